From an optimization exercise on the open Yosys and OpenROAD flow, aimed at small area; shortcuts taken in it are not production practice.
In this exercise RTL edits were held to simulation tests only and were not proved equivalent to the original.
Order is by start time. A run may have started before the one above it ended, and the first run may already hold edits.
Some runs may be left out. An edit can pass the tests and still lose a function that they never use.
Power figures rest on the tool's default switching activity, not on a simulated workload.

File: design/flow/run.sh
#!/bin/bash
# synth_recipe.tcl (not shown) runs the flow's synth.tcl, then flattens the netlist and writes it again
# the make line also repeats each setting of config.mk as NAME=value (left out here)
make -C /OpenROAD-flow-scripts/flow DESIGN_CONFIG=/design/flow/config.mk WORK_HOME=/design/flow/orfs CLKGATE_MAP_FILE= SYNTH_SCRIPT=/design/flow/synth_recipe.tcl finish
File: design/flow/config.mk
export PLATFORM = sky130hd
export DESIGN_NAME = Guess
export DESIGN_NICKNAME = Guess
export VERILOG_FILES = /design/flow/design.v
export SDC_FILE = /design/flow/constraint.sdc
export NUM_CORES = 4
export LEC_CHECK = 0
export CAP_MARGIN = 20
export CORE_MARGIN = 2
export CORE_UTILIZATION = 40
export SLEW_MARGIN = 20
File: design/flow/design.v
module BCD_to_seg(num, seg_out, dot); 
	input[3:0] num; 
	input dot;
	output reg[0:7] seg_out; 
	always@(*) begin
		case(num)
			0: seg_out = 8'b00000010 + dot;
			1: seg_out = 8'b10011110 + dot;
			2: seg_out = 8'b00100100 + dot;
			3: seg_out = 8'b00001100 + dot;
			4: seg_out = 8'b10011000 + dot;
			5: seg_out = 8'b01001000 + dot;
			6: seg_out = 8'b01000000 + dot;
			7: seg_out = 8'b00011110 + dot;
			8: seg_out = 8'b00000000 + dot;
			9: seg_out = 8'b00001000 + dot;
			10:seg_out = 8'b00010000 + dot;
			11:seg_out = 8'b11000000 + dot;
			14:seg_out = 8'b01100000 + dot;
			15:seg_out = 8'b11100010 + dot;
			default: seg_out = 8'b00110000;
		endcase
	end
endmodule
module checker_(ans, in, out);
	input[15:0] ans, in;
	output[15:0] out;
	reg[3:0] A, B;
	assign out = {A,4'ha,B,4'hb};
	always@(ans or in) begin
		A = (ans[15:12] == in[15:12]) + (ans[11:8] == in[11:8]) + (ans[7:4] == in[7:4]) + (ans[3:0] == in[3:0]);
		B = (ans[11:8] == in[15:12]) + (ans[7:4] == in[15:12]) + (ans[3:0] == in[15:12])
			+ (ans[15:12] == in[11:8]) + (ans[7:4] == in[11:8]) + (ans[3:0] == in[11:8])
			+ (ans[15:12] == in[7:4]) + (ans[11:8] == in[7:4]) + (ans[3:0] == in[7:4])
			+ (ans[15:12] == in[3:0]) + (ans[11:8] == in[3:0]) + (ans[7:4] == in[3:0]);
	end
endmodule
module clock_(clk, rst, tick, period);
	input clk, rst;
	input[15:0] period;
	output tick;
	reg clk_;
	reg[31:0] counter, p;
	assign tick = (p != 0) && (counter >= p) && !clk_;
	always@(posedge clk) begin
		if(rst) begin
			counter <= 0;
			clk_ <= 0;
			p <= 0;
		end
		else if(!p) p <= period;
		else if(counter >= p) begin
			counter <= 0;
			clk_ <= ~clk_;
		end
		else
			counter <= counter + 1;
	end
endmodule
module randGen(clk, rst, en, nums);
	input clk, rst, en;
	output reg[15:0] nums;
	reg[79:0] arr1, arr2;
	reg[3:0] i, v;
	always@(posedge clk) begin
		if(rst) begin
			arr2 <= 80'h00000000001736048295;
			nums <= 16'h8763;
			i <= 0;
			v <= 0;
		end
		else if(en) begin
			if(i == 0) begin
				nums <= arr2[15:0];
				if(v == 7) begin
					i <= nums[3:0];
					v <= 2;
				end
				else begin
					v <= v + 1;
				end
				i <= v;
				arr1 <= arr2 << (v * 4);
			end
			else begin
				arr2 <= (arr2 << 4) + arr1[43:40];
				arr1 <= arr1 >> 4;
				i <= i - 1;
			end
		end
	end
endmodule
module Guess(clk, rst, in, seg_out, led_out);
	input clk;
	input rst;
	input[0:12] in;
	output reg[0:31] seg_out;
	output reg[0:9] led_out;
	reg[3:0] hp_v, sel_num_sig;
	reg[5:0] title_delay;
	reg[9:0] hp;
	reg[15:0] val_out, ans, guess_num;
	wire[7:0] seg0, seg1, seg2, seg3;
	wire tick_1, tick_rnd, tick_display;
	wire[15:0] randnum, check_res;
	BCD_to_seg u_seg0(val_out[15:12], seg0, sel_num_sig[3]);
	BCD_to_seg u_seg1(val_out[11:8], seg1, sel_num_sig[2]);
	BCD_to_seg u_seg2(val_out[7:4], seg2, sel_num_sig[1]);
	BCD_to_seg u_seg3(val_out[3:0], seg3, sel_num_sig[0]);
	clock_ u_clk_1(clk, rst, tick_1, 16'd250);
	clock_ u_clk_rnd(clk, rst, tick_rnd, 16'd10);
	clock_ u_clk_display(clk, rst, tick_display, 16'd16);
	randGen u_rand(clk, rst, tick_rnd, randnum);
	checker_ u_check(ans, guess_num, check_res);
	parameter s_init = 4'd0, s_input = 4'd1, s_show = 4'd2, s_end = 4'd3, s_win = 4'd4, s_lose = 4'd5;
	reg[3:0] state;
	wire mode;
	reg[2:0] sel_num;
	assign mode = in[9];
	reg[3:0] n_hp_v, n_sel_num_sig, n_state;
	reg[5:0] n_title_delay;
	reg[9:0] n_hp;
	reg[15:0] n_val_out, n_ans, n_guess_num;
	reg[2:0] n_sel_num;
	always@(*) begin
		n_hp_v = hp_v;
		n_sel_num_sig = sel_num_sig;
		n_state = state;
		n_title_delay = title_delay;
		n_hp = hp;
		n_val_out = val_out;
		n_ans = ans;
		n_guess_num = guess_num;
		n_sel_num = sel_num;
		if(~mode) begin
			case(n_state)
				s_init: begin
					n_hp_v = 10;
					n_hp = 10'h3ff;
					n_guess_num = 0;
					n_ans = randnum;
					n_sel_num = 0;
					n_sel_num_sig = 4'b0111;
					n_val_out = 16'h1a2b;
					if(n_title_delay == 15 || ~in[11]) begin
						n_state = s_input;
						n_title_delay = 0;
					end
					else
						n_title_delay = n_title_delay + 1;
				end
				s_input: begin
					if(~in[10])
						case(n_sel_num)
							0: begin
								if(n_guess_num[15:12] == 9)
									n_guess_num[15:12] = 0;
								else
									n_guess_num[15:12] = n_guess_num[15:12] + 1;
							end
							1: begin
								if(n_guess_num[11:8] == 9)
									n_guess_num[11:8] = 0;
								else
									n_guess_num[11:8] = n_guess_num[11:8] + 1;
							end
							2: begin
								if(n_guess_num[7:4] == 9)
									n_guess_num[7:4] = 0;
								else
									n_guess_num[7:4] = n_guess_num[7:4] + 1;
							end
							3: begin
								if(n_guess_num[3:0] == 9)
									n_guess_num[3:0] = 0;
								else
									n_guess_num[3:0] = n_guess_num[3:0] + 1;
							end
						endcase
					if(~in[11]) begin
						if(n_sel_num == 3)
							n_sel_num = 0;
						else
							n_sel_num = n_sel_num + 1;
						n_sel_num_sig = {n_sel_num_sig[0],n_sel_num_sig[3:1]};
					end
					if(~in[12]) begin
						n_state = s_show;
						if(check_res[15:12] != 4) begin
							if(n_hp_v > 0) begin
								if(n_hp_v == 1)
									n_state = s_lose;
								n_hp_v = n_hp_v - 1;
								n_hp = n_hp >> 1;
							end
						end
						else
							n_state = s_win;
					end
					n_val_out = n_guess_num;
				end
				s_show: begin
					n_val_out = check_res;
					if(~in[11])
						n_state = s_input;
				end
				s_end: begin
				end
				s_win: begin
					if(!in[11])
						n_state = s_init;
				end
				s_lose: begin
					n_val_out = 16'hf05e;
					if(~in[11])
						n_state = s_init;
					if(~in[10])
						n_val_out = ans;
				end
				default: begin
				end
			endcase
		end
		else begin
			if(~in[10])
				n_state = s_init;
			if(~in[11])
				if(n_hp_v < 10)begin
					n_hp_v = n_hp_v + 1;
					n_hp = (n_hp << 1) + 1;
				end
			if(~in[12])
				n_val_out = ans;
		end
	end
	always@(posedge clk) begin
		if(rst) begin
			hp_v <= 10;
			hp <= 10'h3ff;
			guess_num <= 0;
			ans <= 16'h8763;
			sel_num <= 0;
			sel_num_sig <= 4'b0111;
			title_delay <= 0;
			val_out <= 16'h1a2b;
			state <= s_init;
		end
		else if(tick_1) begin
			hp_v <= n_hp_v;
			hp <= n_hp;
			guess_num <= n_guess_num;
			ans <= n_ans;
			sel_num <= n_sel_num;
			sel_num_sig <= n_sel_num_sig;
			title_delay <= n_title_delay;
			val_out <= n_val_out;
			state <= n_state;
		end
	end
	always@(posedge clk) begin
		if(tick_display) begin
			seg_out <= {seg0,seg1,seg2,seg3};
			if(state == s_win)
				led_out <= {led_out[1:9],led_out[0]};
			else
				led_out <= hp;
		end
	end
endmodule
File: design/flow/constraint.sdc
create_clock -name core_clock -period 20.0 [get_ports {clk}]
set_input_delay 4.0000 -clock core_clock [delete_from_list [all_inputs] [get_ports {clk}]]
set_output_delay 4.0000 -clock core_clock [all_outputs]
set_load 0.01 [all_outputs]
==> impl_metrics.ini, run 1 <==
[final_layout]
fin_area_sq_um = 21470
n_antenna_cell = 0
fin_cells = 2735
area_growth_syn_to_layout_pct = 10.70
fin_nets = 2140
fillers = 4587
drive_gt1_frac = 0.09104

[worst_setup_path]
critPathSlowestCell = o211ai_2
endpoint_kind = flop
crit_buf_inv = 2
max_stage_delay_ns = 1.02
start_kind = primary input
cp.arrival_ns = 7.92
crit_chain = clkdlybuf4s50_1 > inv_1 > nand3_1 > o211ai_2 > a211oi_1 > a211o_1
cp.required_ns = 20.47
path_delay_family = buffers and inverters
crit_type = in -> reg
crit_fanout = 25

[clock_network]
htreeDepth = 2
cts_tree = yes
root_buffer = clkbuf_16
post_cts_resized = 0
insertion_delay_ns = 0.58
post_cts_buffers = 0
cts_buffers = 43
path_clk_slew_ns = 0.06
clock_path_buffers = 3
numClockSinks = 366
hold_buffers = 0

[power_and_ir_drop]
powerDensity_nw_per_um2 = 75.70
ir_drop_mv = 0.04764
p_leak_nw = 7.408
p_total_mw = 1.625

[synthesis]
post-synth-top-count-cell = nand2_1
synth_xor_area_frac = 0.05328
synth_top_family_by_area = simple AND/OR/NAND/NOR gates
synth_top_area_frac = 0.2931
synth_area_sq_um = 19400
post_synth_fa_ha_maj_area_fraction = 0.02761
synth_cells = 2150
synth_compound_area_frac = 0.1344
synth_flop_cell = dfxtp_1
synth_area_leader_cell = dfxtp_1
synth.yosys.seq_area_share = 0.4201
avgSynthCellArea_sq_um = 9.021
synth.top_cells.by_count = nand2_1, dfxtp_1, nor2_1
synth.area.mux_share = 0.1147
synth-async-reset-ratio = 0
synth-edff-count = 82
synth_fp_nets = 2203
synthTopCellsByArea = dfxtp_1, edfxtp_1, mux4_2, nand2_1, a21oi_1
yosys_warnings = 5
synth.ff_latch_count = 366
ys_types = 72
synth_simple_gate_area_frac = 0.2031

[detailed_routing]
via_per_inst = 5.624
wirelength_mm = 43.31
antenna_left = 0
drt-pass1-iter-count = 5
wire_per_inst_um = 15.84
drc_errors = 0
vias = 15380
drt_iter0_drc = 999

[floorplan]
start_util = 0.4054
die_area_sq_um = 50270
die-height_um = 224.2
num_rows = 80
core_area_sq_um = 47850
die-width_um = 224.2
design.portCount = 57

[global_route]
grt_max_degree = 83
grtUsageTotal = 0.1713
grt-ovfl-total = 0
antenna_found_initial = 0
grt_pass1_wl_mm = 71.99
grt_pass1_vias = 14380

[timing]
worst_slew_pin_slew_ns = 1.040
rsz0062_at_grt = no
fin_skew_ns = 0.01808
finalSetupViolations = 0
hold_viol = 0
fin_crit_ns = 7.447
finalSetupTns_ns = 0
period_share = 0.3723
relSlewSlack = 0.3070
fmax_ghz = 0.1343
final_max_slew_viol_count = 0

[placement]
hpwlAfterDp_mm = 28.53
placed_cells = 2655
placed_area_sq_um = 20040
io_buffers = 47
place_congestion = 0.8980

[job]
cap_violations = 0

[min_path]
hold_class = reg -> reg

[run_status]
status = finished clean
[worst reg2reg max path, cell delays in order (launching register included)]
cell	delay, ns
dfxtp_1	0.58
xor2_1	0.13
nor4_1	0.32
ha_1	0.29
inv_1	0.08
fa_1	0.43
fa_1	0.56
inv_1	0.06
fa_1	0.51
fa_1	0.46
inv_1	0.09
fa_1	0.41
a21o_1	0.17
a21oi_1	0.28
a211oi_1	0.11
o21ai_1	0.14
[stage by stage]
step / hold slack, ns / setup WS, ns / utilization
finish: 0.4556 / 12.55 / 0.4487
global route: 0.4756 / 12.21 / 0.4487
CTS: 0.4574 / 12.58 / 0.4474
detailed placement: 0.4490 / 11.93 / 0.4189
global placement: 0.4368 / 11.98 / 0.4189
floorplan: 0.4321 / 13.28 / -
[layout make-up]
cell class,count,area [sq um],area share
inverter,49,183.9,0.008566
clock inverter,18,138.9,0.006469
tap,615,769.5,0.03584
sequential,366,8158,0.3800
multi-input combinational,1566,10390,0.4841
clock buffer,60,1221,0.05688
timing repair buffer,61,605.6,0.02821
[report_power, final]
part           leakage (nW)  switching (mW)  internal, mW  total, mW
Sequential             3.01          0.0106         0.768      0.778
Clock                 0.664           0.320         0.431      0.751
Combinational          3.74          0.0600        0.0360     0.0960
Total                  7.41           0.391          1.23       1.63
[state kept, by name, summed over array words and instances, names as in the netlist, 4 cells and up]
signal,count
title_delay,6
u_clk_rnd.counter,32
u_clk_1.counter,32
u_rand.v,4
u_rand.nums,16
hp_v,4
ans,16
u_rand.arr1,40
seg_out,32
sel_num_sig,4
u_rand.arr2,80
led_out,10
guess_num,16
u_clk_display.counter,32
u_rand.i,4
val_out,16
hp,10
[per-layer routing]
metal / vias up / part of all wire / GRT usage
li1: 7534 / - / -
met3: 81 / 0.044 / 0.03214
met4: 0 / 0.024 / 0.05490
met5: - / 0 / 0
met1: 7489 / 0.46 / 0.2256
met2: 279 / 0.47 / 0.2846
[cell usage in the layout (no fill, tap or decap), types with 19 or more instances in the layout]
cell type          n
nand2_1          365
dfxtp_1          280
nor2_1           203
a21oi_1          168
edfxtp_1          82
o21ai_0           81
mux4_2            72
xor2_1            60
xnor2_1           58
nand3_1           56
mux2i_1           49
inv_1             48
clkdlybuf4s50_1   46
clkbuf_16         44
nand4_1           35
ha_1              30
a211oi_1          29
nor2b_1           27
a31oi_1           26
nor4_1            25
nor3_1            23
and3_1            23
nand2b_1          19
[cells by family after synthesis]
| group | Yosys count |
|---|---|
| multiplexers | 131 |
| buffers and inverters | 218 |
| XOR/XNOR | 118 |
| AND/OR/NAND/NOR | 855 |
| flip-flops | 366 |
| AO/OA/AOI/OAI | 424 |
| adder cells (fa/ha/maj) | 38 |
[worst paths after layout]
kind                                startpoint    endpoint  slack, ns  cells past startpoint
worst max register to register   guess_num[12]  val_out[5]      15.33                     15
worst max-delay path                     in[9]     hp_v[1]      12.55                      6
worst min-delay path            u_rand.nums[2]      ans[2]       0.46                      2
worst min register to register  u_rand.nums[2]      ans[2]       0.46                      2
==> run 2, diff against run 1 <==
==> design/flow/design.v (replaced) <==
module BCD_to_seg(num, seg_out, dot); 
	input[3:0] num; 
	input dot;
	output reg[0:7] seg_out; 
	always@(*) begin
		case(num)
			0: seg_out = {7'b0000001, dot};
			1: seg_out = {7'b1001111, dot};
			2: seg_out = {7'b0010010, dot};
			3: seg_out = {7'b0000110, dot};
			4: seg_out = {7'b1001100, dot};
			5: seg_out = {7'b0100100, dot};
			6: seg_out = {7'b0100000, dot};
			7: seg_out = {7'b0001111, dot};
			8: seg_out = {7'b0000000, dot};
			9: seg_out = {7'b0000100, dot};
			10:seg_out = {7'b0001000, dot};
			11:seg_out = {7'b1100000, dot};
			14:seg_out = {7'b0110000, dot};
			15:seg_out = {7'b1110001, dot};
			default: seg_out = 8'b00110000;
		endcase
	end
endmodule
module checker_(ans, in, A, B);
	input[15:0] ans, in;
	output[2:0] A, B;
	wire[3:0] a0 = ans[3:0], a1 = ans[7:4], a2 = ans[11:8], a3 = ans[15:12];
	wire[3:0] g0 = in[3:0], g1 = in[7:4], g2 = in[11:8], g3 = in[15:12];
	assign A = (a3 == g3) + (a2 == g2) + (a1 == g1) + (a0 == g0);
	assign B = (a2 == g3) + (a1 == g3) + (a0 == g3)
		+ (a3 == g2) + (a1 == g2) + (a0 == g2)
		+ (a3 == g1) + (a2 == g1) + (a0 == g1)
		+ (a3 == g0) + (a2 == g0) + (a1 == g0);
endmodule
module ansval(o, v);
	input[7:0] o;
	output reg[15:0] v;
	always@(*) begin
		case(o)
			8'h00: v = 16'h2951;
			8'h05: v = 16'h1374;
			8'h0a: v = 16'h4598;
			8'h0f: v = 16'h8730;
			8'h10: v = 16'h0952;
			8'h01: v = 16'h2371;
			8'h06: v = 16'h1594;
			8'h0b: v = 16'h4738;
			8'h0c: v = 16'h8950;
			8'h11: v = 16'h0372;
			8'h02: v = 16'h2591;
			8'h07: v = 16'h1734;
			8'h08: v = 16'h4958;
			8'h0d: v = 16'h8370;
			8'h12: v = 16'h0592;
			8'h03: v = 16'h2731;
			8'h04: v = 16'h1954;
			8'h09: v = 16'h4378;
			8'h0e: v = 16'h8590;
			8'h13: v = 16'h0732;
			8'h20: v = 16'h5137;
			8'h25: v = 16'h7459;
			8'h2a: v = 16'h9873;
			8'h2f: v = 16'h3095;
			8'h30: v = 16'h5237;
			8'h21: v = 16'h7159;
			8'h26: v = 16'h9473;
			8'h2b: v = 16'h3895;
			8'h2c: v = 16'h5037;
			8'h31: v = 16'h7259;
			8'h22: v = 16'h9173;
			8'h27: v = 16'h3495;
			8'h28: v = 16'h5837;
			8'h2d: v = 16'h7059;
			8'h32: v = 16'h9273;
			8'h23: v = 16'h3195;
			8'h24: v = 16'h5437;
			8'h29: v = 16'h7859;
			8'h2e: v = 16'h9073;
			8'h33: v = 16'h3295;
			8'h40: v = 16'h7406;
			8'h45: v = 16'h9826;
			8'h4a: v = 16'h3016;
			8'h4f: v = 16'h5246;
			8'h50: v = 16'h7186;
			8'h41: v = 16'h9406;
			8'h46: v = 16'h3826;
			8'h4b: v = 16'h5016;
			8'h4c: v = 16'h7246;
			8'h51: v = 16'h9186;
			8'h42: v = 16'h3406;
			8'h47: v = 16'h5826;
			8'h48: v = 16'h7016;
			8'h4d: v = 16'h9246;
			8'h52: v = 16'h3186;
			8'h43: v = 16'h5406;
			8'h44: v = 16'h7826;
			8'h49: v = 16'h9016;
			8'h4e: v = 16'h3246;
			8'h53: v = 16'h5186;
			8'h60: v = 16'h5928;
			8'h65: v = 16'h7310;
			8'h6a: v = 16'h9542;
			8'h6f: v = 16'h3781;
			8'h70: v = 16'h5904;
			8'h61: v = 16'h7328;
			8'h66: v = 16'h9510;
			8'h6b: v = 16'h3742;
			8'h6c: v = 16'h5981;
			8'h71: v = 16'h7304;
			8'h62: v = 16'h9528;
			8'h67: v = 16'h3710;
			8'h68: v = 16'h5942;
			8'h6d: v = 16'h7381;
			8'h72: v = 16'h9504;
			8'h63: v = 16'h3728;
			8'h64: v = 16'h5910;
			8'h69: v = 16'h7342;
			8'h6e: v = 16'h9581;
			8'h73: v = 16'h3704;
			8'h80: v = 16'h4731;
			8'h85: v = 16'h8954;
			8'h8a: v = 16'h0378;
			8'h8f: v = 16'h2590;
			8'h90: v = 16'h1732;
			8'h81: v = 16'h4951;
			8'h86: v = 16'h8374;
			8'h8b: v = 16'h0598;
			8'h8c: v = 16'h2730;
			8'h91: v = 16'h1952;
			8'h82: v = 16'h4371;
			8'h87: v = 16'h8594;
			8'h88: v = 16'h0738;
			8'h8d: v = 16'h2950;
			8'h92: v = 16'h1372;
			8'h83: v = 16'h4591;
			8'h84: v = 16'h8734;
			8'h89: v = 16'h0958;
			8'h8e: v = 16'h2370;
			8'h93: v = 16'h1592;
			8'ha0: v = 16'h2956;
			8'ha5: v = 16'h1376;
			8'haa: v = 16'h4596;
			8'haf: v = 16'h8736;
			8'hb0: v = 16'h0956;
			8'ha1: v = 16'h2376;
			8'ha6: v = 16'h1596;
			8'hab: v = 16'h4736;
			8'hac: v = 16'h8956;
			8'hb1: v = 16'h0376;
			8'ha2: v = 16'h2596;
			8'ha7: v = 16'h1736;
			8'ha8: v = 16'h4956;
			8'had: v = 16'h8376;
			8'hb2: v = 16'h0596;
			8'ha3: v = 16'h2736;
			8'ha4: v = 16'h1956;
			8'ha9: v = 16'h4376;
			8'hae: v = 16'h8596;
			8'hb3: v = 16'h0736;
			8'hd3: v = 16'h8295;
			8'hf3: v = 16'h8295;
			default: v = 16'h8763;
		endcase
	end
endmodule
module clock_(clk, rst, tick);
	parameter W = 8;
	parameter [W-1:0] TAPS = 8'hb8;   
	parameter [W-1:0] LAST = 8'h00;   
	input clk, rst;
	output tick;
	reg[W-1:0] s;
	reg tg;
	wire wrap = (s == LAST);
	wire fb = ^(s & TAPS);
	assign tick = wrap & ~tg;
	always@(posedge clk) begin
		if(rst) begin
			s <= {W{1'b1}};
			tg <= 0;
		end
		else begin
			s <= wrap ? {{(W-1){1'b1}}, 1'b0} : {s[W-2:0], fb};
			tg <= tg ^ wrap;
		end
	end
endmodule
module randGen(clk, rst, en, n);
	input clk, rst, en;
	output[7:0] n;
	reg[2:0] ph, c5, i;
	reg[1:0] c4;
	wire[2:0] nph = (ph == 5) ? 3'd0 : ph + 3'd1;
	assign n = {ph, c5, c4};
	always@(posedge clk) begin
		if(rst) begin
			ph <= 6;
			c5 <= 4;
			c4 <= 3;
			i <= 1;
		end
		else if(en) begin
			if(i == 0) begin
				ph <= nph;
				i <= nph + 3'd2;
				if(nph == 0) begin
					c5 <= (c5 == 4) ? 3'd0 : c5 + 3'd1;
					c4 <= c4 + 2'd1;
				end
			end
			else
				i <= i - 3'd1;
		end
	end
endmodule
module Guess(clk, rst, in, seg_out, led_out);
	input clk;
	input rst;
	input[0:12] in;
	output[0:31] seg_out;
	output reg[0:9] led_out;
	localparam S_INIT = 3'd0, S_INPUT = 3'd1, S_SHOW = 3'd2, S_WIN = 3'd3, S_LOSE = 3'd4;
	localparam K_TITLE = 3'd0, K_GUESS = 3'd1, K_RES = 3'd2, K_F05E = 3'd3, K_ANS = 3'd4;
	wire tick_1, tick_rnd, tick_display;
	wire[7:0] rnd;
	clock_ #(8, 8'hb8, 8'h4f) u_clk_1(clk, rst, tick_1);
	clock_ #(4, 4'hc, 4'ha) u_clk_rnd(clk, rst, tick_rnd);
	clock_ #(5, 5'h14, 5'h10) u_clk_display(clk, rst, tick_display);
	randGen u_rand(clk, rst, tick_rnd, rnd);
	reg[2:0] state, kind;
	reg[3:0] hp_v, title_delay;
	reg[7:0] ans;
	reg[15:0] guess_num;
	reg[1:0] sel_num;
	reg l_rst, l_mode, l_b10, l_b11, l_b12;
	reg[7:0] l_rnd;
	wire[15:0] ans_v;
	ansval u_ans(ans, ans_v);
	wire[2:0] A, B;
	checker_ u_check(ans_v, guess_num, A, B);
	reg[2:0] n_state, n_kind;
	reg[3:0] n_hp_v, n_title_delay;
	reg[7:0] n_ans;
	reg[15:0] n_guess_num;
	reg[1:0] n_sel_num;
	always@(*) begin
		n_state = state;
		n_kind = kind;
		n_hp_v = hp_v;
		n_title_delay = title_delay;
		n_ans = ans;
		n_guess_num = guess_num;
		n_sel_num = sel_num;
		if(l_rst) begin
			n_state = S_INIT;
			n_kind = K_TITLE;
			n_hp_v = 10;
			n_title_delay = 0;
			n_ans = 8'hc0;
			n_guess_num = 0;
			n_sel_num = 0;
		end
		else if(~l_mode) begin
			case(state)
				S_INIT: begin
					n_hp_v = 10;
					n_guess_num = 0;
					n_ans = l_rnd;
					n_sel_num = 0;
					n_kind = K_TITLE;
					if(title_delay == 15 || l_b11) begin
						n_state = S_INPUT;
						n_title_delay = 0;
					end
					else
						n_title_delay = title_delay + 1;
				end
				S_INPUT: begin
					if(l_b10)
						case(sel_num)
							0: n_guess_num[15:12] = (guess_num[15:12] == 9) ? 4'd0 : guess_num[15:12] + 4'd1;
							1: n_guess_num[11:8] = (guess_num[11:8] == 9) ? 4'd0 : guess_num[11:8] + 4'd1;
							2: n_guess_num[7:4] = (guess_num[7:4] == 9) ? 4'd0 : guess_num[7:4] + 4'd1;
							3: n_guess_num[3:0] = (guess_num[3:0] == 9) ? 4'd0 : guess_num[3:0] + 4'd1;
						endcase
					if(l_b11)
						n_sel_num = sel_num + 2'd1;
					if(l_b12) begin
						n_state = S_SHOW;
						if(A != 4) begin
							if(hp_v != 0) begin
								if(hp_v == 1)
									n_state = S_LOSE;
								n_hp_v = hp_v - 1;
							end
						end
						else
							n_state = S_WIN;
					end
					n_kind = K_GUESS;
				end
				S_SHOW: begin
					n_kind = K_RES;
					if(l_b11)
						n_state = S_INPUT;
				end
				S_WIN: begin
					if(l_b11)
						n_state = S_INIT;
				end
				S_LOSE: begin
					n_kind = l_b10 ? K_ANS : K_F05E;
					if(l_b11)
						n_state = S_INIT;
				end
				default: begin
				end
			endcase
		end
		else begin
			if(l_b10)
				n_state = S_INIT;
			if(l_b11 && hp_v < 10)
				n_hp_v = hp_v + 1;
			if(l_b12)
				n_kind = K_ANS;
		end
	end
	always@(posedge clk) begin
		if(tick_display) begin
			state <= n_state;
			kind <= n_kind;
			hp_v <= n_hp_v;
			title_delay <= n_title_delay;
			ans <= n_ans;
			guess_num <= n_guess_num;
			sel_num <= n_sel_num;
		end
	end
	always@(posedge clk) begin
		if(rst) begin
			l_rst <= 1;
			l_mode <= 1;
			l_b10 <= 0;
			l_b11 <= 0;
			l_b12 <= 0;
		end
		else if(tick_1) begin
			l_rst <= 0;
			l_mode <= in[9];
			l_b10 <= ~in[10];
			l_b11 <= ~in[11];
			l_b12 <= ~in[12];
			l_rnd <= rnd;
		end
		else if(tick_display) begin
			l_rst <= 0;
			l_mode <= 1;
			l_b10 <= 0;
			l_b11 <= 0;
			l_b12 <= 0;
		end
	end
	wire[9:0] hp = (10'd1 << n_hp_v) - 10'd1;
	always@(posedge clk) begin
		if(tick_display) begin
			if(n_state == S_WIN)
				led_out <= {led_out[1:9], led_out[0]};
			else
				led_out <= hp;
		end
	end
	reg[15:0] val;
	always@(*) begin
		case(kind)
			K_TITLE: val = 16'h1a2b;
			K_GUESS: val = guess_num;
			K_RES: val = {1'b0, A, 4'ha, 1'b0, B, 4'hb};
			K_F05E: val = 16'hf05e;
			default: val = ans_v;
		endcase
	end
	BCD_to_seg u_seg0(val[15:12], seg_out[0:7], sel_num != 0);
	BCD_to_seg u_seg1(val[11:8], seg_out[8:15], sel_num != 1);
	BCD_to_seg u_seg2(val[7:4], seg_out[16:23], sel_num != 2);
	BCD_to_seg u_seg3(val[3:0], seg_out[24:31], sel_num != 3);
endmodule
--- a/design/flow/config.mk
+++ b/design/flow/config.mk
@@ -5,6 +5,7 @@
 export SDC_FILE = /design/flow/constraint.sdc
 export NUM_CORES = 4
 export LEC_CHECK = 0
+export ABC_AREA = 1
 export CAP_MARGIN = 20
 export CORE_MARGIN = 2
 export CORE_UTILIZATION = 40
==> run 2 against run 1 <==
  * Register-to-register slack gained 0.39 ns
  * Hold slack lost 0.019 ns
  * Setup slack lost 2.4 ns
  * Die area shrank 59%
==> impl_metrics.ini, run 2 <==
[synthesis]
synth.top_cells.by_count = nand2_1, inv_1, nor2_1
synthTopCellsByArea = edfxtp_1, dfxtp_1, nand2_1, inv_1, ha_1
avgSynthCellArea_sq_um = 7.360
synth_flop_cell = edfxtp_1
synth_top_area_frac = 0.2224
synth_fp_nets = 1123
synth_area_sq_um = 7831
synth_area_leader_cell = edfxtp_1
yosys_warnings = 7
synth.ff_latch_count = 110
synth-edff-count = 58
synth_cells = 1064
synth-async-reset-ratio = 0
synth.yosys.seq_area_share = 0.3553
post-synth-top-count-cell = nand2_1
ys_types = 53

[clock_network]
post_cts_resized = 0
cts_buffers = 9
path_clk_slew_ns = 0.08
numClockSinks = 110
insertion_delay_ns = 0.36
root_buffer = clkbuf_16
clock_path_buffers = 2
htreeDepth = 3
cts_tree = yes
hold_buffers = 0
post_cts_buffers = 0

[final_layout]
fin_nets = 1140
area_growth_syn_to_layout_pct = 11.82
final_cell_mix = nand2_1, inv_1, nor2_1
fillers = 1997
fin_cells = 1351
drive_gt1_frac = 0.05617
n_antenna_cell = 0
final_common_cell = nand2_1

[worst_setup_path]
cp.required_ns = 16.00
crit_type = reg -> out
cp.arrival_ns = 5.81
crit_top_cell = fa_1
critPathSlowestCell = clkdlybuf4s50_1
regToRegStartpoint = guess_num[10]
r2r_end = led_out[5]
worstRegToRegCells = 24
crit_buf_inv = 4
endpoint_kind = primary output
crit_fanout = 7
reg2reg_slack_ns = 15.72
crit_chain = inv_1 > nand2_1 > a221oi_1 > ha_1 > fa_1 > fa_1 > fa_1 > fa_1 > inv_1 > fa_1 > o221ai_1 > nor2_1 > inv_1 > nand2_1 > a211oi_1 > clkdlybuf4s50_1
path_delay_family = adder cells
crit_cells = 16
worstSetupStartpoint = guess_num[13]
cp-endpoint = seg_out[21]
max_stage_delay_ns = 0.57
start_kind = flop

[run_status]
status = finished clean

[timing]
worst_slack_ns = 10.19
hold_viol = 0
rsz0062_at_grt = no
final_max_slew_viol_count = 0
fmax_ghz = 0.1020
fin_skew_ns = 0.01002
period_share = 0.4903
relSlewSlack = 0.3763
worst_slew_pin_slew_ns = 0.9355
finalSetupViolations = 0
fin_crit_ns = 9.807
finalSetupTns_ns = 0

[floorplan]
die-height_um = 143.9
num_rows = 51
start_util = 0.4050
design.portCount = 57
die_area_sq_um = 20710
die-width_um = 143.9
core_area_sq_um = 19330

[global_route]
antenna_found_initial = 0
grt_max_degree = 29
grt-ovfl-total = 0
grtUsageTotal = 0.1844
grt_pass1_wl_mm = 30.77
grt_pass1_vias = 6363

[placement]
io_buffers = 47
place_congestion = 0.9481
pre_cts_slack_ns = 10.61
placed_cells = 1335
hpwlAfterDp_mm = 13.79

[min_path]
hold_class = reg -> reg
worstHoldStart = u_clk_display.s[3]

[job]
cap_violations = 0

[detailed_routing]
wirelength_mm = 18.35
antenna_left = 0
drt-pass1-iter-count = 7
vias = 6919
drt_iter0_drc = 526
wire_per_inst_um = 13.58
drc_errors = 0
via_per_inst = 5.121
run 2: area by class of cell:
class                      instances  area, sq um  area share
clock buffer                       9        225.2     0.02572
clock inverter                     7        87.58     0.01000
inverter                         164        620.6     0.07087
multi-input combinational        749         4239      0.4841
sequential                       110         2783      0.3178
tap                              265        331.6     0.03786
timing repair buffer              47        470.5     0.05372
run 2: through the flow:
step                utilization  cell area, sq um  hold WS (ns)
finish                   0.4529              8757        0.4362
global route             0.4529              8757        0.4594
CTS                      0.4529              8757        0.4423
detailed placement       0.4367              8444        0.4217
global placement         0.4367              8444        0.4203
floorplan                     -              7831        0.3993
run 2: kinds of logic (layout without fill, tap and decap cells):
kind of cell | Yosys count | count (layout) | share of synthesized area
buffers and inverters | 205 | 227 | 0.1034
AO/OA/AOI/OAI | 166 | 166 | 0.1342
XOR/XNOR | 57 | 57 | 0.06375
AND/OR/NAND/NOR | 482 | 482 | 0.2654
adder cells (fa/ha/maj) | 44 | 44 | 0.07797
flip-flops | 110 | 110 | 0.3553
run 2: worst min path at each step:
stage,to,cells past startpoint
after floorplan,u_clk_display.s[4],2
after global placement,u_clk_1.s[1],2
after detailed placement,u_clk_display.s[4],2
after CTS,u_clk_rnd.s[2],2
after global routing,u_clk_display.s[4],2
final,u_clk_display.s[4],2
run 2: worst register-to-register path, delay by kind of cell, from the launching register on:
kind | cells | cell delay [ns]
xor gates and xnor gates | 1 | 0.21
buffers and inverters | 5 | 0.38
and+or+nand+nor | 14 | 1.92
adders and majority gates | 4 | 0.99
DFF | 1 | 0.56
run 2: routing by layer:
metal | global-route usage | vias to the layer above | wire, um | part of all wire
met4 | 0.06244 | 0 | 435 | 0.024
li1 | - | 3517 | - | -
met2 | 0.2972 | 186 | 8424 | 0.46
met1 | 0.2526 | 3178 | 8605 | 0.47
met5 | 0 | - | 0 | 0
met3 | 0.02866 | 38 | 883 | 0.048
Power of run 2 is not shown: the default activity estimate is doubtful for this run.
==> run 3, diff against run 2 <==
--- a/design/flow/config.mk
+++ b/design/flow/config.mk
@@ -8,5 +8,5 @@
 export ABC_AREA = 1
 export CAP_MARGIN = 20
 export CORE_MARGIN = 2
-export CORE_UTILIZATION = 40
+export CORE_UTILIZATION = 70
 export SLEW_MARGIN = 20
==> run 3 against run 2 <==
  * Clock skew shrank 0.0017 ns
  * First-iteration DRC count is 33% higher
  * Synthesized area did not move
  * Non-clock buffer count stayed put
  * Flip-flop and latch count is the same
==> impl_metrics.ini, run 3 <==
[floorplan]
die-height_um = 109.8
die-width_um = 109.8
start_util = 0.7193
num_rows = 38
design.portCount = 57
core_area_sq_um = 10890
die_area_sq_um = 12050

[placement]
place_congestion = 1.040
hpwlAfterDp_mm = 13.48
placed_cells = 1210
io_buffers = 47
pre_cts_slack_ns = 10.61

[timing]
finalSetupViolations = 0
worst_slew_pin_slew_ns = 0.8616
period_share = 0.4932
finalSetupTns_ns = 0
fin_skew_ns = 0.008308
rsz0062_at_grt = no
worst_slack_ns = 10.14
final_max_slew_viol_count = 0
hold_viol = 0
fin_crit_ns = 9.864
relSlewSlack = 0.4243
fmax_ghz = 0.1014

[detailed_routing]
drc_errors = 0
vias = 7160
drt-pass1-iter-count = 7
via_per_inst = 5.840
antenna_left = 0
wire_per_inst_um = 14.74
drt_iter0_drc = 698
wirelength_mm = 18.07

[global_route]
antenna_found_initial = 0
grt_pass1_vias = 6483
grtUsageTotal = 0.3155
grt-ovfl-total = 0
grt_max_degree = 29
grt_pass1_wl_mm = 29.60

[synthesis]
synth-edff-count = 58
synth-async-reset-ratio = 0
synth_flop_cell = edfxtp_1
synth_fp_nets = 1123
synth.top_cells.by_count = nand2_1, inv_1, nor2_1
synth_area_leader_cell = edfxtp_1
synth_cells = 1064
synthTopCellsByArea = edfxtp_1, dfxtp_1, nand2_1, inv_1, ha_1
post-synth-top-count-cell = nand2_1
ys_types = 53
synth.ff_latch_count = 110
synth_area_sq_um = 7831
yosys_warnings = 7
synth_top_area_frac = 0.2224
avgSynthCellArea_sq_um = 7.360
synth.yosys.seq_area_share = 0.3553

[final_layout]
fillers = 846
fin_nets = 1140
fin_cells = 1226
regArea_sq_um = 2783
final_cell_mix = nand2_1, inv_1, nor2_1
area_growth_syn_to_layout_pct = 8.388
final_common_cell = nand2_1
n_antenna_cell = 0
final_util = 0.7796
multi_input_area_sq_um = 4239
drive_gt1_frac = 0.05617

[worst_setup_path]
endpoint_kind = primary output
cp.arrival_ns = 5.86
cp-endpoint = seg_out[21]
cp.required_ns = 16.00
reg2reg_slack_ns = 15.86
crit_type = reg -> out
crit_fanout = 9
start_kind = flop
worstSetupStartpoint = guess_num[13]
regToRegStartpoint = guess_num[10]
worstRegToRegCells = 25
r2r_end = led_out[3]

[clock_network]
path_clk_slew_ns = 0.11
post_cts_resized = 0
numClockSinks = 110
post_cts_buffers = 0
htreeDepth = 3
hold_buffers = 0
insertion_delay_ns = 0.39
root_buffer = clkbuf_8
clock_path_buffers = 2
cts_buffers = 9
cts_tree = yes

[min_path]
hold_class = reg -> reg

[run_status]
status = finished clean

[job]
cap_violations = 0
run 3: metrics by stage:
stage / instance area, sq um / hold slack, ns
4_1_cts: 8488 / 0.4464
3_3_place_gp: 8288 / 0.4125
5_1_grt: 8488 / 0.4689
2_1_floorplan: 7831 / 0.3993
3_5_place_dp: 8288 / 0.4237
6_report: 8488 / 0.4492
run 3: how the worst min path moves through the flow:
stage | start | end | slack (ns) | cells after the start
finish | u_clk_1.s[5] | u_clk_1.s[6] | 0.45 | 2
floorplan | u_clk_display.s[3] | u_clk_display.s[4] | 0.40 | 2
CTS | u_clk_1.s[6] | u_clk_1.s[7] | 0.45 | 2
global route | u_clk_1.s[5] | u_clk_1.s[6] | 0.47 | 2
detailed placement | u_clk_1.s[5] | u_clk_1.s[6] | 0.42 | 2
global placement | u_clk_1.s[1] | u_clk_1.s[2] | 0.41 | 2
run 3: kinds of logic after synthesis:
family                   Yosys count  share of synthesized area
XOR/XNOR                          57                    0.06375
adder cells (fa/ha/maj)           44                    0.07797
AO/OA/AOI/OAI                    166                     0.1342
flip-flops                       110                     0.3553
AND/OR/NAND/NOR                  482                     0.2654
buffers and inverters            205                     0.1034
run 3: worst max-delay path: stages (launching register included):
cell and delay [ns]:
edfxtp_1 0.54, inv_1 0.19, nand2_1 0.07, a221oi_1 0.32, ha_1 0.32, fa_1 0.60, fa_1 0.45, fa_1 0.52
fa_1 0.43, inv_1 0.07, fa_1 0.16, inv_1 0.05, or2_2 0.28, nand3_1 0.07, nand3_1 0.07, o21ai_1 0.35
inv_1 0.17, a211oi_1 0.23, clkdlybuf4s50_1 0.56
run 3: per-layer routing:
| metal | up-vias | part of all wire | global-route usage |
|---|---|---|---|
| met3 | 51 | 0.081 | 0.05928 |
| met1 | 3283 | 0.42 | 0.4000 |
| met2 | 307 | 0.47 | 0.5273 |
| met4 | 0 | 0.030 | 0.1347 |
| met5 | - | 0 | 0 |
| li1 | 3519 | - | - |
run 3: area by class of cell:
type                    instances  area share
inverters                     164     0.07311
flip-flops and latches        110      0.3278
clock buffers                   9     0.01459
clock inverters                 7    0.008992
multi-input cells             749      0.4994
well taps                     140     0.02064
repair buffers                 47     0.05542
Power of run 3 is not shown: the default activity estimate is doubtful for this run.
==> run 4, diff against run 3 <==
==> design/flow/design.v (replaced) <==
module BCD_to_seg(num, seg_out, dot); 
	input[3:0] num; 
	input dot;
	output reg[0:7] seg_out; 
	always@(*) begin
		case(num)
			0: seg_out = {7'b0000001, dot};
			1: seg_out = {7'b1001111, dot};
			2: seg_out = {7'b0010010, dot};
			3: seg_out = {7'b0000110, dot};
			4: seg_out = {7'b1001100, dot};
			5: seg_out = {7'b0100100, dot};
			6: seg_out = {7'b0100000, dot};
			7: seg_out = {7'b0001111, dot};
			8: seg_out = {7'b0000000, dot};
			9: seg_out = {7'b0000100, dot};
			10:seg_out = {7'b0001000, dot};
			11:seg_out = {7'b1100000, dot};
			14:seg_out = {7'b0110000, dot};
			15:seg_out = {7'b1110001, dot};
			default: seg_out = 8'b00110000;
		endcase
	end
endmodule
module checker_(clk, clr, ans, in, A, B, all4);
	input clk, clr;
	input[15:0] ans, in;
	output[2:0] A, B;
	output all4;
	reg[1:0] p;
	reg[3:0] x, y;
	wire[3:0] g = (p == 0) ? in[3:0] : (p == 1) ? in[7:4] : (p == 2) ? in[11:8] : in[15:12];
	wire[3:0] e = {ans[15:12] == g, ans[11:8] == g, ans[7:4] == g, ans[3:0] == g};
	wire ex = e[p];
	always@(posedge clk) begin
		if(clr)
			p <= 0;
		else
			p <= p + 2'd1;
		x <= {ex, x[3:1]};
		y <= {(e != 0) & ~ex, y[3:1]};
	end
	assign A = x[3] + x[2] + x[1] + x[0];
	assign B = y[3] + y[2] + y[1] + y[0];
	assign all4 = &x;
endmodule
module ansval(n, v);
	input[7:0] n;
	output reg[15:0] v;
	wire[2:0] ph = n[7:5], c5 = n[4:2];
	wire[1:0] c4 = n[1:0];
	wire[4:0] o5 = 5'b1 << c5;
	wire[1:0] c4_0 = c4 + 2'd0;
	wire[3:0] w4_0 = {c4_0 == 2, ~c4_0[1], c4_0[0], 1'b1};
	wire[1:0] c4_1 = c4 + 2'd1;
	wire[3:0] w4_1 = {c4_1 == 2, ~c4_1[1], c4_1[0], 1'b1};
	wire[1:0] c4_2 = c4 + 2'd2;
	wire[3:0] w4_2 = {c4_2 == 2, ~c4_2[1], c4_2[0], 1'b1};
	wire[1:0] c4_3 = c4 + 2'd3;
	wire[3:0] w4_3 = {c4_3 == 2, ~c4_3[1], c4_3[0], 1'b1};
	always@(*) begin
		case(ph)
			0: v = {{o5[3], o5[2], o5[0], o5[1]}, w4_2, w4_0, {o5[2], o5[1], o5[4], o5[0]}};
			1: v = {w4_0, {o5[2], o5[1], o5[4], o5[0]}, w4_3, w4_1};
			2: v = {w4_1, {o5[1], o5[0], o5[3], o5[4]}, {o5[4], o5[3], o5[1], o5[2]}, 4'd6};
			3: v = {w4_0, w4_2, {o5[3], o5[2], o5[0], o5[1]}, {o5[0], o5[4], o5[2], o5[3]}};
			4: v = {{o5[1], o5[0], o5[3], o5[4]}, w4_1, w4_3, {o5[2], o5[1], o5[4], o5[0]}};
			5: v = {{o5[3], o5[2], o5[0], o5[1]}, w4_2, w4_0, 4'd6};
			default: v = 16'h8763;
		endcase
	end
endmodule
module clock_(clk, rst, tick);
	parameter W = 8;
	parameter [W-1:0] TAPS = 8'hb8;   
	parameter [W-1:0] LAST = 8'h00;   
	input clk, rst;
	output tick;
	reg[W-1:0] s;
	reg tg;
	wire wrap = (s == LAST);
	wire fb = ^(s & TAPS);
	assign tick = wrap & ~tg;
	always@(posedge clk) begin
		if(rst) begin
			s <= {W{1'b1}};
			tg <= 0;
		end
		else begin
			s <= wrap ? {{(W-1){1'b1}}, 1'b0} : {s[W-2:0], fb};
			tg <= tg ^ wrap;
		end
	end
endmodule
module randGen(clk, rst, en, n);
	input clk, rst, en;
	output[7:0] n;
	reg[2:0] ph, c5, i;
	reg[1:0] c4;
	wire[2:0] nph = (ph == 5) ? 3'd0 : ph + 3'd1;
	assign n = {ph, c5, c4};
	always@(posedge clk) begin
		if(rst) begin
			ph <= 6;
			c5 <= 4;
			c4 <= 3;
			i <= 1;
		end
		else if(en) begin
			if(i == 0) begin
				ph <= nph;
				i <= nph + 3'd2;
				if(nph == 0) begin
					c5 <= (c5 == 4) ? 3'd0 : c5 + 3'd1;
					c4 <= c4 + 2'd1;
				end
			end
			else
				i <= i - 3'd1;
		end
	end
endmodule
module Guess(clk, rst, in, seg_out, led_out);
	input clk;
	input rst;
	input[0:12] in;
	output[0:31] seg_out;
	output reg[0:9] led_out;
	localparam S_INIT0 = 3'd0, S_INITC = 3'd1, S_INPUT = 3'd2, S_SHOW = 3'd3, S_WIN = 3'd4, S_LOSE = 3'd5;
	localparam K_TITLE = 3'd0, K_GUESS = 3'd1, K_RES = 3'd2, K_F05E = 3'd3, K_ANS = 3'd4;
	wire tick_1, tick_rnd, tick_display;
	wire[7:0] rnd;
	clock_ #(8, 8'hb8, 8'h4f) u_clk_1(clk, rst, tick_1);
	clock_ #(4, 4'hc, 4'ha) u_clk_rnd(clk, rst, tick_rnd);
	clock_ #(5, 5'h14, 5'h10) u_clk_display(clk, rst, tick_display);
	randGen u_rand(clk, rst, tick_rnd, rnd);
	reg[2:0] state, kind;
	reg[3:0] hp_v;
	reg[7:0] ans;
	reg[15:0] guess_num;
	reg[1:0] sel_num;
	wire init = (state == S_INIT0) || (state == S_INITC);
	reg l_mode, l_b11;
	reg[7:0] l_x;
	wire l_rst = l_mode & l_x[7];
	wire l_b10 = l_x[0], l_b12 = l_x[1];
	wire[15:0] ans_v;
	ansval u_ans(ans, ans_v);
	wire[2:0] A, B;
	wire all4;
	checker_ u_check(clk, tick_display & l_rst, ans_v, guess_num, A, B, all4);
	reg[2:0] n_state, n_kind;
	reg[3:0] n_hp_v;
	reg[7:0] n_ans;
	reg[15:0] n_guess_num;
	reg[1:0] n_sel_num;
	always@(*) begin
		n_state = state;
		n_kind = kind;
		n_hp_v = hp_v;
		n_ans = ans;
		n_guess_num = guess_num;
		n_sel_num = sel_num;
		if(l_rst) begin
			n_state = S_INIT0;
			n_kind = K_TITLE;
			n_hp_v = 10;
			n_ans = 8'hc0;
			n_guess_num = 0;
			n_sel_num = 0;
		end
		else if(~l_mode) begin
			case(state)
				S_INIT0, S_INITC: begin
					n_hp_v = 10;
					n_ans = l_x;
					n_sel_num = 0;
					n_kind = K_TITLE;
					n_guess_num = 0;
					if((state == S_INITC && guess_num[3:0] == 15) || l_b11)
						n_state = S_INPUT;
					else begin
						n_state = S_INITC;
						n_guess_num[3:0] = (state == S_INITC) ? guess_num[3:0] + 4'd1 : 4'd1;
					end
				end
				S_INPUT: begin
					if(l_b10)
						case(sel_num)
							0: n_guess_num[15:12] = (guess_num[15:12] == 9) ? 4'd0 : guess_num[15:12] + 4'd1;
							1: n_guess_num[11:8] = (guess_num[11:8] == 9) ? 4'd0 : guess_num[11:8] + 4'd1;
							2: n_guess_num[7:4] = (guess_num[7:4] == 9) ? 4'd0 : guess_num[7:4] + 4'd1;
							3: n_guess_num[3:0] = (guess_num[3:0] == 9) ? 4'd0 : guess_num[3:0] + 4'd1;
						endcase
					if(l_b11)
						n_sel_num = sel_num + 2'd1;
					if(l_b12) begin
						n_state = S_SHOW;
						if(!all4) begin
							if(hp_v != 0) begin
								if(hp_v == 1)
									n_state = S_LOSE;
								n_hp_v = hp_v - 1;
							end
						end
						else
							n_state = S_WIN;
					end
					n_kind = K_GUESS;
				end
				S_SHOW: begin
					n_kind = K_RES;
					if(l_b11)
						n_state = S_INPUT;
				end
				S_WIN: begin
					if(l_b11)
						n_state = S_INIT0;
				end
				S_LOSE: begin
					n_kind = l_b10 ? K_ANS : K_F05E;
					if(l_b11)
						n_state = S_INIT0;
				end
				default: begin
				end
			endcase
		end
		else begin
			if(l_b10 && !init)
				n_state = S_INIT0;
			if(l_b11 && hp_v < 10)
				n_hp_v = hp_v + 1;
			if(l_b12)
				n_kind = K_ANS;
		end
	end
	always@(posedge clk) begin
		if(tick_display) begin
			state <= n_state;
			kind <= n_kind;
			hp_v <= n_hp_v;
			ans <= n_ans;
			guess_num <= n_guess_num;
			sel_num <= n_sel_num;
		end
	end
	always@(posedge clk) begin
		if(rst) begin
			l_mode <= 1;
			l_b11 <= 0;
			l_x <= 8'h80;
		end
		else if(tick_1) begin
			l_mode <= in[9];
			l_b11 <= ~in[11];
			if(init && !in[9])
				l_x <= rnd;
			else
				l_x <= {6'd0, ~in[12], ~in[10]};
		end
		else if(tick_display) begin
			l_mode <= 1;
			l_b11 <= 0;
			l_x <= 0;
		end
	end
	wire[9:0] hp = (10'd1 << n_hp_v) - 10'd1;
	always@(posedge clk) begin
		if(tick_display) begin
			if(n_state == S_WIN)
				led_out <= {led_out[1:9], led_out[0]};
			else
				led_out <= hp;
		end
	end
	reg[15:0] val;
	always@(*) begin
		case(kind)
			K_TITLE: val = 16'h1a2b;
			K_GUESS: val = guess_num;
			K_RES: val = {1'b0, A, 4'ha, 1'b0, B, 4'hb};
			K_F05E: val = 16'hf05e;
			default: val = ans_v;
		endcase
	end
	BCD_to_seg u_seg0(val[15:12], seg_out[0:7], sel_num != 0);
	BCD_to_seg u_seg1(val[11:8], seg_out[8:15], sel_num != 1);
	BCD_to_seg u_seg2(val[7:4], seg_out[16:23], sel_num != 2);
	BCD_to_seg u_seg3(val[3:0], seg_out[24:31], sel_num != 3);
endmodule
==> run 4 against run 3 <==
  * Synthesized cell count down 7.0%
  * Still clean on timing, DRC and antenna
  * Sequential share of layout area decreased by 0.91 points
  * Critical endpoint is now seg_out[28]
  * Clock skew is 0.0047 ns higher
  * Die area fell by 13%
  * Non-clock buffer count rose by 1
  * Critical path type unchanged
==> impl_metrics.ini, run 4 <==
[run_status]
status = finished clean

[synthesis]
synth_xor_area_frac = 0.01680
synth_simple_gate_area_frac = 0.3258
synth_top_family_by_area = simple AND/OR/NAND/NOR gates
synth.top_cells.by_count = nand2_1, inv_1, nor2_1
synthTopCellsByArea = edfxtp_1, nand2_1, dfxtp_1, inv_1, nor2_1
synth-edff-count = 46
synth_cells = 989
avgSynthCellArea_sq_um = 6.854
post_synth_fa_ha_maj_area_fraction = 0.07235
synth_area_sq_um = 6779
ys_types = 52
synth_area_leader_cell = edfxtp_1
synth_flop_cell = dfxtp_1
synth.ff_latch_count = 97
synth_top_area_frac = 0.2038
yosys_warnings = 8
synth.yosys.seq_area_share = 0.3544
post-synth-top-count-cell = nand2_1
synth_fp_nets = 1042
synth-async-reset-ratio = 0
synth.area.mux_share = 0.001477
synth_compound_area_frac = 0.1329

[timing]
hold_viol = 0
worst_slack_ns = 12.83
final_max_slew_viol_count = 0
finalSetupTns_ns = 0
finalSetupViolations = 0
rsz0062_at_grt = no
fin_crit_ns = 7.169
worst_slew_pin_slew_ns = 0.7064
relSlewSlack = 0.5276
period_share = 0.3584
fmax_ghz = 0.1395
fin_skew_ns = 0.01305

[clock_network]
root_buffer = clkbuf_8
post_cts_buffers = 0
path_clk_slew_ns = 0.09
insertion_delay_ns = 0.37
hold_buffers = 0
cts_tree = yes
clock_path_buffers = 2
post_cts_resized = 0
numClockSinks = 97
cts_buffers = 9
htreeDepth = 3

[power_and_ir_drop]
ir_drop_mv = 0.05955
p_leak_nw = 3.578
powerDensity_nw_per_um2 = 50.80

[final_layout]
final_cell_mix = nand2_1, inv_1, nor2_1
fin_cells = 1172
final_common_cell = nand2_1
n_antenna_cell = 0
largest_reg_flops = 16
largest-register = guess_num
drive_gt1_frac = 0.06424
fin_nets = 1091
area_growth_syn_to_layout_pct = 11.17

[detailed_routing]
drc_errors = 0
wirelength_mm = 15.94
wire_per_inst_um = 13.60
drt_iter0_drc = 473
drt-pass1-iter-count = 8
antenna_left = 0
via_per_inst = 5.632
vias = 6601

[floorplan]
die_area_sq_um = 10490
die-height_um = 102.4
start_util = 0.7268
num_rows = 35
design.portCount = 57
core_area_sq_um = 9328
die-width_um = 102.4

[worst_setup_path]
crit_chain = inv_1 > ha_1 > inv_1 > nand2_1 > o21ai_0 > inv_1 > nand2_1 > o21ai_2 > nor2_1 > nor3b_1 > clkdlybuf4s50_1
crit_top_cell = inv_1
crit_buf_inv = 4
cp.required_ns = 16.00
crit_type = reg -> out
endpoint_kind = primary output
critPathSlowestCell = clkdlybuf4s50_1
cp.arrival_ns = 3.17
max_stage_delay_ns = 0.59
start_kind = flop
path_delay_family = buffers and inverters
crit_fanout = 9

[min_path]
hold_class = reg -> reg

[global_route]
grt_pass1_vias = 5788
antenna_found_initial = 0
grt_max_degree = 22
grt-ovfl-total = 0
grt_pass1_wl_mm = 25.87
grtUsageTotal = 0.3104

[placement]
io_buffers = 47
place_congestion = 0.9818
placed_cells = 1156
hpwlAfterDp_mm = 12.25
pre_cts_slack_ns = 13.33

[job]
cap_violations = 0
-- run 4: cell count changes in the layout (fill, tap and decap cells not counted), moves of 12 or more --
cell | previous run | this run
edfxtp_1 | 58 | 46
xor2_1 | 30 | 6
nand2_1 | 252 | 285
xnor2_1 | 27 | 7
nor2_1 | 93 | 124
a21oi_1 | 36 | 48
-- run 4: layout make-up --
| type | instances | area [sq um] |
|---|---|---|
| fillers | 692 | 1792 |
| clock buffers | 9 | 123.9 |
| well taps | 129 | 161.4 |
| inverters | 156 | 585.6 |
| repair buffers | 48 | 478.0 |
| multi-input cells | 726 | 3724 |
| clock inverters | 7 | 61.31 |
| flip-flops and latches | 97 | 2402 |
-- run 4: report_power, final --
part / switching, mW / leakage [nW] / internal, mW
clock network: 0.0710 / 0.0966 / 0.0476
registers: 0.00263 / 0.863 / 0.211
logic: 0.0315 / 2.62 / 0.0194
total: 0.105 / 3.58 / 0.278
-- run 4: logic make-up (layout without fill, tap and decap cells) --
family	after synthesis	count (layout)
AO/OA/AOI/OAI	148	148
XOR/XNOR	13	13
adder cells (fa/ha/maj)	38	38
buffers and inverters	166	220
flip-flops	97	97
multiplexers	1	1
AND/OR/NAND/NOR	526	526
-- run 4: worst paths after layout --
| kind | start | to | slack (ns) | cells past startpoint |
|---|---|---|---|---|
| worst max-delay path | ans[0] | seg_out[28] | 12.83 | 11 |
| worst min-delay path | u_check.y[1] | u_check.y[0] | 0.36 | 0 |
| worst max register to register | hp_v[0] | led_out[5] | 17.37 | 16 |
| worst min register to register | u_check.y[1] | u_check.y[0] | 0.36 | 0 |
-- run 4: per-layer routing --
layer / global-route usage / up-vias / part of all wire
li1: - / 3308 / -
met1: 0.4006 / 2918 / 0.42
met2: 0.5294 / 324 / 0.47
met3: 0.04856 / 51 / 0.080
met4: 0.1149 / 0 / 0.032
met5: 0 / - / 0
-- run 4: through the flow --
step,hold slack [ns],cell area (sq um),util,power (mW)
6_report,0.3587,7536,0.8079,0.3828
3_5_place_dp,0.3426,7351,0.7881,0.2672
5_1_grt,0.3626,7536,0.8079,0.3966
2_1_floorplan,0.3308,6779,-,0.2520
3_3_place_gp,0.3361,7351,0.7881,0.2652
4_1_cts,0.3596,7536,0.8079,0.3825
==> run 5, diff against run 4 <==
==> design/flow/flow/run.sh (new file) <==
#!/bin/bash
# Own flow: the standard synthesis, then the combinational logic re-mapped
# with a stronger ABC script (flip-flops untouched), then the standard
# layout, with port buffers of the smallest buffer cell.
set -euo pipefail
W=$(pwd)
F=$W/flow
R=$W/orfs/results/$FLOW_PLATFORM/Guess/base
LIB=$FLOW_HOME/platforms/$FLOW_PLATFORM/lib/sky130_fd_sc_hd__tt_025C_1v80.lib
bash standard.sh synth > $W/synth_standard.log 2>&1
cp $R/1_2_yosys.v $W/1_2_yosys_standard.v
python3 $F/cellmap.py $LIB $W/1_2_yosys_standard.v $W/cellmap.v > $W/cellmap.log 2>&1
LIB=$LIB NET=$W/1_2_yosys_standard.v TOP=$FLOW_TOP MAPV=$W/cellmap.v \
  ABCSCRIPT=$F/abc.script DONTUSE="$(cat $F/dontuse.txt)" STAT=$W/remap_stat.txt \
  OUTV=$W/1_2_yosys_remapped.v yosys -c $F/remap.tcl > $W/remap.log 2>&1
cp $W/1_2_yosys_remapped.v $R/1_2_yosys.v
bash standard.sh "BUFFER_PORTS_ARGS=-buffer_cell sky130_fd_sc_hd__buf_1" finish > $W/layout.log 2>&1
==> design/flow/flow/abc.script (new file) <==
strash
&get -n
&deepsyn -T 60
&dch -f
&nf -R 1000
&put
==> design/flow/flow/cellmap.py (new file) <==
# cellmap.py LIB NETLIST OUT: write a Yosys techmap file that replaces each
# combinational cell used in NETLIST by its function from the liberty file
# (flip-flops and tie cells are left alone).
import re, sys
lib, net, out = sys.argv[1:4]
used = set(re.findall(r'\b(sky130_fd_sc_hd__\w+)\s', open(net).read()))
cells = {}; cur = None; pin = None; seq = set()
for line in open(lib):
    m = re.match(r'\s*cell\s*\(\s*"?(\w+)"?\s*\)', line)
    if m: cur = m.group(1); cells[cur] = []; pin = None; continue
    if cur is None: continue
    if re.match(r'\s*(ff|latch|statetable)\s*\(', line): seq.add(cur)
    m = re.match(r'\s*pin\s*\(\s*"?(\w+)"?\s*\)', line)
    if m: pin = [m.group(1), None, None]; cells[cur].append(pin); continue
    m = re.match(r'\s*direction\s*:\s*"?(\w+)"?', line)
    if m and pin: pin[1] = m.group(1); continue
    m = re.match(r'\s*function\s*:\s*"([^"]*)"', line)
    if m and pin: pin[2] = m.group(1)
o = []
for c in sorted(used):
    if c not in cells or c in seq: continue
    pins = cells[c]
    outs = [p for p in pins if p[1] == 'output']
    if not outs or any(p[2] is None for p in outs): continue
    ins = [p[0] for p in pins if p[1] == 'input']
    o.append('module %s(%s);' % (c, ', '.join(ins + [p[0] for p in outs])))
    if ins: o.append('  input %s;' % ', '.join(ins))
    o.append('  output %s;' % ', '.join(p[0] for p in outs))
    for p in outs:
        o.append('  assign %s = %s;' % (p[0], p[2].replace('!', '~')))
    o.append('endmodule')
open(out, 'w').write('\n'.join(o) + '\n')
==> design/flow/flow/dontuse.txt (new file) <==
-dont_use sky130_fd_sc_hd__lpflow_bleeder_1 -dont_use sky130_fd_sc_hd__lpflow_clkbufkapwr_1 -dont_use sky130_fd_sc_hd__lpflow_clkbufkapwr_16 -dont_use sky130_fd_sc_hd__lpflow_clkbufkapwr_2 -dont_use sky130_fd_sc_hd__lpflow_clkbufkapwr_4 -dont_use sky130_fd_sc_hd__lpflow_clkbufkapwr_8 -dont_use sky130_fd_sc_hd__lpflow_clkinvkapwr_1 -dont_use sky130_fd_sc_hd__lpflow_clkinvkapwr_16 -dont_use sky130_fd_sc_hd__lpflow_clkinvkapwr_2 -dont_use sky130_fd_sc_hd__lpflow_clkinvkapwr_4 -dont_use sky130_fd_sc_hd__lpflow_clkinvkapwr_8 -dont_use sky130_fd_sc_hd__lpflow_decapkapwr_12 -dont_use sky130_fd_sc_hd__lpflow_decapkapwr_3 -dont_use sky130_fd_sc_hd__lpflow_decapkapwr_4 -dont_use sky130_fd_sc_hd__lpflow_decapkapwr_6 -dont_use sky130_fd_sc_hd__lpflow_decapkapwr_8 -dont_use sky130_fd_sc_hd__lpflow_inputiso0n_1 -dont_use sky130_fd_sc_hd__lpflow_inputiso0p_1 -dont_use sky130_fd_sc_hd__lpflow_inputiso1n_1 -dont_use sky130_fd_sc_hd__lpflow_inputiso1p_1 -dont_use sky130_fd_sc_hd__lpflow_inputisolatch_1 -dont_use sky130_fd_sc_hd__lpflow_isobufsrc_1 -dont_use sky130_fd_sc_hd__lpflow_isobufsrc_16 -dont_use sky130_fd_sc_hd__lpflow_isobufsrc_2 -dont_use sky130_fd_sc_hd__lpflow_isobufsrc_4 -dont_use sky130_fd_sc_hd__lpflow_isobufsrc_8 -dont_use sky130_fd_sc_hd__lpflow_isobufsrckapwr_16 -dont_use sky130_fd_sc_hd__lpflow_lsbuf_lh_hl_isowell_tap_1 -dont_use sky130_fd_sc_hd__lpflow_lsbuf_lh_hl_isowell_tap_2 -dont_use sky130_fd_sc_hd__lpflow_lsbuf_lh_hl_isowell_tap_4 -dont_use sky130_fd_sc_hd__lpflow_lsbuf_lh_isowell_4 -dont_use sky130_fd_sc_hd__lpflow_lsbuf_lh_isowell_tap_1 -dont_use sky130_fd_sc_hd__lpflow_lsbuf_lh_isowell_tap_2 -dont_use sky130_fd_sc_hd__lpflow_lsbuf_lh_isowell_tap_4 -dont_use sky130_fd_sc_hd__probe_p_8 -dont_use sky130_fd_sc_hd__probec_p_8 
==> design/flow/flow/remap.tcl (new file) <==
# Re-map the combinational logic of the standard synthesis with a stronger
# ABC script; flip-flops, their names and cell types stay as they are.

set lib $::env(LIB)
set net $::env(NET)
yosys read_liberty -lib $lib
yosys read_verilog $net
yosys hierarchy -top $::env(TOP)
yosys read_verilog -lib $::env(MAPV)
yosys techmap -map $::env(MAPV)
yosys proc
yosys opt_clean
yosys techmap
yosys opt -fast
yosys stat
yosys abc -script $::env(ABCSCRIPT) -liberty $lib {*}$::env(DONTUSE)
yosys opt_clean -purge
yosys splitnets
yosys opt_clean -purge
yosys hilomap -singleton -hicell sky130_fd_sc_hd__conb_1 HI -locell sky130_fd_sc_hd__conb_1 LO
yosys insbuf -buf sky130_fd_sc_hd__buf_4 A X
yosys tee -o $::env(STAT) stat -liberty $lib
yosys write_verilog -noattr -nohex -nodec $::env(OUTV)
==> design/flow/standard.sh (new file) <==
#!/bin/bash
# synth_recipe.tcl (not shown) runs the flow's synth.tcl, then flattens the netlist and writes it again
# the make line also repeats each setting of config.mk as NAME=value (left out here)
make -C /OpenROAD-flow-scripts/flow DESIGN_CONFIG=/design/flow/config.mk WORK_HOME=/design/flow/orfs CLKGATE_MAP_FILE= SYNTH_SCRIPT=/design/flow/synth_recipe.tcl "${@:-finish}"
removed: design/flow/run.sh
==> run 5 against run 4 <==
  * Die area shrank 21%
  * Sequential share of layout area grew 9.6 points
  * Core utilization shrank 1.3 points
  * Register-to-register slack lost 1.1 ns
  * Critical path type unchanged
  * Largest cell class unchanged
  * Largest power group unchanged
==> impl_metrics.ini, run 5 <==
[clock_network]
post_cts_buffers = 0
post_cts_resized = 0
htreeDepth = 3
clock_path_buffers = 2
path_clk_slew_ns = 0.11
numClockSinks = 97
root_buffer = clkbuf_8
cts_buffers = 9
insertion_delay_ns = 0.38
hold_buffers = 0
cts_tree = yes

[worst_setup_path]
cp.required_ns = 16.00
start_kind = flop
critPathSlowestCell = a211oi_1
endpoint_kind = primary output
reg2reg_slack_ns = 16.29
worstRegToRegCells = 12
crit_chain = clkinv_1 > nand2_1 > and2_0 > nor2_1 > nor2_1 > a221oi_1 > nand2_1 > a211oi_1 > clkinv_1 > nor2_1 > o21a_1 > nand2_1 > nand2_1 > buf_1
max_stage_delay_ns = 0.83
regToRegStartpoint = state[2]
cp.arrival_ns = 4.15
r2r_end = led_out[9]
crit_type = reg -> out
crit_fanout = 10
crit_top_cell = nand2_1

[min_path]
hold_class = reg -> reg
worstHoldStart = u_check.y[3]
whs_path_depth = 0
hold_end = u_check.y[2]

[power_and_ir_drop]
powerDensity_nw_per_um2 = 63.43
p_total_mw = 0.3678
ir_drop_mv = 0.05645
p_leak_nw = 2.010

[final_layout]
final_common_cell = nor2_1
fin_cells = 776
fillers = 469
largest_reg_flops = 16
drive_gt1_frac = 0.02659
n_antenna_cell = 0
fin_nets = 687
largest-register = guess_num
area_growth_syn_to_layout_pct = 9.447
final_util = 0.7951
final_cell_mix = nor2_1, nand2_1, dfxtp_1

[global_route]
grt_pass1_wl_mm = 22.29
grt_max_degree = 33
antenna_found_initial = 0
grt-ovfl-total = 0
grt_pass1_vias = 4785
grtUsageTotal = 0.3335

[synthesis]
synth_cells = 613
avgSynthCellArea_sq_um = 8.642
yosys_warnings = 8
synth_area_sq_um = 5298
synth_fp_nets = 628

[detailed_routing]
drt_iter0_drc = 506
wirelength_mm = 13.72
wire_per_inst_um = 17.68
via_per_inst = 6.602
drt-pass1-iter-count = 5
vias = 5123
antenna_left = 0
drc_errors = 0

[timing]
finalSetupViolations = 0
hold_viol = 0
final_max_slew_viol_count = 0
fmax_ghz = 0.1228
rsz0062_at_grt = no
fin_crit_ns = 8.145
finalSetupTns_ns = 0
worst_slack_ns = 11.85
relSlewSlack = 0.3440
fin_skew_ns = 0.02049
period_share = 0.4073
worst_slew_pin_slew_ns = 0.9765

[placement]
place_congestion = 0.9490
io_buffers = 47
placed_cells = 760
hpwlAfterDp_mm = 9.765
pre_cts_slack_ns = 12.31

[floorplan]
die-height_um = 91.00
start_util = 0.7265
die_area_sq_um = 8280
design.portCount = 57
core_area_sq_um = 7292
num_rows = 31
die-width_um = 91.00

[run_status]
status = finished clean

[job]
cap_violations = 0
## run 5: worst max path at each step
| stage | startpoint | endpoint | depth (start not counted) | slack [ns] |
|---|---|---|---|---|
| final | ans[5] | seg_out[16] | 14 | 11.85 |
| after global routing | ans[5] | seg_out[25] | 18 | 11.50 |
| after CTS | ans[5] | seg_out[25] | 18 | 11.90 |
| after detailed placement | ans[5] | seg_out[25] | 18 | 12.31 |
| after global placement | ans[5] | seg_out[25] | 18 | 12.32 |
| after floorplan | ans[5] | seg_out[25] | 17 | 12.84 |
## run 5: worst max-delay path, delay by kind of cell (launching register included)
kind	cells	cell delay [ns]
compound gates	3	1.61
flops	1	0.55
buf+inv	3	0.48
simple gates	8	1.14
## run 5: per-layer routing
layer / GRT usage / part of all wire / vias to the layer above
met4: 0.1843 / 0.043 / 0
met5: 0 / 0 / -
met2: 0.5889 / 0.50 / 302
met3: 0.04564 / 0.073 / 70
met1: 0.3903 / 0.38 / 2358
li1: - / - / 2393
## run 5: layout make-up
class / instances / area, sq um / share of cell area
Clock inverter: 6 / 48.80 / 0.008416
Inverter: 22 / 82.58 / 0.01424
Sequential cell: 97 / 2402 / 0.4143
Timing Repair Buffer: 48 / 183.9 / 0.03172
Multi-Input combinational cell: 494 / 2819 / 0.4862
Tap cell: 99 / 123.9 / 0.02136
Clock buffer: 10 / 137.6 / 0.02374
## run 5: report_power, final
part / internal (mW) / switching [mW]
sequential: 0.213 / 0.00630
combinational: 0.0108 / 0.0162
clock: 0.0505 / 0.0712
total: 0.274 / 0.0937
## run 5: through the flow
stage	hold slack [ns]	cell area [sq um]
after floorplan	0.3461	5298
after global placement	0.3553	5605
after detailed placement	0.3580	5605
after CTS	0.3718	5792
after global routing	0.3920	5798
final	0.3729	5798
==> run 6, diff against run 5 <==
--- a/design/flow/config.mk
+++ b/design/flow/config.mk
@@ -8,5 +8,5 @@
 export ABC_AREA = 1
 export CAP_MARGIN = 20
 export CORE_MARGIN = 2
-export CORE_UTILIZATION = 70
+export CORE_UTILIZATION = 85
 export SLEW_MARGIN = 20
==> run 6 against run 5 <==
  * The run now fails in global placement without I/O
  * Synthesized area is the same
  * Synthesized cell count is the same
==> impl_metrics.ini, run 6 <==
[synthesis]
synth_cells = 613
synth_fp_nets = 628
yosys_warnings = 8
avgSynthCellArea_sq_um = 8.642
synth_area_sq_um = 5298

[run_status]
lastStage = global placement without I/O
status = aborted with a tool error
error = [ERROR GPL-0301] Utilization 102.269 % exceeds 100%.

[floorplan]
num_rows = 28
start_util = 0.8895
die-height_um = 82.95
die-width_um = 82.95
==> run 7, diff against run 6 <==
--- a/design/flow/flow/run.sh
+++ b/design/flow/flow/run.sh
@@ -14,4 +14,4 @@
   ABCSCRIPT=$F/abc.script DONTUSE="$(cat $F/dontuse.txt)" STAT=$W/remap_stat.txt \
   OUTV=$W/1_2_yosys_remapped.v yosys -c $F/remap.tcl > $W/remap.log 2>&1
 cp $W/1_2_yosys_remapped.v $R/1_2_yosys.v
-bash standard.sh "BUFFER_PORTS_ARGS=-buffer_cell sky130_fd_sc_hd__buf_1" finish > $W/layout.log 2>&1
+bash standard.sh "BUFFER_PORTS_ARGS=-buffer_cell sky130_fd_sc_hd__buf_1" "CTS_ARGS=-sink_clustering_enable -repair_clock_nets -buf_list sky130_fd_sc_hd__clkbuf_8 -root_buf sky130_fd_sc_hd__clkbuf_8 -dont_use_dummy_load" finish > $W/layout.log 2>&1
--- a/design/flow/config.mk
+++ b/design/flow/config.mk
@@ -8,5 +8,5 @@
 export ABC_AREA = 1
 export CAP_MARGIN = 20
 export CORE_MARGIN = 2
-export CORE_UTILIZATION = 85
+export CORE_UTILIZATION = 70
 export SLEW_MARGIN = 20
==> run 7 against run 6 <==
  * Synthesized area stayed put
  * Synthesized cell count stayed put
  * The run now finishes clean
==> impl_metrics.ini, run 7 <==
[timing]
finalSetupViolations = 0
finalSetupTns_ns = 0
period_share = 0.4043
hold_slack_ns = 0.3720
fin_crit_ns = 8.086
hold_viol = 0
final_max_slew_viol_count = 0
worst_slew_pin_slew_ns = 0.9591
relSlewSlack = 0.3549
fmax_ghz = 0.1237
rsz0062_at_grt = no
fin_skew_ns = 0.03138

[final_layout]
drive_gt1_frac = 0.01642
fin_area_sq_um = 5736
largest_reg_flops = 16
largest-register = guess_num
area_growth_syn_to_layout_pct = 8.266
final_common_cell = nor2_1
final_util = 0.7865
fin_nets = 687
n_antenna_cell = 0
final_cell_mix = nor2_1, nand2_1, dfxtp_1

[placement]
hpwlAfterDp_mm = 9.765
placed_area_sq_um = 5605
place_congestion = 0.9490
io_buffers = 47

[run_status]
status = finished clean

[worst_setup_path]
cp.required_ns = 16.00
max_stage_delay_ns = 0.59
crit_buf_inv = 3
start_kind = flop
crit_chain = clkinv_1 > nand2_1 > and2_0 > nor2_1 > nor2_1 > a221oi_1 > a32o_1 > and3_1 > clkinv_1 > a21oi_1 > nor2_1 > a21oi_1 > nor2_1 > nand2_1 > nand2_1 > a41o_1 > nor2_1 > buf_1
cp.arrival_ns = 4.09
path_delay_family = compound AO/OA/AOI/OAI gates
critPathSlowestCell = a221oi_1
crit_top_cell = nor2_1
crit_type = reg -> out
crit_fanout = 10
endpoint_kind = primary output

[global_route]
grt_max_degree = 33
use_met1 = 0.3796
grt_use_met3 = 0.04315
gr-max-usage-layer = met2
use_met2 = 0.5660
antenna_found_initial = 0
grt_pass1_vias = 4751
grtUsageTotal = 0.3194
grt_pass1_wl_mm = 21.64
grt-ovfl-total = 0

[floorplan]
design.portCount = 57
core_area_sq_um = 7292
die-width_um = 91.00
die-height_um = 91.00
die_area_sq_um = 8280
start_util = 0.7265
num_rows = 31

[power_and_ir_drop]
powerDensity_nw_per_um2 = 59.84
ir_drop_mv = 0.05491
p_total_mw = 0.3432
p_leak_nw = 1.975

[clock_network]
root_buffer = clkbuf_8
cts_tree = yes
insertion_delay_ns = 0.36
cts_buffers = 9
path_clk_slew_ns = 0.09
htreeDepth = 3
post_cts_buffers = 0
hold_buffers = 0
clock_path_buffers = 2
numClockSinks = 97
post_cts_resized = 0

[synthesis]
synth_fp_nets = 628
avgSynthCellArea_sq_um = 8.642
synth_cells = 613
synth_area_sq_um = 5298
yosys_warnings = 8

[detailed_routing]
drt_iter0_drc = 450
drt-pass1-iter-count = 9
drc_errors = 0
wirelength_mm = 13.03
vias = 5010
wire_per_inst_um = 16.95
antenna_left = 0
via_per_inst = 6.515

[job]
cap_violations = 0

[min_path]
hold_class = reg -> reg
run 7: path summary, 6_finish.rpt:
check	slack [ns]	end	depth (start not counted)	startpoint
max reg2reg	16.45	led_out[9]	12	state[2]
min	0.37	u_check.y[2]	0	u_check.y[3]
min reg2reg	0.37	u_check.y[2]	0	u_check.y[3]
max	11.91	seg_out[25]	18	ans[5]
run 7: power by group:
part	internal, mW	switching (mW)
clock network	0.0404	0.0560
logic	0.0108	0.0164
registers	0.213	0.00671
run 7: stage by stage:
stage / instances / setup WS (ns)
finish: 769 / 11.91
global route: 769 / 11.52
CTS: 769 / 11.92
detailed placement: 760 / 12.31
global placement: 760 / 12.32
floorplan: 613 / 12.84
run 7: layout make-up:
type | instances | area [sq um]
repair buffers | 48 | 183.9
well taps | 99 | 123.9
inverters | 22 | 82.58
flip-flops and latches | 97 | 2402
multi-input cells | 494 | 2819
fillers | 486 | 1556
clock buffers | 9 | 123.9
run 7: per-layer routing:
metal / wire, um / vias to the layer above
met5: 0 / -
met2: 6545 / 277
met4: 452 / 0
li1: - / 2381
met1: 5135 / 2298
met3: 899 / 54
run 7: worst register-to-register path, cell delays in order (launching register included):
cell,delay [ns]
edfxtp_1,0.55
nor2_1,0.27
nand2_1,0.13
nor2_1,0.15
nand3_1,0.16
nor3_1,0.42
clkinv_1,0.12
mux2i_1,0.25
a21oi_1,0.11
nor3_1,0.22
and2_0,0.39
nand2_1,0.18
o32a_1,0.36
==> run 8, diff against run 7 <==
--- a/design/flow/flow/run.sh
+++ b/design/flow/flow/run.sh
@@ -14,4 +14,4 @@
   ABCSCRIPT=$F/abc.script DONTUSE="$(cat $F/dontuse.txt)" STAT=$W/remap_stat.txt \
   OUTV=$W/1_2_yosys_remapped.v yosys -c $F/remap.tcl > $W/remap.log 2>&1
 cp $W/1_2_yosys_remapped.v $R/1_2_yosys.v
-bash standard.sh "BUFFER_PORTS_ARGS=-buffer_cell sky130_fd_sc_hd__buf_1" "CTS_ARGS=-sink_clustering_enable -repair_clock_nets -buf_list sky130_fd_sc_hd__clkbuf_8 -root_buf sky130_fd_sc_hd__clkbuf_8 -dont_use_dummy_load" finish > $W/layout.log 2>&1
+bash standard.sh "BUFFER_PORTS_ARGS=-buffer_cell sky130_fd_sc_hd__buf_1" "CTS_ARGS=-sink_clustering_enable -repair_clock_nets -buf_list sky130_fd_sc_hd__clkbuf_4 -root_buf sky130_fd_sc_hd__clkbuf_8 -sink_clustering_size 12 -sink_clustering_max_diameter 50 -dont_use_dummy_load" finish > $W/layout.log 2>&1
==> run 8 against run 7 <==
  * Hold slack stayed put
  * First-iteration DRC count unchanged
  * Core utilization unchanged
  * Combinational power barely moved
  * Fmax unchanged
  * Via count unchanged
  * Die area did not move
  * Synthesized cell count unchanged
  * Critical path type unchanged
  * Largest power group unchanged
  * Highest routed layer unchanged
==> impl_metrics.ini, run 8 <==
[floorplan]
num_rows = 31
core_area_sq_um = 7292
start_util = 0.7265
die_area_sq_um = 8280
design.portCount = 57
die-width_um = 91.00
die-height_um = 91.00

[timing]
period_share = 0.4043
fmax_ghz = 0.1237
fin_crit_ns = 8.086
hold_viol = 0
finalSetupTns_ns = 0
worst_slack_ns = 11.91
worst_slew_pin_slew_ns = 0.9591
fin_skew_ns = 0.03138
relSlewSlack = 0.3549
rsz0062_at_grt = no
final_max_slew_viol_count = 0
finalSetupViolations = 0

[job]
cap_violations = 0

[clock_network]
path_clk_slew_ns = 0.09
hold_buffers = 0
cts_tree = yes
clock_path_buffers = 2
numClockSinks = 97
post_cts_resized = 0
insertion_delay_ns = 0.36
htreeDepth = 3
cts_buffers = 9
post_cts_buffers = 0
root_buffer = clkbuf_8

[detailed_routing]
drt_iter0_drc = 450
antenna_left = 0
drt-pass1-iter-count = 9
vias = 5010
drc_errors = 0
wire_per_inst_um = 16.95
wirelength_mm = 13.03
via_per_inst = 6.515

[placement]
io_buffers = 47
hpwlAfterDp_mm = 9.765
place_congestion = 0.9490
pre_cts_slack_ns = 12.31

[final_layout]
largest_reg_flops = 16
drive_gt1_frac = 0.01642
final_common_cell = nor2_1
regArea_sq_um = 2402
multi_input_area_sq_um = 2819
largest-register = guess_num
fin_nets = 687
n_antenna_cell = 0
area_growth_syn_to_layout_pct = 8.266
fillers = 486
final_cell_mix = nor2_1, nand2_1, dfxtp_1
final_util = 0.7865

[worst_setup_path]
crit_type = reg -> out
cp.required_ns = 16.00
crit_fanout = 10
endpoint_kind = primary output
start_kind = flop
cp.arrival_ns = 4.09

[global_route]
antenna_found_initial = 0
grt_pass1_wl_mm = 21.64
grtUsageTotal = 0.3194
grt_pass1_vias = 4751
grt-ovfl-total = 0
grt_max_degree = 33

[power_and_ir_drop]
powerDensity_nw_per_um2 = 59.84
p_total_mw = 0.3432
p_leak_nw = 1.975
ir_drop_mv = 0.05491

[min_path]
hold_class = reg -> reg

[synthesis]
synth_cells = 613
synth_fp_nets = 628
yosys_warnings = 8
synth_area_sq_um = 5298
avgSynthCellArea_sq_um = 8.642

[run_status]
status = finished clean
[run 8: cell counts in the layout (fill, tap and decap cells not counted)]
No cell type changed its count.
[run 8: per-stage QoR]
stage	std cells	hold slack [ns]	instance area, sq um
floorplan	613	0.3461	5298
global placement	760	0.3553	5605
detailed placement	760	0.3580	5605
CTS	769	0.3712	5729
global route	769	0.3907	5736
finish	769	0.3720	5736
[run 8: layer usage]
metal / routed length, um / vias up / global-route usage
met5: 0 / - / 0
li1: - / 2381 / -
met4: 452 / 0 / 0.1604
met3: 899 / 54 / 0.04315
met2: 6545 / 277 / 0.5660
met1: 5135 / 2298 / 0.3796
[run 8: report_power, final]
group,switching (mW),internal (mW),leakage [nW]
sequential,0.00671,0.213,0.879
clock,0.0560,0.0404,0.0647
combinational,0.0164,0.0108,1.03
[run 8: cell type report]
| cell class | instances | share of cell area |
|---|---|---|
| Clock buffer | 9 | 0.02160 |
| Inverter | 22 | 0.01440 |
| Multi-Input combinational cell | 494 | 0.4915 |
| Sequential cell | 97 | 0.4188 |
| Tap cell | 99 | 0.02160 |
| Timing Repair Buffer | 48 | 0.03207 |
[run 8: worst paths after layout]
check                                    end  cells after the start    startpoint  slack [ns]
worst max register to register    led_out[9]                     12      state[2]       16.45
worst max-delay path             seg_out[25]                     18        ans[5]       11.91
worst min-delay path            u_check.y[2]                      0  u_check.y[3]        0.37
worst min register to register  u_check.y[2]                      0  u_check.y[3]        0.37
[run 8: critical path, cell delays in order (launching register included)]
cell and delay (ns):
edfxtp_1 0.54, clkinv_1 0.14, nand2_1 0.11, and2_0 0.24, nor2_1 0.14, nor2_1 0.06, a221oi_1 0.59, a32o_1 0.34
and3_1 0.22, clkinv_1 0.07, a21oi_1 0.34, nor2_1 0.11, a21oi_1 0.12, nor2_1 0.08, nand2_1 0.09, nand2_1 0.07
a41o_1 0.23, nor2_1 0.09, buf_1 0.15
==> run 9, diff against run 8 <==
--- a/design/flow/design.v
+++ b/design/flow/design.v
@@ -70,26 +70,21 @@
 		endcase
 	end
 endmodule
-module clock_(clk, rst, tick);
+module clock_(clk, rst, odd, tick);
 	parameter W = 8;
 	parameter [W-1:0] TAPS = 8'hb8;   
 	parameter [W-1:0] LAST = 8'h00;   
-	input clk, rst;
+	input clk, rst, odd;
 	output tick;
 	reg[W-1:0] s;
-	reg tg;
 	wire wrap = (s == LAST);
 	wire fb = ^(s & TAPS);
-	assign tick = wrap & ~tg;
-	always@(posedge clk) begin
-		if(rst) begin
+	assign tick = wrap & odd;
+	always@(posedge clk) begin
+		if(rst)
 			s <= {W{1'b1}};
-			tg <= 0;
-		end
-		else begin
+		else
 			s <= wrap ? {{(W-1){1'b1}}, 1'b0} : {s[W-2:0], fb};
-			tg <= tg ^ wrap;
-		end
 	end
 endmodule
 module randGen(clk, rst, en, n);
@@ -130,9 +125,12 @@
 	localparam K_TITLE = 3'd0, K_GUESS = 3'd1, K_RES = 3'd2, K_F05E = 3'd3, K_ANS = 3'd4;
 	wire tick_1, tick_rnd, tick_display;
 	wire[7:0] rnd;
-	clock_ #(8, 8'hb8, 8'h4f) u_clk_1(clk, rst, tick_1);
-	clock_ #(4, 4'hc, 4'ha) u_clk_rnd(clk, rst, tick_rnd);
-	clock_ #(5, 5'h14, 5'h10) u_clk_display(clk, rst, tick_display);
+	reg odd;
+	always@(posedge clk)
+		odd <= ~rst & ~odd;
+	clock_ #(8, 8'hb8, 8'h4f) u_clk_1(clk, rst, odd, tick_1);
+	clock_ #(4, 4'hc, 4'ha) u_clk_rnd(clk, rst, odd, tick_rnd);
+	clock_ #(5, 5'h14, 5'h10) u_clk_display(clk, rst, odd, tick_display);
 	randGen u_rand(clk, rst, tick_rnd, rnd);
 	reg[2:0] state, kind;
 	reg[3:0] hp_v;
@@ -197,11 +195,9 @@
 					if(l_b12) begin
 						n_state = S_SHOW;
 						if(!all4) begin
-							if(hp_v != 0) begin
-								if(hp_v == 1)
-									n_state = S_LOSE;
-								n_hp_v = hp_v - 1;
-							end
+							if(hp_v == 1)
+								n_state = S_LOSE;
+							n_hp_v = hp_v - 1;
 						end
 						else
 							n_state = S_WIN;
--- a/design/flow/flow/run.sh
+++ b/design/flow/flow/run.sh
@@ -14,4 +14,4 @@
   ABCSCRIPT=$F/abc.script DONTUSE="$(cat $F/dontuse.txt)" STAT=$W/remap_stat.txt \
   OUTV=$W/1_2_yosys_remapped.v yosys -c $F/remap.tcl > $W/remap.log 2>&1
 cp $W/1_2_yosys_remapped.v $R/1_2_yosys.v
-bash standard.sh "BUFFER_PORTS_ARGS=-buffer_cell sky130_fd_sc_hd__buf_1" "CTS_ARGS=-sink_clustering_enable -repair_clock_nets -buf_list sky130_fd_sc_hd__clkbuf_4 -root_buf sky130_fd_sc_hd__clkbuf_8 -sink_clustering_size 12 -sink_clustering_max_diameter 50 -dont_use_dummy_load" finish > $W/layout.log 2>&1
+bash standard.sh "BUFFER_PORTS_ARGS=-buffer_cell sky130_fd_sc_hd__buf_1" "CTS_ARGS=-sink_clustering_enable -repair_clock_nets -buf_list sky130_fd_sc_hd__clkbuf_8 -root_buf sky130_fd_sc_hd__clkbuf_8 -dont_use_dummy_load" finish > $W/layout.log 2>&1
==> design/flow/flow/abc.script (replaced) <==
strash
&get -n
&deepsyn -T 60
&dch -f -C 10000
&nf -R 2000 -F 20 -A 20 -E 1000
&put
==> run 9 against run 8 <==
  * Still clean
  * Non-clock buffer count did not move
  * Critical path depth decreased by 2
  * Clock skew is 0.0013 ns lower
  * Power fell by 4.7%
  * Sequential power fell by 5%
  * Sequential share of layout area barely moved
  * Combinational power decreased by 29%
  * Final area is 1.7% lower
  * Clock-buffer cell count is the same
  * Setup slack lost 0.59 ns
  * Critical endpoint is now seg_out[9]
  * Largest power group unchanged
  * Highest routed layer unchanged
==> impl_metrics.ini, run 9 <==
[run_status]
status = finished clean

[timing]
fin_crit_ns = 8.678
finalSetupViolations = 0
hold_viol = 0
finalSetupTns_ns = 0
rsz0062_at_grt = no
fmax_ghz = 0.1152
fin_skew_ns = 0.03006
worst_slew_pin_slew_ns = 0.8860
final_max_slew_viol_count = 0
period_share = 0.4339
relSlewSlack = 0.4093
hold_slack_ns = 0.3648

[min_path]
hold_class = reg -> reg
hold_end = u_check.x[2]
whs_path_depth = 0
worstHoldStart = u_check.x[3]

[floorplan]
die_area_sq_um = 8143
num_rows = 31
die-width_um = 90.24
start_util = 0.7216
core_area_sq_um = 7214
design.portCount = 57
die-height_um = 90.24

[power_and_ir_drop]
p_int_mw = 0.2539
powerDensity_nw_per_um2 = 57.99
p_seq_frac = 0.640
pwr-share-comb = 0.059
netSwitchingFraction = 0.2235
p_total_mw = 0.3270
p_switching_mw = 0.07307
clkPwrFrac = 0.301
p_leak_nw = 1.951
ir_drop_mv = 0.05571

[global_route]
grt_pass1_wl_mm = 21.22
grt-ovfl-total = 0
grt_max_degree = 32
grtUsageTotal = 0.3188
grt_pass1_vias = 4617
antenna_found_initial = 0

[job]
cap_violations = 0

[detailed_routing]
antenna_left = 0
wire_per_inst_um = 17.39
wirelength_mm = 13.04
drt_iter0_drc = 410
drt-pass1-iter-count = 6
drc_errors = 0
via_per_inst = 6.581
vias = 4936

[placement]
place_congestion = 0.9396
io_buffers = 47
hpwlAfterDp_mm = 9.305
placed_cells = 741

[synthesis]
synth_fp_nets = 609
synth_cells = 594
yosys_warnings = 8
synth_area_sq_um = 5206
avgSynthCellArea_sq_um = 8.765

[worst_setup_path]
worstRegToRegCells = 12
crit_chain = nor2b_1 > nor2_1 > nor2_1 > o21bai_1 > a21oi_1 > or3_1 > nand2_1 > o211ai_1 > o22ai_1 > a221oi_1 > clkinv_1 > nor2_1 > xnor2_1 > o22ai_1 > o21ba_1 > buf_1
crit_top_cell = nor2_1
path_delay_family = compound AO/OA/AOI/OAI gates
max_stage_delay_ns = 0.78
regToRegStartpoint = ans[5]
cp.required_ns = 16.00
start_kind = flop
crit_fanout = 10
endpoint_kind = primary output
cp.arrival_ns = 4.68
r2r_end = u_check.y[3]
crit_buf_inv = 2
crit_type = reg -> out
critPathSlowestCell = a221oi_1
reg2reg_slack_ns = 16.51
crit_cells = 16

[final_layout]
drive_gt1_frac = 0.01997
final_util = 0.7817
largest_reg_flops = 16
area_growth_syn_to_layout_pct = 8.315
final_cell_mix = nor2_1, nand2_1, dfxtp_1
fin_cells = 750
largest-register = guess_num
n_antenna_cell = 0
final_common_cell = nor2_1
fin_nets = 668

[clock_network]
hold_buffers = 0
numClockSinks = 95
cts_tree = yes
clock_path_buffers = 2
post_cts_buffers = 0
insertion_delay_ns = 0.36
htreeDepth = 3
path_clk_slew_ns = 0.07
root_buffer = clkbuf_8
cts_buffers = 9
post_cts_resized = 0
==> run 9: through the flow <==
step           cell area, sq um  setup WS, ns
2_1_floorplan              5206         12.67
3_3_place_gp               5514         11.88
3_5_place_dp               5514         11.83
4_1_cts                    5638         11.45
5_1_grt                    5639         10.92
6_report                   5639         11.32
==> run 9: final cells by class <==
| type | count | area [sq um] |
|---|---|---|
| Inverter | 25 | 93.84 |
| Tap cell | 99 | 123.9 |
| Clock buffer | 9 | 123.9 |
| Multi-Input combinational cell | 474 | 2750 |
| Timing Repair Buffer | 48 | 185.2 |
| Sequential cell | 95 | 2362 |
| Fill cell | 518 | 1575 |
==> run 9: worst max path at each step <==
stage / from / to / slack [ns]
global route: ans[7] / seg_out[9] / 10.92
detailed placement: ans[7] / seg_out[9] / 11.83
global placement: ans[7] / seg_out[9] / 11.88
CTS: ans[5] / seg_out[9] / 11.45
finish: ans[5] / seg_out[9] / 11.32
floorplan: ans[7] / seg_out[30] / 12.67
==> run 9: power groups by stage <==
stage / sequential (mW) / clock [mW] / combinational [mW]
6_report: 0.209 / 0.0983 / 0.0193
5_1_grt: 0.210 / 0.104 / 0.0212
4_1_cts: 0.209 / 0.0976 / 0.0190
3_5_place_dp: 0.214 / 0 / 0.0186
3_3_place_gp: 0.213 / 0 / 0.0177
2_1_floorplan: 0.213 / 0 / 0.0139
==> run 9: worst reg2reg max path, cell delays in order, from the launching register on <==
cell,delay [ns]
edfxtp_1,0.53
nor2b_1,0.51
nor2_1,0.15
nor2_1,0.25
a21oi_1,0.13
or3_1,0.47
nand2_1,0.10
o211ai_1,0.17
o22ai_1,0.27
xnor2_1,0.16
nand4_1,0.15
o21ai_0,0.37
a41oi_1,0.10
==> run 9: routing by layer <==
layer  vias to the layer above  share of wire  routed length [um]  global-route usage
met2                       294           0.49                6436              0.5476
met4                         0          0.036                 471              0.1615
li1                       2318              -                   -                   -
met3                        48          0.075                 972             0.03940
met5                         -              0                   0                   0
met1                      2276           0.40                5162              0.3975
==> run 10, diff against run 9 <==
--- a/design/flow/design.v
+++ b/design/flow/design.v
@@ -70,21 +70,26 @@
 		endcase
 	end
 endmodule
-module clock_(clk, rst, odd, tick);
+module clock_(clk, rst, tick);
 	parameter W = 8;
 	parameter [W-1:0] TAPS = 8'hb8;   
 	parameter [W-1:0] LAST = 8'h00;   
-	input clk, rst, odd;
+	input clk, rst;
 	output tick;
 	reg[W-1:0] s;
+	reg tg;
 	wire wrap = (s == LAST);
 	wire fb = ^(s & TAPS);
-	assign tick = wrap & odd;
-	always@(posedge clk) begin
-		if(rst)
+	assign tick = wrap & ~tg;
+	always@(posedge clk) begin
+		if(rst) begin
 			s <= {W{1'b1}};
-		else
+			tg <= 0;
+		end
+		else begin
 			s <= wrap ? {{(W-1){1'b1}}, 1'b0} : {s[W-2:0], fb};
+			tg <= tg ^ wrap;
+		end
 	end
 endmodule
 module randGen(clk, rst, en, n);
@@ -125,12 +130,9 @@
 	localparam K_TITLE = 3'd0, K_GUESS = 3'd1, K_RES = 3'd2, K_F05E = 3'd3, K_ANS = 3'd4;
 	wire tick_1, tick_rnd, tick_display;
 	wire[7:0] rnd;
-	reg odd;
-	always@(posedge clk)
-		odd <= ~rst & ~odd;
-	clock_ #(8, 8'hb8, 8'h4f) u_clk_1(clk, rst, odd, tick_1);
-	clock_ #(4, 4'hc, 4'ha) u_clk_rnd(clk, rst, odd, tick_rnd);
-	clock_ #(5, 5'h14, 5'h10) u_clk_display(clk, rst, odd, tick_display);
+	clock_ #(8, 8'hb8, 8'h4f) u_clk_1(clk, rst, tick_1);
+	clock_ #(4, 4'hc, 4'ha) u_clk_rnd(clk, rst, tick_rnd);
+	clock_ #(5, 5'h14, 5'h10) u_clk_display(clk, rst, tick_display);
 	randGen u_rand(clk, rst, tick_rnd, rnd);
 	reg[2:0] state, kind;
 	reg[3:0] hp_v;
@@ -195,9 +197,11 @@
 					if(l_b12) begin
 						n_state = S_SHOW;
 						if(!all4) begin
-							if(hp_v == 1)
-								n_state = S_LOSE;
-							n_hp_v = hp_v - 1;
+							if(hp_v != 0) begin
+								if(hp_v == 1)
+									n_state = S_LOSE;
+								n_hp_v = hp_v - 1;
+							end
 						end
 						else
 							n_state = S_WIN;
--- a/design/flow/flow/run.sh
+++ b/design/flow/flow/run.sh
@@ -14,4 +14,4 @@
   ABCSCRIPT=$F/abc.script DONTUSE="$(cat $F/dontuse.txt)" STAT=$W/remap_stat.txt \
   OUTV=$W/1_2_yosys_remapped.v yosys -c $F/remap.tcl > $W/remap.log 2>&1
 cp $W/1_2_yosys_remapped.v $R/1_2_yosys.v
-bash standard.sh "BUFFER_PORTS_ARGS=-buffer_cell sky130_fd_sc_hd__buf_1" "CTS_ARGS=-sink_clustering_enable -repair_clock_nets -buf_list sky130_fd_sc_hd__clkbuf_8 -root_buf sky130_fd_sc_hd__clkbuf_8 -dont_use_dummy_load" finish > $W/layout.log 2>&1
+bash standard.sh "BUFFER_PORTS_ARGS=-buffer_cell sky130_fd_sc_hd__buf_1" "CTS_ARGS=-sink_clustering_enable -repair_clock_nets -buf_list sky130_fd_sc_hd__clkbuf_16 -root_buf sky130_fd_sc_hd__clkbuf_16 -sink_clustering_size 50 -sink_clustering_max_diameter 300 -dont_use_dummy_load" finish > $W/layout.log 2>&1
==> design/flow/flow/abc.script (replaced) <==
strash
&get -n
&deepsyn -T 60
&dch -f
&nf -R 1000
&put
==> run 10 against run 9 <==
  * Clock power increased by 43%
  * Largest power group unchanged
  * Still clean on timing, DRC and antenna
  * Critical path type unchanged
  * Synthesized area increased by 1.8%
  * Final cell count increased by 2.5%
==> impl_metrics.ini, run 10 <==
[min_path]
whs_path_depth = 0
hold_class = reg -> reg

[detailed_routing]
antenna_left = 0
drc_errors = 0
wire_per_inst_um = 17.75
wirelength_mm = 13.65
vias = 5096
drt-pass1-iter-count = 7
via_per_inst = 6.627
drt_iter0_drc = 498

[clock_network]
clock_path_buffers = 2
post_cts_buffers = 0
post_cts_resized = 0
numClockSinks = 97
htreeDepth = 3
cts_tree = yes
cts_buffers = 9
hold_buffers = 0
path_clk_slew_ns = 0.07
insertion_delay_ns = 0.34
root_buffer = clkbuf_16

[timing]
period_share = 0.4045
final_max_slew_viol_count = 0
finalSetupTns_ns = 0
relSlewSlack = 0.3345
fin_crit_ns = 8.090
hold_viol = 0
worst_slew_pin_slew_ns = 0.9893
fin_skew_ns = 0.02072
rsz0062_at_grt = no
finalSetupViolations = 0
fmax_ghz = 0.1236
worst_slack_ns = 11.91

[worst_setup_path]
cp.arrival_ns = 4.09
critPathSlowestCell = a211oi_1
max_stage_delay_ns = 0.81
worstRegToRegCells = 12
crit_cells = 14
crit_buf_inv = 3
crit_fanout = 10
crit_top_cell = nand2_1
crit_type = reg -> out
start_kind = flop
path_delay_family = compound AO/OA/AOI/OAI gates
endpoint_kind = primary output
crit_chain = clkinv_1 > nand2_1 > and2_0 > nor2_1 > nor2_1 > a221oi_1 > nand2_1 > a211oi_1 > clkinv_1 > nor2_1 > o21a_1 > nand2_1 > nand2_1 > buf_1
cp.required_ns = 16.00

[power_and_ir_drop]
powerDensity_nw_per_um2 = 66.43
p_leak_nw = 2.021
ir_drop_mv = 0.06697

[floorplan]
die-height_um = 91.00
design.portCount = 57
num_rows = 31
die_area_sq_um = 8280
die-width_um = 91.00
core_area_sq_um = 7292
start_util = 0.7265

[final_layout]
drive_gt1_frac = 0.01642
final_cell_mix = nor2_1, nand2_1, dfxtp_1
n_antenna_cell = 0
largest-register = guess_num
fin_nets = 687
largest_reg_flops = 16
final_common_cell = nor2_1
final_util = 0.8004
area_growth_syn_to_layout_pct = 10.18

[synthesis]
synth_cells = 613
avgSynthCellArea_sq_um = 8.642
yosys_warnings = 8
synth_area_sq_um = 5298
synth_fp_nets = 628

[placement]
hpwlAfterDp_mm = 9.765
io_buffers = 47
place_congestion = 0.9490
pre_cts_slack_ns = 12.31

[global_route]
grt_pass1_wl_mm = 22.15
grt_max_degree = 33
grt_pass1_vias = 4813
grtUsageTotal = 0.3298
grt-ovfl-total = 0
antenna_found_initial = 0

[job]
cap_violations = 0

[run_status]
status = finished clean
==> run 10: layout make-up <==
class                           instances  area [sq um]
Tap cell                               99         123.9
Multi-Input combinational cell        494          2819
Sequential cell                        97          2402
Inverter                               22         82.58
Clock buffer                            9         225.2
Timing Repair Buffer                   48         183.9
Fill cell                             473          1455
==> run 10: worst paths after layout <==
check	start	endpoint	slack (ns)
min	u_check.y[3]	u_check.y[2]	0.37
min reg2reg	u_check.y[3]	u_check.y[2]	0.37
max reg2reg	state[2]	led_out[9]	16.34
max	ans[5]	seg_out[16]	11.91
==> run 10: power by group <==
part,total (mW),internal (mW),switching [mW]
logic,0.0271,0.0108,0.0163
clock network,0.141,0.0792,0.0615
registers,0.220,0.213,0.00676
total,0.388,0.303,0.0846
==> run 10: per-layer routing <==
layer | part of all wire | up-vias | track usage | wire length (um)
li1 | - | 2391 | - | -
met1 | 0.38 | 2307 | 0.3883 | 5119
met2 | 0.50 | 323 | 0.5796 | 6824
met3 | 0.085 | 75 | 0.04813 | 1163
met4 | 0.040 | 0 | 0.1780 | 544
met5 | 0 | - | 0 | 0
==> run 10: per-stage QoR <==
stage | total power, mW | hold slack, ns | std cells | area (sq um)
after CTS | 0.3874 | 0.3669 | 769 | 5831
final | 0.3878 | 0.3685 | 769 | 5837
after detailed placement | 0.2498 | 0.3580 | 760 | 5605
after global routing | 0.4000 | 0.3860 | 769 | 5837
after floorplan | 0.2417 | 0.3461 | 613 | 5298
after global placement | 0.2471 | 0.3553 | 760 | 5605
==> run 10: worst reg2reg max path, delay by kind of cell, from the launching register on <==
kind                   cells  cell delay, ns
AO/OA/AOI/OAI              2            0.47
buffers and inverters      1            0.12
flip-flops                 1            0.58
multiplexers               1            0.25
AND/OR/NAND/NOR            8            1.99
==> run 11, diff against run 10 <==
--- a/design/flow/design.v
+++ b/design/flow/design.v
@@ -70,35 +70,32 @@
 		endcase
 	end
 endmodule
-module clock_(clk, rst, tick);
+module clock_(clk, rst, odd, tick);
 	parameter W = 8;
 	parameter [W-1:0] TAPS = 8'hb8;   
 	parameter [W-1:0] LAST = 8'h00;   
-	input clk, rst;
+	input clk, rst, odd;
 	output tick;
 	reg[W-1:0] s;
-	reg tg;
 	wire wrap = (s == LAST);
 	wire fb = ^(s & TAPS);
-	assign tick = wrap & ~tg;
-	always@(posedge clk) begin
-		if(rst) begin
+	assign tick = wrap & odd;
+	always@(posedge clk) begin
+		if(rst)
 			s <= {W{1'b1}};
-			tg <= 0;
-		end
-		else begin
+		else
 			s <= wrap ? {{(W-1){1'b1}}, 1'b0} : {s[W-2:0], fb};
-			tg <= tg ^ wrap;
-		end
-	end
-endmodule
-module randGen(clk, rst, en, n);
+	end
+endmodule
+module randGen(clk, rst, en, n, rstart);
 	input clk, rst, en;
 	output[7:0] n;
+	output rstart;   
 	reg[2:0] ph, c5, i;
 	reg[1:0] c4;
 	wire[2:0] nph = (ph == 5) ? 3'd0 : ph + 3'd1;
 	assign n = {ph, c5, c4};
+	assign rstart = en & ~rst & (i == 0);
 	always@(posedge clk) begin
 		if(rst) begin
 			ph <= 6;
@@ -130,20 +127,32 @@
 	localparam K_TITLE = 3'd0, K_GUESS = 3'd1, K_RES = 3'd2, K_F05E = 3'd3, K_ANS = 3'd4;
 	wire tick_1, tick_rnd, tick_display;
 	wire[7:0] rnd;
-	clock_ #(8, 8'hb8, 8'h4f) u_clk_1(clk, rst, tick_1);
-	clock_ #(4, 4'hc, 4'ha) u_clk_rnd(clk, rst, tick_rnd);
-	clock_ #(5, 5'h14, 5'h10) u_clk_display(clk, rst, tick_display);
-	randGen u_rand(clk, rst, tick_rnd, rnd);
+	reg odd;
+	always@(posedge clk)
+		odd <= ~rst & ~odd;
+	clock_ #(8, 8'hb8, 8'h4f) u_clk_1(clk, rst, odd, tick_1);
+	clock_ #(4, 4'hc, 4'ha) u_clk_rnd(clk, rst, odd, tick_rnd);
+	clock_ #(5, 5'h14, 5'h10) u_clk_display(clk, rst, odd, tick_display);
+	randGen u_rand(clk, rst, tick_rnd, rnd, rstart);
 	reg[2:0] state, kind;
 	reg[3:0] hp_v;
 	reg[7:0] ans;
 	reg[15:0] guess_num;
 	reg[1:0] sel_num;
 	wire init = (state == S_INIT0) || (state == S_INITC);
-	reg l_mode, l_b11;
-	reg[7:0] l_x;
-	wire l_rst = l_mode & l_x[7];
-	wire l_b10 = l_x[0], l_b12 = l_x[1];
+	reg l_rst, l_mode, l_b10, l_b11, l_b12;
+	wire rstart;
+	reg rs;
+	always@(posedge clk)
+		if(rstart)
+			rs <= 1;
+		else if(tick_1)
+			rs <= 0;
+	wire[2:0] r_ph = rnd[7:5], r_c5 = rnd[4:2];
+	wire[1:0] r_c4 = rnd[1:0];
+	wire[7:0] l_rnd = !rs ? rnd :
+		(r_ph == 0) ? {3'd5, (r_c5 == 0) ? 3'd4 : r_c5 - 3'd1, r_c4 - 2'd1} :
+		{r_ph - 3'd1, r_c5, r_c4};
 	wire[15:0] ans_v;
 	ansval u_ans(ans, ans_v);
 	wire[2:0] A, B;
@@ -173,7 +182,7 @@
 			case(state)
 				S_INIT0, S_INITC: begin
 					n_hp_v = 10;
-					n_ans = l_x;
+					n_ans = l_rnd;
 					n_sel_num = 0;
 					n_kind = K_TITLE;
 					n_guess_num = 0;
@@ -197,11 +206,9 @@
 					if(l_b12) begin
 						n_state = S_SHOW;
 						if(!all4) begin
-							if(hp_v != 0) begin
-								if(hp_v == 1)
-									n_state = S_LOSE;
-								n_hp_v = hp_v - 1;
-							end
+							if(hp_v == 1)
+								n_state = S_LOSE;
+							n_hp_v = hp_v - 1;
 						end
 						else
 							n_state = S_WIN;
@@ -247,22 +254,25 @@
 	end
 	always@(posedge clk) begin
 		if(rst) begin
+			l_rst <= 1;
 			l_mode <= 1;
+			l_b10 <= 0;
 			l_b11 <= 0;
-			l_x <= 8'h80;
+			l_b12 <= 0;
 		end
 		else if(tick_1) begin
+			l_rst <= 0;
 			l_mode <= in[9];
+			l_b10 <= ~in[10];
 			l_b11 <= ~in[11];
-			if(init && !in[9])
-				l_x <= rnd;
-			else
-				l_x <= {6'd0, ~in[12], ~in[10]};
+			l_b12 <= ~in[12];
 		end
 		else if(tick_display) begin
+			l_rst <= 0;
 			l_mode <= 1;
+			l_b10 <= 0;
 			l_b11 <= 0;
-			l_x <= 0;
+			l_b12 <= 0;
 		end
 	end
 	wire[9:0] hp = (10'd1 << n_hp_v) - 10'd1;
--- a/design/flow/flow/run.sh
+++ b/design/flow/flow/run.sh
@@ -14,4 +14,4 @@
   ABCSCRIPT=$F/abc.script DONTUSE="$(cat $F/dontuse.txt)" STAT=$W/remap_stat.txt \
   OUTV=$W/1_2_yosys_remapped.v yosys -c $F/remap.tcl > $W/remap.log 2>&1
 cp $W/1_2_yosys_remapped.v $R/1_2_yosys.v
-bash standard.sh "BUFFER_PORTS_ARGS=-buffer_cell sky130_fd_sc_hd__buf_1" "CTS_ARGS=-sink_clustering_enable -repair_clock_nets -buf_list sky130_fd_sc_hd__clkbuf_16 -root_buf sky130_fd_sc_hd__clkbuf_16 -sink_clustering_size 50 -sink_clustering_max_diameter 300 -dont_use_dummy_load" finish > $W/layout.log 2>&1
+bash standard.sh "BUFFER_PORTS_ARGS=-buffer_cell sky130_fd_sc_hd__buf_1" "CTS_ARGS=-sink_clustering_enable -repair_clock_nets -buf_list sky130_fd_sc_hd__clkbuf_8 -root_buf sky130_fd_sc_hd__clkbuf_8 -dont_use_dummy_load" finish > $W/layout.log 2>&1
==> design/flow/flow/abc.script (replaced) <==
strash
&get -n
&deepsyn -T 60
&dch -f -C 10000
&nf -R 2000 -F 20 -A 20 -E 1000
&put
==> run 11 against run 10 <==
  * Synthesized cell count shrank 4.2%
  * Power shrank 16%
  * Critical path depth grew 1
  * Critical endpoint is now seg_out[11]
  * Routed wire length shrank 14%
  * Register-to-register slack lost 0.29 ns
  * Clock-buffer cell count is the same
  * Global-route usage shrank 3.4 points
  * Sequential power shrank 7%
  * Clock power shrank 33%
==> impl_metrics.ini, run 11 <==
[run_status]
status = finished clean

[clock_network]
post_cts_buffers = 0
cts_tree = yes
clock_path_buffers = 2
path_clk_slew_ns = 0.07
htreeDepth = 3
cts_buffers = 9
root_buffer = clkbuf_8
post_cts_resized = 0
numClockSinks = 91
insertion_delay_ns = 0.36
hold_buffers = 0

[floorplan]
num_rows = 31
die-width_um = 89.79
design.portCount = 57
die-height_um = 89.79
start_util = 0.7179
core_area_sq_um = 7176
die_area_sq_um = 8061

[final_layout]
fillers = 493
drive_gt1_frac = 0.02477
fin_nets = 663
multi_input_area_sq_um = 2764
regArea_sq_um = 2282
final_common_cell = nor2_1
final_util = 0.7801
fin_cells = 745
area_growth_syn_to_layout_pct = 8.671
n_antenna_cell = 0
final_cell_mix = nor2_1, nand2_1, buf_1
largest_reg_flops = 16
largest-register = guess_num

[timing]
finalSetupTns_ns = 0
fin_skew_ns = 0.02942
finalSetupViolations = 0
relSlewSlack = 0.4024
final_max_slew_viol_count = 0
hold_viol = 0
fin_crit_ns = 8.683
worst_slew_pin_slew_ns = 0.8739
rsz0062_at_grt = no
period_share = 0.4342
fmax_ghz = 0.1152
worst_slack_ns = 11.32

[detailed_routing]
wirelength_mm = 11.71
antenna_left = 0
drt-pass1-iter-count = 5
via_per_inst = 6.353
drt_iter0_drc = 390
wire_per_inst_um = 15.71
drc_errors = 0
vias = 4733

[worst_setup_path]
cp.arrival_ns = 4.68
endpoint_kind = primary output
crit_chain = clkinv_1 > nor2_1 > nor2_1 > nor2_1 > xor2_1 > o21ai_0 > o21ai_0 > a2111oi_0 > a22o_1 > clkinv_1 > nor3_1 > a311o_1 > a21oi_1 > a311o_1 > buf_1
crit_top_cell = nor2_1
critPathSlowestCell = a2111oi_0
start_kind = flop
crit_fanout = 12
cp.required_ns = 16.00
max_stage_delay_ns = 0.75
crit_type = reg -> out

[power_and_ir_drop]
netSwitchingFraction = 0.2288
pwr-share-comb = 0.086
ir_drop_mv = 0.05695
p_seq_frac = 0.626
clkPwrFrac = 0.289
p_int_mw = 0.2509
p_switching_mw = 0.07442
powerDensity_nw_per_um2 = 58.12
p_leak_nw = 1.940
p_total_mw = 0.3253

[global_route]
antenna_found_initial = 0
grt_max_degree = 33
grtUsageTotal = 0.2961
grt_pass1_vias = 4307
grt_pass1_wl_mm = 19.69
grt-ovfl-total = 0

[placement]
place_congestion = 0.9496
hpwlAfterDp_mm = 8.439
io_buffers = 47
pre_cts_slack_ns = 11.75
placed_cells = 736

[synthesis]
yosys_warnings = 8
synth_fp_nets = 602
avgSynthCellArea_sq_um = 8.775
synth_cells = 587
synth_area_sq_um = 5151

[min_path]
hold_class = reg -> reg

[job]
cap_violations = 0
==> run 11: cell types whose count changed in the layout (fill, tap and decap cells not counted), moves of 8 or more <==
cell	delta
a21boi_0	-8
clkbuf_16	-9
clkbuf_8	+9
nand2_1	-8
nor2_1	-10
o21ai_0	-12
o31ai_1	+12
==> run 11: power by group through the flow <==
stage	logic [mW]	registers [mW]	clock network [mW]
after floorplan	0.0204	0.206	0
after global placement	0.0260	0.207	0
after detailed placement	0.0273	0.208	0
after CTS	0.0277	0.203	0.0943
after global routing	0.0309	0.204	0.101
final	0.0279	0.204	0.0939
==> run 11: layout make-up <==
cell class | count | share of cell area
tap | 99 | 0.02213
inverter | 28 | 0.01878
clock buffer | 9 | 0.02213
sequential | 91 | 0.4077
timing repair buffer | 50 | 0.03554
multi-input combinational | 468 | 0.4937
==> run 11: layer usage <==
layer | up-vias | wire length [um] | GRT usage | share of wire
li1 | 2296 | - | - | -
met1 | 2179 | 4879 | 0.3795 | 0.42
met2 | 223 | 5716 | 0.5076 | 0.49
met3 | 35 | 824 | 0.05029 | 0.070
met4 | 0 | 288 | 0.1103 | 0.025
met5 | - | 0 | 0 | 0
==> run 11: worst max-delay path, delay by kind of cell, from the launching register on <==
family	cells	cell delay, ns
AOI/OAI and AO/OA	7	2.08
and+or+nand+nor	4	0.97
DFF	1	0.63
buffers and inverters	3	0.54
xor gates and xnor gates	1	0.12
==> run 11: path summary, 6_finish.rpt <==
kind | start | end | slack [ns] | cells after the start
setup / recovery | ans[5] | seg_out[11] | 11.32 | 15
hold / removal | u_check.y[3] | u_check.y[2] | 0.39 | 0
setup reg to reg | ans[5] | u_check.y[3] | 16.05 | 12
hold reg to reg | u_check.y[3] | u_check.y[2] | 0.39 | 0
==> run 11: metrics by stage <==
step	hold slack, ns	cell area (sq um)
3_5_place_dp	0.3819	5474
4_1_cts	0.3922	5598
6_report	0.3913	5598
2_1_floorplan	0.3651	5151
3_3_place_gp	0.3744	5474
5_1_grt	0.4014	5598
==> run 12, diff against run 11 <==
--- a/design/flow/design.v
+++ b/design/flow/design.v
@@ -1,7 +1,7 @@
-module BCD_to_seg(num, seg_out, dot); 
-	input[3:0] num; 
+module BCD_to_seg0(num, seg_out, dot);
+	input[3:0] num;
 	input dot;
-	output reg[0:7] seg_out; 
+	output reg[0:7] seg_out;
 	always@(*) begin
 		case(num)
 			0: seg_out = {7'b0000001, dot};
@@ -14,11 +14,87 @@
 			7: seg_out = {7'b0001111, dot};
 			8: seg_out = {7'b0000000, dot};
 			9: seg_out = {7'b0000100, dot};
-			10:seg_out = {7'b0001000, dot};
-			11:seg_out = {7'b1100000, dot};
-			14:seg_out = {7'b0110000, dot};
-			15:seg_out = {7'b1110001, dot};
-			default: seg_out = 8'b00110000;
+			10: seg_out = {7'b0000000, dot};
+			11: seg_out = {7'b0000000, dot};
+			12: seg_out = {7'b0000000, dot};
+			13: seg_out = {7'b0000000, dot};
+			14: seg_out = {7'b0000000, dot};
+			15: seg_out = {7'b1110001, dot};
+		endcase
+	end
+endmodule
+module BCD_to_seg1(num, seg_out, dot);
+	input[3:0] num;
+	input dot;
+	output reg[0:7] seg_out;
+	always@(*) begin
+		case(num)
+			0: seg_out = {7'b0000001, dot};
+			1: seg_out = {7'b1001111, dot};
+			2: seg_out = {7'b0010010, dot};
+			3: seg_out = {7'b0000110, dot};
+			4: seg_out = {7'b1001100, dot};
+			5: seg_out = {7'b0100100, dot};
+			6: seg_out = {7'b0100000, dot};
+			7: seg_out = {7'b0001111, dot};
+			8: seg_out = {7'b0000000, dot};
+			9: seg_out = {7'b0000100, dot};
+			10: seg_out = {7'b0001000, dot};
+			11: seg_out = {7'b0000000, dot};
+			12: seg_out = {7'b0000000, dot};
+			13: seg_out = {7'b0000000, dot};
+			14: seg_out = {7'b0000000, dot};
+			15: seg_out = {7'b0000000, dot};
+		endcase
+	end
+endmodule
+module BCD_to_seg2(num, seg_out, dot);
+	input[3:0] num;
+	input dot;
+	output reg[0:7] seg_out;
+	always@(*) begin
+		case(num)
+			0: seg_out = {7'b0000001, dot};
+			1: seg_out = {7'b1001111, dot};
+			2: seg_out = {7'b0010010, dot};
+			3: seg_out = {7'b0000110, dot};
+			4: seg_out = {7'b1001100, dot};
+			5: seg_out = {7'b0100100, dot};
+			6: seg_out = {7'b0100000, dot};
+			7: seg_out = {7'b0001111, dot};
+			8: seg_out = {7'b0000000, dot};
+			9: seg_out = {7'b0000100, dot};
+			10: seg_out = {7'b0000000, dot};
+			11: seg_out = {7'b0000000, dot};
+			12: seg_out = {7'b0000000, dot};
+			13: seg_out = {7'b0000000, dot};
+			14: seg_out = {7'b0000000, dot};
+			15: seg_out = {7'b0000000, dot};
+		endcase
+	end
+endmodule
+module BCD_to_seg3(num, seg_out, dot);
+	input[3:0] num;
+	input dot;
+	output reg[0:7] seg_out;
+	always@(*) begin
+		case(num)
+			0: seg_out = {7'b0000001, dot};
+			1: seg_out = {7'b1001111, dot};
+			2: seg_out = {7'b0010010, dot};
+			3: seg_out = {7'b0000110, dot};
+			4: seg_out = {7'b1001100, dot};
+			5: seg_out = {7'b0100100, dot};
+			6: seg_out = {7'b0100000, dot};
+			7: seg_out = {7'b0001111, dot};
+			8: seg_out = {7'b0000000, dot};
+			9: seg_out = {7'b0000100, dot};
+			10: seg_out = {7'b0000000, dot};
+			11: seg_out = {7'b1100000, dot};
+			12: seg_out = {7'b0000000, dot};
+			13: seg_out = {7'b0000000, dot};
+			14: seg_out = {7'b0110000, dot};
+			15: seg_out = {7'b0000000, dot};
 		endcase
 	end
 endmodule
@@ -294,8 +370,8 @@
 			default: val = ans_v;
 		endcase
 	end
-	BCD_to_seg u_seg0(val[15:12], seg_out[0:7], sel_num != 0);
-	BCD_to_seg u_seg1(val[11:8], seg_out[8:15], sel_num != 1);
-	BCD_to_seg u_seg2(val[7:4], seg_out[16:23], sel_num != 2);
-	BCD_to_seg u_seg3(val[3:0], seg_out[24:31], sel_num != 3);
+	BCD_to_seg0 u_seg0(val[15:12], seg_out[0:7], sel_num != 0);
+	BCD_to_seg1 u_seg1(val[11:8], seg_out[8:15], sel_num != 1);
+	BCD_to_seg2 u_seg2(val[7:4], seg_out[16:23], sel_num != 2);
+	BCD_to_seg3 u_seg3(val[3:0], seg_out[24:31], sel_num != 3);
 endmodule
==> run 12 against run 11 <==
  * Critical endpoint is now seg_out[27]
  * Flip-flop and latch count unchanged
  * Highest routed layer unchanged
  * Die area is 1.5% lower
  * Clock skew rose by 0.0011 ns
==> impl_metrics.ini, run 12 <==
[synthesis]
synth_cells = 578
yosys_warnings = 11
avgSynthCellArea_sq_um = 8.771
synth_area_sq_um = 5070
synth_fp_nets = 593

[global_route]
grt_max_degree = 33
grtUsageTotal = 0.3019
grt-ovfl-total = 0
antenna_found_initial = 0
grt_pass1_vias = 4124
grt_pass1_wl_mm = 18.41

[floorplan]
die_area_sq_um = 7940
die-height_um = 89.11
core_area_sq_um = 7137
start_util = 0.7104
design.portCount = 57
die-width_um = 89.11
num_rows = 31

[power_and_ir_drop]
p_leak_nw = 1.903
powerDensity_nw_per_um2 = 56.76
ir_drop_mv = 0.04598

[timing]
relSlewSlack = 0.4793
finalSetupViolations = 0
rsz0062_at_grt = no
final_max_slew_viol_count = 0
fmax_ghz = 0.1228
fin_crit_ns = 8.142
period_share = 0.4071
finalSetupTns_ns = 0
fin_skew_ns = 0.03054
hold_viol = 0
worst_slew_pin_slew_ns = 0.7712
worst_slack_ns = 11.86

[final_layout]
final_common_cell = nor2_1
fin_cells = 730
area_growth_syn_to_layout_pct = 7.947
fillers = 525
fin_nets = 648
largest-register = guess_num
drive_gt1_frac = 0.02377
fin_area_sq_um = 5473
n_antenna_cell = 0
largest_reg_flops = 16
final_util = 0.7668
final_cell_mix = nor2_1, nand2_1, a21oi_1

[detailed_routing]
drt-pass1-iter-count = 5
drc_errors = 0
drt_iter0_drc = 236
via_per_inst = 6.362
wire_per_inst_um = 15.90
wirelength_mm = 11.61
antenna_left = 0
vias = 4644

[worst_setup_path]
endpoint_kind = primary output
crit_fanout = 14
cp.required_ns = 16.00
crit_chain = nor2b_1 > nor2_1 > nor2_1 > xnor2_1 > o221ai_1 > nand2_1 > a21oi_1 > nand2_1 > o21ai_0 > nor2b_1 > nor2b_1 > a211o_1 > nand4_1 > o21ai_0 > buf_1
max_stage_delay_ns = 0.62
critPathSlowestCell = edfxtp_1
crit_type = reg -> out
cp.arrival_ns = 4.14
crit_top_cell = nor2b_1
start_kind = flop

[min_path]
hold_class = reg -> reg

[placement]
pre_cts_slack_ns = 12.31
placed_cells = 721
placed_area_sq_um = 5348
place_congestion = 0.9199
hpwlAfterDp_mm = 8.497
io_buffers = 47

[clock_network]
htreeDepth = 3
cts_buffers = 9
clock_path_buffers = 2
numClockSinks = 91
post_cts_buffers = 0
insertion_delay_ns = 0.36
hold_buffers = 0
path_clk_slew_ns = 0.08
cts_tree = yes
root_buffer = clkbuf_8
post_cts_resized = 0

[run_status]
status = finished clean

[job]
cap_violations = 0
==> run 12: layer usage <==
layer,up-vias,track usage,part of all wire,routed length [um]
li1,2245,-,-,-
met1,2148,0.3676,0.40,4619
met2,211,0.5077,0.51,5881
met3,40,0.04801,0.055,637
met4,0,0.1764,0.040,469
met5,-,0,0,0
==> run 12: per-stage QoR <==
| stage | hold WS [ns] | power, mW |
|---|---|---|
| after floorplan | 0.3739 | 0.2158 |
| after CTS | 0.3983 | 0.3113 |
| after global placement | 0.3781 | 0.2198 |
| final | 0.3971 | 0.3106 |
| after global routing | 0.4048 | 0.3196 |
| after detailed placement | 0.3833 | 0.2206 |
==> run 12: cell type report <==
class / count / area, sq um / area share
tap: 99 / 123.9 / 0.02263
clock buffer: 9 / 123.9 / 0.02263
sequential: 91 / 2282 / 0.4170
multi-input combinational: 458 / 2664 / 0.4867
inverter: 25 / 93.84 / 0.01715
timing repair buffer: 48 / 185.2 / 0.03384
==> run 12: power breakdown <==
group	total, mW	switching, mW	internal [mW]	leakage (nW)
logic	0.0156	0.00907	0.00655	1.04
clock network	0.0939	0.0536	0.0403	0.0647
registers	0.201	0.00337	0.198	0.802
==> run 12: critical path: cells and delay by family, from the launching register on <==
family                 cells  cell delay [ns]
XOR/XNOR                   1             0.14
AND/OR/NAND/NOR            8             1.69
AO/OA/AOI/OAI              5             1.18
flip-flops                 1             0.62
buffers and inverters      1             0.17
==> run 12: final timing paths <==
check	slack [ns]	depth (start not counted)	to	start
worst max-delay path	11.86	15	seg_out[27]	ans[5]
worst min-delay path	0.40	0	u_check.x[1]	u_check.x[2]
worst max register to register	16.39	12	u_check.y[3]	ans[5]
worst min register to register	0.40	0	u_check.x[1]	u_check.x[2]
==> run 13, diff against run 12 <==
--- a/design/flow/design.v
+++ b/design/flow/design.v
@@ -272,10 +272,10 @@
 				S_INPUT: begin
 					if(l_b10)
 						case(sel_num)
-							0: n_guess_num[15:12] = (guess_num[15:12] == 9) ? 4'd0 : guess_num[15:12] + 4'd1;
-							1: n_guess_num[11:8] = (guess_num[11:8] == 9) ? 4'd0 : guess_num[11:8] + 4'd1;
-							2: n_guess_num[7:4] = (guess_num[7:4] == 9) ? 4'd0 : guess_num[7:4] + 4'd1;
-							3: n_guess_num[3:0] = (guess_num[3:0] == 9) ? 4'd0 : guess_num[3:0] + 4'd1;
+							0: n_guess_num[15:12] = inc10(guess_num[15:12]);
+							1: n_guess_num[11:8] = inc10(guess_num[11:8]);
+							2: n_guess_num[7:4] = inc10(guess_num[7:4]);
+							3: n_guess_num[3:0] = inc10(guess_num[3:0]);
 						endcase
 					if(l_b11)
 						n_sel_num = sel_num + 2'd1;
@@ -318,6 +318,10 @@
 				n_kind = K_ANS;
 		end
 	end
+	function[3:0] inc10;
+		input[3:0] g;
+		inc10 = {g[3] & ~g[0] | g[2] & g[1] & g[0], g[2] ^ (g[1] & g[0]), ~g[3] & (g[1] ^ g[0]), ~g[0]};
+	endfunction
 	always@(posedge clk) begin
 		if(tick_display) begin
 			state <= n_state;
==> run 13 against run 12 <==
  * Still clean
  * Synthesized cell count increased by 0.69%
  * Critical path depth decreased by 5
  * Register-to-register slack improved by 0.32 ns
==> impl_metrics.ini, run 13 <==
[run_status]
status = finished clean

[final_layout]
regArea_sq_um = 2282
fin_nets = 653
area_growth_syn_to_layout_pct = 8.064
final_common_cell = nand2_1
drive_gt1_frac = 0.02358
largest_reg_flops = 16
largest-register = guess_num
fillers = 518
multi_input_area_sq_um = 2653
n_antenna_cell = 0
final_cell_mix = nand2_1, nor2_1, a21oi_1

[clock_network]
post_cts_resized = 0
hold_buffers = 0
insertion_delay_ns = 0.36
cts_buffers = 9
post_cts_buffers = 0
numClockSinks = 91
htreeDepth = 3
cts_tree = yes
clock_path_buffers = 2
root_buffer = clkbuf_8
path_clk_slew_ns = 0.07

[detailed_routing]
antenna_left = 0
top_layer = met4
drt_iter0_drc = 394
wirelength_mm = 11.70
via_per_inst = 6.314
route.met3.wl_um = 683
drt-pass1-iter-count = 5
met1_length_mm = 4.795
drc_errors = 0
vias = 4641
route.met2.wl_mm = 5.654
wire_per_inst_um = 15.92

[power_and_ir_drop]
ir_drop_mv = 0.05154
p_total_mw = 0.3106
powerDensity_nw_per_um2 = 56.64
p_leak_nw = 1.873

[timing]
finalSetupTns_ns = 0
finalSetupViolations = 0
worst_slew_pin_slew_ns = 0.7795
hold_viol = 0
final_max_slew_viol_count = 0
period_share = 0.3830
worst_slack_ns = 12.34
relSlewSlack = 0.4764
fin_crit_ns = 7.661
fin_skew_ns = 0.03573
rsz0062_at_grt = no
fmax_ghz = 0.1305

[job]
cap_violations = 0

[floorplan]
die_area_sq_um = 7945
die-height_um = 89.14
die-width_um = 89.14
num_rows = 31
core_area_sq_um = 7137
design.portCount = 57
start_util = 0.7109

[synthesis]
synth_cells = 582
synth_fp_nets = 597
avgSynthCellArea_sq_um = 8.718
yosys_warnings = 11
synth_area_sq_um = 5074

[placement]
pre_cts_slack_ns = 12.77
io_buffers = 47
place_congestion = 0.9483
hpwlAfterDp_mm = 8.723

[worst_setup_path]
crit_top_cell = a21oi_1
crit_type = reg -> out
path_delay_family = simple AND/OR/NAND/NOR gates
critPathSlowestCell = nor3b_1
crit_fanout = 7
crit_chain = nor3b_1 > clkinv_1 > o211ai_1 > nor4_1 > a21oi_1 > a21oi_1 > or2_0 > or3_1 > o21ai_0 > buf_1
endpoint_kind = primary output
start_kind = flop
cp.arrival_ns = 3.66
crit_buf_inv = 2
max_stage_delay_ns = 0.60
cp.required_ns = 16.00

[global_route]
antenna_found_initial = 0
grt_max_degree = 33
grt-ovfl-total = 0
grt_pass1_wl_mm = 18.71
grt_pass1_vias = 4159
grtUsageTotal = 0.3067

[min_path]
hold_class = reg -> reg
-- run 13: routing by layer --
layer / track usage / vias to the layer above
met1: 0.3648 / 2133
met2: 0.5246 / 200
li1: - / 2252
met3: 0.06556 / 56
met5: 0 / -
met4: 0.1560 / 0
-- run 13: layout make-up --
type,count,area share
Tap cell,99,0.02259
Sequential cell,91,0.4162
Inverter,29,0.01985
Multi-Input combinational cell,458,0.4838
Clock buffer,9,0.02259
Timing Repair Buffer,49,0.03492
-- run 13: where the power goes --
group          internal, mW  total (mW)  switching (mW)
sequential            0.198       0.202         0.00385
combinational       0.00700      0.0146         0.00759
clock                0.0404      0.0942          0.0538
total                 0.245       0.311          0.0653
-- run 13: worst paths after layout --
path / end / depth (start not counted) / slack (ns) / start
worst max-delay path: seg_out[30] / 10 / 12.34 / ans[3]
worst min-delay path: u_check.y[0] / 0 / 0.39 / u_check.y[1]
worst max register to register: led_out[7] / 9 / 16.71 / state[0]
worst min register to register: u_check.y[0] / 0 / 0.39 / u_check.y[1]
-- run 13: through the flow --
step | util | std cells | instance area, sq um | hold WS (ns)
2_1_floorplan | - | 582 | 5074 | 0.3710
5_1_grt | 0.7682 | 735 | 5483 | 0.4040
6_report | 0.7682 | 735 | 5483 | 0.3934
3_5_place_dp | 0.7509 | 726 | 5359 | 0.3859
4_1_cts | 0.7682 | 735 | 5483 | 0.3947
3_3_place_gp | 0.7509 | 726 | 5359 | 0.3790
==> run 14, diff against run 13 <==
--- a/design/flow/design.v
+++ b/design/flow/design.v
@@ -272,10 +272,10 @@
 				S_INPUT: begin
 					if(l_b10)
 						case(sel_num)
-							0: n_guess_num[15:12] = inc10(guess_num[15:12]);
-							1: n_guess_num[11:8] = inc10(guess_num[11:8]);
-							2: n_guess_num[7:4] = inc10(guess_num[7:4]);
-							3: n_guess_num[3:0] = inc10(guess_num[3:0]);
+							0: n_guess_num[15:12] = (guess_num[15:12] == 9) ? 4'd0 : guess_num[15:12] + 4'd1;
+							1: n_guess_num[11:8] = (guess_num[11:8] == 9) ? 4'd0 : guess_num[11:8] + 4'd1;
+							2: n_guess_num[7:4] = (guess_num[7:4] == 9) ? 4'd0 : guess_num[7:4] + 4'd1;
+							3: n_guess_num[3:0] = (guess_num[3:0] == 9) ? 4'd0 : guess_num[3:0] + 4'd1;
 						endcase
 					if(l_b11)
 						n_sel_num = sel_num + 2'd1;
@@ -318,10 +318,6 @@
 				n_kind = K_ANS;
 		end
 	end
-	function[3:0] inc10;
-		input[3:0] g;
-		inc10 = {g[3] & ~g[0] | g[2] & g[1] & g[0], g[2] ^ (g[1] & g[0]), ~g[3] & (g[1] ^ g[0]), ~g[0]};
-	endfunction
 	always@(posedge clk) begin
 		if(tick_display) begin
 			state <= n_state;
--- a/design/flow/config.mk
+++ b/design/flow/config.mk
@@ -8,5 +8,5 @@
 export ABC_AREA = 1
 export CAP_MARGIN = 20
 export CORE_MARGIN = 2
-export CORE_UTILIZATION = 70
+export CORE_UTILIZATION = 78
 export SLEW_MARGIN = 20
==> run 14 against run 13 <==
  * Power rose by 0.46%
  * Register-to-register slack got worse by 0.17 ns
  * Fmax fell by 4.6%
  * Largest power group unchanged
  * Critical path type unchanged
  * First-iteration DRC count rose by 15%
  * Still clean
  * Flip-flop and latch count did not move
  * Critical endpoint is now seg_out[27]
==> impl_metrics.ini, run 14 <==
[run_status]
status = finished clean

[global_route]
grt-ovfl-total = 0
grt_pass1_wl_mm = 20.04
grtUsageTotal = 0.3490
grt_pass1_vias = 4334
grt_max_degree = 33
antenna_found_initial = 0

[timing]
hold_slack_ns = 0.3879
fin_crit_ns = 8.030
finalSetupViolations = 0
finalSetupTns_ns = 0
rsz0062_at_grt = no
relSlewSlack = 0.4942
fin_skew_ns = 0.02007
fmax_ghz = 0.1245
worst_slew_pin_slew_ns = 0.7541
period_share = 0.4015
final_max_slew_viol_count = 0
hold_viol = 0

[floorplan]
design.portCount = 57
core_area_sq_um = 6314
die-width_um = 84.62
die-height_um = 84.62
die_area_sq_um = 7161
start_util = 0.8030
num_rows = 29

[placement]
place_congestion = 0.9687
hpwlAfterDp_mm = 8.899
io_buffers = 47

[min_path]
hold_class = reg -> reg

[clock_network]
path_clk_slew_ns = 0.08
numClockSinks = 91
post_cts_resized = 0
root_buffer = clkbuf_8
hold_buffers = 0
cts_buffers = 9
post_cts_buffers = 0
insertion_delay_ns = 0.36
htreeDepth = 3
clock_path_buffers = 2
cts_tree = yes

[final_layout]
area_growth_syn_to_layout_pct = 7.404
n_antenna_cell = 0
largest-register = guess_num
final_common_cell = nor2_1
largest_reg_flops = 16
fin_nets = 648
drive_gt1_frac = 0.02377
final_cell_mix = nor2_1, nand2_1, a21oi_1
final_util = 0.8625

[synthesis]
synth_fp_nets = 593
avgSynthCellArea_sq_um = 8.771
yosys_warnings = 11
synth_cells = 578
synth_area_sq_um = 5070

[detailed_routing]
drt_iter0_drc = 452
drc_errors = 0
via_per_inst = 6.713
wire_per_inst_um = 17.29
antenna_left = 0
drt-pass1-iter-count = 6
wirelength_mm = 12.24
vias = 4753

[worst_setup_path]
cp.arrival_ns = 4.03
reg2reg_slack_ns = 16.54
crit_fanout = 14
crit_type = reg -> out
endpoint_kind = primary output
cp.required_ns = 16.00
start_kind = flop

[power_and_ir_drop]
ir_drop_mv = 0.08012
powerDensity_nw_per_um2 = 57.30
p_leak_nw = 1.903

[job]
cap_violations = 0
-- run 14: stage by stage --
step / cells / area (sq um) / worst slack [ns] / power [mW]
after detailed placement: 699 / 5320 / 12.43 / 0.2208
after floorplan: 578 / 5070 / 12.93 / 0.2158
final: 708 / 5445 / 11.97 / 0.3120
after global placement: 699 / 5320 / 12.57 / 0.2197
after global routing: 708 / 5445 / 11.56 / 0.3206
after CTS: 708 / 5444 / 12.06 / 0.3115
-- run 14: worst paths after layout --
check,endpoint,cells past startpoint,start
max,seg_out[27],15,ans[5]
min,u_check.x[2],0,u_check.x[3]
max reg2reg,u_check.y[3],12,ans[5]
min reg2reg,u_check.x[2],0,u_check.x[3]
-- run 14: report_power, final --
part,switching [mW],internal (mW),total (mW),leakage [nW]
Sequential,0.00354,0.198,0.201,0.802
Combinational,0.00953,0.00655,0.0161,1.04
Clock,0.0544,0.0403,0.0947,0.0647
-- run 14: cell type report --
type                    instances  area (sq um)
flip-flops and latches         91          2282
repair buffers                 48         185.2
fillers                       341         868.3
clock buffers                   9         123.9
well taps                      77         96.34
inverters                      25         93.84
multi-input cells             458          2664
-- run 14: metal layers --
| layer | track usage | part of all wire | vias to the layer above |
|---|---|---|---|
| met4 | 0.1674 | 0.037 | 0 |
| met5 | 0 | 0 | - |
| met2 | 0.6020 | 0.50 | 292 |
| met1 | 0.4281 | 0.38 | 2174 |
| met3 | 0.05605 | 0.079 | 44 |
| li1 | - | - | 2243 |
-- run 14: critical path: stages, from the launching register on --
cell and delay (ns):
edfxtp_1 0.58, nor2b_1 0.27, nor2_1 0.33, nor2_1 0.12
xnor2_1 0.18, o221ai_1 0.37, nand2_1 0.13, a21oi_1 0.28
nand2_1 0.08, o21ai_0 0.24, nor2b_1 0.24, nor2b_1 0.26
a211o_1 0.15, nand4_1 0.15, o21ai_0 0.12, buf_1 0.17
==> run 15, diff against run 14 <==
--- a/design/flow/config.mk
+++ b/design/flow/config.mk
@@ -8,5 +8,5 @@
 export ABC_AREA = 1
 export CAP_MARGIN = 20
 export CORE_MARGIN = 2
-export CORE_UTILIZATION = 78
+export CORE_UTILIZATION = 55
 export SLEW_MARGIN = 20
==> run 15 against run 14 <==
  * Still clean on timing, DRC and antenna
  * Critical path depth is the same
  * Sequential power is essentially flat
  * Clock-buffer cell count is the same
  * Largest cell class unchanged
  * Largest power group unchanged
==> impl_metrics.ini, run 15 <==
[final_layout]
n_antenna_cell = 0
fin_cells = 743
fin_nets = 649
largest_reg_flops = 16
drive_gt1_frac = 0.02373
final_cell_mix = nor2_1, nand2_1, a21oi_1
fillers = 837
largest-register = guess_num
area_growth_syn_to_layout_pct = 8.366
final_common_cell = nor2_1

[floorplan]
die-height_um = 100.0
design.portCount = 57
die-width_um = 100.0
core_area_sq_um = 9109
die_area_sq_um = 10000
num_rows = 35
start_util = 0.5566

[timing]
finalSetupViolations = 0
hold_viol = 0
fin_skew_ns = 0.03415
final_max_slew_viol_count = 0
finalSetupTns_ns = 0
worst_slew_pin_slew_ns = 0.7197
period_share = 0.4067
rsz0062_at_grt = no
relSlewSlack = 0.5151
fin_crit_ns = 8.134
fmax_ghz = 0.1229

[clock_network]
clock_path_buffers = 2
hold_buffers = 0
htreeDepth = 3
post_cts_resized = 0
post_cts_buffers = 0
insertion_delay_ns = 0.36
root_buffer = clkbuf_8
cts_tree = yes
numClockSinks = 91
path_clk_slew_ns = 0.08
cts_buffers = 9

[worst_setup_path]
cp.required_ns = 16.00
start_kind = flop
endpoint_kind = primary output
worstRegToRegCells = 12
cp.arrival_ns = 4.13
worstSetupStartpoint = ans[5]
regToRegStartpoint = ans[5]
crit_type = reg -> out
crit_fanout = 14

[synthesis]
avgSynthCellArea_sq_um = 8.771
synth_fp_nets = 593
synth_area_sq_um = 5070
yosys_warnings = 11
synth_cells = 578

[global_route]
grt_max_degree = 33
antenna_found_initial = 0
grt-ovfl-total = 0
grt_pass1_wl_mm = 18.91
grt_pass1_vias = 4140
grtUsageTotal = 0.2347

[placement]
place_congestion = 0.9582
placed_cells = 734
hpwlAfterDp_mm = 8.684
io_buffers = 47

[power_and_ir_drop]
ir_drop_mv = 0.04391
powerDensity_nw_per_um2 = 56.84
p_leak_nw = 1.905
p_total_mw = 0.3123

[detailed_routing]
vias = 4467
wirelength_mm = 11.48
wire_per_inst_um = 15.45
drt-pass1-iter-count = 4
antenna_left = 0
via_per_inst = 6.012
drt_iter0_drc = 154
drc_errors = 0

[job]
cap_violations = 0

[min_path]
worstHoldStart = u_check.x[2]
hold_class = reg -> reg
whs_path_depth = 0

[run_status]
status = finished clean
-- run 15: final cells by class --
cell class / count / area, sq um / share of cell area
multi-input cells: 458 / 2664 / 0.4849
flip-flops and latches: 91 / 2282 / 0.4154
repair buffers: 49 / 191.4 / 0.03484
inverters: 25 / 93.84 / 0.01708
well taps: 111 / 138.9 / 0.02528
clock buffers: 9 / 123.9 / 0.02255
-- run 15: path summary, 6_finish.rpt --
| kind | endpoint | slack, ns |
|---|---|---|
| setup reg to reg | u_check.y[3] | 16.62 |
| hold reg to reg | u_check.x[1] | 0.39 |
| hold / removal | u_check.x[1] | 0.39 |
| setup / recovery | seg_out[27] | 11.87 |
-- run 15: power breakdown --
part	switching [mW]	internal, mW	total, mW	leakage (nW)
combinational	0.00892	0.00665	0.0156	1.04
clock	0.0552	0.0404	0.0956	0.0647
sequential	0.00343	0.198	0.201	0.802
total	0.0676	0.245	0.312	1.90
-- run 15: per-stage QoR --
step / area (sq um) / hold WS, ns / setup WS (ns) / util
6_report: 5494 / 0.3918 / 11.87 / 0.6032
3_3_place_gp: 5370 / 0.3783 / 12.51 / 0.5896
5_1_grt: 5494 / 0.4109 / 11.42 / 0.6032
4_1_cts: 5494 / 0.3969 / 12.02 / 0.6032
3_5_place_dp: 5370 / 0.3877 / 12.42 / 0.5896
2_1_floorplan: 5070 / 0.3739 / 12.93 / -
-- run 15: critical path, stage by stage, from the launching register on --
cell and delay [ns]:
edfxtp_1 0.59, nor2b_1 0.27, nor2_1 0.32, nor2_1 0.12, xnor2_1 0.17, o221ai_1 0.40, nand2_1 0.12, a21oi_1 0.24
nand2_1 0.09, o21ai_0 0.27, nor2_1 0.13, o21ai_0 0.38, a211o_1 0.22, nand4_1 0.16, o21ai_0 0.13, buf_1 0.17
-- run 15: per-layer routing --
metal / vias to the layer above / share of wire / track usage / wire (um)
li1: 2240 / - / - / -
met2: 130 / 0.47 / 0.3935 / 5435
met3: 28 / 0.043 / 0.04178 / 499
met4: 0 / 0.027 / 0.09800 / 310
met5: - / 0 / 0 / 0
met1: 2069 / 0.46 / 0.3013 / 5235
==> run 16, diff against run 15 <==
--- a/design/flow/design.v
+++ b/design/flow/design.v
@@ -125,7 +125,7 @@
 	output reg[15:0] v;
 	wire[2:0] ph = n[7:5], c5 = n[4:2];
 	wire[1:0] c4 = n[1:0];
-	wire[4:0] o5 = 5'b1 << c5;
+	wire[4:0] o5 = {c5[2], c5[1] & c5[0], c5[1] & ~c5[0], ~c5[1] & c5[0], ~(c5[2] | c5[1] | c5[0])};
 	wire[1:0] c4_0 = c4 + 2'd0;
 	wire[3:0] w4_0 = {c4_0 == 2, ~c4_0[1], c4_0[0], 1'b1};
 	wire[1:0] c4_1 = c4 + 2'd1;
@@ -184,7 +184,7 @@
 				ph <= nph;
 				i <= nph + 3'd2;
 				if(nph == 0) begin
-					c5 <= (c5 == 4) ? 3'd0 : c5 + 3'd1;
+					c5 <= c5[2] ? 3'd0 : c5 + 3'd1;   
 					c4 <= c4 + 2'd1;
 				end
 			end
@@ -272,17 +272,17 @@
 				S_INPUT: begin
 					if(l_b10)
 						case(sel_num)
-							0: n_guess_num[15:12] = (guess_num[15:12] == 9) ? 4'd0 : guess_num[15:12] + 4'd1;
-							1: n_guess_num[11:8] = (guess_num[11:8] == 9) ? 4'd0 : guess_num[11:8] + 4'd1;
-							2: n_guess_num[7:4] = (guess_num[7:4] == 9) ? 4'd0 : guess_num[7:4] + 4'd1;
-							3: n_guess_num[3:0] = (guess_num[3:0] == 9) ? 4'd0 : guess_num[3:0] + 4'd1;
+							0: n_guess_num[15:12] = inc10(guess_num[15:12]);
+							1: n_guess_num[11:8] = inc10(guess_num[11:8]);
+							2: n_guess_num[7:4] = inc10(guess_num[7:4]);
+							3: n_guess_num[3:0] = inc10(guess_num[3:0]);
 						endcase
 					if(l_b11)
 						n_sel_num = sel_num + 2'd1;
 					if(l_b12) begin
 						n_state = S_SHOW;
 						if(!all4) begin
-							if(hp_v == 1)
+							if(hp_v[3:1] == 0)   
 								n_state = S_LOSE;
 							n_hp_v = hp_v - 1;
 						end
@@ -312,12 +312,16 @@
 		else begin
 			if(l_b10 && !init)
 				n_state = S_INIT0;
-			if(l_b11 && hp_v < 10)
+			if(l_b11 && !(hp_v[3] & hp_v[1]))   
 				n_hp_v = hp_v + 1;
 			if(l_b12)
 				n_kind = K_ANS;
 		end
 	end
+	function[3:0] inc10;
+		input[3:0] g;
+		inc10 = {g[3] & ~g[0] | g[2] & g[1] & g[0], g[2] ^ (g[1] & g[0]), ~g[3] & (g[1] ^ g[0]), ~g[0]};
+	endfunction
 	always@(posedge clk) begin
 		if(tick_display) begin
 			state <= n_state;
@@ -351,7 +355,8 @@
 			l_b12 <= 0;
 		end
 	end
-	wire[9:0] hp = (10'd1 << n_hp_v) - 10'd1;
+	wire[9:0] hp = {n_hp_v[3] & n_hp_v[1], n_hp_v[3] & (n_hp_v[1] | n_hp_v[0]), n_hp_v > 7, n_hp_v > 6, n_hp_v > 5,
+		n_hp_v > 4, n_hp_v > 3, n_hp_v > 2, n_hp_v > 1, n_hp_v != 0};
 	always@(posedge clk) begin
 		if(tick_display) begin
 			if(n_state == S_WIN)
--- a/design/flow/config.mk
+++ b/design/flow/config.mk
@@ -8,5 +8,5 @@
 export ABC_AREA = 1
 export CAP_MARGIN = 20
 export CORE_MARGIN = 2
-export CORE_UTILIZATION = 55
+export CORE_UTILIZATION = 70
 export SLEW_MARGIN = 20
==> run 16 against run 15 <==
  * Still clean
  * Hold slack lost 0.011 ns
  * Sequential power hardly changed
  * Combinational power grew to 2.5 times the previous value
  * Final cell count shrank 2.0%
  * Final area is 1.4% lower
  * Synthesized area down 1.1%
  * Non-clock buffer count decreased by 1
  * Global-route usage grew 6.4 points
  * Largest power group unchanged
  * Highest routed layer unchanged
==> impl_metrics.ini, run 16 <==
[global_route]
grt_pass1_vias = 4111
grtUsageTotal = 0.2989
grt-ovfl-total = 0
grt_pass1_wl_mm = 18.40
grt_max_degree = 24
antenna_found_initial = 0

[timing]
worst_slew_pin_slew_ns = 1.091
fin_crit_ns = 8.347
finalSetupTns_ns = 0
finalSetupViolations = 0
fmax_ghz = 0.1198
relSlewSlack = 0.2635
final_max_slew_viol_count = 0
hold_viol = 0
rsz0062_at_grt = no
hold_slack_ns = 0.3808
fin_skew_ns = 0.02524
period_share = 0.4173
worst_slack_ns = 11.65

[min_path]
hold_class = reg -> reg

[detailed_routing]
vias = 4647
drt-pass1-iter-count = 5
wire_per_inst_um = 15.70
drc_errors = 0
via_per_inst = 6.383
drt_iter0_drc = 313
antenna_left = 0
wirelength_mm = 11.43

[final_layout]
drive_gt1_frac = 0.02057
fillers = 449
final_util = 0.7889
multi_input_area_sq_um = 2584
final_cell_mix = nor2_1, nand2_1, a21oi_1
n_antenna_cell = 0
largest-register = guess_num
area_growth_syn_to_layout_pct = 8.032
regArea_sq_um = 2282
fin_nets = 649
largest_reg_flops = 16
fin_cells = 728
final_common_cell = nor2_1
fin_area_sq_um = 5419

[power_and_ir_drop]
p_leak_nw = 1.863
powerDensity_nw_per_um2 = 61.78
p_total_mw = 0.3348
ir_drop_mv = 0.05691

[worst_setup_path]
worstSetupStartpoint = ans[5]
endpoint_kind = primary output
worstRegToRegCells = 10
r2r_end = u_check.y[3]
cp-endpoint = seg_out[2]
crit_type = reg -> out
cp.arrival_ns = 4.35
reg2reg_slack_ns = 15.88
regToRegStartpoint = ans[2]
start_kind = flop
crit_fanout = 8
cp.required_ns = 16.00

[floorplan]
die-width_um = 88.65
design.portCount = 57
die-height_um = 88.65
die_area_sq_um = 7859
num_rows = 30
start_util = 0.7302
core_area_sq_um = 6869

[clock_network]
post_cts_resized = 0
root_buffer = clkbuf_8
clock_path_buffers = 2
numClockSinks = 91
path_clk_slew_ns = 0.07
insertion_delay_ns = 0.36
htreeDepth = 3
hold_buffers = 0
cts_buffers = 9
cts_tree = yes
post_cts_buffers = 0

[placement]
place_congestion = 0.9345
placed_area_sq_um = 5283
pre_cts_slack_ns = 11.95
placed_cells = 718
io_buffers = 47
hpwlAfterDp_mm = 8.369

[synthesis]
synth_cells = 579
synth_fp_nets = 594
yosys_warnings = 11
synth_area_sq_um = 5016
avgSynthCellArea_sq_um = 8.663

[run_status]
status = finished clean

[job]
cap_violations = 0
-- run 16: cell types whose count changed in the layout (fill, tap and decap cells not counted), sizes merged, moves of 4 or more --
cell / delta
a211o: -4
a21o: -4
clkinv: +7
nand2: +7
nand3: -6
nor2: +6
nor2b: -6
xnor2: -12
-- run 16: worst min path at each step --
stage	start	to	slack (ns)	depth (start not counted)
after floorplan	u_check.x[2]	u_check.x[1]	0.36	0
after global placement	u_check.x[1]	u_check.x[0]	0.37	0
after detailed placement	u_check.x[1]	u_check.x[0]	0.37	0
after CTS	u_check.x[1]	u_check.x[0]	0.38	0
after global routing	u_check.y[3]	u_check.y[2]	0.39	0
final	u_check.x[2]	u_check.x[1]	0.38	0
-- run 16: cell type report --
type	count	share of cell area
Sequential cell	91	0.4211
Multi-Input combinational cell	452	0.4768
Timing Repair Buffer	48	0.03486
Inverter	32	0.02217
Tap cell	96	0.02217
Clock buffer	9	0.02286
-- run 16: report_power, final --
group          leakage, nW  internal, mW  switching [mW]
Combinational         1.00        0.0160          0.0237
Sequential           0.797         0.198         0.00388
Clock               0.0647        0.0403          0.0530
Total                 1.86         0.254          0.0805
-- run 16: routing by layer --
layer | GRT usage | part of all wire | wire, um
met5 | 0 | 0 | 0
met4 | 0.1474 | 0.034 | 392
met3 | 0.05131 | 0.069 | 787
met2 | 0.5034 | 0.49 | 5570
met1 | 0.3722 | 0.41 | 4683
-- run 16: critical path, stage by stage, from the launching register on --
cell and delay [ns]:
edfxtp_1 0.49, clkinv_1 0.19, nor2_1 0.46, nor2_1 0.28, a22oi_1 0.29, nor2_1 0.09, o221ai_1 0.33, nor2_1 0.07
nor3_1 0.30, a31oi_1 0.13, nor2_1 0.19, a21o_1 0.13, clkinv_1 0.05, a21boi_0 0.39, o21ai_0 0.23, o31ai_1 0.22
buf_1 0.18
==> run 17, diff against run 16 <==
--- a/design/flow/flow/run.sh
+++ b/design/flow/flow/run.sh
@@ -14,4 +14,4 @@
   ABCSCRIPT=$F/abc.script DONTUSE="$(cat $F/dontuse.txt)" STAT=$W/remap_stat.txt \
   OUTV=$W/1_2_yosys_remapped.v yosys -c $F/remap.tcl > $W/remap.log 2>&1
 cp $W/1_2_yosys_remapped.v $R/1_2_yosys.v
-bash standard.sh "BUFFER_PORTS_ARGS=-buffer_cell sky130_fd_sc_hd__buf_1" "CTS_ARGS=-sink_clustering_enable -repair_clock_nets -buf_list sky130_fd_sc_hd__clkbuf_8 -root_buf sky130_fd_sc_hd__clkbuf_8 -dont_use_dummy_load" finish > $W/layout.log 2>&1
+bash standard.sh "BUFFER_PORTS_ARGS=-buffer_cell sky130_fd_sc_hd__buf_1" "CTS_ARGS=-sink_clustering_enable -repair_clock_nets -buf_list sky130_fd_sc_hd__clkbuf_8 -root_buf sky130_fd_sc_hd__clkbuf_8 -sink_clustering_size 20 -sink_clustering_max_diameter 100 -dont_use_dummy_load" finish > $W/layout.log 2>&1
==> run 17 against run 16 <==
  * Non-clock buffer count unchanged
  * Clock power barely moved
  * Die area unchanged
  * Final cell count did not move
  * Synthesized area unchanged
==> impl_metrics.ini, run 17 <==
[timing]
period_share = 0.4173
finalSetupTns_ns = 0
worst_slack_ns = 11.65
fin_skew_ns = 0.02524
final_max_slew_viol_count = 0
relSlewSlack = 0.2635
hold_viol = 0
fin_crit_ns = 8.347
fmax_ghz = 0.1198
finalSetupViolations = 0
worst_slew_pin_slew_ns = 1.091
rsz0062_at_grt = no

[synthesis]
synth_area_sq_um = 5016
synth_fp_nets = 594
avgSynthCellArea_sq_um = 8.663
yosys_warnings = 11
synth_cells = 579

[worst_setup_path]
reg2reg_slack_ns = 15.88
crit_fanout = 8
cp.arrival_ns = 4.35
worstSetupStartpoint = ans[5]
regToRegStartpoint = ans[2]
worstRegToRegCells = 10
endpoint_kind = primary output
crit_type = reg -> out
r2r_end = u_check.y[3]
start_kind = flop
cp-endpoint = seg_out[2]
cp.required_ns = 16.00

[global_route]
grt_pass1_wl_mm = 18.40
antenna_found_initial = 0
grtUsageTotal = 0.2989
grt-ovfl-total = 0
grt_max_degree = 24
grt_pass1_vias = 4111

[clock_network]
hold_buffers = 0
numClockSinks = 91
path_clk_slew_ns = 0.07
insertion_delay_ns = 0.36
cts_tree = yes
post_cts_resized = 0
cts_buffers = 9
htreeDepth = 3
clock_path_buffers = 2
post_cts_buffers = 0
root_buffer = clkbuf_8

[detailed_routing]
via_per_inst = 6.383
drt_iter0_drc = 313
vias = 4647
wire_per_inst_um = 15.70
drc_errors = 0
wirelength_mm = 11.43
antenna_left = 0
drt-pass1-iter-count = 5

[floorplan]
die-height_um = 88.65
start_util = 0.7302
die-width_um = 88.65
die_area_sq_um = 7859
core_area_sq_um = 6869
design.portCount = 57
num_rows = 30

[final_layout]
fin_area_sq_um = 5419
final_util = 0.7889
fin_nets = 649
largest_reg_flops = 16
largest-register = guess_num
fin_cells = 728
final_common_cell = nor2_1
drive_gt1_frac = 0.02057
final_cell_mix = nor2_1, nand2_1, a21oi_1
n_antenna_cell = 0
area_growth_syn_to_layout_pct = 8.032

[placement]
hpwlAfterDp_mm = 8.369
pre_cts_slack_ns = 11.95
place_congestion = 0.9345
placed_cells = 718
placed_area_sq_um = 5283
io_buffers = 47

[run_status]
status = finished clean

[job]
cap_violations = 0

[power_and_ir_drop]
ir_drop_mv = 0.05691
p_leak_nw = 1.863
powerDensity_nw_per_um2 = 61.78

[min_path]
hold_class = reg -> reg
-- run 17: worst min path at each step --
| stage | from | to | slack [ns] | depth (start not counted) |
|---|---|---|---|---|
| floorplan | u_check.x[2] | u_check.x[1] | 0.36 | 0 |
| detailed placement | u_check.x[1] | u_check.x[0] | 0.37 | 0 |
| global route | u_check.y[3] | u_check.y[2] | 0.39 | 0 |
| finish | u_check.x[2] | u_check.x[1] | 0.38 | 0 |
| CTS | u_check.x[1] | u_check.x[0] | 0.38 | 0 |
| global placement | u_check.x[1] | u_check.x[0] | 0.37 | 0 |
-- run 17: worst max-delay path, cell delays in order (launching register included) --
cell and delay [ns]:
edfxtp_1 0.49, clkinv_1 0.19, nor2_1 0.46, nor2_1 0.28, a22oi_1 0.29, nor2_1 0.09, o221ai_1 0.33, nor2_1 0.07
nor3_1 0.30, a31oi_1 0.13, nor2_1 0.19, a21o_1 0.13, clkinv_1 0.05, a21boi_0 0.39, o21ai_0 0.23, o31ai_1 0.22
buf_1 0.18
-- run 17: layout make-up --
class,count,area [sq um]
multi-input combinational,452,2584
fill,449,1450
tap,96,120.1
clock buffer,9,123.9
sequential,91,2282
timing repair buffer,48,188.9
inverter,32,120.1
-- run 17: through the flow --
stage | total power, mW | hold WS [ns]
floorplan | 0.2331 | 0.3623
global placement | 0.2432 | 0.3657
detailed placement | 0.2452 | 0.3704
CTS | 0.3350 | 0.3782
global route | 0.3455 | 0.3945
finish | 0.3348 | 0.3808
-- run 17: where the power goes --
part	internal [mW]	switching [mW]	leakage [nW]	total, mW
combinational	0.0160	0.0237	1.00	0.0396
clock	0.0403	0.0530	0.0647	0.0933
sequential	0.198	0.00388	0.797	0.202
-- run 17: metal layers --
| layer | track usage | vias up | wire length (um) | share of wire |
|---|---|---|---|---|
| met4 | 0.1474 | 0 | 392 | 0.034 |
| met1 | 0.3722 | 2117 | 4683 | 0.41 |
| met5 | 0 | - | 0 | 0 |
| met2 | 0.5034 | 242 | 5570 | 0.49 |
| li1 | - | 2242 | - | - |
| met3 | 0.05131 | 46 | 787 | 0.069 |
==> run 18, diff against run 17 <==
--- a/design/flow/flow/run.sh
+++ b/design/flow/flow/run.sh
@@ -14,4 +14,4 @@
   ABCSCRIPT=$F/abc.script DONTUSE="$(cat $F/dontuse.txt)" STAT=$W/remap_stat.txt \
   OUTV=$W/1_2_yosys_remapped.v yosys -c $F/remap.tcl > $W/remap.log 2>&1
 cp $W/1_2_yosys_remapped.v $R/1_2_yosys.v
-bash standard.sh "BUFFER_PORTS_ARGS=-buffer_cell sky130_fd_sc_hd__buf_1" "CTS_ARGS=-sink_clustering_enable -repair_clock_nets -buf_list sky130_fd_sc_hd__clkbuf_8 -root_buf sky130_fd_sc_hd__clkbuf_8 -sink_clustering_size 20 -sink_clustering_max_diameter 100 -dont_use_dummy_load" finish > $W/layout.log 2>&1
+bash standard.sh "BUFFER_PORTS_ARGS=-buffer_cell sky130_fd_sc_hd__buf_1" "CTS_ARGS=-sink_clustering_enable -repair_clock_nets -buf_list sky130_fd_sc_hd__clkbuf_4 -root_buf sky130_fd_sc_hd__clkbuf_8 -sink_clustering_buffer sky130_fd_sc_hd__clkbuf_4 -sink_clustering_size 8 -sink_clustering_max_diameter 40 -dont_use_dummy_load" finish > $W/layout.log 2>&1
==> run 18 against run 17 <==
  * Critical endpoint unchanged
  * Synthesized cell count is the same
  * Setup slack unchanged
  * Still clean on timing, DRC and antenna
  * Synthesized area unchanged
  * Fmax did not move
  * Highest routed layer unchanged
  * Global-route usage did not move
  * Non-clock buffer count is the same
==> impl_metrics.ini, run 18 <==
[final_layout]
drive_gt1_frac = 0.02057
final_util = 0.7889
largest-register = guess_num
final_cell_mix = nor2_1, nand2_1, a21oi_1
area_growth_syn_to_layout_pct = 8.032
fin_cells = 728
n_antenna_cell = 0
fin_nets = 649
final_common_cell = nor2_1
largest_reg_flops = 16

[timing]
fin_skew_ns = 0.02524
hold_viol = 0
worst_slack_ns = 11.65
fin_crit_ns = 8.347
relSlewSlack = 0.2635
rsz0062_at_grt = no
worst_slew_pin_slew_ns = 1.091
finalSetupTns_ns = 0
period_share = 0.4173
finalSetupViolations = 0
final_max_slew_viol_count = 0
fmax_ghz = 0.1198

[detailed_routing]
via_per_inst = 6.383
antenna_left = 0
wirelength_mm = 11.43
drt_iter0_drc = 313
drc_errors = 0
wire_per_inst_um = 15.70
drt-pass1-iter-count = 5
vias = 4647

[placement]
pre_cts_slack_ns = 11.95
hpwlAfterDp_mm = 8.369
place_congestion = 0.9345
io_buffers = 47
placed_cells = 718

[clock_network]
cts_tree = yes
cts_buffers = 9
insertion_delay_ns = 0.36
post_cts_buffers = 0
htreeDepth = 3
path_clk_slew_ns = 0.07
root_buffer = clkbuf_8
post_cts_resized = 0
hold_buffers = 0
clock_path_buffers = 2
numClockSinks = 91

[power_and_ir_drop]
p_total_mw = 0.3348
p_leak_nw = 1.863
ir_drop_mv = 0.05691
powerDensity_nw_per_um2 = 61.78

[floorplan]
die-width_um = 88.65
start_util = 0.7302
num_rows = 30
die_area_sq_um = 7859
design.portCount = 57
core_area_sq_um = 6869
die-height_um = 88.65

[min_path]
hold_class = reg -> reg
whs_path_depth = 0

[worst_setup_path]
start_kind = flop
worstRegToRegCells = 10
reg2reg_slack_ns = 15.88
crit_type = reg -> out
crit_fanout = 8
critPathSlowestCell = edfxtp_1
cp.required_ns = 16.00
max_stage_delay_ns = 0.49
cp.arrival_ns = 4.35
crit_chain = clkinv_1 > nor2_1 > nor2_1 > a22oi_1 > nor2_1 > o221ai_1 > nor2_1 > nor3_1 > a31oi_1 > nor2_1 > a21o_1 > clkinv_1 > a21boi_0 > o21ai_0 > o31ai_1 > buf_1
crit_top_cell = nor2_1
endpoint_kind = primary output

[global_route]
grtUsageTotal = 0.2989
grt-ovfl-total = 0
grt_max_degree = 24
grt_pass1_wl_mm = 18.40
antenna_found_initial = 0
grt_pass1_vias = 4111

[synthesis]
synth_area_sq_um = 5016
yosys_warnings = 11
avgSynthCellArea_sq_um = 8.663
synth_cells = 579
synth_fp_nets = 594

[job]
cap_violations = 0

[run_status]
status = finished clean
[run 18: layout make-up]
cell class / instances / area [sq um]
Multi-Input combinational cell: 452 / 2584
Sequential cell: 91 / 2282
Fill cell: 449 / 1450
Timing Repair Buffer: 48 / 188.9
Clock buffer: 9 / 123.9
Inverter: 32 / 120.1
Tap cell: 96 / 120.1
[run 18: worst max-delay path, delay by kind of cell (launching register included)]
kind	cells	cell delay, ns
AO/OA/AOI/OAI	7	1.72
AND/OR/NAND/NOR	6	1.39
buffers and inverters	3	0.42
flip-flops	1	0.49
[run 18: path summary, 6_finish.rpt]
path	to	from
max	seg_out[2]	ans[5]
min	u_check.x[1]	u_check.x[2]
max reg2reg	u_check.y[3]	ans[2]
min reg2reg	u_check.x[1]	u_check.x[2]
[run 18: routing by layer]
| layer | GRT usage | up-vias | part of all wire |
|---|---|---|---|
| met3 | 0.05131 | 46 | 0.069 |
| met2 | 0.5034 | 242 | 0.49 |
| met4 | 0.1474 | 0 | 0.034 |
| met5 | 0 | - | 0 |
| met1 | 0.3722 | 2117 | 0.41 |
| li1 | - | 2242 | - |
[run 18: per-stage QoR]
step	hold slack (ns)	area (sq um)
floorplan	0.3623	5016
global placement	0.3657	5283
detailed placement	0.3704	5283
CTS	0.3782	5406
global route	0.3945	5419
finish	0.3808	5419
[run 18: where the power goes]
| group | internal, mW | switching (mW) |
|---|---|---|
| Clock | 0.0403 | 0.0530 |
| Combinational | 0.0160 | 0.0237 |
| Sequential | 0.198 | 0.00388 |
| Total | 0.254 | 0.0805 |

[separate check: timing with driven ports]
How much do the figures lean on ideal ports? The routed layouts below were timed once more, with nothing changed but the port constraints. Step 1 (the two cells are an assumption about what drives the block):
set clk [get_ports {clk}]
set_driving_cell -lib_cell sky130_fd_sc_hd__clkbuf_16 $clk
set_driving_cell -lib_cell sky130_fd_sc_hd__buf_2 [delete_from_list [all_inputs] $clk]
Step 2, shift: input delay + t, output delay - t, t = (earliest + latest rising clock arrival at the registers) / 2. This alone moves slack from input paths to output paths. Slacks: ideal ports / drivers / drivers and shift; pairs: ideal ports / drivers.
run | t, ns | setup WS [ns] | worst setup path after step 2 | slew at the worst register clock pin (ns) | worst slew at a driven data input, ns
run 1 | 0.628 | 12.553 / 12.576 / 11.948 | input to register | 0.06 / 0.06 | 0.05
run 2 | 0.395 | 10.193 / 10.152 / 10.547 | register to output | 0.08 / 0.08 | 0.03
run 3 | 0.426 | 10.136 / 10.099 / 10.525 | register to output | 0.11 / 0.11 | 0.03
run 4 | 0.397 | 12.831 / 12.799 / 13.196 | register to output | 0.10 / 0.10 | 0.03
run 5 | 0.407 | 11.855 / 11.820 / 12.227 | register to output | 0.11 / 0.11 | 0.03
run 7 | 0.374 | 11.914 / 11.884 / 12.258 | register to output | 0.09 / 0.09 | 0.03
run 8 | 0.374 | 11.914 / 11.884 / 12.258 | register to output | 0.09 / 0.09 | 0.03
run 9 | 0.381 | 11.322 / 11.289 / 11.670 | register to output | 0.10 / 0.10 | 0.03
run 10 | 0.360 | 11.910 / 11.875 / 12.236 | register to output | 0.07 / 0.07 | 0.03
run 11 | 0.372 | 11.317 / 11.286 / 11.658 | register to output | 0.09 / 0.09 | 0.03
run 12 | 0.382 | 11.858 / 11.824 / 12.206 | register to output | 0.09 / 0.09 | 0.03
run 13 | 0.378 | 12.339 / 12.307 / 12.684 | register to output | 0.10 / 0.10 | 0.03
run 14 | 0.380 | 11.970 / 11.935 / 12.315 | register to output | 0.08 / 0.08 | 0.03
run 15 | 0.373 | 11.866 / 11.833 / 12.207 | register to output | 0.10 / 0.10 | 0.04
run 16 | 0.377 | 11.653 / 11.620 / 11.997 | register to output | 0.09 / 0.09 | 0.03
run 17 | 0.377 | 11.653 / 11.620 / 11.997 | register to output | 0.09 / 0.09 | 0.03
run 18 | 0.377 | 11.653 / 11.620 / 11.997 | register to output | 0.09 / 0.09 | 0.03
After both steps setup and hold are still met in every run listed. The setup slack of run 1, which loses most, moves by +0.023 ns with the drivers and by -0.605 ns with both steps.
